What follows belongs to an exercise in optimizing a design on an open flow for small area; a production flow would make more cautious choices.
At most, simulation tests tie the RTL to the original design; equivalence was not proved.
Runs are listed by start time; runs that overlapped did not see each other's results, and the first one shown may already differ from the original design.
Some runs may be left out. An edit can pass the tests and still lose a function that they never use.
No functional check of the RTL was part of run 6.
The clock cells of runs 11 to 15 come from the design's own scripts or RTL, not from TritonCTS.
The clock input has no modelled driver; a real chip could not lean on it and would need a root buffer or a full tree.
Power and IR drop assume default switching activity.

$ cat flow/design.v
module LCD_WATCH_SEP(
	NUMBER,
	SEP_A,SEP_B
	);
	input[6:0] NUMBER;
	output[3:0] SEP_A,SEP_B;
	reg[3:0]SEP_A,SEP_B;
	always @(NUMBER)
	begin
		if (NUMBER <= 9)
			begin
				SEP_A = 3'b000;
				SEP_B = NUMBER[3:0];
			end
	else if (NUMBER <= 19)
		begin
			SEP_A = 1;
			SEP_B = NUMBER - 10;
		end
	else if (NUMBER <= 29)
		begin
			SEP_A = 2;
			SEP_B = NUMBER - 20;
		end
	else if (NUMBER <= 39)
		begin
			SEP_A = 3;
			SEP_B = NUMBER - 30;
		end
	else if (NUMBER <= 49)
		begin
			SEP_A = 4;
			SEP_B = NUMBER - 40;
		end
	else if (NUMBER <= 59)
		begin
			SEP_A = 5;
			SEP_B = NUMBER - 50;
		end
	else if (NUMBER <= 69)
		begin
			SEP_A = 6;
			SEP_B = NUMBER - 60;
		end
	else if (NUMBER <= 79)
		begin
			SEP_A = 7;
			SEP_B = NUMBER - 70;
		end
	else if (NUMBER <= 89)
		begin
			SEP_A = 8;
			SEP_B = NUMBER - 80;
		end
	else if (NUMBER <= 99)
		begin
			SEP_A = 9;
			SEP_B = NUMBER - 90;
		end
	else
		begin
			SEP_A = 0;
			SEP_B = 0;
		end
	end
endmodule
module LCD_WATCH(
	RESETN,CLK,
	H10,H1,M10,M1,S10,S1,
	KEY1,KEY2,KEY3,KEY4,KEY5,KEY6,KEY7,KEY8,MODE,
	SET_H10,SET_H1,SET_M10,SET_M1);
input RESETN,CLK;
input [1:0] MODE;
integer CNT;
input  KEY1,KEY2,KEY3,KEY4,KEY5,KEY6,KEY7,KEY8;
reg[6:0] HOUR,MIN,SEC;
reg[6:0] SET_M, SET_H;
reg[6:0] HOUR_V,MIN_V,SEC_V;
output [3:0] H10,H1,M10,M1,S10,S1;
output [3:0] SET_H10,SET_H1,SET_M10,SET_M1;
always @(posedge CLK)
begin   
	if(~RESETN)
		CNT<=0;
	else
		begin
			if(CNT>=99999)
				CNT<=0;
			else
				CNT<=CNT+1;
		end
end
always @(posedge CLK)
begin	 
	SEC_V = SEC;
	if(~RESETN)
		SEC_V=0;
	else
		begin
			if(MODE == 2'b00)
				begin
					if(KEY5 && CNT == 99999)
						begin
							if(SEC_V>=59)
								SEC_V=0;
							else
								SEC_V=SEC_V+1;
						end
					if(KEY6 && CNT == 99999)
						begin
							if(SEC_V<=0)
								SEC_V=59;
							else
								SEC_V=SEC_V-1;
						end
				end
			if(CNT==99999)
				begin
					if(SEC_V>=59)
						SEC_V=0;
					else
						SEC_V=SEC_V+1;
				end
		end
	SEC <= SEC_V;
end
always @(posedge CLK)
begin   
	MIN_V = MIN;
	if(~RESETN)
		MIN_V=0;
	else
		begin
			if(MODE == 2'b00)
				begin
					if(KEY3 && CNT == 99999)
						begin
							if(MIN_V>=59)
								MIN_V=0;
							else
								MIN_V=MIN_V+1;
						end
					if(KEY4 && CNT == 99999)
						begin
							if(MIN_V<=0)
								MIN_V=59;
							else
								MIN_V=MIN_V-1;
						end
				end
			if((CNT==99999)&&(SEC==59))
				begin
					if(MIN_V>=59)
						MIN_V=0;
					else
						MIN_V=MIN_V+1;
				end
		end
	MIN <= MIN_V;
end
always @(posedge CLK)
begin   
	HOUR_V = HOUR;
	if(~RESETN)
		HOUR_V=0;
	else
		begin
			if(MODE == 2'b00)
				begin
					if(KEY1 && CNT == 99999)
						begin
							if(HOUR_V>=23)
								HOUR_V=0;
							else
								HOUR_V=HOUR_V+1;
						end
					if(KEY2 && CNT == 99999)
						begin
							if(HOUR_V<=0)
								HOUR_V=23;
							else
								HOUR_V=HOUR_V-1;
						end
				end
			if((CNT==99999)&&(SEC==59)&&(MIN==59))
				begin
					if(HOUR_V>=23)
						HOUR_V=0;
					else
						HOUR_V=HOUR_V+1;
				end
		end
	HOUR <= HOUR_V;
end
always @(posedge CLK)
begin   
	if (~RESETN)
		SET_M <= 0;
	else
		begin
			if(MODE == 2'b01)
				begin
					if(KEY8 && CNT == 99999)
						begin
							if(SET_M >= 59)
								SET_M <= 0;
							else
								SET_M <= SET_M + 1;
						end
				end
		end
end
always @(posedge CLK)
begin   
	if (~RESETN)
		SET_H <= 0;
	else
		begin
			if(MODE == 2'b01)
				begin
					if(KEY7 && CNT == 99999)
						begin
							if(SET_H >= 23)
								SET_H <= 0;
							else
								SET_H <= SET_H + 1;
						end
				end
		end
end
LCD_WATCH_SEP S_SEP(SEC,S10,S1);
LCD_WATCH_SEP M_SEP(MIN,M10,M1);
LCD_WATCH_SEP H_SEP(HOUR,H10,H1);
LCD_WATCH_SEP M_SEP_A(SET_M, SET_M10, SET_M1);
LCD_WATCH_SEP H_SEP_A(SET_H, SET_H10, SET_H1);
endmodule
module LCD_WATCH_ALARM(
	RESETN, CLK,
	KEY9, MODE
);
input RESETN, CLK, KEY9;
output reg [1:0] MODE;
parameter CLOCK_MODE = 2'b00, ALARM_MODE = 2'b01;
integer CNT;
always @(posedge CLK)
begin
	if (~RESETN)
		 CNT <= 0;
	else
		begin
			if (CNT >= 99999)
				CNT <= 0;
			else
				CNT <= CNT + 1;
		end
end
always@(posedge CLK)
begin
	if(~RESETN)
		MODE <= CLOCK_MODE;
	else
		begin
			case(MODE)
				CLOCK_MODE :
					if (KEY9 && CNT == 99999)
							MODE <= ALARM_MODE;
				ALARM_MODE :
					if (KEY9 && CNT == 99999)
						MODE <= CLOCK_MODE;
				default : MODE <= CLOCK_MODE;
			endcase
		end
end
endmodule
module LCD_PIEZO_EX(
	RESETN, CLK, M10,M1,H10,H1,
	SET_H10,SET_H1,SET_M10,SET_M1,
	PIEZO
);
input RESETN, CLK;
input [3:0] SET_H10,SET_H1,SET_M10,SET_M1;
input [3:0] H10,H1,M10,M1;
output PIEZO;
reg BUFF;
integer CNT_SOUND;
integer CNT;
always @(posedge CLK)
begin
		if (~RESETN)
			 CNT <= 0;
		else
	begin
		if (CNT >= 99999)
			 CNT <= 0;
		else
			CNT <= CNT + 1;
	end
end
always @(posedge CLK)
begin
	if(~RESETN)
		begin
			CNT_SOUND <= 0;
			BUFF <= 1'b0;
		end
	else
		begin
			if((M10 == SET_M10) && (M1 == SET_M1) && (H10 == SET_H10) && (H1 == SET_H1))
				begin
					if(CNT_SOUND >= 169)
						begin
							CNT_SOUND <= 0;
							BUFF <= ~BUFF;
						end
					else
						CNT_SOUND <= CNT_SOUND + 1;
				end
			else
				begin
					CNT_SOUND <= 0;
					BUFF <= ~BUFF;
				end
		end
end
assign PIEZO = BUFF;
endmodule
module LCD_WATCH_VFD(
	RESETN,CLK,
	LCD_RS, LCD_RW,
	LCD_DATA,H10,H1,M10,M1,S10,S1,
	SET_H10, SET_H1, SET_M10, SET_M1,
	MODE
);
input RESETN, CLK;
input [3:0]H10,H1,M10,M1,S10,S1;
input [3:0] SET_H10, SET_H1, SET_M10, SET_M1;
input [1:0]MODE;
output LCD_RS, LCD_RW;
output [7:0] LCD_DATA;
reg LCD_RS, LCD_RW;
reg [7:0] LCD_DATA;
reg [2:0] STATE;
parameter DELAY = 3'b000,
	FUNCTION_SET = 3'b001,
	ENTRY_MODE = 3'b010,
	DISP_ONOFF=3'b011,
	LINE1 = 3'b100,
   LINE2 = 3'b101,
	CLEAR_DISP = 3'b111;
integer CNT;
always @(posedge CLK)
	begin
	if (RESETN == 1'b0)
		STATE <= DELAY;
	else
		begin
			case (STATE)
				DELAY :
					if (CNT == 70) STATE <= FUNCTION_SET;
				FUNCTION_SET :
					if (CNT == 30) STATE <= DISP_ONOFF;
				DISP_ONOFF :
					if (CNT == 30) STATE <= ENTRY_MODE;
				ENTRY_MODE :
					if (CNT == 30) STATE <= LINE1;
				LINE1 :
					if (CNT == 20) STATE <= LINE2;
				LINE2 :
					if (CNT == 20) STATE <= LINE1;
				CLEAR_DISP :
					if (CNT == 200) STATE <= DELAY;
				default : STATE <= DELAY;
			endcase
		end
	end
always @(posedge CLK)
	begin
		if (RESETN == 1'b0)
			CNT <= 0;
		else
			begin
				case (STATE)
					DELAY :
						if (CNT >= 70) CNT <= 0;
						else CNT <= CNT + 1;
					FUNCTION_SET :
						if (CNT >= 30) CNT <= 0;
						else CNT <= CNT + 1;
					DISP_ONOFF :
						if (CNT >= 30) CNT <= 0;
						else CNT <= CNT + 1;
					ENTRY_MODE :
						if (CNT >= 30) CNT <= 0;
						else CNT <= CNT + 1;
					LINE1 :
						if (CNT >= 20) CNT <= 0;
						else CNT <= CNT + 1;
					LINE2 :
						if (CNT >= 20) CNT <= 0;
						else CNT <= CNT + 1;
					CLEAR_DISP :
						if (CNT >= 200) CNT <= 0;
						else CNT <= CNT + 1;
					default : CNT <= 0;
				endcase
			end
	end
always @(posedge CLK)
	begin
		if (RESETN == 1'b0)
			begin
				LCD_RS <= 1'b1;
				LCD_RW <= 1'b1;
				LCD_DATA <= 8'b00000000;
			end
		else
			begin
				case (STATE)
					FUNCTION_SET :
						begin
							LCD_RS <= 1'b0;
							LCD_RW <= 1'b0;
							LCD_DATA <= 8'b00111100;
						end
					DISP_ONOFF :
						begin
							LCD_RS <= 1'b0;
							LCD_RW <= 1'b0;
							LCD_DATA <= 8'b00001100;
						end
					ENTRY_MODE :
						begin
							LCD_RS <= 1'b0;
							LCD_RW <= 1'b0;
							LCD_DATA <= 8'b00000110;
						end
					LINE1 :
						begin
							LCD_RW <= 1'b0;
							if(MODE == 2'b01)
								case (CNT)
									0 :
										begin
											LCD_RS <= 1'b0;
											LCD_DATA <= 8'b10000000;
										end
									1 :
										begin
											LCD_RS <= 1'b1;
											LCD_DATA <= 8'b10011000; 
										end
									2 :
										begin
											LCD_RS <= 1'b1;
											LCD_DATA <= 8'b00100000; 
										end
									3 :
										begin
											LCD_RS <= 1'b1;
											LCD_DATA <= 8'b00100000; 
										end
									4 :
										begin
											LCD_RS <= 1'b1;
											LCD_DATA <= 8'b00100000; 
										end
									5 :
											begin
											LCD_RS <= 1'b1;
											case(SET_H10)
												4'b0000: LCD_DATA <=8'b00110000;  
												4'b0001: LCD_DATA <=8'b00110001;  
												4'b0010: LCD_DATA <=8'b00110010;  
												4'b0011: LCD_DATA <=8'b00110011;  
												4'b0100: LCD_DATA <=8'b00110100;  
												4'b0101: LCD_DATA <=8'b00110101;  
												4'b0110: LCD_DATA <=8'b00110110;  
												4'b0111: LCD_DATA <=8'b00110111;  
												4'b1000: LCD_DATA <=8'b00111000;  
												4'b1001: LCD_DATA <=8'b00111001;  
											endcase
										end
									6 :
											begin
											LCD_RS <= 1'b1;
											case(SET_H1)
												4'b0000: LCD_DATA <=8'b00110000;  
												4'b0001: LCD_DATA <=8'b00110001;  
												4'b0010: LCD_DATA <=8'b00110010;  
												4'b0011: LCD_DATA <=8'b00110011;  
												4'b0100: LCD_DATA <=8'b00110100;  
												4'b0101: LCD_DATA <=8'b00110101;  
												4'b0110: LCD_DATA <=8'b00110110;  
												4'b0111: LCD_DATA <=8'b00110111;  
												4'b1000: LCD_DATA <=8'b00111000;  
												4'b1001: LCD_DATA <=8'b00111001;  
											endcase
										end
									7 :
										begin
											LCD_RS <= 1'b1;
											LCD_DATA <= 8'b00111010;  
										end
									8 :
											begin
											LCD_RS <= 1'b1;
											case(SET_M10)
												4'b0000: LCD_DATA <=8'b00110000;  
												4'b0001: LCD_DATA <=8'b00110001;  
												4'b0010: LCD_DATA <=8'b00110010;  
												4'b0011: LCD_DATA <=8'b00110011;  
												4'b0100: LCD_DATA <=8'b00110100;  
												4'b0101: LCD_DATA <=8'b00110101;  
												4'b0110: LCD_DATA <=8'b00110110;  
												4'b0111: LCD_DATA <=8'b00110111;  
												4'b1000: LCD_DATA <=8'b00111000;  
												4'b1001: LCD_DATA <=8'b00111001;  
											endcase
										end
									9 :
											begin
											LCD_RS <= 1'b1;
											case(SET_M1)
												4'b0000: LCD_DATA <=8'b00110000;  
												4'b0001: LCD_DATA <=8'b00110001;  
												4'b0010: LCD_DATA <=8'b00110010;  
												4'b0011: LCD_DATA <=8'b00110011;  
												4'b0100: LCD_DATA <=8'b00110100;  
												4'b0101: LCD_DATA <=8'b00110101;  
												4'b0110: LCD_DATA <=8'b00110110;  
												4'b0111: LCD_DATA <=8'b00110111;  
												4'b1000: LCD_DATA <=8'b00111000;  
												4'b1001: LCD_DATA <=8'b00111001;  
											endcase
										end
									10 :
										begin
											LCD_RS <= 1'b1;
											LCD_DATA <= 8'b00111010;  
										end
									11 :
										begin
											LCD_RS <= 1'b1;
											case(S10)
												4'b0000: LCD_DATA <=8'b00110000;  
												4'b0001: LCD_DATA <=8'b00110001;  
												4'b0010: LCD_DATA <=8'b00110010;  
												4'b0011: LCD_DATA <=8'b00110011;  
												4'b0100: LCD_DATA <=8'b00110100;  
												4'b0101: LCD_DATA <=8'b00110101;  
												4'b0110: LCD_DATA <=8'b00110110;  
												4'b0111: LCD_DATA <=8'b00110111;  
												4'b1000: LCD_DATA <=8'b00111000;  
												4'b1001: LCD_DATA <=8'b00111001;  
											endcase
										end
									12 :
										begin
											LCD_RS <= 1'b1;
											case(S1)
												4'b0000: LCD_DATA <=8'b00110000;  
												4'b0001: LCD_DATA <=8'b00110001;  
												4'b0010: LCD_DATA <=8'b00110010;  
												4'b0011: LCD_DATA <=8'b00110011;  
												4'b0100: LCD_DATA <=8'b00110100;  
												4'b0101: LCD_DATA <=8'b00110101;  
												4'b0110: LCD_DATA <=8'b00110110;  
												4'b0111: LCD_DATA <=8'b00110111;  
												4'b1000: LCD_DATA <=8'b00111000;  
												4'b1001: LCD_DATA <=8'b00111001;  
											endcase
										end
									13 :
										begin
											LCD_RS <= 1'b1;
											LCD_DATA <= 8'b00100000; 
										end
									14 :
										begin
											LCD_RS <= 1'b1;
											LCD_DATA <= 8'b00100000; 
										end
									15 :
										begin
											LCD_RS <= 1'b1;
											LCD_DATA <= 8'b00100000; 
										end
									16 :
										begin
											LCD_RS <= 1'b1;
											LCD_DATA <= 8'b10011000; 
										end
									default :
										begin
											LCD_RS <= 1'b1;
											LCD_DATA <= 8'b01100101;
										end
								endcase
							else
								begin
								case (CNT)
									0 :
										begin
											LCD_RS <= 1'b0;
											LCD_DATA <= 8'b10000000;
										end
									1 :
										begin
											LCD_RS <= 1'b1;
											LCD_DATA <= 8'b10011101; 
										end
									2 :
										begin
											LCD_RS <= 1'b1;
											LCD_DATA <= 8'b00100000; 
										end
									3 :
										begin
											LCD_RS <= 1'b1;
											LCD_DATA <= 8'b00100000; 
										end
									4 :
										begin
											LCD_RS <= 1'b1;
											LCD_DATA <= 8'b00100000; 
										end
									5 :
											begin
											LCD_RS <= 1'b1;
											case(H10)
												4'b0000: LCD_DATA <=8'b00110000;  
												4'b0001: LCD_DATA <=8'b00110001;  
												4'b0010: LCD_DATA <=8'b00110010;  
												4'b0011: LCD_DATA <=8'b00110011;  
												4'b0100: LCD_DATA <=8'b00110100;  
												4'b0101: LCD_DATA <=8'b00110101;  
												4'b0110: LCD_DATA <=8'b00110110;  
												4'b0111: LCD_DATA <=8'b00110111;  
												4'b1000: LCD_DATA <=8'b00111000;  
												4'b1001: LCD_DATA <=8'b00111001;  
											endcase
										end
									6 :
											begin
											LCD_RS <= 1'b1;
											case(H1)
												4'b0000: LCD_DATA <=8'b00110000;  
												4'b0001: LCD_DATA <=8'b00110001;  
												4'b0010: LCD_DATA <=8'b00110010;  
												4'b0011: LCD_DATA <=8'b00110011;  
												4'b0100: LCD_DATA <=8'b00110100;  
												4'b0101: LCD_DATA <=8'b00110101;  
												4'b0110: LCD_DATA <=8'b00110110;  
												4'b0111: LCD_DATA <=8'b00110111;  
												4'b1000: LCD_DATA <=8'b00111000;  
												4'b1001: LCD_DATA <=8'b00111001;  
											endcase
										end
									7 :
										begin
											LCD_RS <= 1'b1;
											LCD_DATA <= 8'b00111010;  
										end
									8 :
											begin
											LCD_RS <= 1'b1;
											case(M10)
												4'b0000: LCD_DATA <=8'b00110000;  
												4'b0001: LCD_DATA <=8'b00110001;  
												4'b0010: LCD_DATA <=8'b00110010;  
												4'b0011: LCD_DATA <=8'b00110011;  
												4'b0100: LCD_DATA <=8'b00110100;  
												4'b0101: LCD_DATA <=8'b00110101;  
												4'b0110: LCD_DATA <=8'b00110110;  
												4'b0111: LCD_DATA <=8'b00110111;  
												4'b1000: LCD_DATA <=8'b00111000;  
												4'b1001: LCD_DATA <=8'b00111001;  
											endcase
										end
									9 :
											begin
											LCD_RS <= 1'b1;
											case(M1)
												4'b0000: LCD_DATA <=8'b00110000;  
												4'b0001: LCD_DATA <=8'b00110001;  
												4'b0010: LCD_DATA <=8'b00110010;  
												4'b0011: LCD_DATA <=8'b00110011;  
												4'b0100: LCD_DATA <=8'b00110100;  
												4'b0101: LCD_DATA <=8'b00110101;  
												4'b0110: LCD_DATA <=8'b00110110;  
												4'b0111: LCD_DATA <=8'b00110111;  
												4'b1000: LCD_DATA <=8'b00111000;  
												4'b1001: LCD_DATA <=8'b00111001;  
											endcase
										end
									10 :
										begin
											LCD_RS <= 1'b1;
											LCD_DATA <= 8'b00111010;  
										end
									11 :
											begin
											LCD_RS <= 1'b1;
											case(S10)
												4'b0000: LCD_DATA <=8'b00110000;  
												4'b0001: LCD_DATA <=8'b00110001;  
												4'b0010: LCD_DATA <=8'b00110010;  
												4'b0011: LCD_DATA <=8'b00110011;  
												4'b0100: LCD_DATA <=8'b00110100;  
												4'b0101: LCD_DATA <=8'b00110101;  
												4'b0110: LCD_DATA <=8'b00110110;  
												4'b0111: LCD_DATA <=8'b00110111;  
												4'b1000: LCD_DATA <=8'b00111000;  
												4'b1001: LCD_DATA <=8'b00111001;  
											endcase
										end
									12 :
											begin
											LCD_RS <= 1'b1;
											case(S1)
												4'b0000: LCD_DATA <=8'b00110000;  
												4'b0001: LCD_DATA <=8'b00110001;  
												4'b0010: LCD_DATA <=8'b00110010;  
												4'b0011: LCD_DATA <=8'b00110011;  
												4'b0100: LCD_DATA <=8'b00110100;  
												4'b0101: LCD_DATA <=8'b00110101;  
												4'b0110: LCD_DATA <=8'b00110110;  
												4'b0111: LCD_DATA <=8'b00110111;  
												4'b1000: LCD_DATA <=8'b00111000;  
												4'b1001: LCD_DATA <=8'b00111001;  
											endcase
										end
									13 :
										begin
											LCD_RS <= 1'b1;
											LCD_DATA <= 8'b00100000; 
										end
									14 :
										begin
											LCD_RS <= 1'b1;
											LCD_DATA <= 8'b00100000; 
										end
									15 :
										begin
											LCD_RS <= 1'b1;
											LCD_DATA <= 8'b00100000; 
										end
									16 :
										begin
											LCD_RS <= 1'b1;
											LCD_DATA <= 8'b10011101; 
										end
									default :
										begin
											LCD_RS <= 1'b1;
											LCD_DATA <= 8'b01100101;
										end
							endcase
						end
						end
					LINE2 :
						begin
							LCD_RW <= 1'b0;
								case (CNT)
									0 :
										begin
											LCD_RS <= 1'b0;
											LCD_DATA <= 8'b11000000;
										end
									1 :
										begin
											LCD_RS <= 1'b1;
											LCD_DATA <= 8'b00100000; 
										end
									2 :
										begin
											LCD_RS <= 1'b1;
											LCD_DATA <= 8'b00100000; 
										end
									3 :
										begin
											LCD_RS <= 1'b1;
											LCD_DATA <= 8'b00100000; 
										end
									4 :
										begin
											LCD_RS <= 1'b1;
											LCD_DATA <= 8'b00100000; 
										end
									5 :
										begin
											LCD_RS <= 1'b1;
											LCD_DATA <= 8'b00100000; 
										end
									6 :
										begin
											LCD_RS <= 1'b1;
											LCD_DATA <= 8'b00100000; 
										end
									7 :
										begin
											LCD_RS <= 1'b1;
											LCD_DATA <= 8'b00100000; 
										end
									8 :
										begin
											LCD_RS <= 1'b1;
											LCD_DATA <= 8'b00100000; 
										end
									9 :
										begin
											LCD_RS <= 1'b1;
											LCD_DATA <= 8'b00100000; 
										end
									10 :
										begin
											LCD_RS <= 1'b1;
											LCD_DATA <= 8'b00100000; 
										end
									11 :
										begin
											LCD_RS <= 1'b1;
											LCD_DATA <= 8'b00100000; 
										end
									12 :
										begin
											LCD_RS <= 1'b1;
											LCD_DATA <= 8'b00100000; 
										end
									13 :
										begin
											LCD_RS <= 1'b1;
											LCD_DATA <= 8'b00100000; 
										end
									14 :
										begin
											LCD_RS <= 1'b1;
											LCD_DATA <= 8'b00100000; 
										end
									15 :
										begin
											LCD_RS <= 1'b1;
											LCD_DATA <= 8'b00100000; 
										end
									16 :
										begin
											LCD_RS <= 1'b1;
											LCD_DATA <= 8'b00100000; 
										end
									default :
										begin
											LCD_RS <= 1'b1;
											LCD_DATA <= 8'b00100000;
										end
							endcase
						end
					CLEAR_DISP :
						begin
							LCD_RS <= 1'b0;
							LCD_RW <= 1'b0;
							LCD_DATA <= 8'b00000001;
						end
					default :
						begin
							LCD_RS <= 1'b1;
							LCD_RW <= 1'b1;
							LCD_DATA <= 8'b00000000;
						end
			endcase
		end
	end
endmodule
module MINI_LCD_WATCH(CLK,RESETN,
LCD_RS,LCD_RW,LCD_DATA,PIEZO,
   KEY1,KEY2,KEY3,KEY4,KEY5,KEY6,KEY7,KEY8,KEY9
);
	input CLK,RESETN;
	input KEY1,KEY2,KEY3,KEY4,KEY5,KEY6,KEY7,KEY8,KEY9;
	output LCD_RS, LCD_RW;
	output [7:0] LCD_DATA;
	wire CLK;
	wire LCD_RS, LCD_RW;
	wire [3:0]H10,H1,M10,M1,S10,S1;
	wire [3:0]SET_H10, SET_H1, SET_M10, SET_M1;
	output PIEZO;
	wire [1:0] MODE;
	LCD_WATCH X1(RESETN,CLK,H10,H1,M10,M1,S10,S1,KEY1,KEY2,KEY3,KEY4,KEY5,KEY6,KEY7,KEY8,MODE, SET_H10,SET_H1,SET_M10,SET_M1);
	LCD_WATCH_VFD X2(RESETN,CLK,LCD_RS, LCD_RW, LCD_DATA,H10,H1,M10,M1,S10,S1,SET_H10, SET_H1, SET_M10, SET_M1,MODE);
	LCD_PIEZO_EX X3(RESETN, CLK, M10,M1,H10,H1,SET_H10,SET_H1,SET_M10,SET_M1,PIEZO);
	LCD_WATCH_ALARM X4(RESETN, CLK, KEY9, MODE);
endmodule
$ cat flow/run.sh
#!/bin/bash
# synth_recipe.tcl (not shown) runs the flow's synth.tcl, then flattens the netlist and writes it again
# the make line also repeats each setting of config.mk as NAME=value (left out here)
make -C /OpenROAD-flow-scripts/flow DESIGN_CONFIG=/design/flow/config.mk WORK_HOME=/design/flow/orfs CLKGATE_MAP_FILE= SYNTH_SCRIPT=/design/flow/synth_recipe.tcl finish
$ cat flow/config.mk
export PLATFORM = sky130hd
export DESIGN_NAME = MINI_LCD_WATCH
export DESIGN_NICKNAME = MINI_LCD_WATCH
export VERILOG_FILES = /design/flow/design.v
export SDC_FILE = /design/flow/constraint.sdc
export NUM_CORES = 4
export LEC_CHECK = 0
export CAP_MARGIN = 20
export CORE_MARGIN = 2
export CORE_UTILIZATION = 40
export SLEW_MARGIN = 20
$ cat flow/constraint.sdc
create_clock -name core_clock -period 10.0 [get_ports {CLK}]
set_input_delay 2.0000 -clock core_clock [delete_from_list [all_inputs] [get_ports {CLK}]]
set_output_delay 2.0000 -clock core_clock [all_outputs]
set_load 0.01 [all_outputs]
==> results.cfg, run 1 <==
[finish]
nFillCells = 3843
number_of_cells_in_the_finished_layout_apart_from_fillers = 2521
finish.instance_area_mm2 = 0.0165
num-nets-final = 2079
fraction_of_layout_instances_using_a_drive_strength_above_1_pct = 5.77
most-common-layout-cells = nor2_1, dfxtp_1, nand2_1, nand3_1, a21oi_1
synthToLayoutAreaGrowth_pct = 7.81
num_antenna_cells = 0
most_frequent_standard_cell_in_the_layout_excluding_fill_and_tap_cells = nor2_1

[floorplan]
placeableCoreArea_mm2 = 0.0377
start_util_pct = 40.6
fp-row-count = 71
pin_count = 22
die_w_um = 199
die_y_um = 199
area_of_the_die_mm2 = 0.0398

[setup_path]
worstPathCellList = inv_1, ha_1, a211o_1, a31oi_1, nor3b_1, nor4_1, a211oi_1, nor2_1, or4b_2, a31oi_1, a21oi_1, a211oi_1
cpLargestDelayFamily = compound AO/OA/AOI/OAI gates
crit_arrival_ns = 5.41
crit_path_end_kind = flip-flop
critical_path.startpoint_type = flip-flop
required_ns = 10.37
number_of_buffers_and_inverters_on_the_critical_path = 1
crit_fanout = 15
timing_worst_setup_path_type = reg2reg
crit_path_top_delay_cell = a211oi_1
cpPeakStageDelay_ns = 0.75

[logic_synthesis]
synth_fp_nets = 2132
count_of_mapped_cells_out_of_synthesis = 2051
post_synth_mux_area_share_pct = 0.868
synthAdderAreaFrac_pct = 5.73
post_synth_num_cell_types = 92
post_synth_edffs = 0
synthesis.area_mm2 = 0.0153
synthesized_area_per_cell_um2 = 7.45
synthFlopType = dfxtp_1
largest_family_of_logic_cells_by_synthesized_area = simple AND/OR/NAND/NOR gates
synthXorXnorAreaFrac_pct = 9.46
synth_compound_gate_area_share_pct = 26.3
ys_ff_latch = 180
synth.yosys.seq_area_share_pct = 23.6
synth-warning-count = 5
async_flop_share_pct = 0
synth_simple_gate_area_share_pct = 29.7

[run]
maxCapViolCount = 0

[placed_design]
io_buffer_count = 21
place.gp.congestion = 0.948
place.detailed.instances = 2490
place_area_mm2 = 0.0159
post-place-ws_ns = 4.57
hpwlAfterDp_um = 31700

[worst_hold_path]
hold_class = reg2reg

[cts]
htreeDepth = 4
ctsResizeCount = 0
ctsLongestPathBuffers = 2
clock_sinks = 180
cts.repair_timing.setup_buffer_count = 0
cts_tree = done
ctsHoldBuffers = 0
cts.reportedPaths.clkPinSlew_ns = 0.08
clock_tree.root_cell = clkbuf_16
cts_made_buffers = 17
clock_insertion_delay_worst_skew_ns = 0.45

[status]
outcome = timing/DRC/antenna clean

[global_routing]
grt_pass1_vias = 14200
pin_count_of_the_biggest_net_entering_global_routing = 47
global_route.usage.total_pct = 22.2
number_of_antenna_violations_at_the_first_check_in_global_routing = 0
grt_first_pass_wirelength_um = 72300
globalRoute.totalOverflow = 0

[timing]
actual_slew_at_the_worst_max_slew_pin_ns = 1.13
finalCriticalPeriod_ns = 5.04
setup_viol = 0
setup_repair_after_global_routing_missed_its_margin = no
fin_tns_setup_ns = 0
report.final.hold_viol_count = 0
slew-limit-headroom_pct = 23.3
clock_skew_ns = 0.00903
final-max-slew-violation-count = 0
maxClockFrequency_ghz = 0.198
layout_setup_ws_ns = 4.96
final_min_period_over_clock_period_pct = 50.4

[detailed_routing]
drt_first_pass_iters = 6
drtAntennaViolNets = 0
viasPerCell = 6.11
detail_route.drc_violations = 0
vias = 15400
drt-total-wl_um = 44300
wire_per_inst_um = 17.6
drt_iter0_drc = 1578

[power]
post-layout-total-power_uw = 1580
cellPowerDensity_mw_per_mm2 = 95.8
max-vdd-ir-drop_mv = 0.136
cellLeakagePower_uw = 0.00582
==> layout make-up <==
class | count | area, um2 | area share [%]
timing repair buffer | 40 | 353 | 2.14
clock buffer | 21 | 480 | 2.92
inverter | 60 | 225 | 1.37
tap | 511 | 639 | 3.88
clock inverter | 10 | 123 | 0.744
multi-input combinational | 1699 | 11000 | 67.1
sequential | 180 | 3600 | 21.9
==> worst paths after layout <==
kind / from / slack, ns / depth (start not counted) / end
worst max-delay path: X1.HOUR[2] / 4.96 / 12 / X2.LCD_DATA[0]
worst min-delay path: X4.CNT[0] / 0.44 / 1 / X4.CNT[0]
worst max register to register: X1.HOUR[2] / 4.96 / 12 / X2.LCD_DATA[0]
worst min register to register: X4.CNT[0] / 0.44 / 1 / X4.CNT[0]
==> worst reg2reg max path: cells and delay by family, from the launching register on <==
family                   cells  cell delay [ns]
flip-flops                   1             0.69
buffers and inverters        1             0.33
adder cells (fa/ha/maj)      1             0.31
AND/OR/NAND/NOR              4             1.16
AO/OA/AOI/OAI                6             2.48
==> per-layer routing <==
metal	global-route usage, %	vias up	routed length, um
li1	-	7518	-
met2	35.4	563	19800
met5	0	-	0
met4	8.67	0	1190
met3	3.32	76	2470
met1	30.0	7257	20900
==> state kept, by name (all words and copies together), names as in the netlist, named ones only <==
name and flops:
X1.SET_M 7, X3.BUFF 1, X1.CNT 32, X1.MIN 7, X2.STATE 3, X1.SET_H 7
X2.LCD_RW 1, X3.CNT_SOUND 32, X1.HOUR 7, X1.SEC 7, X4.MODE 1, X2.LCD_RS 1
X2.CNT 32, X2.LCD_DATA 8, X4.CNT 32
==> logic make-up (layout without fill, tap and decap cells) <==
kind of cell             after synthesis  in the layout
AND/OR/NAND/NOR                      894            894
AO/OA/AOI/OAI                        557            557
flip-flops                           180            180
buffers and inverters                172            131
XOR/XNOR                             165            165
adder cells (fa/ha/maj)               70             70
multiplexers                          13             13
==> power by group <==
| group | leakage, uW | internal [uW] | switching, uW |
|---|---|---|---|
| clock | 0.000293 | 396 | 311 |
| combinational | 0.00407 | 50.1 | 88.7 |
| sequential | 0.00145 | 723 | 9.45 |
==> Yosys cell counts, types with 46 or more instances <==
cell | count | area share [%]
nor2_1 | 244 | 6.0
dfxtp_1 | 180 | 24
nand2_1 | 178 | 4.4
nand3_1 | 109 | 3.6
clkbuf_1 | 98 | 2.4
a21oi_1 | 96 | 3.1
xor2_1 | 94 | 5.4
o21ai_0 | 80 | 2.6
xnor2_1 | 71 | 4.1
ha_1 | 70 | 5.7
inv_1 | 60 | 1.5
and3_1 | 55 | 2.3
nor3_1 | 46 | 1.5
==> through the flow <==
| step | utilization, % | hold slack (ns) |
|---|---|---|
| 6_report | 43.7 | 0.439 |
| 3_5_place_dp | 42.1 | 0.428 |
| 5_1_grt | 43.7 | 0.491 |
| 4_1_cts | 43.7 | 0.440 |
| 3_3_place_gp | 42.1 | 0.428 |
| 2_1_floorplan | - | 0.413 |
==> inputs of run 2 (changes only) <==
==> flow/design.v (replaced) <==
module MINI_LCD_WATCH(CLK,RESETN,
LCD_RS,LCD_RW,LCD_DATA,PIEZO,
   KEY1,KEY2,KEY3,KEY4,KEY5,KEY6,KEY7,KEY8,KEY9
);
input CLK,RESETN;
input KEY1,KEY2,KEY3,KEY4,KEY5,KEY6,KEY7,KEY8,KEY9;
output LCD_RS, LCD_RW;
output [7:0] LCD_DATA;
output PIEZO;
wire rst = ~RESETN;
wire tick;
reg [16:0] cnt;
always @(posedge CLK)
	if (rst | tick) cnt <= 17'd43690;
	else cnt <= {~cnt[15:0], (cnt[16] ^ cnt[13])};
assign tick = (cnt == 17'd65217);
reg mode;
always @(posedge CLK)
	if (rst) mode <= 1'b0;
	else if (tick & KEY9) mode <= ~mode;
function fb; input [3:0] q; fb = ~((~q[2] & q[0]) | (q[2] & ~q[1] & ~q[0]) | (q[3])); endfunction
function gb; input [3:0] q; gb = ~((q[0]) | (~q[3] & ~q[2] & q[1]) | (q[3] & ~q[1])); endfunction
function f2b; input [3:0] q; f2b = ~((~q[3] & ~q[1] & ~q[0]) | (q[2]) | (q[3] & q[1] & ~q[0])); endfunction
function [3:0] up1; input [3:0] q; up1 = {q[2:0], fb(q)}; endfunction
function [3:0] up2; input [3:0] q; up2 = {q[1:0], fb(q), f2b(q)}; endfunction
function [3:0] dn1; input [3:0] q; dn1 = {gb(q), q[3:1]}; endfunction
function is9; input [3:0] q; is9 = (~q[3] & ~q[2] & q[1]); endfunction
function is0; input [3:0] q; is0 = (~q[3] & q[2] & q[0]); endfunction
function is89; input [3:0] q; is89 = ~((~q[1] & ~q[0]) | (q[2]) | (q[3])); endfunction
function is3; input [3:0] q; is3 = (q[3] & q[2]); endfunction
function is2; input [3:0] q; is2 = (q[2] & q[1]); endfunction
reg [3:0] so, mo, ho, amo, aho;
reg [2:0] st, mt, amt;
reg [1:0] ht, aht;
wire cm = ~mode & tick;
wire am = mode & tick;
wire s59 = st[2] & ~st[1] & is9(so);
wire m59 = mt[2] & ~mt[1] & is9(mo);
wire su2 = cm & KEY5 & ~KEY6;
wire su0 = cm & KEY6 & ~KEY5;
wire su1 = tick & ~su2 & ~su0;
wire sc = su1 & is9(so) | su2 & is89(so);
wire mu = cm & KEY3, md = cm & KEY4, mc = tick & s59;
wire mu2 = mu & mc & ~md;
wire md1 = md & ~mu & ~mc;
wire mu1 = tick & ((mu ^ mc ^ md) & ~md1);
wire mcu = mu1 & is9(mo) | mu2 & is89(mo);
wire mcd = md1 & is0(mo);
wire hu = cm & KEY1, hd = cm & KEY2, hc = tick & s59 & m59;
wire hu2 = hu & hc & ~hd;
wire hd1 = hd & ~hu & ~hc;
wire hu1 = tick & ((hu ^ hc ^ hd) & ~hd1);
wire h23 = ht[1] & is3(ho);
wire h22 = ht[1] & is2(ho);
wire h00 = ~ht[0] & is0(ho);
wire hclr = hu1 & h23 | hu2 & h22;
wire hset23 = hd1 & h00;
wire hset01 = hu2 & h23;
wire hcu = hu1 & is9(ho) | hu2 & is89(ho);
wire hcd = hd1 & is0(ho);
wire amu = am & KEY8;
wire amc = amu & is9(amo);
wire ahu = am & KEY7;
wire a23 = aht[1] & is3(aho);
always @(posedge CLK)
	if (rst) begin
		so <= 4'd5; st <= 0; mo <= 4'd5; mt <= 0; ho <= 4'd5; ht <= 0;
		amo <= 4'd5; amt <= 0; aho <= 4'd5; aht <= 0;
	end else begin
		so <= su2 ? up2(so) : su1 ? up1(so) : so;
		if (sc) st <= {st[1:0], ~st[2]};
		mo <= mu2 ? up2(mo) : mu1 ? up1(mo) : md1 ? dn1(mo) : mo;
		mt <= mcu ? {mt[1:0], ~mt[2]} : mcd ? {~mt[0], mt[2:1]} : mt;
		if (hclr) begin ho <= 4'd5; ht <= 2'b00; end
		else if (hset23) begin ho <= 4'd13; ht <= 2'b11; end
		else if (hset01) begin ho <= 4'd11; ht <= 2'b00; end
		else begin
			ho <= hu2 ? up2(ho) : hu1 ? up1(ho) : hd1 ? dn1(ho) : ho;
			ht <= hcu ? {ht[0], 1'b1} : hcd ? {1'b0, ht[1]} : ht;
		end
		if (amu) amo <= up1(amo);
		if (amc) amt <= {amt[1:0], ~amt[2]};
		if (ahu & a23) begin aho <= 4'd5; aht <= 2'b00; end
		else if (ahu) begin
			aho <= up1(aho);
			if (is9(aho)) aht <= {aht[0], 1'b1};
		end
	end
wire eq = (ho == aho) & (ht == aht) & (mo == amo) & (mt == amt);
wire send;
reg buff;
reg [7:0] scnt;
always @(posedge CLK)
	if (rst | ~eq | send) scnt <= 8'd170;
	else scnt <= {~scnt[6:0], (scnt[7] ^ scnt[4])};
assign send = (scnt == 8'd127);
always @(posedge CLK)
	if (rst) buff <= 1'b0;
	else if (~eq | send) buff <= ~buff;
assign PIEZO = buff;
reg [4:0] c;
reg [2:0] g;
wire loop = g[2] & g[1];
wire cend = loop ? (c[4] & c[2]) : (c[4] & c[3] & c[2] & c[1]);    
always @(posedge CLK)
	if (rst) begin
		c <= 5'd21; g <= 3'd0;
	end else begin
		c <= cend ? 5'd0 : c + 1'b1;
		if (cend) g <= g[2] & g[1] ? {2'b11, ~g[0]} : g + 1'b1;
	end
reg [3:0] oc;
reg [2:0] tc;
always @* begin
	case (c)
		5'd4, 5'd5: begin oc = mode ? aho : ho; tc = {1'b0, mode ? aht : ht}; end
		5'd7, 5'd8: begin oc = mode ? amo : mo; tc = mode ? amt : mt; end
		default: begin oc = so; tc = st; end
	endcase
end
reg [3:0] d1;
always @* begin
	d1[0] = ~((~oc[3] & oc[0]) | (oc[2] & oc[1]) | (oc[3] & ~oc[0]));
	d1[1] = (~oc[2] & ~oc[1] & ~oc[0]) | (oc[2] & oc[1]) | (oc[3] & oc[2]);
	d1[2] = ~((oc[0]) | (~oc[3] & oc[1]));
	d1[3] = ~((~oc[1] & ~oc[0]) | (oc[2]) | (oc[3]));
end
reg [3:0] dt;
always @* begin
	if (c == 5'd4) dt = {2'b00, tc[1], tc[0] & ~tc[1]};
	else case (tc)
		3'b000: dt = 0; 3'b001: dt = 1; 3'b011: dt = 2; 3'b111: dt = 3;
		3'b110: dt = 4; default: dt = 5;
	endcase
end
reg [3:0] nib;
reg [3:0] nn;
always @* begin
	nn = 4'h0;
	if (cend) begin
		case (g)
			3'd2, 3'd3: nn = 4'hC;
			3'd4: nn = 4'h6;
			default: nn = 4'h0;
		endcase
	end else begin
		case (g)
			3'd3, 3'd4: nn = 4'hC;
			3'd5: nn = 4'h6;
			3'd6: case (c)
				5'd0, 5'd15: nn = {1'b1, ~mode, 1'b0, ~mode};
				5'd4, 5'd7, 5'd10: nn = dt;
				5'd5, 5'd8, 5'd11: nn = d1;
				5'd6, 5'd9: nn = 4'hA;
				5'd16, 5'd17, 5'd18, 5'd19: nn = 4'h5;
				default: nn = 4'h0;
			endcase
			default: nn = 4'h0;
		endcase
	end
end
always @(posedge CLK) nib <= rst ? 4'h0 : nn;
reg rs, rw;
reg [3:0] hi;
always @* begin
	rs = 1'b0; rw = 1'b0; hi = 4'h0;
	case (g)
		3'd0, 3'd1, 3'd2: begin rs = 1'b1; rw = 1'b1; end
		3'd3: hi = 4'h3;
		3'd4, 3'd5: hi = 4'h0;
		3'd7: begin rs = (c != 0); hi = (c == 0) ? 4'hC : 4'h2; end
		default: begin
			rs = (c != 0);
			case (c)
				5'd0: hi = 4'h8;
				5'd1, 5'd16: hi = 4'h9;
				5'd2, 5'd3, 5'd4, 5'd13, 5'd14, 5'd15: hi = 4'h2;
				5'd5, 5'd6, 5'd7, 5'd8, 5'd9, 5'd10, 5'd11, 5'd12: hi = 4'h3;
				default: hi = 4'h6;
			endcase
		end
	endcase
end
assign LCD_RS = rs;
assign LCD_RW = rw;
assign LCD_DATA = {hi, nib};
endmodule
--- a/flow/config.mk
+++ b/flow/config.mk
@@ -5,6 +5,7 @@
 export SDC_FILE = /design/flow/constraint.sdc
 export NUM_CORES = 4
 export LEC_CHECK = 0
+export ABC_AREA = 1
 export CAP_MARGIN = 20
 export CORE_MARGIN = 2
 export CORE_UTILIZATION = 40
==> run 2 against run 1 <==
  * Still clean on timing, DRC and antenna
  * Synthesized cell count decreased by 66%
  * Critical path depth decreased by 4
  * Worst setup slack improved by 0.45 ns
  * Via count decreased by 72%
  * Cell count decreased by 66%
  * Utilization increased by 2.3 points
  * Die area decreased by 70%
  * Global-route usage decreased by 2.7 points
  * Sequential cell count decreased by 108
  * Critical endpoint is now LCD_DATA[5]
  * Largest cell class unchanged
  * Largest power group unchanged
==> results.cfg, run 2 <==
[cts]
cts.repair_timing.setup_buffer_count = 0
ctsLongestPathBuffers = 2
clock_sinks = 72
clock_tree.root_cell = clkbuf_8
ctsResizeCount = 0
cts_tree = done
clock_insertion_delay_worst_skew_ns = 0.37
cts_made_buffers = 9
ctsHoldBuffers = 0
htreeDepth = 3
cts.reportedPaths.clkPinSlew_ns = 0.08

[placed_design]
place.gp.congestion = 0.838
hpwlAfterDp_um = 8200
place.detailed.instances = 837
io_buffer_count = 21

[floorplan]
die_w_um = 109
area_of_the_die_mm2 = 0.0120
fp-row-count = 38
start_util_pct = 41.0
die_y_um = 109
placeableCoreArea_mm2 = 0.0108
pin_count = 22

[finish]
synthToLayoutAreaGrowth_pct = 12.2
biggest_register = cnt
most_frequent_standard_cell_in_the_layout_excluding_fill_and_tap_cells = nand2_1
registers_with_the_highest_flip_flop_counts = cnt x17, scnt x8, c x5
fraction_of_layout_instances_using_a_drive_strength_above_1_pct = 7.30
num-nets-final = 732
number_of_cells_in_the_finished_layout_apart_from_fillers = 852
nFillCells = 1150
most-common-layout-cells = nand2_1, inv_1, nor2_1, dfxtp_1, a21oi_1
num_antenna_cells = 0
largest_register_ffs = 17

[timing]
fin_tns_setup_ns = 0
setup_viol = 0
clock_skew_ns = 0.0114
final-max-slew-violation-count = 0
maxClockFrequency_ghz = 0.218
actual_slew_at_the_worst_max_slew_pin_ns = 0.872
finalCriticalPeriod_ns = 4.58
report.final.hold_viol_count = 0
hold-worst-slack_ns = 0.390
setup_repair_after_global_routing_missed_its_margin = no
final_min_period_over_clock_period_pct = 45.8
slew-limit-headroom_pct = 41.8

[setup_path]
cpPeakStageDelay_ns = 0.55
crit_path_top_delay_cell = clkdlybuf4s50_1
required_ns = 8.00
crit_fanout = 8
crit_arrival_ns = 2.58
cpLargestDelayFamily = buffers and inverters
critical_path.startpoint_type = flip-flop
timing_worst_setup_path_type = reg2out
crit_path_end_kind = output port
worstPathCellList = inv_1, ha_1, a21oi_1, inv_1, nor3_1, a211oi_1, a21oi_1, clkdlybuf4s50_1
number_of_buffers_and_inverters_on_the_critical_path = 3

[detailed_routing]
drt_iter0_drc = 261
vias = 4303
drtAntennaViolNets = 0
viasPerCell = 5.05
drt-total-wl_um = 11000
drt_first_pass_iters = 7
wire_per_inst_um = 12.9
detail_route.drc_violations = 0

[worst_hold_path]
hold_class = reg2reg

[power]
cellLeakagePower_uw = 0.00221
post-layout-total-power_uw = 633
max-vdd-ir-drop_mv = 0.0959
cellPowerDensity_mw_per_mm2 = 127

[logic_synthesis]
synthFlopType = dfxtp_1
commonest_cells_post_synth = nand2_1, inv_1, nor2_1, dfxtp_1, a21oi_1
post_synth_edffs = 0
synthesis.area_mm2 = 0.00444
synth.top_cells.by_area = dfxtp_1, nand2_1, inv_1, nor2_1, a21oi_1
synth-warning-count = 1
synth.yosys.seq_area_share_pct = 32.4
synth_most_common_cell = nand2_1
synth_top_area_share_pct = 32.4
count_of_mapped_cells_out_of_synthesis = 688
synthesized_area_per_cell_um2 = 6.46
async_flop_share_pct = 0
post_synth_num_cell_types = 46
ys_ff_latch = 72
synth_fp_nets = 712
yosys.area.top_type = dfxtp_1

[global_routing]
global_route.usage.total_pct = 19.5
grt_first_pass_wirelength_um = 18300
globalRoute.totalOverflow = 0
grt_pass1_vias = 3963
number_of_antenna_violations_at_the_first_check_in_global_routing = 0
pin_count_of_the_biggest_net_entering_global_routing = 27

[status]
outcome = timing/DRC/antenna clean

[run]
maxCapViolCount = 0
[run 2: cell count changes after synthesis, moves of 57 or more]
cell	delta
xor2_1	-90
xnor2_1	-61
nor2_1	-155
ha_1	-57
dfxtp_1	-108
nand3_1	-73
clkbuf_1	-92
[run 2: worst paths after layout]
kind,startpoint,end,slack [ns],cells past startpoint
setup / recovery,g[2],LCD_DATA[5],5.42,8
hold / removal,scnt[4],scnt[5],0.39,1
setup reg to reg,mode,ho[0],6.46,13
hold reg to reg,scnt[4],scnt[5],0.39,1
[run 2: stage by stage]
stage / setup slack (ns) / utilization (%) / area [um2]
2_1_floorplan: 6.48 / - / 4440
3_3_place_gp: 5.88 / 44.0 / 4770
3_5_place_dp: 5.84 / 44.0 / 4770
4_1_cts: 5.43 / 46.0 / 4980
5_1_grt: 5.26 / 46.0 / 4980
6_report: 5.42 / 46.0 / 4980
[run 2: report_power, final]
group          switching [uW]  total, uW  internal (uW)
sequential               8.65        301            293
combinational            42.3       68.7           26.3
clock                     122        263            141
[run 2: metal layers]
metal | up-vias | GRT usage [%] | routed length, um
met3 | 20 | 5.39 | 514
met1 | 1922 | 25.0 | 5280
met5 | - | 0 | 0
li1 | 2262 | - | -
met2 | 99 | 31.5 | 5010
met4 | 0 | 6.69 | 199
[run 2: cells by family (layout without fill, tap and decap cells)]
logic type	after synthesis	count (layout)	synth area share, %
xor+xnor	14	14	2.76
simple gates	351	351	34.8
buf+inv	112	136	9.94
flops	72	72	32.4
compound gates	126	126	16.4
fa+ha+maj	13	13	3.66
[run 2: worst reg2reg max path, stage by stage (launching register included)]
cell and delay, ns:
dfxtp_1 0.90, clkinv_1 0.81, nand3_1 0.39, inv_1 0.08, ha_1 0.28, inv_1 0.08
o31ai_2 0.32, a21oi_4 0.09, nand3_1 0.08, nand2_1 0.08, inv_1 0.08, nand2_1 0.09
nor2_1 0.12, nand2_1 0.06
[run 2: final cells by class]
cell class	count	area, um2	share of cell area, %
sequential	72	1440	28.9
clock buffer	9	124	2.48
timing repair buffer	22	218	4.37
multi-input combinational	504	2560	51.4
tap	140	175	3.51
inverter	99	372	7.45
clock inverter	6	93.8	1.88
==> inputs of run 3 (changes only) <==
==> flow/flow/run.sh (new file) <==
#!/bin/bash
# Layout flow: the standard ORFS flow, with two changes to how the netlist is made:
#  - synthesis maps the logic with the ABC script flow/area.abc (area-oriented) instead of
#    ORFS's abc_area.script; everything else in synthesis (including the register mapping,
#    flattening and renaming in synth_recipe.tcl) is unchanged;
#  - extra ORFS make variables from flow/make_vars.txt (one NAME=VALUE per line).
# Each tool's output goes to its own log in this folder (and ORFS's logs under orfs/logs).
set -euo pipefail
W=$PWD
sed "s#log_cmd abc {\*}\$abc_args#log_cmd abc -script $W/flow/area.abc {*}[lrange \$abc_args 2 end]#" \
  "$FLOW_HOME/scripts/synth.tcl" > "$W/own_synth_core.tcl"
grep -q "flow/area.abc" "$W/own_synth_core.tcl"
sed "s#source \$::env(SCRIPTS_DIR)/synth.tcl#source $W/own_synth_core.tcl#" synth_recipe.tcl > "$W/own_synth.tcl"
grep -q "own_synth_core.tcl" "$W/own_synth.tcl"
EXTRA=()
if [[ -f flow/make_vars.txt ]]; then
  while IFS= read -r line; do [[ -n "$line" ]] && EXTRA+=("$line"); done < flow/make_vars.txt
fi
sed "s#SYNTH_SCRIPT=[^ ]*#SYNTH_SCRIPT=$W/own_synth.tcl#" standard.sh > "$W/own_standard.sh"
grep -q "own_synth.tcl" "$W/own_standard.sh"
bash "$W/own_standard.sh" finish "${EXTRA[@]}" > "$W/make_finish.log" 2>&1
==> flow/flow/area.abc (new file) <==
strash
&get -n
&deepsyn -T 60
&put
dch -f
amap
==> flow/flow/make_vars.txt (new file) <==
CTS_ARGS=-sink_clustering_enable -repair_clock_nets -dont_use_dummy_load
BUFFER_PORTS_ARGS=-buffer_cell sky130_fd_sc_hd__buf_1
RECOVER_POWER=100
==> flow/standard.sh (new file) <==
#!/bin/bash
# synth_recipe.tcl (not shown) runs the flow's synth.tcl, then flattens the netlist and writes it again
# the make line also repeats each setting of config.mk as NAME=value (left out here)
make -C /OpenROAD-flow-scripts/flow DESIGN_CONFIG=/design/flow/config.mk WORK_HOME=/design/flow/orfs CLKGATE_MAP_FILE= SYNTH_SCRIPT=/design/flow/synth_recipe.tcl "${@:-finish}"
--- a/flow/config.mk
+++ b/flow/config.mk
@@ -5,7 +5,6 @@
 export SDC_FILE = /design/flow/constraint.sdc
 export NUM_CORES = 4
 export LEC_CHECK = 0
-export ABC_AREA = 1
 export CAP_MARGIN = 20
 export CORE_MARGIN = 2
 export CORE_UTILIZATION = 40
removed: flow/run.sh
==> run 3 against run 2 <==
  * Worst hold slack gained 0.016 ns
  * Synthesized area shrank 17%
  * Largest cell class unchanged
  * Register-to-register slack lost 1.2 ns
  * Critical path depth grew 5
  * Count of clock-buffer cells in the layout is the same
  * Cell count shrank 26%
  * Combinational power shrank 32%
  * Via count shrank 14%
==> results.cfg, run 3 <==
[status]
outcome = timing/DRC/antenna clean

[setup_path]
timing_worst_setup_path_type = reg2reg
required_ns = 10.28
critical_path.startpoint_type = flip-flop
crit_fanout = 16
crit_arrival_ns = 5.00
crit_path_end_kind = flip-flop

[logic_synthesis]
synth_top_area_share_pct = 38.9
post_synth_num_cell_types = 38
post_synth_mux_area_share_pct = 0
count_of_mapped_cells_out_of_synthesis = 486
yosys.area.top_type = dfxtp_1
post_synth_edffs = 0
synth-warning-count = 1
synthAdderAreaFrac_pct = 4.39
synthesis.area_mm2 = 0.00370
synth.top_cells.by_area = dfxtp_1, clkinv_1, nor2_1, ha_1, o22ai_1
synth_compound_gate_area_share_pct = 28.0
async_flop_share_pct = 0
synthXorXnorAreaFrac_pct = 0
commonest_cells_post_synth = clkinv_1, nor2_1, dfxtp_1, o21ai_0, nand2_1
synth_fp_nets = 510
synthesized_area_per_cell_um2 = 7.62
synthFlopType = dfxtp_1
synth_simple_gate_area_share_pct = 20.3
synth.yosys.seq_area_share_pct = 38.9
ys_ff_latch = 72
largest_family_of_logic_cells_by_synthesized_area = compound AO/OA/AOI/OAI gates
synth_most_common_cell = clkinv_1

[finish]
post_layout_utilization_of_the_core_pct = 44.5
nFillCells = 925
most_frequent_standard_cell_in_the_layout_excluding_fill_and_tap_cells = clkinv_1
biggest_register = cnt
num_antenna_cells = 0
registers_with_the_highest_flip_flop_counts = cnt x17, scnt x8, c x5
synthToLayoutAreaGrowth_pct = 9.32
largest_register_ffs = 17
most-common-layout-cells = clkinv_1, nor2_1, dfxtp_1, o21ai_0, nand2_1
fraction_of_layout_instances_using_a_drive_strength_above_1_pct = 1.74
num-nets-final = 543

[power]
pwr-share-comb_pct = 8.9
cellLeakagePower_uw = 0.00134
p_int_uw = 387
max-vdd-ir-drop_mv = 0.0669
clockPowerShare_pct = 34.2
post-layout-total-power_uw = 523
switching_power_total_uw = 136
seq_power_share_pct = 56.9
cellPowerDensity_mw_per_mm2 = 129
p_sw_share_pct = 26.1

[cts]
cts.reportedPaths.clkPinSlew_ns = 0.08
cts_tree = done
clock_tree.root_cell = clkbuf_8
htreeDepth = 3
ctsLongestPathBuffers = 2
ctsResizeCount = 0
clock_sinks = 72
clock_insertion_delay_worst_skew_ns = 0.35
ctsHoldBuffers = 0
cts_made_buffers = 9
cts.repair_timing.setup_buffer_count = 0

[timing]
setup_repair_after_global_routing_missed_its_margin = no
setup_viol = 0
clock_skew_ns = 0.0189
actual_slew_at_the_worst_max_slew_pin_ns = 1.33
report.final.hold_viol_count = 0
final-max-slew-violation-count = 0
hold-worst-slack_ns = 0.406
slew-limit-headroom_pct = 11.4
maxClockFrequency_ghz = 0.212
final_min_period_over_clock_period_pct = 47.2
fin_tns_setup_ns = 0
finalCriticalPeriod_ns = 4.72

[floorplan]
start_util_pct = 40.7
pin_count = 22
fp-row-count = 35
die_w_um = 100
die_y_um = 100
placeableCoreArea_mm2 = 0.00911
area_of_the_die_mm2 = 0.0100

[detailed_routing]
drtAntennaViolNets = 0
drt_iter0_drc = 238
wire_per_inst_um = 15.2
drt_first_pass_iters = 5
detail_route.drc_violations = 0
viasPerCell = 5.89
drt-total-wl_um = 9560
vias = 3696

[run]
maxCapViolCount = 0

[global_routing]
grt_pass1_vias = 3340
global_route.usage.total_pct = 19.9
pin_count_of_the_biggest_net_entering_global_routing = 29
globalRoute.totalOverflow = 0
grt_first_pass_wirelength_um = 15900
number_of_antenna_violations_at_the_first_check_in_global_routing = 0

[worst_hold_path]
hold_class = reg2reg

[placed_design]
hpwlAfterDp_um = 7190
place.gp.congestion = 0.947
io_buffer_count = 21
## run 3: cell types whose count changed after synthesis, moves of 14 or more
cell      before  now
a21oi_1       46   18
clkinv_1       3   82
inv_1         93    0
nand2_1      172   28
nor2_1        89   73
o221ai_1       0   14
o22ai_1        4   25
## run 3: kinds of logic after synthesis
| logic type | count (synthesis) |
|---|---|
| AOI/OAI and AO/OA | 152 |
| adders and majority gates | 13 |
| buffers and inverters | 82 |
| DFF | 72 |
| and+or+nand+nor | 167 |
## run 3: power by group through the flow
stage          logic (uW)  registers (uW)  clock network (uW)
3_3_place_gp         45.8             304                   0
4_1_cts              46.3             297                 185
5_1_grt              53.4             298                 196
6_report             46.7             297                 179
3_5_place_dp         46.0             304                   0
2_1_floorplan        33.1             302                   0
## run 3: layout make-up
class	count	area, um2	share of cell area [%]
inverter	82	308	7.60
multi-input combinational	332	1950	48.3
tap	111	139	3.43
sequential	72	1440	35.6
clock buffer	9	124	3.06
timing repair buffer	22	82.6	2.04
## run 3: final timing paths
path,startpoint,to,slack (ns),cells after the start
max,cnt[1],ho[3],5.28,13
min,cnt[8],cnt[9],0.41,1
max reg2reg,cnt[1],ho[3],5.28,13
min reg2reg,cnt[8],cnt[9],0.41,1
## run 3: routing by layer
metal	track usage, %	vias to the layer above	wire [um]
met2	31.5	116	4370
li1	-	1853	-
met3	4.53	11	616
met5	0	-	0
met4	6.43	0	118
met1	27.0	1716	4460
## run 3: per-stage QoR
step | cell area, um2 | instances | setup slack [ns]
6_report | 4050 | 628 | 5.28
5_1_grt | 4050 | 628 | 4.76
4_1_cts | 4050 | 628 | 5.33
3_5_place_dp | 3930 | 619 | 5.35
3_3_place_gp | 3930 | 619 | 5.49
2_1_floorplan | 3700 | 486 | 6.05
## run 3: critical path, cell delays in order (launching register included)
cell	delay [ns]
dfxtp_1	0.31
nor4b_1	0.32
nand3_1	0.13
nor4_1	0.90
clkinv_1	0.74
o31ai_1	0.78
clkinv_1	0.31
nor3_1	0.32
clkinv_1	0.15
o21ai_0	0.14
clkinv_1	0.18
o21ai_0	0.22
nor2_1	0.06
nor2_1	0.07
==> inputs of run 4 (changes only) <==
==> flow/flow/make_vars.txt (replaced) <==
CTS_ARGS=-sink_clustering_enable -repair_clock_nets -dont_use_dummy_load -buf_list {sky130_fd_sc_hd__clkbuf_4} -sink_clustering_size 24 -sink_clustering_max_diameter 120
BUFFER_PORTS_ARGS=-buffer_cell sky130_fd_sc_hd__buf_1
RECOVER_POWER=100
==> run 4 against run 3 <==
  * Register-to-register slack got worse by 0.04 ns
  * Critical path depth increased by 1
  * Via count up 0.16%
  * Die area did not move
  * Fmax fell by 0.89%
  * Worst hold slack worse by 0.0023 ns
  * Largest cell class unchanged
==> results.cfg, run 4 <==
[placed_design]
place.detailed.instances = 619
place_area_mm2 = 0.00393
io_buffer_count = 21
hpwlAfterDp_um = 7190
place.gp.congestion = 0.947

[logic_synthesis]
post_synth_num_cell_types = 38
synth_top_area_share_pct = 38.9
async_flop_share_pct = 0
synth_fp_nets = 510
synthesized_area_per_cell_um2 = 7.62
synth.yosys.seq_area_share_pct = 38.9
synthesis.area_mm2 = 0.00370
ys_ff_latch = 72
synth-warning-count = 1
synth_most_common_cell = clkinv_1
post_synth_edffs = 0
commonest_cells_post_synth = clkinv_1, nor2_1, dfxtp_1, o21ai_0, nand2_1
synth.top_cells.by_area = dfxtp_1, clkinv_1, nor2_1, ha_1, o22ai_1
yosys.area.top_type = dfxtp_1
count_of_mapped_cells_out_of_synthesis = 486
synthFlopType = dfxtp_1

[finish]
largest_register_ffs = 17
num-nets-final = 543
post_layout_utilization_of_the_core_pct = 43.8
multi_input_area_mm2 = 0.00195
synthToLayoutAreaGrowth_pct = 7.80
most_frequent_standard_cell_in_the_layout_excluding_fill_and_tap_cells = clkinv_1
num_antenna_cells = 0
registers_with_the_highest_flip_flop_counts = cnt x17, scnt x8, c x5
nFillCells = 927
most-common-layout-cells = clkinv_1, nor2_1, dfxtp_1, o21ai_0, nand2_1
finish.instance_area_mm2 = 0.00399
number_of_cells_in_the_finished_layout_apart_from_fillers = 628
seq_area_mm2 = 0.00144
fraction_of_layout_instances_using_a_drive_strength_above_1_pct = 1.74
biggest_register = cnt

[timing]
setup_viol = 0
setup_repair_after_global_routing_missed_its_margin = no
actual_slew_at_the_worst_max_slew_pin_ns = 1.31
report.final.hold_viol_count = 0
clock_skew_ns = 0.0311
finalCriticalPeriod_ns = 4.76
slew-limit-headroom_pct = 12.4
maxClockFrequency_ghz = 0.210
final-max-slew-violation-count = 0
final_min_period_over_clock_period_pct = 47.6
fin_tns_setup_ns = 0

[floorplan]
die_w_um = 100
pin_count = 22
area_of_the_die_mm2 = 0.0100
start_util_pct = 40.7
placeableCoreArea_mm2 = 0.00911
die_y_um = 100
fp-row-count = 35

[global_routing]
globalRoute.totalOverflow = 0
global_route.usage.total_pct = 19.7
number_of_antenna_violations_at_the_first_check_in_global_routing = 0
grt_pass1_vias = 3289
pin_count_of_the_biggest_net_entering_global_routing = 29
grt_first_pass_wirelength_um = 15800

[detailed_routing]
drt-total-wl_um = 9450
vias = 3702
detail_route.drc_violations = 0
drtAntennaViolNets = 0
detail_route.wirelength.met1_um = 4430
drt_first_pass_iters = 5
viasPerCell = 5.89
wire_per_inst_um = 15.0
drt_iter0_drc = 255
top_layer_used = met4
met2WireLength_um = 4320
dr_wl_met3_um = 587

[power]
p_int_uw = 348
cellLeakagePower_uw = 0.00131
clockPowerShare_pct = 28.2
p_sw_share_pct = 27.4
switching_power_total_uw = 131
max-vdd-ir-drop_mv = 0.0686
pwr-share-comb_pct = 9.7
seq_power_share_pct = 62.1
post-layout-total-power_uw = 479
cellPowerDensity_mw_per_mm2 = 120

[cts]
clock_insertion_delay_worst_skew_ns = 0.43
cts.repair_timing.setup_buffer_count = 0
cts_tree = done
clock_tree.root_cell = clkbuf_4
ctsLongestPathBuffers = 2
htreeDepth = 3
ctsResizeCount = 0
cts.reportedPaths.clkPinSlew_ns = 0.12
ctsHoldBuffers = 0
clock_sinks = 72
cts_made_buffers = 9

[status]
outcome = timing/DRC/antenna clean

[setup_path]
required_ns = 10.31
critical_path.startpoint_type = flip-flop
regToRegSetupSlack_ns = 5.24
timing_worst_setup_path_type = reg2reg
crit_arrival_ns = 5.07
crit_fanout = 16
crit_path_end_kind = flip-flop

[run]
maxCapViolCount = 0

[worst_hold_path]
hold_class = reg2reg
run 4: logic make-up (layout without fill, tap and decap cells):
group	after synthesis	count (layout)	share of synthesized area [%]
and+or+nand+nor	167	167	20.3
adders and majority gates	13	13	4.39
AOI/OAI and AO/OA	152	152	28.0
DFF	72	72	38.9
buffers and inverters	82	113	8.31
run 4: path summary, 6_finish.rpt:
path | to | from | cells past startpoint
setup / recovery | ho[3] | cnt[2] | 14
hold / removal | cnt[2] | cnt[1] | 1
setup reg to reg | ho[3] | cnt[2] | 14
hold reg to reg | cnt[2] | cnt[1] | 1
run 4: routing by layer:
layer | global-route usage [%] | up-vias
met1 | 27.2 | 1733
met5 | 0 | -
met2 | 31.2 | 105
met4 | 4.64 | 0
met3 | 4.94 | 12
li1 | - | 1852
run 4: per-stage QoR:
stage                     hold slack [ns]  setup WS, ns
after floorplan                     0.376          6.05
after global placement              0.386          5.49
after detailed placement            0.389          5.35
after CTS                           0.404          5.32
after global routing                0.432          4.75
final                               0.403          5.24
run 4: final cells by class:
| cell class | count | share of cell area [%] |
|---|---|---|
| repair buffers | 22 | 2.07 |
| well taps | 111 | 3.48 |
| inverters | 82 | 7.71 |
| clock buffers | 9 | 1.69 |
| flip-flops and latches | 72 | 36.1 |
| multi-input cells | 332 | 49.0 |
run 4: power groups by stage:
stage	Clock [uW]	Combinational, uW	Sequential, uW
2_1_floorplan	0	33.1	302
3_3_place_gp	0	45.8	304
3_5_place_dp	0	46.0	304
4_1_cts	141	46.4	297
5_1_grt	152	53.4	299
6_report	135	46.6	297
run 4: worst max-delay path, cell delays in order (launching register included):
cell and delay (ns):
dfxtp_1 0.33, nor4b_1 0.30, nand3_1 0.13, nor4_1 0.93
clkinv_1 0.76, o31ai_1 0.78, clkinv_1 0.30, nor3_1 0.33
clkinv_1 0.15, o21ai_0 0.14, clkinv_1 0.18, nand2_1 0.10
a211oi_1 0.05, nor2_1 0.11, nor2_1 0.04
==> inputs of run 5 (changes only) <==
==> flow/flow/make_vars.txt (replaced) <==
CTS_ARGS=-sink_clustering_enable -repair_clock_nets -dont_use_dummy_load -buf_list {sky130_fd_sc_hd__clkbuf_2 sky130_fd_sc_hd__clkbuf_4}
BUFFER_PORTS_ARGS=-buffer_cell sky130_fd_sc_hd__buf_1
RECOVER_POWER=100
==> run 5 against run 4 <==
  * Still clean on timing, DRC and antenna
  * Synthesized cell count unchanged
  * Final area did not move
  * First-iteration DRC count is the same
  * Critical path depth unchanged
  * Sequential share of layout area unchanged
  * Non-clock buffer count stayed put
  * Count of clock-buffer cells in the layout is the same
  * Routed wire length did not move
  * Sequential cell count unchanged
==> results.cfg, run 5 <==
[status]
outcome = timing/DRC/antenna clean

[power]
post-layout-total-power_uw = 479
max-vdd-ir-drop_mv = 0.0686
cellPowerDensity_mw_per_mm2 = 120
cellLeakagePower_uw = 0.00131

[finish]
num-nets-final = 543
synthToLayoutAreaGrowth_pct = 7.80
fraction_of_layout_instances_using_a_drive_strength_above_1_pct = 1.74
nFillCells = 927
num_antenna_cells = 0
largest_register_ffs = 17
biggest_register = cnt
most-common-layout-cells = clkinv_1, nor2_1, dfxtp_1, o21ai_0, nand2_1
post_layout_utilization_of_the_core_pct = 43.8
registers_with_the_highest_flip_flop_counts = cnt x17, scnt x8, c x5
most_frequent_standard_cell_in_the_layout_excluding_fill_and_tap_cells = clkinv_1

[placed_design]
post-place-ws_ns = 5.35
place.gp.congestion = 0.947
hpwlAfterDp_um = 7190
io_buffer_count = 21

[setup_path]
required_ns = 10.31
ff2ff_path_depth = 14
cpPeakStageDelay_ns = 0.93
crit_path_top_delay_cell = nor4_1
crit_arrival_ns = 5.07
crit_path_end_kind = flip-flop
most_frequent_cp_cell = clkinv_1
crit-reg2reg-launch = cnt[2]
crit_fanout = 16
cpLargestDelayFamily = simple AND/OR/NAND/NOR gates
regToRegEndpoint = ho[3]
regToRegSetupSlack_ns = 5.24
timing_worst_setup_path_type = reg2reg
number_of_buffers_and_inverters_on_the_critical_path = 4
critical_path.startpoint_type = flip-flop
worstPathCellList = nor4b_1, nand3_1, nor4_1, clkinv_1, o31ai_1, clkinv_1, nor3_1, clkinv_1, o21ai_0, clkinv_1, nand2_1, a211oi_1, nor2_1, nor2_1

[cts]
htreeDepth = 3
cts_tree = done
cts.reportedPaths.clkPinSlew_ns = 0.12
clock_insertion_delay_worst_skew_ns = 0.43
clock_sinks = 72
cts.repair_timing.setup_buffer_count = 0
cts_made_buffers = 9
ctsHoldBuffers = 0
ctsResizeCount = 0
ctsLongestPathBuffers = 2
clock_tree.root_cell = clkbuf_4

[timing]
finalCriticalPeriod_ns = 4.76
report.final.hold_viol_count = 0
setup_repair_after_global_routing_missed_its_margin = no
clock_skew_ns = 0.0311
fin_tns_setup_ns = 0
layout_setup_ws_ns = 5.24
final-max-slew-violation-count = 0
maxClockFrequency_ghz = 0.210
final_min_period_over_clock_period_pct = 47.6
actual_slew_at_the_worst_max_slew_pin_ns = 1.31
slew-limit-headroom_pct = 12.4
setup_viol = 0
hold-worst-slack_ns = 0.403

[global_routing]
grt_pass1_vias = 3289
number_of_antenna_violations_at_the_first_check_in_global_routing = 0
global_route.usage.total_pct = 19.7
pin_count_of_the_biggest_net_entering_global_routing = 29
globalRoute.totalOverflow = 0
grt_first_pass_wirelength_um = 15800

[logic_synthesis]
synthesis.area_mm2 = 0.00370
synth_fp_nets = 510
synth_compound_gate_area_share_pct = 28.0
yosys.area.top_type = dfxtp_1
count_of_mapped_cells_out_of_synthesis = 486
synthAdderAreaFrac_pct = 4.39
synth.yosys.seq_area_share_pct = 38.9
post_synth_mux_area_share_pct = 0
synth_simple_gate_area_share_pct = 20.3
synth_most_common_cell = clkinv_1
ys_ff_latch = 72
async_flop_share_pct = 0
commonest_cells_post_synth = clkinv_1, nor2_1, dfxtp_1, o21ai_0, nand2_1
synth_top_area_share_pct = 38.9
largest_family_of_logic_cells_by_synthesized_area = compound AO/OA/AOI/OAI gates
post_synth_num_cell_types = 38
synth-warning-count = 1
synthXorXnorAreaFrac_pct = 0
post_synth_edffs = 0
synthesized_area_per_cell_um2 = 7.62
synth.top_cells.by_area = dfxtp_1, clkinv_1, nor2_1, ha_1, o22ai_1
synthFlopType = dfxtp_1

[worst_hold_path]
hold_class = reg2reg
hold_path_startpoint = cnt[1]
hold_path_depth = 1
worst_hold_path.endpoint = cnt[2]

[floorplan]
pin_count = 22
die_w_um = 100
die_y_um = 100
placeableCoreArea_mm2 = 0.00911
start_util_pct = 40.7
fp-row-count = 35
area_of_the_die_mm2 = 0.0100

[detailed_routing]
drtAntennaViolNets = 0
drt-total-wl_um = 9450
drt_first_pass_iters = 5
wire_per_inst_um = 15.0
vias = 3702
viasPerCell = 5.89
drt_iter0_drc = 255
detail_route.drc_violations = 0

[run]
maxCapViolCount = 0
[run 5: layout make-up]
type                            count  area (um2)  area share, %
Tap cell                          111         139           3.48
Clock buffer                        9        67.6           1.69
Inverter                           82         308           7.71
Timing Repair Buffer               22        82.6           2.07
Sequential cell                    72        1440           36.1
Multi-Input combinational cell    332        1950           49.0
[run 5: logic make-up (layout without fill, tap and decap cells)]
kind of cell    Yosys count  count (layout)
buf+inv                  82             113
compound gates          152             152
simple gates            167             167
flops                    72              72
fa+ha+maj                13              13
[run 5: worst max path at each step]
stage           start  cells after the start           to  slack (ns)
4_1_cts        cnt[2]                     14        ho[3]        5.32
6_report       cnt[2]                     14        ho[3]        5.24
2_1_floorplan    g[0]                      7  LCD_DATA[7]        6.05
3_3_place_gp   cnt[1]                     14        ho[3]        5.49
5_1_grt        cnt[1]                     14        ho[3]        4.75
3_5_place_dp   cnt[1]                     14        ho[3]        5.35
[run 5: where the power goes]
group	internal, uW	switching (uW)
Sequential	291	5.96
Clock	41.9	93.3
Combinational	14.7	31.8
[run 5: stage by stage]
| step | cells | area (um2) |
|---|---|---|
| after floorplan | 486 | 3700 |
| after detailed placement | 619 | 3930 |
| after global placement | 619 | 3930 |
| after global routing | 628 | 3990 |
| after CTS | 628 | 4000 |
| final | 628 | 3990 |
[run 5: worst register-to-register path: stages, from the launching register on]
cell and delay, ns:
dfxtp_1 0.33, nor4b_1 0.30, nand3_1 0.13, nor4_1 0.93, clkinv_1 0.76, o31ai_1 0.78, clkinv_1 0.30, nor3_1 0.33
clkinv_1 0.15, o21ai_0 0.14, clkinv_1 0.18, nand2_1 0.10, a211oi_1 0.05, nor2_1 0.11, nor2_1 0.04
[run 5: routing by layer]
metal | track usage (%) | part of all wire, %
met4 | 4.64 | 1.3
met3 | 4.94 | 6.2
met1 | 27.2 | 47
met2 | 31.2 | 46
met5 | 0 | 0
==> inputs of run 6 (changes only) <==
--- a/flow/design.v
+++ b/flow/design.v
@@ -18,17 +18,14 @@
 always @(posedge CLK)
 	if (rst) mode <= 1'b0;
 	else if (tick & KEY9) mode <= ~mode;
-function fb; input [3:0] q; fb = ~((~q[2] & q[0]) | (q[2] & ~q[1] & ~q[0]) | (q[3])); endfunction
-function gb; input [3:0] q; gb = ~((q[0]) | (~q[3] & ~q[2] & q[1]) | (q[3] & ~q[1])); endfunction
-function f2b; input [3:0] q; f2b = ~((~q[3] & ~q[1] & ~q[0]) | (q[2]) | (q[3] & q[1] & ~q[0])); endfunction
-function [3:0] up1; input [3:0] q; up1 = {q[2:0], fb(q)}; endfunction
-function [3:0] up2; input [3:0] q; up2 = {q[1:0], fb(q), f2b(q)}; endfunction
-function [3:0] dn1; input [3:0] q; dn1 = {gb(q), q[3:1]}; endfunction
-function is9; input [3:0] q; is9 = (~q[3] & ~q[2] & q[1]); endfunction
-function is0; input [3:0] q; is0 = (~q[3] & q[2] & q[0]); endfunction
-function is89; input [3:0] q; is89 = ~((~q[1] & ~q[0]) | (q[2]) | (q[3])); endfunction
-function is3; input [3:0] q; is3 = (q[3] & q[2]); endfunction
-function is2; input [3:0] q; is2 = (q[2] & q[1]); endfunction
+function [3:0] up1; input [3:0] q; up1 = (q == 4'd9) ? 4'd0 : q + 4'd1; endfunction
+function [3:0] up2; input [3:0] q; up2 = (q == 4'd9) ? 4'd1 : (q == 4'd8) ? 4'd0 : q + 4'd2; endfunction
+function [3:0] dn1; input [3:0] q; dn1 = (q == 4'd0) ? 4'd9 : q - 4'd1; endfunction
+function is9; input [3:0] q; is9 = (q[3] & q[0]); endfunction
+function is0; input [3:0] q; is0 = (~q[3] & ~q[2] & ~q[1] & ~q[0]); endfunction
+function is89; input [3:0] q; is89 = (q[3]); endfunction
+function is3; input [3:0] q; is3 = (~q[2] & q[1] & q[0]); endfunction
+function is2; input [3:0] q; is2 = (~q[2] & q[1] & ~q[0]); endfunction
 reg [3:0] so, mo, ho, amo, aho;
 reg [2:0] st, mt, amt;
 reg [1:0] ht, aht;
@@ -64,23 +61,23 @@
 wire a23 = aht[1] & is3(aho);
 always @(posedge CLK)
 	if (rst) begin
-		so <= 4'd5; st <= 0; mo <= 4'd5; mt <= 0; ho <= 4'd5; ht <= 0;
-		amo <= 4'd5; amt <= 0; aho <= 4'd5; aht <= 0;
+		so <= 4'd0; st <= 0; mo <= 4'd0; mt <= 0; ho <= 4'd0; ht <= 0;
+		amo <= 4'd0; amt <= 0; aho <= 4'd0; aht <= 0;
 	end else begin
 		so <= su2 ? up2(so) : su1 ? up1(so) : so;
 		if (sc) st <= {st[1:0], ~st[2]};
 		mo <= mu2 ? up2(mo) : mu1 ? up1(mo) : md1 ? dn1(mo) : mo;
 		mt <= mcu ? {mt[1:0], ~mt[2]} : mcd ? {~mt[0], mt[2:1]} : mt;
-		if (hclr) begin ho <= 4'd5; ht <= 2'b00; end
-		else if (hset23) begin ho <= 4'd13; ht <= 2'b11; end
-		else if (hset01) begin ho <= 4'd11; ht <= 2'b00; end
+		if (hclr) begin ho <= 4'd0; ht <= 2'b00; end
+		else if (hset23) begin ho <= 4'd3; ht <= 2'b11; end
+		else if (hset01) begin ho <= 4'd1; ht <= 2'b00; end
 		else begin
 			ho <= hu2 ? up2(ho) : hu1 ? up1(ho) : hd1 ? dn1(ho) : ho;
 			ht <= hcu ? {ht[0], 1'b1} : hcd ? {1'b0, ht[1]} : ht;
 		end
 		if (amu) amo <= up1(amo);
 		if (amc) amt <= {amt[1:0], ~amt[2]};
-		if (ahu & a23) begin aho <= 4'd5; aht <= 2'b00; end
+		if (ahu & a23) begin aho <= 4'd0; aht <= 2'b00; end
 		else if (ahu) begin
 			aho <= up1(aho);
 			if (is9(aho)) aht <= {aht[0], 1'b1};
@@ -120,10 +117,10 @@
 end
 reg [3:0] d1;
 always @* begin
-	d1[0] = ~((~oc[3] & oc[0]) | (oc[2] & oc[1]) | (oc[3] & ~oc[0]));
-	d1[1] = (~oc[2] & ~oc[1] & ~oc[0]) | (oc[2] & oc[1]) | (oc[3] & oc[2]);
-	d1[2] = ~((oc[0]) | (~oc[3] & oc[1]));
-	d1[3] = ~((~oc[1] & ~oc[0]) | (oc[2]) | (oc[3]));
+	d1[0] = (oc[0]);
+	d1[1] = (oc[1]);
+	d1[2] = (oc[2]);
+	d1[3] = (oc[3]);
 end
 reg [3:0] dt;
 always @* begin
==> flow/flow/area.abc (replaced) <==
strash
&get -n
&deepsyn -T 60
&put
dch -f
amap -F 20 -A 30
==> flow/flow/make_vars.txt (replaced) <==
ADDER_MAP_FILE=
CTS_ARGS=-sink_clustering_enable -repair_clock_nets -dont_use_dummy_load
BUFFER_PORTS_ARGS=-buffer_cell sky130_fd_sc_hd__buf_1
==> run 6 against run 5 <==
  * Sequential power about the same
  * Still clean on timing, DRC and antenna
  * Largest power group unchanged
  * Worst hold slack lost 0.036 ns
  * Count of clock-buffer cells in the layout unchanged
==> results.cfg, run 6 <==
[logic_synthesis]
async_flop_share_pct = 0
synth.top_cells.by_area = dfxtp_1, nor2_1, clkinv_1, o22ai_1, a21oi_1
synthFlopType = dfxtp_1
commonest_cells_post_synth = nor2_1, dfxtp_1, clkinv_1, nand2_1, a21oi_1
synth_top_area_share_pct = 44.3
post_synth_num_cell_types = 33
synth_most_common_cell = nor2_1
count_of_mapped_cells_out_of_synthesis = 430
yosys.area.top_type = dfxtp_1
synth.yosys.seq_area_share_pct = 44.3
synthesized_area_per_cell_um2 = 7.57
synth-warning-count = 1
synthesis.area_mm2 = 0.00325
post_synth_edffs = 0
ys_ff_latch = 72
synth_fp_nets = 441

[timing]
clock_skew_ns = 0.0299
actual_slew_at_the_worst_max_slew_pin_ns = 0.885
final-max-slew-violation-count = 0
hold-worst-slack_ns = 0.367
finalCriticalPeriod_ns = 4.16
slew-limit-headroom_pct = 40.5
maxClockFrequency_ghz = 0.240
setup_repair_after_global_routing_missed_its_margin = no
report.final.hold_viol_count = 0
fin_tns_setup_ns = 0
final_min_period_over_clock_period_pct = 41.6
setup_viol = 0

[floorplan]
area_of_the_die_mm2 = 0.00887
placeableCoreArea_mm2 = 0.00781
start_util_pct = 41.7
fp-row-count = 32
die_y_um = 94.2
pin_count = 22
die_w_um = 94.2

[detailed_routing]
drt_first_pass_iters = 5
drt-total-wl_um = 8420
drt_iter0_drc = 263
drtAntennaViolNets = 0
viasPerCell = 5.73
wire_per_inst_um = 14.9
detail_route.drc_violations = 0
vias = 3227

[setup_path]
worstPathCellList = clkinv_1, a32oi_1, o21a_1, nor2_1, o41ai_1, buf_1
crit-reg2reg-launch = cnt[2]
cpPeakStageDelay_ns = 0.51
number_of_buffers_and_inverters_on_the_critical_path = 2
regToRegSetupSlack_ns = 6.04
crit_fanout = 10
crit_arrival_ns = 2.16
crit_path_end_kind = output port
timing_worst_setup_path_type = reg2out
cpLargestDelayFamily = compound AO/OA/AOI/OAI gates
crit_path_top_delay_cell = dfxtp_1
required_ns = 8.00
worst-path-stages = 6
critical_path.startpoint_type = flip-flop
ff2ff_path_depth = 16
regToRegEndpoint = ho[3]

[finish]
largest_register_ffs = 17
most-common-layout-cells = nor2_1, dfxtp_1, clkinv_1, nand2_1, a21oi_1
fraction_of_layout_instances_using_a_drive_strength_above_1_pct = 2.17
synthToLayoutAreaGrowth_pct = 10.4
seq_area_mm2 = 0.00144
num_antenna_cells = 0
post_layout_utilization_of_the_core_pct = 46.0
nFillCells = 802
num-nets-final = 474
number_of_cells_in_the_finished_layout_apart_from_fillers = 563
multi_input_area_mm2 = 0.00155
registers_with_the_highest_flip_flop_counts = cnt x17, scnt x8, c x5
biggest_register = cnt
most_frequent_standard_cell_in_the_layout_excluding_fill_and_tap_cells = nor2_1

[cts]
clock_tree.root_cell = clkbuf_8
cts.reportedPaths.clkPinSlew_ns = 0.07
cts_tree = done
ctsLongestPathBuffers = 2
htreeDepth = 3
clock_insertion_delay_worst_skew_ns = 0.36
cts_made_buffers = 9
cts.repair_timing.setup_buffer_count = 0
clock_sinks = 72
ctsHoldBuffers = 0
ctsResizeCount = 0

[power]
cellPowerDensity_mw_per_mm2 = 141
max-vdd-ir-drop_mv = 0.0835
cellLeakagePower_uw = 0.00115

[placed_design]
place.gp.congestion = 0.942
io_buffer_count = 21
hpwlAfterDp_um = 6240
place.detailed.instances = 554

[global_routing]
globalRoute.totalOverflow = 0
number_of_antenna_violations_at_the_first_check_in_global_routing = 0
pin_count_of_the_biggest_net_entering_global_routing = 30
global_route.usage.total_pct = 20.6
grt_pass1_vias = 2956
grt_first_pass_wirelength_um = 14300

[worst_hold_path]
hold_path_startpoint = scnt[2]
hold_class = reg2reg
hold_path_depth = 1
worst_hold_path.endpoint = scnt[3]

[run]
maxCapViolCount = 0

[status]
outcome = timing/DRC/antenna clean
==> run 6: cell count changes after synthesis, sizes merged, moves of 3 or more <==
cell,delta
a21oi,+7
a311oi,-3
a222oi,+4
o32ai,-3
clkinv,-12
nand3,-3
nor3,+3
and3,-3
nand2,+3
o221ai,-9
o21ai,-15
o31ai,-3
ha,-13
a211oi,-3
==> run 6: through the flow <==
stage	area (um2)	worst slack (ns)	total power (uW)
after global placement	3470	5.86	335
after CTS	3590	5.84	511
after global routing	3590	5.37	526
after detailed placement	3470	5.82	336
final	3590	5.84	505
after floorplan	3250	6.18	324
==> run 6: metal layers <==
metal / global-route usage, % / vias to the layer above / part of all wire [%] / wire length [um]
li1: - / 1617 / - / -
met1: 29.0 / 1483 / 48 / 4060
met2: 31.5 / 115 / 44 / 3720
met3: 4.65 / 12 / 6.5 / 549
met4: 6.04 / 0 / 1.0 / 85
met5: 0 / - / 0 / 0
==> run 6: worst register-to-register path, stage by stage, from the launching register on <==
cell and delay (ns):
dfxtp_1 0.32, nor4b_1 0.31, nand3_1 0.16, nor4_1 0.69, clkinv_1 0.64, a211oi_1 0.53, nand2_1 0.12, nand2_1 0.08
o221ai_1 0.12, clkinv_1 0.14, nand2_1 0.09, nor2_1 0.18, nor2_1 0.06, a21oi_1 0.11, nor2_1 0.05, a211oi_1 0.16
nor2_1 0.06
==> run 6: how the worst max path moves through the flow <==
stage	startpoint	to	slack [ns]
3_5_place_dp	KEY2	ho[2]	5.82
5_1_grt	cnt[2]	ho[2]	5.37
4_1_cts	c[3]	LCD_DATA[4]	5.84
2_1_floorplan	KEY2	ho[3]	6.18
3_3_place_gp	KEY2	ho[2]	5.86
6_report	c[3]	LCD_DATA[4]	5.84
==> run 6: kinds of logic after synthesis <==
family	synth area share (%)
AO/OA/AOI/OAI	24.4
AND/OR/NAND/NOR	23.2
buffers and inverters	8.07
flip-flops	44.3
==> run 6: final cells by class <==
class                      instances  share of cell area [%]
multi-input combinational        288                    43.2
sequential                        72                    40.1
inverter                          70                    7.31
tap                              102                    3.55
clock buffer                       9                    3.45
timing repair buffer              22                    2.40
==> run 6: report_power, final <==
part / internal (uW) / switching, uW
Combinational: 9.96 / 23.0
Sequential: 291 / 6.27
Clock: 80.3 / 94.6
Total: 381 / 124
==> inputs of run 7 (changes only) <==
==> flow/design.v (replaced) <==
module MINI_LCD_WATCH(CLK,RESETN,
LCD_RS,LCD_RW,LCD_DATA,PIEZO,
   KEY1,KEY2,KEY3,KEY4,KEY5,KEY6,KEY7,KEY8,KEY9
);
input CLK,RESETN;
input KEY1,KEY2,KEY3,KEY4,KEY5,KEY6,KEY7,KEY8,KEY9;
output LCD_RS, LCD_RW;
output [7:0] LCD_DATA;
output PIEZO;
wire rst = ~RESETN;
wire tick;
reg [16:0] cnt;
always @(posedge CLK)
	if (rst | tick) cnt <= 17'd43690;
	else cnt <= {~cnt[15:0], (cnt[16] ^ cnt[13])};
assign tick = (cnt == 17'd65217);
reg mode;
always @(posedge CLK)
	if (rst) mode <= 1'b0;
	else if (tick & KEY9) mode <= ~mode;
function [3:0] up1; input [3:0] q; up1 = (q == 4'd9) ? 4'd0 : q + 4'd1; endfunction
function [3:0] up2; input [3:0] q; up2 = (q == 4'd9) ? 4'd1 : (q == 4'd8) ? 4'd0 : q + 4'd2; endfunction
function [3:0] dn1; input [3:0] q; dn1 = (q == 4'd0) ? 4'd9 : q - 4'd1; endfunction
function is9; input [3:0] q; is9 = q[3] & q[0]; endfunction
function is89; input [3:0] q; is89 = q[3]; endfunction
function is0; input [3:0] q; is0 = ~q[3] & ~q[2] & ~q[1] & ~q[0]; endfunction
reg [3:0] so, mo, amo;
reg [2:0] st, mt, amt;
reg [4:0] hr, ahr;
wire cm = ~mode & tick;
wire am = mode & tick;
wire s59 = st[2] & ~st[1] & is9(so);
wire m59 = mt[2] & ~mt[1] & is9(mo);
wire su2 = cm & KEY5 & ~KEY6;
wire su0 = cm & KEY6 & ~KEY5;
wire su1 = tick & ~su2 & ~su0;
wire sc = su1 & is9(so) | su2 & is89(so);
wire mu = cm & KEY3, md = cm & KEY4, mc = tick & s59;
wire mu2 = mu & mc & ~md;
wire md1 = md & ~mu & ~mc;
wire mu1 = tick & ((mu ^ mc ^ md) & ~md1);
wire mcu = mu1 & is9(mo) | mu2 & is89(mo);
wire mcd = md1 & is0(mo);
wire hu = cm & KEY1, hd = cm & KEY2, hc = tick & s59 & m59;
wire hu2 = hu & hc & ~hd;
wire hd1 = hd & ~hu & ~hc;
wire hu1 = tick & ((hu ^ hc ^ hd) & ~hd1);
wire amu = am & KEY8;
wire amc = amu & is9(amo);
wire ahu = am & KEY7;
always @(posedge CLK)
	if (rst) begin
		so <= 4'd0; st <= 3'd0; mo <= 4'd0; mt <= 3'd0; hr <= 5'd0;
		amo <= 4'd0; amt <= 3'd0; ahr <= 5'd0;
	end else begin
		so <= su2 ? up2(so) : su1 ? up1(so) : so;
		if (sc) st <= {st[1:0], ~st[2]};
		mo <= mu2 ? up2(mo) : mu1 ? up1(mo) : md1 ? dn1(mo) : mo;
		mt <= mcu ? {mt[1:0], ~mt[2]} : mcd ? {~mt[0], mt[2:1]} : mt;
		if (hu2) hr <= (hr == 5'd22) ? 5'd0 : (hr == 5'd23) ? 5'd1 : hr + 5'd2;
		else if (hu1) hr <= (hr == 5'd23) ? 5'd0 : hr + 5'd1;
		else if (hd1) hr <= (hr == 5'd0) ? 5'd23 : hr - 5'd1;
		if (amu) amo <= up1(amo);
		if (amc) amt <= {amt[1:0], ~amt[2]};
		if (ahu) ahr <= (ahr == 5'd23) ? 5'd0 : ahr + 5'd1;
	end
wire eq = (hr == ahr) & (mo == amo) & (mt == amt);
wire send;
reg buff;
reg [7:0] scnt;
always @(posedge CLK)
	if (rst | ~eq | send) scnt <= 8'd170;
	else scnt <= {~scnt[6:0], (scnt[7] ^ scnt[4])};
assign send = (scnt == 8'd127);
always @(posedge CLK)
	if (rst) buff <= 1'b0;
	else if (~eq | send) buff <= ~buff;
assign PIEZO = buff;
reg [4:0] c;
reg [2:0] g;
wire loop = g[2] & g[1];
wire cend = loop ? (c[4] & c[2]) : (c[4] & c[3] & c[2] & c[1]);    
always @(posedge CLK)
	if (rst) begin
		c <= 5'd21; g <= 3'd0;
	end else begin
		c <= cend ? 5'd0 : c + 1'b1;
		if (cend) g <= loop ? {2'b11, ~g[0]} : g + 1'b1;
	end
wire [3:0] ones = (c == 5'd7 || c == 5'd8) ? (mode ? amo : mo) : so;
wire [2:0] tj = (c == 5'd7 || c == 5'd8) ? (mode ? amt : mt) : st;
reg [3:0] tens;
always @* begin
	case (tj)
		3'b000: tens = 4'd0; 3'b001: tens = 4'd1; 3'b011: tens = 4'd2;
		3'b111: tens = 4'd3; 3'b110: tens = 4'd4; default: tens = 4'd5;
	endcase
end
wire [4:0] hx = mode ? ahr : hr;
wire [1:0] hten = (hx >= 5'd20) ? 2'd2 : (hx >= 5'd10) ? 2'd1 : 2'd0;
wire [3:0] hone = hx - ((hx >= 5'd20) ? 5'd20 : (hx >= 5'd10) ? 5'd10 : 5'd0);
reg [3:0] nib;
reg [3:0] nn;
always @* begin
	case (c)
		5'd0, 5'd15: nn = {1'b1, ~mode, 1'b0, ~mode};    
		5'd4: nn = {2'b00, hten};
		5'd5: nn = hone;
		5'd7, 5'd10: nn = tens;
		5'd8, 5'd11: nn = ones;
		5'd6, 5'd9: nn = 4'hA;                         
		5'd16, 5'd17, 5'd18, 5'd19: nn = 4'h5;         
		default: nn = 4'h0;
	endcase
end
always @(posedge CLK) nib <= nn;
reg rs, rw;
reg [3:0] hi, lo;
always @* begin
	case (g)
		3'd3, 3'd4: lo = 4'hC;                                 
		3'd5: lo = 4'h6;                                       
		3'd6: lo = nib;
		default: lo = 4'h0;
	endcase
end
always @* begin
	rs = 1'b0; rw = 1'b0; hi = 4'h0;
	case (g)
		3'd0, 3'd1, 3'd2: begin rs = 1'b1; rw = 1'b1; end    
		3'd3: hi = 4'h3;
		3'd4, 3'd5: hi = 4'h0;
		3'd7: begin rs = (c != 5'd0); hi = (c == 5'd0) ? 4'hC : 4'h2; end
		default: begin
			rs = (c != 5'd0);
			case (c)
				5'd0: hi = 4'h8;
				5'd1, 5'd16: hi = 4'h9;
				5'd2, 5'd3, 5'd4, 5'd13, 5'd14, 5'd15: hi = 4'h2;
				5'd5, 5'd6, 5'd7, 5'd8, 5'd9, 5'd10, 5'd11, 5'd12: hi = 4'h3;
				default: hi = 4'h6;
			endcase
		end
	endcase
end
assign LCD_RS = rs;
assign LCD_RW = rw;
assign LCD_DATA = {hi, lo};
endmodule
==> run 7 against run 6 <==
  * Critical endpoint is now LCD_DATA[5]
  * Critical path type unchanged
  * Fmax is 7.3% lower
  * Cell count shrank 1.8%
  * Largest power group unchanged
  * Final area shrank 1.5%
==> results.cfg, run 7 <==
[status]
outcome = timing/DRC/antenna clean

[timing]
final-max-slew-violation-count = 0
actual_slew_at_the_worst_max_slew_pin_ns = 0.688
slew-limit-headroom_pct = 53.8
fin_tns_setup_ns = 0
maxClockFrequency_ghz = 0.223
hold-worst-slack_ns = 0.400
finalCriticalPeriod_ns = 4.49
report.final.hold_viol_count = 0
setup_viol = 0
clock_skew_ns = 0.0192
final_min_period_over_clock_period_pct = 44.9
setup_repair_after_global_routing_missed_its_margin = no

[power]
switching_power_total_uw = 115
seq_power_share_pct = 59.1
p_int_uw = 376
cellPowerDensity_mw_per_mm2 = 139
cellLeakagePower_uw = 0.00112
p_sw_share_pct = 23.4
pwr-share-comb_pct = 6.6
max-vdd-ir-drop_mv = 0.0899
clockPowerShare_pct = 34.3

[logic_synthesis]
synth.top_cells.by_area = dfxtp_1, nor2_1, clkinv_1, o22ai_1, a21oi_1
synth_top_area_share_pct = 43.9
synthesis.area_mm2 = 0.00319
synth_fp_nets = 430
commonest_cells_post_synth = nor2_1, dfxtp_1, clkinv_1, o22ai_1, a21oi_1
yosys.area.top_type = dfxtp_1
synth.yosys.seq_area_share_pct = 43.9
async_flop_share_pct = 0
synth-warning-count = 1
ys_ff_latch = 70
synth_most_common_cell = nor2_1
post_synth_edffs = 0
synthFlopType = dfxtp_1
post_synth_num_cell_types = 40
synthesized_area_per_cell_um2 = 7.62
count_of_mapped_cells_out_of_synthesis = 419

[setup_path]
required_ns = 8.00
regToRegSetupSlack_ns = 6.62
crit_arrival_ns = 2.49
crit_path_end_kind = output port
timing_worst_setup_path_type = reg2out
regToRegEndpoint = hr[4]
ff2ff_path_depth = 15
crit-reg2reg-launch = st[2]
critical_path.startpoint_type = flip-flop
crit_fanout = 6

[run]
maxCapViolCount = 0

[detailed_routing]
drt-total-wl_um = 7710
vias = 3071
detail_route.drc_violations = 0
drt_first_pass_iters = 5
drtAntennaViolNets = 0
wire_per_inst_um = 13.9
drt_iter0_drc = 189
viasPerCell = 5.55

[global_routing]
globalRouteMet1Util_pct = 24.4
grt_first_pass_wirelength_um = 13000
global_route.usage.total_pct = 19.3
globalRoute.totalOverflow = 0
grt_pass1_vias = 2796
groute.layer.met3.usage_pct = 5.00
grt.met2_usage_pct = 30.2
pin_count_of_the_biggest_net_entering_global_routing = 28
number_of_antenna_violations_at_the_first_check_in_global_routing = 0
top_usage_layer = met2

[finish]
most_frequent_standard_cell_in_the_layout_excluding_fill_and_tap_cells = nor2_1
most-common-layout-cells = nor2_1, dfxtp_1, clkinv_1, o22ai_1, a21oi_1
num-nets-final = 464
synthToLayoutAreaGrowth_pct = 10.8
fraction_of_layout_instances_using_a_drive_strength_above_1_pct = 2.44
largest_register_ffs = 17
post_layout_utilization_of_the_core_pct = 45.8
registers_with_the_highest_flip_flop_counts = cnt x17, scnt x8
num_antenna_cells = 0
biggest_register = cnt

[cts]
cts.reportedPaths.clkPinSlew_ns = 0.06
htreeDepth = 3
cts_made_buffers = 9
ctsHoldBuffers = 0
clock_insertion_delay_worst_skew_ns = 0.34
ctsResizeCount = 0
clock_tree.root_cell = clkbuf_8
ctsLongestPathBuffers = 2
cts.repair_timing.setup_buffer_count = 0
cts_tree = done
clock_sinks = 70

[floorplan]
area_of_the_die_mm2 = 0.00871
die_y_um = 93.3
pin_count = 22
start_util_pct = 41.3
fp-row-count = 32
die_w_um = 93.3
placeableCoreArea_mm2 = 0.00773

[worst_hold_path]
hold_path_startpoint = scnt[3]
worst_hold_path.endpoint = scnt[4]
hold_path_depth = 1
hold_class = reg2reg

[placed_design]
place.gp.congestion = 0.881
io_buffer_count = 21
hpwlAfterDp_um = 5880
## run 7: worst max path at each step
stage | from | end | slack [ns] | depth (start not counted)
2_1_floorplan | c[1] | LCD_DATA[5] | 6.16 | 7
3_3_place_gp | RESETN | mt[1] | 5.65 | 8
3_5_place_dp | RESETN | mt[0] | 5.59 | 8
4_1_cts | c[1] | LCD_DATA[5] | 5.56 | 8
5_1_grt | c[1] | LCD_DATA[5] | 5.33 | 8
6_report | c[1] | LCD_DATA[5] | 5.51 | 8
## run 7: routing by layer
metal | up-vias | wire length, um
met3 | 12 | 331
met5 | - | 0
li1 | 1588 | -
met1 | 1402 | 3610
met2 | 69 | 3650
met4 | 0 | 121
## run 7: critical path: stages, from the launching register on
cell      delay [ns]
dfxtp_1         0.44
clkinv_1        0.17
nor2_1          0.29
nand2_1         0.14
nor3_1          0.39
nor2_1          0.12
a221oi_1        0.39
nor2_1          0.09
buf_1           0.13
## run 7: cell type report
| type | count | area [um2] |
|---|---|---|
| Timing Repair Buffer | 23 | 93.8 |
| Fill cell | 814 | 4190 |
| Multi-Input combinational cell | 282 | 1540 |
| Tap cell | 102 | 128 |
| Clock buffer | 9 | 124 |
| Sequential cell | 70 | 1400 |
| Inverter | 67 | 251 |
## run 7: cell families (layout without fill, tap and decap cells)
logic type             after synthesis  after routing  share of synthesized area [%]
AO/OA/AOI/OAI                      117            117                           24.5
XOR/XNOR                             1              1                          0.274
buffers and inverters               67             99                           7.88
flip-flops                          70             70                           43.9
AND/OR/NAND/NOR                    164            164                           23.4
## run 7: per-stage QoR
stage / total power [uW] / std cells / cell area [um2] / setup WS (ns)
floorplan: 317 / 419 / 3190 / 6.16
global placement: 327 / 544 / 3410 / 5.65
detailed placement: 328 / 544 / 3410 / 5.59
CTS: 499 / 553 / 3540 / 5.56
global route: 515 / 553 / 3540 / 5.33
finish: 490 / 553 / 3540 / 5.51
## run 7: power groups by stage
stage | clock (uW) | combinational, uW | sequential, uW
2_1_floorplan | 0 | 22.9 | 294
3_3_place_gp | 0 | 31.7 | 296
3_5_place_dp | 0 | 32.0 | 296
4_1_cts | 177 | 32.3 | 289
5_1_grt | 188 | 36.6 | 290
6_report | 168 | 32.4 | 289
==> inputs of run 8 (changes only) <==
--- a/flow/config.mk
+++ b/flow/config.mk
@@ -7,5 +7,5 @@
 export LEC_CHECK = 0
 export CAP_MARGIN = 20
 export CORE_MARGIN = 2
-export CORE_UTILIZATION = 40
+export CORE_UTILIZATION = 65
 export SLEW_MARGIN = 20
==> run 8 against run 7 <==
  * Worst hold slack improved by 0.0040 ns
  * Die area fell by 37%
  * Worst setup slack got worse by 0.0091 ns
  * Synthesized cell count did not move
  * Synthesized area did not move
  * Final area fell by 1.4%
  * Utilization rose by 28 points
  * Sequential share of layout area rose by 0.58 points
  * Critical path depth did not move
  * Via count rose by 5.2%
  * Sequential cell count did not move
  * Critical path type unchanged
  * Largest cell class unchanged
==> results.cfg, run 8 <==
[timing]
fin_tns_setup_ns = 0
clock_skew_ns = 0.0181
final_min_period_over_clock_period_pct = 45.0
setup_repair_after_global_routing_missed_its_margin = no
report.final.hold_viol_count = 0
actual_slew_at_the_worst_max_slew_pin_ns = 0.915
layout_setup_ws_ns = 5.50
finalCriticalPeriod_ns = 4.50
final-max-slew-violation-count = 0
setup_viol = 0
maxClockFrequency_ghz = 0.222
slew-limit-headroom_pct = 38.4

[placed_design]
hpwlAfterDp_um = 5790
post-place-ws_ns = 5.54
place_area_mm2 = 0.00336
place.gp.congestion = 0.893
io_buffer_count = 21

[cts]
clock_sinks = 70
clock_tree.root_cell = clkbuf_8
ctsLongestPathBuffers = 2
clock_insertion_delay_worst_skew_ns = 0.35
htreeDepth = 3
ctsHoldBuffers = 0
cts.repair_timing.setup_buffer_count = 0
cts_made_buffers = 9
cts_tree = done
ctsResizeCount = 0
cts.reportedPaths.clkPinSlew_ns = 0.07

[global_routing]
number_of_antenna_violations_at_the_first_check_in_global_routing = 0
grt_first_pass_wirelength_um = 13200
global_route.usage.total_pct = 31.3
grt_pass1_vias = 3017
globalRoute.totalOverflow = 0
pin_count_of_the_biggest_net_entering_global_routing = 28

[logic_synthesis]
count_of_mapped_cells_out_of_synthesis = 419
synth_top_area_share_pct = 43.9
synth.yosys.seq_area_share_pct = 43.9
synth_most_common_cell = nor2_1
commonest_cells_post_synth = nor2_1, dfxtp_1, clkinv_1, o22ai_1, a21oi_1
async_flop_share_pct = 0
post_synth_num_cell_types = 40
synthFlopType = dfxtp_1
synth.top_cells.by_area = dfxtp_1, nor2_1, clkinv_1, o22ai_1, a21oi_1
synthesized_area_per_cell_um2 = 7.62
synth-warning-count = 1
synth_fp_nets = 430
ys_ff_latch = 70
post_synth_edffs = 0
synthesis.area_mm2 = 0.00319
yosys.area.top_type = dfxtp_1

[floorplan]
die_y_um = 74.1
start_util_pct = 67.6
placeableCoreArea_mm2 = 0.00472
area_of_the_die_mm2 = 0.00549
pin_count = 22
fp-row-count = 25
die_w_um = 74.1

[detailed_routing]
detail_route.drc_violations = 0
wire_per_inst_um = 15.3
viasPerCell = 6.25
top_layer_used = met4
dr_wl_met3_um = 633
detail_route.wirelength.met1_um = 3550
drt_first_pass_iters = 5
drtAntennaViolNets = 0
met2WireLength_um = 3570
drt_iter0_drc = 382
vias = 3230
drt-total-wl_um = 7930

[power]
post-layout-total-power_uw = 492
cellLeakagePower_uw = 0.00112
cellPowerDensity_mw_per_mm2 = 141
max-vdd-ir-drop_mv = 0.140

[setup_path]
critical_path.startpoint_type = flip-flop
required_ns = 8.00
cpLargestDelayFamily = simple AND/OR/NAND/NOR gates
number_of_buffers_and_inverters_on_the_critical_path = 2
crit_path_top_delay_cell = dfxtp_1
worstPathCellList = clkinv_1, nor2_1, nand2_1, nor3_1, nor2_1, a221oi_1, nor2_1, buf_1
crit_fanout = 6
crit_path_end_kind = output port
timing_worst_setup_path_type = reg2out
crit_arrival_ns = 2.50
most_frequent_cp_cell = nor2_1
cpPeakStageDelay_ns = 0.44

[run]
maxCapViolCount = 0

[finish]
finish.instance_area_mm2 = 0.00349
num_antenna_cells = 0
largest_register_ffs = 17
biggest_register = cnt
most_frequent_standard_cell_in_the_layout_excluding_fill_and_tap_cells = nor2_1
registers_with_the_highest_flip_flop_counts = cnt x17, scnt x8
fraction_of_layout_instances_using_a_drive_strength_above_1_pct = 2.22
num-nets-final = 463
most-common-layout-cells = nor2_1, dfxtp_1, clkinv_1, o22ai_1, a21oi_1
synthToLayoutAreaGrowth_pct = 9.21

[worst_hold_path]
hold_class = reg2reg

[status]
outcome = timing/DRC/antenna clean
[run 8: cell count changes in the layout (fill, tap and decap cells not counted)]
cell,change
buf_4,-1
[run 8: path summary, 6_finish.rpt]
path         depth (start not counted)     from     endpoint  slack (ns)
min reg2reg                          1  scnt[2]      scnt[3]        0.40
max reg2reg                         12   cnt[2]        hr[4]        6.26
max                                  8     c[1]  LCD_DATA[5]        5.50
min                                  1  scnt[2]      scnt[3]        0.40
[run 8: through the flow]
| stage | hold WS [ns] | std cells | util [%] |
|---|---|---|---|
| after floorplan | 0.376 | 419 | - |
| after global placement | 0.386 | 508 | 71.2 |
| after detailed placement | 0.394 | 508 | 71.2 |
| after CTS | 0.405 | 517 | 73.8 |
| after global routing | 0.421 | 517 | 73.8 |
| final | 0.404 | 517 | 73.8 |
[run 8: metal layers]
layer	vias up	global-route usage, %
met3	21	5.69
li1	1586	-
met1	1462	41.0
met2	161	50.4
met5	-	0
met4	0	14.5
[run 8: kinds of logic after synthesis]
kind of cell,Yosys count,share of synthesized area [%]
xor+xnor,1,0.274
flops,70,43.9
buf+inv,67,7.88
compound gates,117,24.5
simple gates,164,23.4
[run 8: area by class of cell]
type | instances | area (um2)
clock buffer | 9 | 124
fill | 396 | 1240
inverter | 67 | 251
multi-input combinational | 282 | 1540
sequential | 70 | 1400
tap | 67 | 83.8
timing repair buffer | 22 | 86.3
[run 8: worst register-to-register path: cells and delay by family (launching register included)]
| family | cells | cell delay (ns) |
|---|---|---|
| buffers and inverters | 1 | 0.63 |
| AND/OR/NAND/NOR | 8 | 2.17 |
| AO/OA/AOI/OAI | 3 | 0.48 |
| flip-flops | 1 | 0.32 |
[run 8: power breakdown]
part           internal [uW]  switching, uW  total [uW]
Combinational           11.1           21.7        32.8
Clock                   80.1           90.0         170
Sequential               284           4.75         289
==> inputs of run 9 (changes only) <==
--- a/flow/config.mk
+++ b/flow/config.mk
@@ -7,5 +7,5 @@
 export LEC_CHECK = 0
 export CAP_MARGIN = 20
 export CORE_MARGIN = 2
-export CORE_UTILIZATION = 65
+export CORE_UTILIZATION = 80
 export SLEW_MARGIN = 20
==> run 9 against run 8 <==
  * The run now fails in 3_3_place_gp
  * Synthesized cell count did not move
  * Synthesized area did not move
==> results.cfg, run 9 <==
[floorplan]
pin_count = 22
die_y_um = 67.2
start_util_pct = 85.3
die_w_um = 67.2
fp-row-count = 22

[logic_synthesis]
post_synth_mux_area_share_pct = 0
post_synth_edffs = 0
synth_simple_gate_area_share_pct = 23.4
largest_family_of_logic_cells_by_synthesized_area = compound AO/OA/AOI/OAI gates
count_of_mapped_cells_out_of_synthesis = 419
synth.top_cells.by_area = dfxtp_1, nor2_1, clkinv_1, o22ai_1, a21oi_1
synth_top_area_share_pct = 43.9
synth_most_common_cell = nor2_1
ys_ff_latch = 70
post_synth_num_cell_types = 40
synth_fp_nets = 430
synthesis.area_mm2 = 0.00319
synth_compound_gate_area_share_pct = 24.5
async_flop_share_pct = 0
synthAdderAreaFrac_pct = 0
synth.yosys.seq_area_share_pct = 43.9
synthFlopType = dfxtp_1
commonest_cells_post_synth = nor2_1, dfxtp_1, clkinv_1, o22ai_1, a21oi_1
yosys.area.top_type = dfxtp_1
synth-warning-count = 1
synthesized_area_per_cell_um2 = 7.62
synthXorXnorAreaFrac_pct = 0.274

[status]
tool.error = [ERROR GPL-0301] Utilization 102.003 % exceeds 100%.
outcome = aborted with a tool error
haltStage = 3_3_place_gp

[placed_design]
io_buffer_count = 21
[run 9: cell counts after synthesis]
No cell type changed its count.
[run 9: kinds of logic after synthesis]
| group | after synthesis |
|---|---|
| AOI/OAI and AO/OA | 117 |
| and+or+nand+nor | 164 |
| DFF | 70 |
| buffers and inverters | 67 |
| xor gates and xnor gates | 1 |
==> inputs of run 10 (changes only) <==
==> flow/flow/make_vars.txt (replaced) <==
ADDER_MAP_FILE=
CTS_ARGS=-sink_clustering_enable -repair_clock_nets -dont_use_dummy_load -buf_list sky130_fd_sc_hd__clkbuf_16 -sink_buffer_max_cap_derate 1.0
BUFFER_PORTS_ARGS=-buffer_cell sky130_fd_sc_hd__buf_1
--- a/flow/config.mk
+++ b/flow/config.mk
@@ -7,5 +7,5 @@
 export LEC_CHECK = 0
 export CAP_MARGIN = 20
 export CORE_MARGIN = 2
-export CORE_UTILIZATION = 80
+export CORE_UTILIZATION = 40
 export SLEW_MARGIN = 20
==> run 10 against run 9 <==
  * Now clean on timing, DRC and antenna
  * Synthesized cell count up 1.2%
  * Synthesized area decreased by 0.82%
==> results.cfg, run 10 <==
[placed_design]
io_buffer_count = 21
hpwlAfterDp_um = 6030
place.gp.congestion = 0.894

[global_routing]
number_of_antenna_violations_at_the_first_check_in_global_routing = 0
grt.met2_usage_pct = 32.2
groute.layer.met3.usage_pct = 4.75
grt_first_pass_wirelength_um = 13700
top_usage_layer = met2
pin_count_of_the_biggest_net_entering_global_routing = 27
grt_pass1_vias = 2905
globalRouteMet1Util_pct = 26.4
global_route.usage.total_pct = 19.9
globalRoute.totalOverflow = 0

[floorplan]
placeableCoreArea_mm2 = 0.00769
fp-row-count = 32
area_of_the_die_mm2 = 0.00864
die_w_um = 93.0
pin_count = 22
start_util_pct = 41.2
die_y_um = 93.0

[timing]
final_min_period_over_clock_period_pct = 43.2
maxClockFrequency_ghz = 0.231
setup_viol = 0
actual_slew_at_the_worst_max_slew_pin_ns = 0.781
slew-limit-headroom_pct = 47.6
report.final.hold_viol_count = 0
finalCriticalPeriod_ns = 4.32
clock_skew_ns = 0.0200
setup_repair_after_global_routing_missed_its_margin = no
final-max-slew-violation-count = 0
fin_tns_setup_ns = 0
hold-worst-slack_ns = 0.379

[cts]
ctsHoldBuffers = 0
clock_tree.root_cell = clkbuf_16
cts_made_buffers = 9
ctsLongestPathBuffers = 2
cts.repair_timing.setup_buffer_count = 0
htreeDepth = 3
clock_insertion_delay_worst_skew_ns = 0.33
ctsResizeCount = 0
cts_tree = done
cts.reportedPaths.clkPinSlew_ns = 0.05
clock_sinks = 70

[finish]
fraction_of_layout_instances_using_a_drive_strength_above_1_pct = 2.41
largest_register_ffs = 17
num_antenna_cells = 0
num-nets-final = 469
most-common-layout-cells = nor2_1, dfxtp_1, clkinv_1, a21oi_1, o22ai_1
registers_with_the_highest_flip_flop_counts = cnt x17, scnt x8
synthToLayoutAreaGrowth_pct = 14.1
most_frequent_standard_cell_in_the_layout_excluding_fill_and_tap_cells = nor2_1
biggest_register = cnt
nFillCells = 798

[detailed_routing]
viasPerCell = 5.49
drt_iter0_drc = 167
vias = 3061
wire_per_inst_um = 14.3
drt-total-wl_um = 7960
drtAntennaViolNets = 0
drt_first_pass_iters = 4
detail_route.drc_violations = 0

[logic_synthesis]
post_synth_num_cell_types = 37
synth-warning-count = 1
post_synth_edffs = 0
synth.yosys.seq_area_share_pct = 44.3
ys_ff_latch = 70
count_of_mapped_cells_out_of_synthesis = 424
synth.top_cells.by_area = dfxtp_1, nor2_1, clkinv_1, o22ai_1, a21oi_1
synth_top_area_share_pct = 44.3
async_flop_share_pct = 0
commonest_cells_post_synth = nor2_1, dfxtp_1, clkinv_1, a21oi_1, o22ai_1
synthesized_area_per_cell_um2 = 7.47
synthesis.area_mm2 = 0.00317
synthFlopType = dfxtp_1
synth_fp_nets = 435
synth_most_common_cell = nor2_1
yosys.area.top_type = dfxtp_1

[worst_hold_path]
hold_class = reg2reg

[power]
cellPowerDensity_mw_per_mm2 = 161
max-vdd-ir-drop_mv = 0.0969
clockPowerShare_pct = 44.2
p_int_uw = 454
pwr-share-comb_pct = 6.0
p_sw_share_pct = 22.2
cellLeakagePower_uw = 0.00121
switching_power_total_uw = 129
seq_power_share_pct = 49.8

[setup_path]
required_ns = 8.00
crit_arrival_ns = 2.32
critical_path.startpoint_type = flip-flop
crit_path_end_kind = output port
crit_fanout = 5
timing_worst_setup_path_type = reg2out

[status]
outcome = timing/DRC/antenna clean

[run]
maxCapViolCount = 0
run 10: cell count changes after synthesis, moves of 3 or more:
cell      delta
nand2_1      +9
o21a_1       +4
nand3_1      -9
nor2b_1      +3
a211oi_1     -5
or3_1        -4
o22ai_1      +4
nor3_1       -7
nor2_1       +7
o21ai_0     +12
clkinv_1     -4
a222oi_1     -4
a21oi_1      +5
run 10: stage by stage:
stage | total power, uW | utilization [%] | instances | instance area, um2 | setup WS [ns]
2_1_floorplan | 319 | - | 424 | 3170 | 6.09
3_3_place_gp | 331 | 44.1 | 549 | 3390 | 5.86
3_5_place_dp | 330 | 44.1 | 549 | 3390 | 5.68
4_1_cts | 588 | 47.0 | 558 | 3610 | 5.69
5_1_grt | 606 | 47.0 | 558 | 3610 | 5.53
6_report | 583 | 47.0 | 558 | 3610 | 5.68
run 10: cell families after synthesis:
logic type             share of synthesized area, %
buffers and inverters                          7.47
AO/OA/AOI/OAI                                  25.7
flip-flops                                     44.3
AND/OR/NAND/NOR                                22.6
run 10: path summary, 6_finish.rpt:
check        startpoint          end  slack (ns)  cells after the start
max                g[2]  LCD_DATA[5]        5.68                     11
min             scnt[6]      scnt[7]        0.38                      1
max reg2reg        mode        mo[3]        6.30                     16
min reg2reg     scnt[6]      scnt[7]        0.38                      1
run 10: critical path, stage by stage, from the launching register on:
cell and delay [ns]:
dfxtp_1 0.39, clkinv_1 0.14, nor2_1 0.34, clkinv_1 0.14
nor2_1 0.15, o21ai_0 0.10, a21oi_1 0.12, o31ai_1 0.09
a21oi_1 0.21, o21a_1 0.16, nor2_1 0.05, buf_1 0.12
run 10: metal layers:
layer,wire length (um),vias up
li1,-,1575
met1,3820,1411
met2,3710,67
met3,335,8
met4,100,0
met5,0,-
run 10: layout make-up:
cell class / instances / area [um2] / share of cell area (%)
clock buffers: 9 / 225 / 6.23
well taps: 102 / 128 / 3.53
repair buffers: 23 / 93.8 / 2.60
multi-input cells: 291 / 1530 / 42.3
inverters: 63 / 236 / 6.54
flip-flops and latches: 70 / 1400 / 38.8
run 10: power groups by stage:
| stage | Sequential, uW | Combinational [uW] | Clock [uW] |
|---|---|---|---|
| finish | 290 | 34.9 | 258 |
| detailed placement | 296 | 34.6 | 0 |
| floorplan | 294 | 24.8 | 0 |
| global route | 291 | 39.8 | 275 |
| CTS | 290 | 34.8 | 263 |
| global placement | 296 | 34.7 | 0 |
==> inputs of run 11 (changes only) <==
--- a/flow/flow/run.sh
+++ b/flow/flow/run.sh
@@ -1,12 +1,17 @@
 #!/bin/bash
-# Layout flow: the standard ORFS flow, with two changes to how the netlist is made:
+# Layout flow: the standard ORFS flow, with these changes to how the layout is made:
 #  - synthesis maps the logic with the ABC script flow/area.abc (area-oriented) instead of
 #    ORFS's abc_area.script; everything else in synthesis (including the register mapping,
 #    flattening and renaming in synth_recipe.tcl) is unchanged;
-#  - extra ORFS make variables from flow/make_vars.txt (one NAME=VALUE per line).
+#  - extra ORFS make variables from flow/make_vars.txt (one NAME=VALUE per line): no adder
+#    cells in synthesis, no CTS dummy loads, buf_1 port buffers;
+#  - after CTS, flow/clktree.tcl replaces the clock tree with three clkbuf_16 buffers fed by
+#    the clock port, each driving the flip-flops of one vertical slice of the die (the
+#    buffers are the same cell, so every register's clock sees the same buffer delay).
 # Each tool's output goes to its own log in this folder (and ORFS's logs under orfs/logs).
 set -euo pipefail
 W=$PWD
+R=$W/orfs/results/$FLOW_PLATFORM/MINI_LCD_WATCH/base
 sed "s#log_cmd abc {\*}\$abc_args#log_cmd abc -script $W/flow/area.abc {*}[lrange \$abc_args 2 end]#" \
   "$FLOW_HOME/scripts/synth.tcl" > "$W/own_synth_core.tcl"
 grep -q "flow/area.abc" "$W/own_synth_core.tcl"
@@ -18,4 +23,12 @@
 fi
 sed "s#SYNTH_SCRIPT=[^ ]*#SYNTH_SCRIPT=$W/own_synth.tcl#" standard.sh > "$W/own_standard.sh"
 grep -q "own_synth.tcl" "$W/own_standard.sh"
+bash "$W/own_standard.sh" "$R/4_cts.odb" "${EXTRA[@]}" > "$W/make_to_cts.log" 2>&1
+cat > "$W/clktree_run.tcl" <<EOT
+read_db $R/4_cts.odb
+source $W/flow/clktree.tcl
+write_db $R/4_cts.odb
+EOT
+CT_NLEAF=3 CT_BUF=sky130_fd_sc_hd__clkbuf_16 openroad -no_init -exit "$W/clktree_run.tcl" > "$W/clktree.log" 2>&1
+grep -q "leaf 2 drives" "$W/clktree.log"
 bash "$W/own_standard.sh" finish "${EXTRA[@]}" > "$W/make_finish.log" 2>&1
==> flow/flow/clktree.tcl (new file) <==
# Rebuild the clock tree of a placed design: N clkbuf_16 buffers fed by the clock port,
# each driving the flip-flops of one vertical slice of the die.
set nleaf $::env(CT_NLEAF)
set bufname $::env(CT_BUF)
set db [ord::get_db]
set block [[$db getChip] getBlock]
set clkport_net [$block findNet CLK]
set master [$db findMaster $bufname]
# flip-flop clock pins and old clock buffers
set sinks {}
set oldbufs {}
foreach inst [$block getInsts] {
  set m [[$inst getMaster] getName]
  if {[string match "sky130_fd_sc_hd__df*" $m]} {
    lappend sinks [$inst findITerm CLK]
  } elseif {[string match "clkbuf_*_CLK" [$inst getName]]} {
    lappend oldbufs $inst
  }
}
puts "clktree: [llength $sinks] sinks, [llength $oldbufs] old buffers"
set oldnets {}
foreach b $oldbufs {
  set o [$b findITerm X]
  set n [$o getNet]
  if {$n ne "NULL"} { lappend oldnets $n }
}
foreach s $sinks { $s disconnect }
foreach b $oldbufs { odb::dbInst_destroy $b }
foreach n $oldnets { if {[llength [$n getITerms]] == 0} { odb::dbNet_destroy $n } }
# sort sinks by x and split into nleaf groups
set xs {}
foreach s $sinks {
  set inst [$s getInst]
  set loc [$inst getLocation]
  lappend xs [list [lindex $loc 0] [lindex $loc 1] $s]
}
set xs [lsort -integer -index 0 $xs]
set per [expr {int(ceil([llength $xs] / double($nleaf)))}]
for {set i 0} {$i < $nleaf} {incr i} {
  set grp [lrange $xs [expr {$i * $per}] [expr {($i + 1) * $per - 1}]]
  if {[llength $grp] == 0} { continue }
  set net [odb::dbNet_create $block "clknet_leaf_$i"]
  $net setSigType CLOCK
  set buf [odb::dbInst_create $block $master "clkbuf_leaf_$i"]
  [$buf findITerm A] connect $clkport_net
  [$buf findITerm X] connect $net
  set sx 0; set sy 0
  foreach e $grp { incr sx [lindex $e 0]; incr sy [lindex $e 1]; [lindex $e 2] connect $net }
  set n [llength $grp]
  $buf setLocation [expr {$sx / $n}] [expr {$sy / $n}]
  $buf setPlacementStatus PLACED
  foreach mt [[$buf getMaster] getMTerms] {
    if {[$mt getSigType] eq "POWER"} { [$buf findITerm [$mt getName]] connect [$block findNet VDD] }
    if {[$mt getSigType] eq "GROUND"} { [$buf findITerm [$mt getName]] connect [$block findNet VSS] }
  }
  puts "clktree: leaf $i drives $n sinks"
}
detailed_placement
check_placement
==> flow/flow/make_vars.txt (replaced) <==
ADDER_MAP_FILE=
CTS_ARGS=-sink_clustering_enable -repair_clock_nets -dont_use_dummy_load
BUFFER_PORTS_ARGS=-buffer_cell sky130_fd_sc_hd__buf_1
==> run 11 against run 10 <==
  * Total power down 23%
  * Die area unchanged
  * Highest routed layer unchanged
  * Via count down 1.6%
  * First-iteration DRC count up 9.6%
  * Sequential share of layout area up 1.7 points
  * Worst setup slack better by 0.17 ns
  * Largest cell class unchanged
  * Critical path type is now in2reg
==> results.cfg, run 11 <==
[setup_path]
required_ns = 10.02
cpPeakStageDelay_ns = 0.29
crit_path_top_delay_cell = nor3_1
crit_arrival_ns = 4.17
critical_path.startpoint_type = primary input
crit_path_end_kind = flip-flop
cpLargestDelayFamily = simple AND/OR/NAND/NOR gates
most_frequent_cp_cell = nor2_1
number_of_buffers_and_inverters_on_the_critical_path = 4
crit_fanout = 3
timing_worst_setup_path_type = in2reg
worstPathCellList = buf_1, clkinv_1, nor3_1, or2_0, nor2_1, a21oi_1, or2_0, nor2_1, nand2_1, clkinv_1, o21ai_0, nor2_1, clkinv_1, nor2_1, a21oi_1, o21a_1, o21a_1, nor3_1

[logic_synthesis]
synthFlopType = dfxtp_1
synthesized_area_per_cell_um2 = 7.47
synth.top_cells.by_area = dfxtp_1, nor2_1, clkinv_1, o22ai_1, a21oi_1
post_synth_edffs = 0
count_of_mapped_cells_out_of_synthesis = 424
commonest_cells_post_synth = nor2_1, dfxtp_1, clkinv_1, a21oi_1, o22ai_1
synth-warning-count = 1
synth_most_common_cell = nor2_1
post_synth_num_cell_types = 37
synthesis.area_mm2 = 0.00317
async_flop_share_pct = 0
yosys.area.top_type = dfxtp_1
synth_top_area_share_pct = 44.3
synth.yosys.seq_area_share_pct = 44.3
ys_ff_latch = 70
synth_fp_nets = 435

[finish]
fraction_of_layout_instances_using_a_drive_strength_above_1_pct = 1.11
number_of_cells_in_the_finished_layout_apart_from_fillers = 552
largest_register_ffs = 17
registers_with_the_highest_flip_flop_counts = cnt x17, scnt x8
synthToLayoutAreaGrowth_pct = 9.36
biggest_register = cnt
num-nets-final = 463
post_layout_utilization_of_the_core_pct = 45.1
most-common-layout-cells = nor2_1, dfxtp_1, clkinv_1, a21oi_1, o22ai_1
nFillCells = 813
num_antenna_cells = 0
finish.instance_area_mm2 = 0.00346
most_frequent_standard_cell_in_the_layout_excluding_fill_and_tap_cells = nor2_1
multi_input_area_mm2 = 0.00153
seq_area_mm2 = 0.00140

[global_routing]
grt_first_pass_wirelength_um = 13400
number_of_antenna_violations_at_the_first_check_in_global_routing = 0
pin_count_of_the_biggest_net_entering_global_routing = 27
global_route.usage.total_pct = 18.9
globalRoute.totalOverflow = 0
grt_pass1_vias = 2850

[timing]
slew-limit-headroom_pct = 46.4
finalCriticalPeriod_ns = 4.15
setup_repair_after_global_routing_missed_its_margin = no
report.final.hold_viol_count = 0
clock_skew_ns = 0.0114
fin_tns_setup_ns = 0
hold-worst-slack_ns = 0.378
actual_slew_at_the_worst_max_slew_pin_ns = 0.799
final_min_period_over_clock_period_pct = 41.5
maxClockFrequency_ghz = 0.241
setup_viol = 0
final-max-slew-violation-count = 0

[detailed_routing]
vias = 3013
drt-total-wl_um = 7820
drt_first_pass_iters = 5
viasPerCell = 5.46
wire_per_inst_um = 14.2
drt_iter0_drc = 183
detail_route.drc_violations = 0
drtAntennaViolNets = 0

[cts]
clock_insertion_delay_worst_skew_ns = 0.16
cts.reportedPaths.clkPinSlew_ns = 0.10
ctsResizeCount = 0
cts.repair_timing.setup_buffer_count = 0
ctsHoldBuffers = 0
clock_sinks = 70

[power]
max-vdd-ir-drop_mv = 0.207
cellPowerDensity_mw_per_mm2 = 130
cellLeakagePower_uw = 0.00114

[floorplan]
start_util_pct = 41.2
fp-row-count = 32
die_y_um = 93.0
placeableCoreArea_mm2 = 0.00769
die_w_um = 93.0
pin_count = 22
area_of_the_die_mm2 = 0.00864

[placed_design]
io_buffer_count = 21
place.detailed.instances = 549
hpwlAfterDp_um = 6030
place_area_mm2 = 0.00339
place.gp.congestion = 0.894

[status]
outcome = timing/DRC/antenna clean

[worst_hold_path]
hold_class = reg2reg

[run]
maxCapViolCount = 0
-- run 11: cell count changes in the layout (fill, tap and decap cells not counted) --
cell / change
clkbuf_16: -6
-- run 11: metal layers --
layer  wire length [um]  GRT usage [%]  up-vias  share of wire [%]
met2               3690           31.9       58                 47
met1               3750           25.9     1390                 48
met5                  0              0        -                  0
li1                   -              -     1561                  -
met3                319           3.22        4                4.1
met4                 65           3.19        0               0.83
-- run 11: worst reg2reg max path, cell delays in order, from the launching register on --
cell and delay [ns]:
dfxtp_1 0.71, clkinv_1 0.64, and3_1 0.42, or2_0 0.23, a21oi_1 0.13, or2_0 0.15
nor2_1 0.06, nand2_1 0.09, clkinv_1 0.09, o21ai_0 0.29, nor2_1 0.11, clkinv_1 0.07
nor2_1 0.04, a21oi_1 0.18, o21a_1 0.17, o21a_1 0.13, nor3_1 0.04
-- run 11: power by group --
part	switching, uW	internal (uW)
clock	70.2	55.0
combinational	23.5	11.5
sequential	5.34	284
total	99.0	351
-- run 11: kinds of logic after synthesis --
logic type	synth area share [%]
buf+inv	7.47
simple gates	22.6
flops	44.3
compound gates	25.7
-- run 11: path summary, 6_finish.rpt --
path,start,endpoint,slack [ns],cells after the start
max,KEY4,mo[3],5.85,18
max reg2reg,mode,mo[3],6.31,16
min,scnt[0],scnt[1],0.38,1
min reg2reg,scnt[0],scnt[1],0.38,1
-- run 11: cell type report --
| cell class | instances | area share (%) |
|---|---|---|
| repair buffers | 23 | 2.71 |
| flip-flops and latches | 70 | 40.5 |
| plain buffers | 3 | 2.17 |
| well taps | 102 | 3.68 |
| multi-input cells | 291 | 44.1 |
| inverters | 63 | 6.83 |
-- run 11: stage by stage --
stage / setup slack (ns) / power [uW]
floorplan: 6.09 / 319
global placement: 5.86 / 331
detailed placement: 5.68 / 330
CTS: 5.67 / 501
global route: 5.41 / 468
finish: 5.85 / 450
==> inputs of run 12 (changes only) <==
--- a/flow/flow/run.sh
+++ b/flow/flow/run.sh
@@ -1,8 +1,9 @@
 #!/bin/bash
 # Layout flow: the standard ORFS flow, with these changes to how the layout is made:
-#  - synthesis maps the logic with the ABC script flow/area.abc (area-oriented) instead of
-#    ORFS's abc_area.script; everything else in synthesis (including the register mapping,
-#    flattening and renaming in synth_recipe.tcl) is unchanged;
+#  - synthesis maps the logic with flow/own_abc.tcl instead of ORFS's abc_area.script: ABC
+#    runs deepsyn with several seeds followed by area mapping, and the smallest result is
+#    kept; everything else in synthesis (register mapping, flattening and renaming in
+#    synth_recipe.tcl) is unchanged;
 #  - extra ORFS make variables from flow/make_vars.txt (one NAME=VALUE per line): no adder
 #    cells in synthesis, no CTS dummy loads, buf_1 port buffers;
 #  - after CTS, flow/clktree.tcl replaces the clock tree with three clkbuf_16 buffers fed by
@@ -12,9 +13,9 @@
 set -euo pipefail
 W=$PWD
 R=$W/orfs/results/$FLOW_PLATFORM/MINI_LCD_WATCH/base
-sed "s#log_cmd abc {\*}\$abc_args#log_cmd abc -script $W/flow/area.abc {*}[lrange \$abc_args 2 end]#" \
+sed "s#log_cmd abc {\*}\$abc_args#source $W/flow/own_abc.tcl; own_abc {*}[lrange \$abc_args 2 end]#" \
   "$FLOW_HOME/scripts/synth.tcl" > "$W/own_synth_core.tcl"
-grep -q "flow/area.abc" "$W/own_synth_core.tcl"
+grep -q "own_abc {" "$W/own_synth_core.tcl"
 sed "s#source \$::env(SCRIPTS_DIR)/synth.tcl#source $W/own_synth_core.tcl#" synth_recipe.tcl > "$W/own_synth.tcl"
 grep -q "own_synth_core.tcl" "$W/own_synth.tcl"
 EXTRA=()
@@ -23,6 +24,8 @@
 fi
 sed "s#SYNTH_SCRIPT=[^ ]*#SYNTH_SCRIPT=$W/own_synth.tcl#" standard.sh > "$W/own_standard.sh"
 grep -q "own_synth.tcl" "$W/own_standard.sh"
+mkdir -p "$W/own_abc"
+export OWN_ABC_DIR="$W/own_abc" OWN_ABC_SEEDS="1 2 3 4 5 6 7 8" OWN_ABC_TIME=30
 bash "$W/own_standard.sh" "$R/4_cts.odb" "${EXTRA[@]}" > "$W/make_to_cts.log" 2>&1
 cat > "$W/clktree_run.tcl" <<EOT
 read_db $R/4_cts.odb
==> flow/flow/own_abc.tcl (new file) <==
# own_abc ARGS...: map the design's logic with ABC several times (deepsyn with different
# seeds, then area mapping) and keep the smallest result. ARGS are ORFS's abc arguments
# without -script.
proc own_abc {args} {
  global lib_args
  design -save own_abc_in
  set best -1
  set best_area 0
  foreach s $::env(OWN_ABC_SEEDS) {
    design -load own_abc_in
    set fn $::env(OWN_ABC_DIR)/own_abc_$s.script
    set f [open $fn w]
    puts $f "strash\n&get -n\n&deepsyn -T $::env(OWN_ABC_TIME) -S $s\n&put\ndch -f\namap -F 20 -A 30"
    close $f
    abc -script $fn {*}$args
    set st [tee -q -s result.string stat {*}$lib_args]
    if {![regexp {Chip area for module[^:]*:\s*([0-9.]+)} $st -> area]} { error "own_abc: no area" }
    puts "own_abc: seed $s area $area"
    if {$best < 0 || $area < $best_area} {
      set best $s
      set best_area $area
      design -save own_abc_best
    }
  }
  design -load own_abc_best
  puts "own_abc: chose seed $best area $best_area"
}
removed: flow/flow/area.abc
==> run 12 against run 11 <==
  * Routed wire length increased by 1.9%
  * Utilization about the same
  * Fmax decreased by 1.3%
  * Synthesized cell count decreased by 5.7%
  * First-iteration DRC count increased by 34%
  * Sequential cell count unchanged
  * Critical path depth decreased by 9
  * Cell count decreased by 4.2%
  * Critical path type unchanged
  * Global-route usage increased by 0.18 points
==> results.cfg, run 12 <==
[finish]
registers_with_the_highest_flip_flop_counts = cnt x17, scnt x8
most_frequent_standard_cell_in_the_layout_excluding_fill_and_tap_cells = dfxtp_1
num-nets-final = 440
num_antenna_cells = 0
biggest_register = cnt
nFillCells = 782
largest_register_ffs = 17
synthToLayoutAreaGrowth_pct = 9.69
fraction_of_layout_instances_using_a_drive_strength_above_1_pct = 1.41
most-common-layout-cells = dfxtp_1, nor2_1, clkinv_1, o21ai_0, o22ai_1

[logic_synthesis]
post_synth_mux_area_share_pct = 0
yosys.area.top_type = dfxtp_1
synth_top_area_share_pct = 44.6
post_synth_num_cell_types = 38
synth_compound_gate_area_share_pct = 27.1
count_of_mapped_cells_out_of_synthesis = 400
synth_simple_gate_area_share_pct = 21.0
synthXorXnorAreaFrac_pct = 0
post_synth_edffs = 0
async_flop_share_pct = 0
synth_most_common_cell = dfxtp_1
largest_family_of_logic_cells_by_synthesized_area = compound AO/OA/AOI/OAI gates
commonest_cells_post_synth = dfxtp_1, nor2_1, clkinv_1, o21ai_0, o22ai_1
synthFlopType = dfxtp_1
synth.top_cells.by_area = dfxtp_1, nor2_1, clkinv_1, o22ai_1, o21ai_0
ys_ff_latch = 70
synth.yosys.seq_area_share_pct = 44.6
synth_fp_nets = 411
synth-warning-count = 1
synthesis.area_mm2 = 0.00314
synthAdderAreaFrac_pct = 0
synthesized_area_per_cell_um2 = 7.85

[floorplan]
area_of_the_die_mm2 = 0.00857
die_y_um = 92.6
fp-row-count = 32
pin_count = 22
placeableCoreArea_mm2 = 0.00765
start_util_pct = 41.1
die_w_um = 92.6

[global_routing]
globalRoute.totalOverflow = 0
number_of_antenna_violations_at_the_first_check_in_global_routing = 0
grt_first_pass_wirelength_um = 13300
grt_pass1_vias = 2773
global_route.usage.total_pct = 19.1
pin_count_of_the_biggest_net_entering_global_routing = 26

[cts]
cts.repair_timing.setup_buffer_count = 0
clock_sinks = 70
ctsHoldBuffers = 0
ctsResizeCount = 0
cts.reportedPaths.clkPinSlew_ns = 0.09
clock_insertion_delay_worst_skew_ns = 0.15

[detailed_routing]
wire_per_inst_um = 15.1
drtAntennaViolNets = 0
drt_first_pass_iters = 5
drt_iter0_drc = 246
drt-total-wl_um = 7970
vias = 3103
detail_route.drc_violations = 0
viasPerCell = 5.87

[timing]
actual_slew_at_the_worst_max_slew_pin_ns = 0.912
slew-limit-headroom_pct = 38.7
report.final.hold_viol_count = 0
final-max-slew-violation-count = 0
setup_repair_after_global_routing_missed_its_margin = no
clock_skew_ns = 0.00528
layout_setup_ws_ns = 5.79
finalCriticalPeriod_ns = 4.21
hold-worst-slack_ns = 0.387
final_min_period_over_clock_period_pct = 42.1
fin_tns_setup_ns = 0
setup_viol = 0
maxClockFrequency_ghz = 0.238

[status]
outcome = timing/DRC/antenna clean

[setup_path]
ff2ff_path_depth = 12
critPathLaunch = RESETN
crit_arrival_ns = 4.25
crit_path_end_kind = flip-flop
regToRegEndpoint = mt[2]
cp-endpoint = mt[2]
timing_worst_setup_path_type = in2reg
critical_path.startpoint_type = primary input
required_ns = 10.04
crit_fanout = 25
crit-reg2reg-launch = cnt[8]
regToRegSetupSlack_ns = 5.86

[power]
cellPowerDensity_mw_per_mm2 = 128
cellLeakagePower_uw = 0.00110
max-vdd-ir-drop_mv = 0.136

[placed_design]
place.gp.congestion = 0.915
io_buffer_count = 21
hpwlAfterDp_um = 6020
post-place-ws_ns = 5.70

[worst_hold_path]
hold_class = reg2reg

[run]
maxCapViolCount = 0
[run 12: worst min-delay path by stage]
stage | start | to | cells past startpoint
5_1_grt | scnt[2] | scnt[3] | 1
3_5_place_dp | scnt[6] | scnt[7] | 1
2_1_floorplan | scnt[6] | scnt[7] | 1
3_3_place_gp | scnt[2] | scnt[3] | 1
6_report | scnt[2] | scnt[3] | 1
4_1_cts | scnt[2] | scnt[3] | 1
[run 12: power breakdown]
group,switching [uW],leakage [uW],total [uW],internal (uW)
clock network,69.1,0.0000370,124,54.9
logic,19.7,0.000495,28.6,8.91
registers,5.48,0.000568,290,284
total,94.3,0.00110,442,348
[run 12: cell type report]
| type | count | area, um2 | area share, % |
|---|---|---|---|
| buffer | 3 | 75.1 | 2.18 |
| inverter | 60 | 225 | 6.54 |
| multi-input combinational | 270 | 1510 | 43.9 |
| sequential | 70 | 1400 | 40.7 |
| tap | 102 | 128 | 3.71 |
| timing repair buffer | 24 | 101 | 2.94 |
[run 12: kinds of logic (layout without fill, tap and decap cells)]
family                 Yosys count  in the layout
DFF                             70             70
AOI/OAI and AO/OA              127            127
and+or+nand+nor                143            143
buffers and inverters           60             87
[run 12: worst max-delay path: stages]
cell and delay (ns):
buf_1 0.07, buf_4 0.28, clkinv_1 0.40, buf_4 0.33
nor4_1 0.43, or2_0 0.20, a31oi_1 0.09, a222oi_1 0.32
clkinv_1 0.11
[run 12: routing by layer]
layer	global-route usage (%)	vias to the layer above	wire, um
li1	-	1535	-
met1	26.0	1411	3640
met2	30.5	144	3570
met3	3.34	13	636
met4	6.59	0	120
met5	0	-	0
[run 12: through the flow]
step	std cells	area [um2]	power [uW]	util [%]
floorplan	400	3140	313	-
global placement	526	3370	324	44.0
detailed placement	526	3370	324	44.0
CTS	535	3490	493	45.7
global route	529	3440	461	45.0
finish	529	3440	442	45.0
==> inputs of run 13 (changes only) <==
--- a/flow/flow/run.sh
+++ b/flow/flow/run.sh
@@ -25,7 +25,7 @@
 sed "s#SYNTH_SCRIPT=[^ ]*#SYNTH_SCRIPT=$W/own_synth.tcl#" standard.sh > "$W/own_standard.sh"
 grep -q "own_synth.tcl" "$W/own_standard.sh"
 mkdir -p "$W/own_abc"
-export OWN_ABC_DIR="$W/own_abc" OWN_ABC_SEEDS="1 2 3 4 5 6 7 8" OWN_ABC_TIME=30
+export OWN_ABC_DIR="$W/own_abc" OWN_ABC_SEEDS="1 2 3 4 5 6 7 8 9 10 11 12 13 14 15 16" OWN_ABC_TIME=30
 bash "$W/own_standard.sh" "$R/4_cts.odb" "${EXTRA[@]}" > "$W/make_to_cts.log" 2>&1
 cat > "$W/clktree_run.tcl" <<EOT
 read_db $R/4_cts.odb
==> run 13 against run 12 <==
  * Final area shrank 0.51%
  * Clock skew grew 0.013 ns
  * Sequential power is essentially flat
  * Synthesized cell count grew 3.0%
  * Critical path depth grew 2
  * First-iteration DRC count shrank 5.7%
  * Routed wire length shrank 4.4%
  * Worst hold slack is essentially flat
  * Die area is essentially flat
  * Combinational power grew 38%
  * Critical path type unchanged
  * Critical endpoint is now mo[3]
  * Highest routed layer unchanged
==> results.cfg, run 13 <==
[power]
seq_power_share_pct = 63.7
clockPowerShare_pct = 27.6
p_int_uw = 353
cellPowerDensity_mw_per_mm2 = 133
p_sw_share_pct = 22.3
cellLeakagePower_uw = 0.00109
pwr-share-comb_pct = 8.7
switching_power_total_uw = 101
max-vdd-ir-drop_mv = 0.156

[timing]
report.final.hold_viol_count = 0
final_min_period_over_clock_period_pct = 39.2
slew-limit-headroom_pct = 54.7
setup_repair_after_global_routing_missed_its_margin = no
final-max-slew-violation-count = 0
fin_tns_setup_ns = 0
actual_slew_at_the_worst_max_slew_pin_ns = 0.675
finalCriticalPeriod_ns = 3.92
clock_skew_ns = 0.0179
maxClockFrequency_ghz = 0.255
setup_viol = 0

[worst_hold_path]
hold_path_depth = 1
hold_class = reg2reg
hold_path_startpoint = scnt[2]
worst_hold_path.endpoint = scnt[3]

[detailed_routing]
drtAntennaViolNets = 0
wire_per_inst_um = 14.1
drt_iter0_drc = 232
drt_first_pass_iters = 5
vias = 2971
drt-total-wl_um = 7620
detail_route.drc_violations = 0
viasPerCell = 5.51

[logic_synthesis]
synthesized_area_per_cell_um2 = 7.61
post_synth_edffs = 0
synthFlopType = dfxtp_1
yosys.area.top_type = dfxtp_1
commonest_cells_post_synth = nor2_1, dfxtp_1, clkinv_1, nand2_1, o22ai_1
synth-warning-count = 1
synthesis.area_mm2 = 0.00314
synth_top_area_share_pct = 44.7
synth.top_cells.by_area = dfxtp_1, nor2_1, clkinv_1, o22ai_1, nand2_1
synth_fp_nets = 423
async_flop_share_pct = 0
post_synth_num_cell_types = 39
count_of_mapped_cells_out_of_synthesis = 412
synth_most_common_cell = nor2_1
ys_ff_latch = 70
synth.yosys.seq_area_share_pct = 44.7

[status]
outcome = timing/DRC/antenna clean

[cts]
ctsResizeCount = 0
clock_insertion_delay_worst_skew_ns = 0.16
ctsHoldBuffers = 0
clock_sinks = 70
cts.reportedPaths.clkPinSlew_ns = 0.10
cts.repair_timing.setup_buffer_count = 0

[placed_design]
io_buffer_count = 21
place.gp.congestion = 0.870
hpwlAfterDp_um = 5780

[setup_path]
crit_path_top_delay_cell = nor3_1
required_ns = 10.09
crit_fanout = 5
most_frequent_cp_cell = nor2_1
critical_path.startpoint_type = primary input
crit_path_end_kind = flip-flop
regToRegEndpoint = ahr[4]
crit_arrival_ns = 4.02
worstPathCellList = buf_1, nor2_1, a211oi_1, nor2_1, nor3_1, nor2_1, nor2_1, nand2_1, or3_1, o21a_1, o22ai_1
timing_worst_setup_path_type = in2reg
regToRegSetupSlack_ns = 6.43
cpPeakStageDelay_ns = 0.43
crit-reg2reg-launch = cnt[1]
ff2ff_path_depth = 13

[finish]
nFillCells = 804
largest_register_ffs = 17
post_layout_utilization_of_the_core_pct = 44.8
num-nets-final = 450
synthToLayoutAreaGrowth_pct = 9.21
biggest_register = cnt
num_antenna_cells = 0
registers_with_the_highest_flip_flop_counts = cnt x17, scnt x8
fraction_of_layout_instances_using_a_drive_strength_above_1_pct = 0.915
most-common-layout-cells = nor2_1, dfxtp_1, clkinv_1, nand2_1, o22ai_1
most_frequent_standard_cell_in_the_layout_excluding_fill_and_tap_cells = nor2_1

[global_routing]
pin_count_of_the_biggest_net_entering_global_routing = 26
global_route.usage.total_pct = 18.1
number_of_antenna_violations_at_the_first_check_in_global_routing = 0
grt_first_pass_wirelength_um = 12500
grt_pass1_vias = 2678
globalRoute.totalOverflow = 0

[floorplan]
placeableCoreArea_mm2 = 0.00765
die_w_um = 92.6
fp-row-count = 32
die_y_um = 92.6
pin_count = 22
start_util_pct = 41.0
area_of_the_die_mm2 = 0.00857

[run]
maxCapViolCount = 0
-- run 13: cells by family after synthesis --
| kind of cell | share of synthesized area (%) |
|---|---|
| simple gates | 22.3 |
| compound gates | 25.6 |
| flops | 44.7 |
| buf+inv | 7.42 |
-- run 13: routing by layer --
metal / vias up / part of all wire, % / GRT usage, %
met4: 0 / 1.9 / 5.72
met3: 11 / 4.6 / 3.09
met2: 57 / 46 / 29.7
met1: 1346 / 47 / 24.2
met5: - / 0 / 0
li1: 1557 / - / -
-- run 13: power groups by stage --
| stage | Clock [uW] | Sequential (uW) | Combinational (uW) |
|---|---|---|---|
| floorplan | 0 | 294 | 28.6 |
| global placement | 0 | 295 | 38.6 |
| detailed placement | 0 | 295 | 39.2 |
| CTS | 180 | 289 | 39.4 |
| global route | 140 | 290 | 44.6 |
| finish | 125 | 289 | 39.5 |
-- run 13: critical path, delay by kind of cell --
kind	cells	cell delay [ns]
simple gates	7	1.32
compound gates	3	0.57
buf+inv	1	0.11
-- run 13: stage by stage --
| stage | cells | area, um2 | hold WS (ns) | worst slack, ns | total power, uW |
|---|---|---|---|---|---|
| finish | 539 | 3430 | 0.388 | 6.08 | 454 |
| global route | 539 | 3430 | 0.401 | 5.74 | 475 |
| CTS | 545 | 3470 | 0.375 | 5.89 | 508 |
| detailed placement | 536 | 3350 | 0.367 | 5.92 | 335 |
| global placement | 536 | 3350 | 0.364 | 5.99 | 334 |
| floorplan | 412 | 3140 | 0.358 | 6.28 | 323 |
-- run 13: worst max path at each step --
stage / start / endpoint / slack, ns
CTS: g[2] / LCD_DATA[4] / 5.89
floorplan: KEY3 / mo[3] / 6.28
global placement: RESETN / scnt[0] / 5.99
finish: KEY4 / mo[3] / 6.08
detailed placement: KEY4 / mo[3] / 5.92
global route: KEY4 / mo[3] / 5.74
-- run 13: final cells by class --
type | instances | area, um2 | area share (%)
timing repair buffer | 22 | 86.3 | 2.52
tap | 102 | 128 | 3.73
sequential | 70 | 1400 | 40.9
buffer | 3 | 75.1 | 2.19
inverter | 62 | 233 | 6.79
multi-input combinational | 280 | 1500 | 43.9
==> inputs of run 14 (changes only) <==
--- a/flow/design.v
+++ b/flow/design.v
@@ -11,9 +11,9 @@
 wire tick;
 reg [16:0] cnt;
 always @(posedge CLK)
-	if (rst | tick) cnt <= 17'd43690;
+	if (rst | tick) cnt <= 17'd101340;
 	else cnt <= {~cnt[15:0], (cnt[16] ^ cnt[13])};
-assign tick = (cnt == 17'd65217);
+assign tick = ((cnt & 17'd122859) == 17'd120163);
 reg mode;
 always @(posedge CLK)
 	if (rst) mode <= 1'b0;
@@ -69,9 +69,9 @@
 reg buff;
 reg [7:0] scnt;
 always @(posedge CLK)
-	if (rst | ~eq | send) scnt <= 8'd170;
+	if (rst | ~eq | send) scnt <= 8'd102;
 	else scnt <= {~scnt[6:0], (scnt[7] ^ scnt[4])};
-assign send = (scnt == 8'd127);
+assign send = ((scnt & 8'd95) == 8'd17);
 always @(posedge CLK)
 	if (rst) buff <= 1'b0;
 	else if (~eq | send) buff <= ~buff;
==> run 14 against run 13 <==
  * Still clean on timing, DRC and antenna
  * First-iteration DRC count decreased by 30%
  * Critical path depth shrank 6
  * Routed wire length decreased by 3.6%
  * Sequential power grew 3%
  * Final area fell by 0.88%
  * Via count fell by 0.77%
  * Fmax down 16%
  * Cell count is 0.74% lower
  * Largest power group unchanged
==> results.cfg, run 14 <==
[timing]
actual_slew_at_the_worst_max_slew_pin_ns = 0.818
maxClockFrequency_ghz = 0.215
fin_tns_setup_ns = 0
report.final.hold_viol_count = 0
final_min_period_over_clock_period_pct = 46.5
finalCriticalPeriod_ns = 4.65
clock_skew_ns = 0.0165
slew-limit-headroom_pct = 45.4
setup_repair_after_global_routing_missed_its_margin = no
final-max-slew-violation-count = 0
setup_viol = 0

[floorplan]
start_util_pct = 40.8
die_y_um = 92.1
placeableCoreArea_mm2 = 0.00761
die_w_um = 92.1
fp-row-count = 32
pin_count = 22
area_of_the_die_mm2 = 0.00849

[setup_path]
cpLargestDelayFamily = buffers and inverters
most_frequent_cp_cell = clkinv_1
crit_arrival_ns = 4.72
crit_fanout = 26
cpPeakStageDelay_ns = 0.84
crit_path_top_delay_cell = clkinv_1
required_ns = 10.07
timing_worst_setup_path_type = in2reg
critical_path.startpoint_type = primary input
number_of_buffers_and_inverters_on_the_critical_path = 3
worstPathCellList = buf_1, clkinv_1, nor2_1, clkinv_1, a211oi_1
crit_path_end_kind = flip-flop

[cts]
clock_sinks = 70
cts.repair_timing.setup_buffer_count = 0
ctsHoldBuffers = 0
cts.reportedPaths.clkPinSlew_ns = 0.10
ctsResizeCount = 0
clock_insertion_delay_worst_skew_ns = 0.16

[logic_synthesis]
synthesized_area_per_cell_um2 = 7.61
synth.yosys.seq_area_share_pct = 45.1
post_synth_num_cell_types = 32
synth-warning-count = 1
synthesis.area_mm2 = 0.00311
post_synth_edffs = 0
synthFlopType = dfxtp_1
ys_ff_latch = 70
synth_top_area_share_pct = 45.1
synth.top_cells.by_area = dfxtp_1, nor2_1, clkinv_1, o22ai_1, nand2_1
commonest_cells_post_synth = dfxtp_1, nor2_1, clkinv_1, nand2_1, o22ai_1
synth_fp_nets = 419
async_flop_share_pct = 0
count_of_mapped_cells_out_of_synthesis = 408
yosys.area.top_type = dfxtp_1
synth_most_common_cell = dfxtp_1

[status]
outcome = timing/DRC/antenna clean

[global_routing]
global_route.usage.total_pct = 18.1
pin_count_of_the_biggest_net_entering_global_routing = 27
number_of_antenna_violations_at_the_first_check_in_global_routing = 0
grt_first_pass_wirelength_um = 12500
grt_pass1_vias = 2673
globalRoute.totalOverflow = 0

[finish]
num-nets-final = 446
num_antenna_cells = 0
most_frequent_standard_cell_in_the_layout_excluding_fill_and_tap_cells = dfxtp_1
registers_with_the_highest_flip_flop_counts = cnt x17, scnt x8
fraction_of_layout_instances_using_a_drive_strength_above_1_pct = 0.924
largest_register_ffs = 17
seq_area_mm2 = 0.00140
multi_input_area_mm2 = 0.00148
biggest_register = cnt
nFillCells = 798
most-common-layout-cells = dfxtp_1, nor2_1, clkinv_1, nand2_1, o22ai_1
synthToLayoutAreaGrowth_pct = 9.30
post_layout_utilization_of_the_core_pct = 44.6

[power]
max-vdd-ir-drop_mv = 0.127
cellPowerDensity_mw_per_mm2 = 133
cellLeakagePower_uw = 0.00111

[detailed_routing]
drt-total-wl_um = 7340
drtAntennaViolNets = 0
vias = 2948
wire_per_inst_um = 13.7
viasPerCell = 5.51
drt_first_pass_iters = 6
detail_route.drc_violations = 0
drt_iter0_drc = 162

[placed_design]
place.gp.congestion = 0.892
hpwlAfterDp_um = 5640
io_buffer_count = 21

[worst_hold_path]
hold_class = reg2reg

[run]
maxCapViolCount = 0
-- run 14: cell types whose count changed in the layout (fill, tap and decap cells not counted), sizes merged, moves of 5 or more --
| cell | previous run | this run |
|---|---|---|
| a21oi | 17 | 22 |
| nor2 | 85 | 67 |
| nor2b | 1 | 6 |
| nor3 | 12 | 19 |
| nand2 | 30 | 38 |
| nand3 | 13 | 7 |
-- run 14: metrics by stage --
step                      area (um2)  cells  hold WS, ns  power [uW]  setup WS, ns
final                           3400    535        0.368         451          5.35
after global routing            3400    535        0.397         469          4.94
after CTS                       3440    541        0.372         498          5.39
after detailed placement        3320    532        0.353         330          5.11
after global placement          3320    532        0.347         330          5.19
after floorplan                 3110    408        0.343         320          5.97
-- run 14: per-layer routing --
layer / vias up / global-route usage, % / wire length [um]
li1: 1517 / - / -
met1: 1342 / 25.3 / 3510
met2: 80 / 30.0 / 3370
met3: 9 / 2.38 / 380
met4: 0 / 4.10 / 85
met5: - / 0 / 0
-- run 14: final timing paths --
kind,start,end,slack (ns),cells after the start
worst max-delay path,RESETN,cnt[0],5.35,5
worst min-delay path,cnt[6],cnt[7],0.37,1
worst max register to register,mode,nib[3],6.62,11
worst min register to register,cnt[6],cnt[7],0.37,1
-- run 14: logic make-up (layout without fill, tap and decap cells) --
group           Yosys count  in the layout  synth area share (%)
compound gates          123            123                  25.7
buf+inv                  59             84                  7.13
flops                    70             70                  45.1
simple gates            156            156                  22.1
-- run 14: where the power goes --
part	total (uW)	switching [uW]	internal [uW]
sequential	297	8.33	289
clock	127	71.5	55.0
combinational	27.3	18.0	9.29
total	451	97.8	353
-- run 14: layout make-up --
class / instances / share of cell area (%)
repair buffers: 22 / 2.54
well taps: 102 / 3.76
plain buffers: 3 / 2.21
inverters: 59 / 6.52
flip-flops and latches: 70 / 41.3
multi-input cells: 279 / 43.7
-- run 14: worst reg2reg max path: cells and delay by family, from the launching register on --
kind                   cells  cell delay [ns]
AOI/OAI and AO/OA          6             1.15
buffers and inverters      1             0.61
DFF                        1             0.87
and+or+nand+nor            4             0.67
==> inputs of run 15 (changes only) <==
--- a/flow/flow/run.sh
+++ b/flow/flow/run.sh
@@ -25,7 +25,7 @@
 sed "s#SYNTH_SCRIPT=[^ ]*#SYNTH_SCRIPT=$W/own_synth.tcl#" standard.sh > "$W/own_standard.sh"
 grep -q "own_synth.tcl" "$W/own_standard.sh"
 mkdir -p "$W/own_abc"
-export OWN_ABC_DIR="$W/own_abc" OWN_ABC_SEEDS="1 2 3 4 5 6 7 8 9 10 11 12 13 14 15 16" OWN_ABC_TIME=30
+export OWN_ABC_DIR="$W/own_abc" OWN_ABC_SEEDS="1 2 3 4 5 6 7 8 9 10 11 12 13 14 15 16 17 18 19 20" OWN_ABC_TIME=30
 bash "$W/own_standard.sh" "$R/4_cts.odb" "${EXTRA[@]}" > "$W/make_to_cts.log" 2>&1
 cat > "$W/clktree_run.tcl" <<EOT
 read_db $R/4_cts.odb
==> run 15 against run 14 <==
  * Utilization did not move
  * Clock skew unchanged
  * Sequential share of layout area unchanged
  * Clock power is essentially flat
  * Fmax unchanged
  * Still clean on timing, DRC and antenna
  * Global-route usage unchanged
  * Worst setup slack unchanged
  * First-iteration DRC count did not move
  * Synthesized cell count is the same
==> results.cfg, run 15 <==
[logic_synthesis]
synthesized_area_per_cell_um2 = 7.61
synth_most_common_cell = dfxtp_1
synth_fp_nets = 419
yosys.area.top_type = dfxtp_1
synth-warning-count = 1
synthFlopType = dfxtp_1
ys_ff_latch = 70
post_synth_edffs = 0
synthesis.area_mm2 = 0.00311
synth.yosys.seq_area_share_pct = 45.1
count_of_mapped_cells_out_of_synthesis = 408
post_synth_num_cell_types = 32
synth.top_cells.by_area = dfxtp_1, nor2_1, clkinv_1, o22ai_1, nand2_1
commonest_cells_post_synth = dfxtp_1, nor2_1, clkinv_1, nand2_1, o22ai_1
async_flop_share_pct = 0
synth_top_area_share_pct = 45.1

[setup_path]
required_ns = 10.07
crit_arrival_ns = 4.72
critPathLaunch = RESETN
crit_fanout = 26
crit_path_end_kind = flip-flop
crit-reg2reg-launch = mode
timing_worst_setup_path_type = in2reg
critical_path.startpoint_type = primary input

[finish]
synthToLayoutAreaGrowth_pct = 9.30
number_of_cells_in_the_finished_layout_apart_from_fillers = 535
biggest_register = cnt
nFillCells = 798
fraction_of_layout_instances_using_a_drive_strength_above_1_pct = 0.924
registers_with_the_highest_flip_flop_counts = cnt x17, scnt x8
num-nets-final = 446
finish.instance_area_mm2 = 0.00340
most_frequent_standard_cell_in_the_layout_excluding_fill_and_tap_cells = dfxtp_1
num_antenna_cells = 0
most-common-layout-cells = dfxtp_1, nor2_1, clkinv_1, nand2_1, o22ai_1
largest_register_ffs = 17

[global_routing]
pin_count_of_the_biggest_net_entering_global_routing = 27
grt_first_pass_wirelength_um = 12500
grt_pass1_vias = 2673
number_of_antenna_violations_at_the_first_check_in_global_routing = 0
globalRoute.totalOverflow = 0
global_route.usage.total_pct = 18.1

[cts]
cts.repair_timing.setup_buffer_count = 0
clock_sinks = 70
cts.reportedPaths.clkPinSlew_ns = 0.10
ctsHoldBuffers = 0
clock_insertion_delay_worst_skew_ns = 0.16
ctsResizeCount = 0

[detailed_routing]
drt-total-wl_um = 7340
drt_iter0_drc = 162
wire_per_inst_um = 13.7
drtAntennaViolNets = 0
drt_first_pass_iters = 6
viasPerCell = 5.51
vias = 2948
detail_route.drc_violations = 0

[worst_hold_path]
hold_class = reg2reg
hold_path_startpoint = cnt[6]

[floorplan]
area_of_the_die_mm2 = 0.00849
die_y_um = 92.1
placeableCoreArea_mm2 = 0.00761
start_util_pct = 40.8
fp-row-count = 32
pin_count = 22
die_w_um = 92.1

[timing]
setup_repair_after_global_routing_missed_its_margin = no
actual_slew_at_the_worst_max_slew_pin_ns = 0.818
maxClockFrequency_ghz = 0.215
slew-limit-headroom_pct = 45.4
report.final.hold_viol_count = 0
clock_skew_ns = 0.0165
setup_viol = 0
finalCriticalPeriod_ns = 4.65
final_min_period_over_clock_period_pct = 46.5
final-max-slew-violation-count = 0
fin_tns_setup_ns = 0

[run]
maxCapViolCount = 0

[power]
cellLeakagePower_uw = 0.00111
cellPowerDensity_mw_per_mm2 = 133
max-vdd-ir-drop_mv = 0.127

[placed_design]
hpwlAfterDp_um = 5640
io_buffer_count = 21
place.gp.congestion = 0.892
place.detailed.instances = 532
place_area_mm2 = 0.00332

[status]
outcome = timing/DRC/antenna clean
-- run 15: cell counts after synthesis --
Identical to the previous run, type by type.
-- run 15: worst max-delay path, cell delays in order --
cell and delay (ns):
buf_1 0.48, clkinv_1 0.84, nor2_1 0.80, clkinv_1 0.34, a211oi_1 0.24
-- run 15: routing by layer --
metal | wire [um] | vias to the layer above | global-route usage (%)
met5 | 0 | - | 0
met4 | 85 | 0 | 4.10
met3 | 380 | 9 | 2.38
met2 | 3370 | 80 | 30.0
met1 | 3510 | 1342 | 25.3
li1 | - | 1517 | -
-- run 15: where the power goes --
group	switching, uW	internal, uW	total [uW]
Sequential	8.33	289	297
Clock	71.5	55.0	127
Combinational	18.0	9.29	27.3
Total	97.8	353	451
-- run 15: stage by stage --
stage	hold slack [ns]	setup WS (ns)	utilization (%)	power [uW]
2_1_floorplan	0.343	5.97	-	320
3_5_place_dp	0.353	5.11	43.7	330
6_report	0.368	5.35	44.6	451
4_1_cts	0.372	5.39	45.3	498
3_3_place_gp	0.347	5.19	43.7	330
5_1_grt	0.397	4.94	44.6	469
-- run 15: cell type report --
type	count	area (um2)	share of cell area, %
repair buffers	22	86.3	2.54
inverters	59	221	6.52
multi-input cells	279	1480	43.7
well taps	102	128	3.76
plain buffers	3	75.1	2.21
flip-flops and latches	70	1400	41.3
-- run 15: path summary, 6_finish.rpt --
| check | endpoint | slack, ns | cells past startpoint |
|---|---|---|---|
| setup / recovery | cnt[0] | 5.35 | 5 |
| hold / removal | cnt[7] | 0.37 | 1 |
| setup reg to reg | nib[3] | 6.62 | 11 |
| hold reg to reg | cnt[7] | 0.37 | 1 |
-- run 15: cell families (layout without fill, tap and decap cells) --
| kind of cell | after synthesis | in the layout | share of synthesized area (%) |
|---|---|---|---|
| compound gates | 123 | 123 | 25.7 |
| buf+inv | 59 | 84 | 7.13 |
| flops | 70 | 70 | 45.1 |
| simple gates | 156 | 156 | 22.1 |

[static timing again, ports no longer ideal]
No port has a modelled driver above. Below, the same layouts with a new extraction and two added sets of constraints.
Step 1 assumes that a clkbuf_16 drives the clock port and a buf_2 every other input.
Step 2 also shifts input and output timing later by t, the mid clock arrival at the registers, as if the neighbouring blocks saw the same clock.
Three values: ideal, step 1, step 2; two values: the first two.
| run | t (ns) | setup WS [ns] | cell pins on the clock port's net |
|---|---|---|---|
| run 1 | 0.500 | 4.962 / 4.962 / 4.484 | 1 |
| run 2 | 0.402 | 5.415 / 5.382 / 5.784 | 1 |
| run 3 | 0.372 | 5.282 / 5.282 / 5.011 | 1 |
| run 4 | 0.440 | 5.239 / 5.239 / 5.042 | 1 |
| run 5 | 0.440 | 5.239 / 5.239 / 5.042 | 1 |
| run 6 | 0.370 | 5.840 / 5.812 / 5.802 | 1 |
| run 7 | 0.361 | 5.513 / 5.482 / 5.592 | 1 |
| run 8 | 0.368 | 5.504 / 5.475 / 5.492 | 1 |
| run 10 | 0.353 | 5.679 / 5.645 / 5.664 | 1 |
| run 11 | 0.211 | 5.846 / 5.792 / 5.670 | 3 |
| run 12 | 0.209 | 5.790 / 5.824 / 5.614 | 3 |
| run 13 | 0.215 | 6.076 / 6.042 / 5.900 | 3 |
| run 14 | 0.215 | 5.350 / 5.383 / 5.167 | 3 |
| run 15 | 0.215 | 5.350 / 5.383 / 5.167 | 3 |
After both steps setup and hold are still met in every run listed. The setup slack of run 1, which loses most, moves by 0.000 ns with the drivers and by -0.478 ns with both steps.
